Background: an optimization exercise with open tools, aiming at a short achievable clock period and few clock cycles. Do not read the settings as production practice.
RTL that was checked went through simulation tests only; none was proved equivalent to the original.
Order is by start time. A run may have started before the one above it ended, and the first run may already hold edits.
Some runs may be left out. An edit can pass the tests and still lose a function that they never use.
For runs 2 and 3, only the layout was checked, not whether the RTL still works.
Power is estimated from default activity; no workload was simulated.

`design.v`:
```
`default_nettype none
module vma(
	input		i_clk,
	input		i_rst,
	input	[31:0]	i_v_addr,
	input		i_v_stb,
	input	[3:0]	i_v_we,
	output		o_v_ack,
	output	[31:0]	o_p_addr,
	output		o_p_stb,
	output	[3:0]	o_p_we,
	input		i_p_ack,
	input	[31:0]	i_p_dat_r,
	input	[31:0]	i_satp,
	input		i_smode,
	input		i_sfence_vma,
	output		o_exception
);
wire [21:0] 	satp_ppn  = i_satp[21:0];
wire 		satp_mode = i_satp[31] & i_smode;
wire rst = i_rst|i_sfence_vma|exception;
assign o_exception=0;
assign o_p_addr[11:0]  = ~satp_mode? i_v_addr[11:0]: walk1? {i_v_addr[31:22],2'd0} : walk2? {i_v_addr[21:12],2'd0} : i_v_addr[11:0];
assign o_p_addr[31:12] = ~satp_mode? i_v_addr[31:12] : walk1? satp_ppn[19:0] : pte[29:10];
wire exception = (walk1|walk2) & i_p_ack & ~i_p_dat_r[0];
assign o_p_stb = ~satp_mode? i_v_stb: (walk3_stb|walk1_stb|walk2_stb);
assign o_v_ack = ~satp_mode? i_p_ack: (walk3 & i_p_ack);
assign o_p_we  = (~satp_mode | walk3)? i_v_we: 4'd0;
wire start_walk = satp_mode & i_v_stb;
reg walk1;
always @(posedge i_clk)
	if (rst) walk1 <= 0;
	else if (start_walk) walk1 <= 1;
	else if (walk1 & i_p_ack) walk1 <= 0;
reg walk2;
always @(posedge i_clk)
	if (rst) walk2 <= 0;
	else if (walk1 & i_p_ack) walk2 <= 1;
	else if (walk2 & i_p_ack) walk2 <= 0;
reg walk3;
always @(posedge i_clk)
	if (rst) walk3 <= 0;
	else if (walk2 & i_p_ack) walk3 <= 1;
	else if (walk3 & i_p_ack) walk3 <= 0;
reg walk1_stb;
always @(posedge i_clk)
	if (rst | walk1_stb) walk1_stb <= 0;
	else if (start_walk) walk1_stb <= 1;
reg walk2_stb;
always @(posedge i_clk)
	if (rst | walk2_stb) walk2_stb <= 0;
	else if (walk1 & i_p_ack) walk2_stb <= 1;
reg walk3_stb;
always @(posedge i_clk)
	if (rst | walk3_stb) walk3_stb <= 0;
	else if (walk2 & i_p_ack) walk3_stb <= 1;
reg [31:0] pte;
always @(posedge i_clk)
	if (rst) pte <= 0;
	else if ((walk1|walk2) & i_p_ack) pte <= i_p_dat_r;
endmodule
`default_nettype none
module rv32(
	input     		i_rst, 
	input	 		i_clk,
	output [31:0]	o_addr,
	output [31:0]	o_dat_w,
	output 	[3:0]   o_we, 
	input  [31:0]   i_dat_r,
	output	 		o_stb,
	output [1:0]	o_led,
	input      		i_ack,
	input      		i_mtip,
	input      		i_msip,
	input      		i_meip,
	input			i_seip
);
assign o_led=privileged_mode;
parameter RESET_ADDR       = 32'h00001000;
reg r_stb;					 
always @(posedge i_clk)
	if (i_rst | r_decode | (r_load | r_store) & virtual_memory_ack) r_stb <= 1;
	else r_stb <= 0;
wire fetch=(r_decode & ~(instr_Load|instr_Store|instr_Amoswap)) | ((r_load&~instr_Amoswap|r_store)&virtual_memory_ack); 
reg r_fetch;					 
always @(posedge i_clk)
	if (i_rst | fetch) r_fetch <= 1;
	else if (r_fetch & virtual_memory_ack) r_fetch <= 0;
wire decode = (r_fetch & virtual_memory_ack); 
reg r_decode;					 
always @(posedge i_clk)
	if (i_rst | r_decode) r_decode <= 0;
	else if (decode) r_decode <= 1;
reg r_load;					 
always @(posedge i_clk)
	if (i_rst | (r_load & virtual_memory_ack)) r_load <= 0;
	else if (r_decode & (instr_Load|instr_Amoswap)) r_load <= 1;
reg r_store;					 
always @(posedge i_clk)
	if (i_rst | (r_store & virtual_memory_ack)) r_store <= 0;
	else if ((r_decode & instr_Store) | (r_load & instr_Amoswap & virtual_memory_ack)) r_store <= 1;
reg  [31:0] r_pc;				 
always @(posedge i_clk)
	if (i_rst) r_pc <= RESET_ADDR;
	else if (interrupt_m) r_pc <= csr_mtvec;
	else if (interrupt_s) r_pc <= csr_stvec;
	else if (fetch) r_pc <= PC_new;
reg [31:0] r_instruction;			 
always @(posedge i_clk)
	if (i_rst) r_instruction <= 3;
	else if (decode) r_instruction <= i_dat_r;
reg [31:0] r_reg[31:0];
reg [31:0] r_rs1;						 
always @(posedge i_clk)
	if (decode) r_rs1 <= (i_dat_r[19:15] == 5'd0) ? 32'd0 : r_reg[i_dat_r[19:15]];	 
reg [31:0] r_rs2;						 
always @(posedge i_clk)
	if (decode) r_rs2 <= (i_dat_r[24:20] == 5'd0) ? 32'd0 : r_reg[i_dat_r[24:20]];	 
reg [4:0] r_rs2_r;						 
always @(posedge i_clk)
	if (decode) r_rs2_r <= i_dat_r[24:20];
wire [4:0] instr_rd = r_instruction[11:7];		 
wire [7:0] instr_funct3 = 8'b00000001 << r_instruction[14:12];
wire [31:0] instr_Uimm={    r_instruction[31],   r_instruction[30:12], {12{1'b0}}};
wire [31:0] instr_Iimm={{21{r_instruction[31]}}, r_instruction[30:20]};
wire [31:0] instr_Simm={{21{r_instruction[31]}}, r_instruction[30:25],r_instruction[11:7]};
wire [31:0] instr_Bimm={{20{r_instruction[31]}}, r_instruction[7],r_instruction[30:25],r_instruction[11:8],1'b0};
wire [31:0] instr_Jimm={{12{r_instruction[31]}}, r_instruction[19:12],r_instruction[20],r_instruction[30:21],1'b0};
wire [6:0] instr_opcode = r_instruction[6:0];
wire instr_Load    =  (instr_opcode[6:2] == 5'b00000);  
wire instr_ALUimm  =  (instr_opcode[6:2] == 5'b00100);  
wire instr_AUIPC   =  (instr_opcode[6:2] == 5'b00101);  
wire instr_Store   =  (instr_opcode[6:2] == 5'b01000);  
wire instr_ALUreg  =  (instr_opcode[6:2] == 5'b01100);  
wire instr_LUI     =  (instr_opcode[6:2] == 5'b01101);  
wire instr_Branch  =  (instr_opcode[6:2] == 5'b11000);  
wire instr_JALR    =  (instr_opcode[6:2] == 5'b11001);  
wire instr_JAL     =  (instr_opcode[6:2] == 5'b11011);  
wire instr_SYSTEM  =  (instr_opcode[6:2] == 5'b11100);  
wire instr_FENCE   =  (instr_opcode[6:2] == 5'b00011);  
wire instr_Amoswap =  (instr_opcode[6:2] == 5'b01011);  
wire instr_ALU = instr_ALUimm | instr_ALUreg;
wire [31:0] alu_In1 = r_rs1;
wire [31:0] alu_In2 = instr_ALUreg | instr_Branch ? r_rs2 : instr_Iimm;
wire [31:0] alu_Plus = alu_In1 + alu_In2;
wire [32:0] alu_Minus = {1'b1, ~alu_In2} + {1'b0,alu_In1} + 33'b1;
wire alu_lt  = (alu_In1[31]^alu_In2[31])? alu_In1[31] : alu_Minus[32];
wire alu_ltu = alu_Minus[32];
wire alu_eq  = (alu_Minus[31:0] == 0);
wire [31:0] alu_leftShift0 = alu_In1;
wire [31:0] alu_rightShift0 = alu_In1;
wire alu_rightShiftIn = r_instruction[30] & alu_rightShift0[31];
wire [31:0] alu_rightShift1 = alu_In2[4]? {{16{alu_rightShiftIn}},alu_rightShift0[31:16]} : alu_rightShift0;
wire [31:0] alu_rightShift2 = alu_In2[3]? {{ 8{alu_rightShiftIn}},alu_rightShift1[31: 8]} : alu_rightShift1;
wire [31:0] alu_rightShift3 = alu_In2[2]? {{ 4{alu_rightShiftIn}},alu_rightShift2[31: 4]} : alu_rightShift2;
wire [31:0] alu_rightShift4 = alu_In2[1]? {{ 2{alu_rightShiftIn}},alu_rightShift3[31: 2]} : alu_rightShift3;
wire [31:0] alu_rightShift5 = alu_In2[0]? {{ 1{alu_rightShiftIn}},alu_rightShift4[31: 1]} : alu_rightShift4;
wire [31:0] alu_leftShift1 = alu_In2[4]? (alu_leftShift0 << 16) : alu_leftShift0;
wire [31:0] alu_leftShift2 = alu_In2[3]? (alu_leftShift1 <<  8) : alu_leftShift1;
wire [31:0] alu_leftShift3 = alu_In2[2]? (alu_leftShift2 <<  4) : alu_leftShift2;
wire [31:0] alu_leftShift4 = alu_In2[1]? (alu_leftShift3 <<  2) : alu_leftShift3;
wire [31:0] alu_leftShift5 = alu_In2[0]? (alu_leftShift4 <<  1) : alu_leftShift4;
wire [31:0] alu_Out =
     (instr_funct3[0]  ? r_instruction[30] & r_instruction[5] ? alu_Minus[31:0] : alu_Plus : 32'b0) |
     (instr_funct3[1]  ? alu_leftShift5                                                    : 32'b0) |
     (instr_funct3[2]  ? {31'b0, alu_lt}                                                   : 32'b0) |
     (instr_funct3[3]  ? {31'b0, alu_ltu}                                                  : 32'b0) |
     (instr_funct3[4]  ? alu_In1 ^ alu_In2                                                 : 32'b0) |
     (instr_funct3[5]  ? alu_rightShift5                                                   : 32'b0) |
     (instr_funct3[6]  ? alu_In1 | alu_In2                                                 : 32'b0) |
     (instr_funct3[7]  ? alu_In1 & alu_In2                                                 : 32'b0) ;
wire alu_predicate =
        instr_funct3[0] &  alu_eq  |  
        instr_funct3[1] & !alu_eq  |  
        instr_funct3[4] &  alu_lt  |  
        instr_funct3[5] & !alu_lt  |  
        instr_funct3[6] &  alu_ltu |  
        instr_funct3[7] & !alu_ltu ;  
wire [31:0] load_store_addr = instr_Amoswap ? r_rs1 : r_rs1[31:0] + (r_instruction[5] ? instr_Simm[31:0] : instr_Iimm[31:0]);
wire load_store_byteAccess     = r_instruction[13:12] == 2'b00;
wire load_store_halfwordAccess = r_instruction[13:12] == 2'b01;
wire load_sign = !r_instruction[14] & (load_store_byteAccess ? load_byte[7] : load_halfword[15]);
wire [31:0] load_data     = load_store_byteAccess ? {{24{load_sign}},     load_byte} :
                            load_store_halfwordAccess ? {{16{load_sign}}, load_halfword} :  i_dat_r;
wire [15:0] load_halfword = load_store_addr[1] ? i_dat_r[31:16] : i_dat_r[15:0];
wire  [7:0] load_byte     = load_store_addr[0] ? load_halfword[15:8] : load_halfword[7:0];
assign o_dat_w[ 7: 0] = r_rs2[7:0];
assign o_dat_w[15: 8] = load_store_addr[0] ? r_rs2[7:0]  : r_rs2[15: 8];
assign o_dat_w[23:16] = load_store_addr[1] ? r_rs2[7:0]  : r_rs2[23:16];
assign o_dat_w[31:24] = load_store_addr[0] ? r_rs2[7:0]  :
                        load_store_addr[1] ? r_rs2[15:8] : r_rs2[31:24];
wire [3:0] store_wmask = load_store_byteAccess ?
								(load_store_addr[1] ?
									(load_store_addr[0] ? 4'b1000 : 4'b0100) :
									(load_store_addr[0] ? 4'b0010 : 4'b0001)
							) :
								load_store_halfwordAccess ?
									(load_store_addr[1] ? 4'b1100 : 4'b0011) :
									4'b1111;
wire[3:0] virtual_memory_we = {4{r_store}} & store_wmask;
wire [31:0] pc_plusImm = r_pc + ( r_instruction[3] ? instr_Jimm[31:0] : r_instruction[4] ? instr_Uimm[31:0] : instr_Bimm[31:0] );
wire [31:0] pc_plus4 = r_pc + 4;
wire writeBack = (r_decode & ~(instr_Branch | instr_Store | instr_Load | instr_Amoswap)) | (r_load & virtual_memory_ack);
wire [31:0] writeBackData  =
      (instr_SYSTEM                ? CSR_read    : 32'b0) |   
      (instr_LUI                   ? instr_Uimm  : 32'b0) |   
      (instr_ALU                   ? alu_Out     : 32'b0) |   
      (instr_AUIPC                 ? pc_plusImm  : 32'b0) |   
      (instr_JALR | instr_JAL      ? pc_plus4    : 32'b0) |   
      (instr_Load | instr_Amoswap  ? load_data   : 32'b0) ;   
reg [31:0] r_amo;
always @(posedge i_clk)
	if (i_rst) r_amo <= 0;
	else if (writeBack) r_amo <= writeBackData;
always @(posedge i_clk)
	if (writeBack & (instr_rd != 5'd0)) r_reg[instr_rd] <= writeBackData;
	else if ((r_rs2_r!=5'd0) & instr_Amoswap & r_store & r_stb) r_reg[r_rs2_r] <= r_amo; 
wire instr_Jump      =   instr_JAL | (instr_Branch & alu_predicate);
wire [31:0] PC_new   =   instr_ECALL ? csr_stvec :
						 instr_JALR ? {alu_Plus[31:1],1'b0} :
                         instr_Jump ? pc_plusImm :
                         instr_MRET ? csr_mepc :
                         instr_SRET ? csr_sepc :
                         pc_plus4;
wire [11:0] instr_csr = r_instruction[31:20];
wire csr_write = instr_CSRW & ~exception_csr & r_decode;
wire [31:0] CSR_modifier = r_instruction[14] ? {27'd0, r_instruction[19:15]} : r_rs1; 
wire [31:0] CSR_write = (r_instruction[13:12] == 2'b10) ? CSR_modifier | CSR_read  :
                        (r_instruction[13:12] == 2'b11) ? ~CSR_modifier & CSR_read :
                        CSR_modifier ;
wire exception_page_fault;
wire exception_csr = instr_CSRW & |(instr_csr[9:8] & ~privileged_mode);
wire exception_illegal_instruction = 0; 
wire [31:0] csr_mep = {16'd0,exception_page_fault&r_store,1'b0,exception_page_fault&r_load,exception_page_fault&r_fetch,r_decode&instr_ECALL&privileged_mode[1],1'b0,r_decode&instr_ECALL&~privileged_mode[1]&privileged_mode[0],r_decode&instr_ECALL&~privileged_mode[0],5'd0,exception_illegal_instruction&r_decode,2'b0};
wire exception_m = 0; 
wire exception_s = 0; 
wire interrupt_m = fetch & (|(csr_mip & csr_mie & ~csr_mideleg)) & (~privileged_mode[1] | (privileged_mode[1]&r_mie));        
wire interrupt_s = fetch & (|(csr_sip & csr_sie )) & (~privileged_mode[0] | (~privileged_mode[1]&privileged_mode[0]&r_sie));
wire instr_ECALL = instr_SYSTEM & instr_funct3[0] & (r_instruction[31:20]==12'h000) & r_decode;
wire instr_MRET = instr_SYSTEM & instr_funct3[0] & (r_instruction[31:20]==12'h302) & r_decode;
wire instr_SRET = instr_SYSTEM & instr_funct3[0] & (r_instruction[31:20]==12'h102) & r_decode;
wire instr_SFENCE_VMA = instr_SYSTEM & instr_funct3[0] & (r_instruction[31:25]==7'h09) & r_decode;
wire instr_CSRW = instr_SYSTEM & (r_instruction[14:12] != 0) & r_decode;
reg [1:0] privileged_mode;					 
always @(posedge i_clk)
	if (i_rst) privileged_mode <=2'b11;
	else if (exception_m) privileged_mode <= 2'b11;
	else if (exception_s) privileged_mode <= 2'b01;
	else if (interrupt_m) privileged_mode <= 2'b11;
	else if (interrupt_s) privileged_mode <= 2'b01;
	else if (instr_ECALL) privileged_mode <= 2'b01;
	else if (instr_MRET) privileged_mode <= r_mpp;
	else if (instr_SRET & ~privileged_mode[1]) privileged_mode <= {1'b0,r_spp};
reg r_sie;
always @(posedge i_clk)
	if (i_rst) r_sie <= 0;
	else if (exception_m) r_sie <= r_sie;
	else if (exception_s) r_sie <= 0;
	else if (interrupt_m) r_sie <= r_sie;
	else if (interrupt_s) r_sie <= 0;
	else if (csr_write & sel_mstatus) r_sie <= CSR_write[1];
	else if (csr_write & sel_sstatus) r_sie <= CSR_write[1];
reg r_mie;
always @(posedge i_clk)
	if (i_rst) r_mie <= 0;
	else if (exception_m) r_mie <= 0;
	else if (exception_s) r_mie <= r_mie;
	else if (interrupt_m) r_mie <= 0;
	else if (interrupt_s) r_mie <= r_mie;
	else if (csr_write & sel_mstatus) r_mie <= CSR_write[3];
reg r_spie;
always @(posedge i_clk)
	if (i_rst) r_spie <= 0;
	else if (exception_m) r_spie <= r_spie;
	else if (exception_s) r_spie <= r_sie;
	else if (interrupt_m) r_spie <= r_spie;
	else if (interrupt_s) r_spie <= r_sie;
reg r_mpie;
always @(posedge i_clk)
	if (i_rst) r_mpie <= 0;
	else if (exception_m) r_mpie <= r_mie;
	else if (exception_s) r_mpie <= r_mpie;
	else if (interrupt_m) r_mpie <= r_mie;
	else if (interrupt_s) r_mpie <= r_mpie;
	else if (csr_write & sel_mstatus) r_mpie <= CSR_write[7];
reg r_spp;
always @(posedge i_clk)
	if (i_rst) r_spp <= 0;
	else if (exception_m) r_spp <= r_spp;
	else if (exception_s) r_spp <= privileged_mode[0];
	else if (interrupt_m) r_spp <= r_spp;
	else if (interrupt_s) r_spp <= privileged_mode[0];
	else if (csr_write & sel_mstatus) r_spp <= CSR_write[8];
	else if (csr_write & sel_sstatus) r_spp <= CSR_write[8];
reg [1:0] r_mpp;
always @(posedge i_clk)
	if (i_rst) r_mpp <= 0;
	else if (exception_m) r_mpp <= privileged_mode;
	else if (exception_s) r_mpp <= r_mpp;
	else if (interrupt_m) r_mpp <= privileged_mode;
	else if (interrupt_s) r_mpp <= r_mpp;
	else if (instr_MRET) r_mpp <= 0;
	else if (csr_write & sel_mstatus) r_mpp <= CSR_write[12:11];
wire sel_mstatus = (instr_csr == 12'h300);
wire [31:0] csr_mstatus={19'd0,r_mpp,2'b00,r_spp,r_mpie,1'b0,r_spie,1'b0,r_mie,1'b0,r_sie,1'b0};
wire [31:0] csr_sstatus={19'd0,2'b00,2'b00,r_spp,1'b0,1'b0,r_spie,1'b0,1'b0,1'b0,r_sie,1'b0};
wire sel_sstatus = (instr_csr == 12'h100);
reg  [31:0] csr_medeleg;	 
wire sel_medeleg = (instr_csr == 12'h302);
always @(posedge i_clk)
	if (i_rst) csr_medeleg <= 0;
	else if (csr_write & sel_medeleg) csr_medeleg <= CSR_write[31:0];
reg  [31:0] csr_mideleg;	 
wire sel_mideleg = (instr_csr == 12'h303);
always @(posedge i_clk)
	if (i_rst) csr_mideleg <= 0;
	else if (csr_write & sel_mideleg) csr_mideleg <= CSR_write[31:0] & 32'b00000000000000000000_0010_0010_0010;
reg [31:0] csr_mie;
wire sel_mie = (instr_csr == 12'h304);
always @(posedge i_clk)
	if (i_rst) csr_mie <= 0;
	else if (csr_write & sel_mie) csr_mie <= CSR_write;
	else if (csr_write & sel_sie) csr_mie <= (csr_mie   & ~csr_mideleg) | (CSR_write & csr_mideleg);
wire  [31:0] csr_sie = csr_mie & csr_mideleg;	 
wire sel_sie     = (instr_csr == 12'h104);
reg r_ssip;
reg r_stip;
reg r_seip;
wire sel_mip = (instr_csr == 12'h344);
wire [31:0] csr_mip = {20'd0,i_meip,1'b0,r_seip|i_seip,1'b0,i_mtip,1'b0,r_stip,1'b0,i_msip,1'b0,r_ssip,1'b0};
always @(posedge i_clk)
	if (i_rst) r_ssip <= 0;
	else if (csr_write & sel_mip) r_ssip <= CSR_write[1];
	else if (csr_write & sel_sip & csr_mideleg[1]) r_ssip <= CSR_write[1];
always @(posedge i_clk)
	if (i_rst) r_stip <= 0;
	else if (csr_write & sel_mip) r_stip <= CSR_write[5];
always @(posedge i_clk)
	if (i_rst) r_seip <= 0;
	else if (csr_write & sel_mip) r_seip <= CSR_write[9];
wire  [31:0] csr_sip = csr_mip & csr_mideleg;
wire sel_sip     = (instr_csr == 12'h144);
reg  [31:0] csr_mtvec;    
wire sel_mtvec   = (instr_csr == 12'h305);
always @(posedge i_clk)
	if (i_rst) csr_mtvec <= 0;
	else if (csr_write & sel_mtvec) csr_mtvec <= CSR_write[31:0];
reg  [31:0] csr_stvec;	 
wire sel_stvec   = (instr_csr == 12'h105);
always @(posedge i_clk)
	if (i_rst) csr_stvec <= 0;
	else if (csr_write & sel_stvec) csr_stvec <= CSR_write[31:0];
reg  [31:0] csr_mscratch;	 
wire sel_mscratch= (instr_csr == 12'h340);
always @(posedge i_clk)
	if (i_rst) csr_mscratch <= 0;
	else if (csr_write & sel_mscratch) csr_mscratch <= CSR_write[31:0];
reg  [31:0] csr_sscratch;	 
wire sel_sscratch= (instr_csr == 12'h140);
always @(posedge i_clk)
	if (i_rst) csr_sscratch <= 0;
	else if (csr_write & sel_sscratch) csr_sscratch <= CSR_write[31:0];
reg  [31:0] csr_mepc;     
wire sel_mepc    = (instr_csr == 12'h341);
always @(posedge i_clk)
	if (i_rst) csr_mepc <= 0;
	else if (exception_m) csr_mepc <= PC_new; 
	else if (exception_s) csr_mepc <= csr_mepc;
	else if (interrupt_m) csr_mepc <= PC_new;
	else if (interrupt_s) csr_mepc <= csr_mepc;
	else if (csr_write & sel_mepc) csr_mepc <= CSR_write[31:0];
reg  [31:0] csr_sepc;	 
wire sel_sepc    = (instr_csr == 12'h141);
always @(posedge i_clk)
	if (i_rst) csr_sepc <= 0;
	else if (exception_m) csr_sepc <= csr_sepc;
	else if (exception_s) csr_sepc <= r_pc;
	else if (interrupt_m) csr_sepc <= csr_sepc;
	else if (interrupt_s) csr_sepc <= PC_new;
	else if (instr_ECALL) csr_sepc <= r_pc;
	else if (csr_write & sel_sepc) csr_sepc <= CSR_write[31:0];
reg  [31:0] csr_mcause;   
wire sel_mcause  = (instr_csr == 12'h342);
always @(posedge i_clk)
	if (i_rst) csr_mcause <= 0;
	else if (exception_m) csr_mcause <= 32'd42; 
	else if (exception_s) csr_mcause <= csr_mcause;
	else if (interrupt_m) csr_mcause <= csr_mip[7]? {1'b1,31'd7}: csr_mip[11]? {1'b1,31'd11}:csr_mip[9]?{1'b1,31'd9}:32'd42;
	else if (interrupt_s) csr_mcause <= csr_mcause;
reg  [31:0] csr_scause;	 
wire sel_scause  = (instr_csr == 12'h142);
always @(posedge i_clk)
	if (i_rst) csr_scause <= 0;
	else if (exception_m) csr_scause <= csr_scause; 
	else if (exception_s) csr_scause <= 32'd42;
	else if (interrupt_m) csr_scause <= csr_scause;
	else if (interrupt_s) csr_scause <= csr_mip[1]? {1'b1,31'd1}: csr_mip[9]?{1'b1,31'd9}:32'd41;
	else if (instr_ECALL) csr_scause <= 32'd8;
reg  [31:0] csr_mtval;    
wire sel_mtval   = (instr_csr == 12'h343);
always @(posedge i_clk)
	if (i_rst) csr_mtval <= 0;
	else if (exception_m) csr_mtval <= exception_illegal_instruction?r_instruction: exception_page_fault?virtual_memory_addr:32'd42;
	else if (exception_s) csr_mtval <= csr_mtval;
	else if (csr_write & sel_mtval) csr_mtval <= CSR_write[31:0];
reg  [31:0] csr_stval;	 
wire sel_stval   = (instr_csr == 12'h143);
always @(posedge i_clk)
	if (i_rst) csr_stval <= 0;
	else if (exception_m) csr_stval <= csr_stval;
	else if (exception_s) csr_stval <= exception_illegal_instruction?r_instruction: exception_page_fault?virtual_memory_addr:32'd42;
	else if (csr_write & sel_stval) csr_stval <= CSR_write[31:0];
reg  [31:0] csr_satp;	 
wire sel_satp    = (instr_csr == 12'h180);
always @(posedge i_clk)
	if (i_rst) csr_satp <= 0;
	else if (csr_write & sel_satp) csr_satp <= CSR_write[31:0];
reg  [63:0] csr_cycles;   
wire sel_cycles  = (instr_csr == 12'hC00);
wire sel_cyclesh = (instr_csr == 12'hC80);
always @(posedge i_clk)
	if(i_rst) csr_cycles <= 0;
	else csr_cycles <= csr_cycles + 1;
wire [31:0] CSR_read =
     (sel_sstatus ? csr_sstatus         : 32'b0) |
     (sel_sie     ? csr_sie             : 32'b0) |
     (sel_stvec   ? csr_stvec           : 32'b0) |
     (sel_sscratch? csr_sscratch        : 32'b0) |
     (sel_sepc    ? csr_sepc            : 32'b0) |
     (sel_scause  ? csr_scause          : 32'b0) |
     (sel_stval   ? csr_stval           : 32'b0) |
     (sel_sip     ? csr_sip             : 32'b0) |
     (sel_satp    ? csr_satp            : 32'b0) |
     (sel_mstatus ? csr_mstatus         : 32'b0) |
     (sel_medeleg ? csr_medeleg         : 32'b0) |
     (sel_mideleg ? csr_mideleg         : 32'b0) |
     (sel_mie     ? csr_mie             : 32'b0) |
     (sel_mtvec   ? csr_mtvec           : 32'b0) |
     (sel_mscratch? csr_mscratch        : 32'b0) |
     (sel_mepc    ? csr_mepc            : 32'b0) |
     (sel_mcause  ? csr_mcause          : 32'b0) |
     (sel_mtval   ? csr_mtval           : 32'b0) |
     (sel_mip     ? csr_mip             : 32'b0) |
     (sel_cycles  ? csr_cycles[31:0]    : 32'b0) |
     (sel_cyclesh ? csr_cycles[63:32]   : 32'b0) ;
wire [31:0] virtual_memory_addr = (r_fetch) ? r_pc: (r_load | r_store)? load_store_addr:r_pc;
wire virtual_memory_ack;
vma VMA(
	.i_rst(i_rst),
	.i_clk(i_clk),
	.i_v_addr(virtual_memory_addr),
	.i_v_stb(r_stb),
	.i_v_we(virtual_memory_we),
	.o_v_ack(virtual_memory_ack),
	.o_p_addr(o_addr),
	.o_p_stb(o_stb),
	.o_p_we(o_we),
	.i_p_ack(i_ack),
	.i_p_dat_r(i_dat_r),
	.i_satp(csr_satp),
	.i_smode(~privileged_mode[1]),
	.i_sfence_vma(instr_SFENCE_VMA),
	.o_exception(exception_page_fault)
);
endmodule
```
`constraint.sdc`:
```
create_clock -name core_clock -period 11.0 [get_ports {i_clk}]
set_input_delay 2.2000 -clock core_clock [delete_from_list [all_inputs] [get_ports {i_clk}]]
set_output_delay 2.2000 -clock core_clock [all_outputs]
set_load 0.01 [all_outputs]
```
`run.sh`:
```
#!/bin/bash
# synth_recipe.tcl (not shown) runs the flow's synth.tcl, then flattens the netlist and writes it again
# the make line also repeats each setting of config.mk as NAME=value (left out here)
make -C /OpenROAD-flow-scripts/flow DESIGN_CONFIG=/design/flow/config.mk WORK_HOME=/design/flow/orfs CLKGATE_MAP_FILE= SYNTH_SCRIPT=/design/flow/synth_recipe.tcl finish
```
`config.mk`:
```
export PLATFORM = sky130hd
export DESIGN_NAME = rv32
export DESIGN_NICKNAME = rv32
export VERILOG_FILES = /design/flow/design.v
export SDC_FILE = /design/flow/constraint.sdc
export NUM_CORES = 4
export LEC_CHECK = 0
export CAP_MARGIN = 20
export CORE_MARGIN = 2
export CORE_UTILIZATION = 40
export SLEW_MARGIN = 20
```
==> results of run 1 <==
[how the worst max path moves through the flow]
| stage | start | to | slack, ns | depth (start not counted) |
|---|---|---|---|---|
| global route | r_instruction[5]$_SDFFE_PP0P_ | o_addr[28] | 1.20 | 19 |
| global placement | r_instruction[5]$_SDFFE_PP0P_ | o_addr[28] | 2.04 | 19 |
| CTS | r_instruction[5]$_SDFFE_PP0P_ | o_addr[30] | 1.55 | 19 |
| floorplan | r_instruction[5]$_SDFFE_PP0P_ | o_addr[28] | 4.09 | 19 |
| detailed placement | r_instruction[5]$_SDFFE_PP0P_ | o_addr[30] | 2.41 | 19 |
| finish | r_instruction[5]$_SDFFE_PP0P_ | o_addr[30] | 1.49 | 19 |
[power by group through the flow]
| stage | registers, mW | logic, mW | clock network [mW] |
|---|---|---|---|
| final | 7.07 | 2.99 | 6.14 |
| after global routing | 7.07 | 3.11 | 6.43 |
| after CTS | 7.06 | 2.90 | 6.18 |
| after detailed placement | 7.20 | 2.90 | 0 |
| after global placement | 7.19 | 2.87 | 0 |
| after floorplan | 7.16 | 1.68 | 0 |
[cell families (layout without fill, tap and decap cells)]
group	after synthesis	in the layout
DFF	1658	1658
muxes	909	909
other	1	43
xor gates and xnor gates	190	190
AOI/OAI and AO/OA	2194	2194
buffers and inverters	849	844
adders and majority gates	155	155
and+or+nand+nor	2552	2552
[cells in the mapped netlist (all sizes together) (92+ instances only)]
library cell,n
xnor2,105
inv,132
nor2,709
mux2i,266
a21oi,762
nand2,1258
clkbuf,576
nor3,123
edfxtp,1093
nand3,115
mux4,577
a21o,92
a22oi,101
buf,132
ha,152
o21ai,386
dfxtp,565
a211oi,150
[final cells by class]
class                      count  area (um2)  area share (%)
sequential                  1658       44100            42.6
clock inverter                98        1150            1.11
tap                         3026        3790            3.65
antenna                       11        27.5          0.0266
timing repair buffer         381        3290            3.17
clock buffer                 224        4740            4.57
inverter                     141         532           0.513
multi-input combinational   6032       46000            44.4
[per-stage QoR]
stage	setup WS [ns]	utilization [%]	cells	cell area, um2	hold WS, ns
after CTS	1.55	45.0	11600	104000	0.429
after floorplan	4.09	-	8539	92700	0.398
after global routing	1.20	45.0	11600	104000	0.439
after detailed placement	2.41	42.4	11200	97600	0.420
after global placement	2.04	42.4	11200	97600	0.409
final	1.49	45.0	11600	104000	0.426
[cells in the final DEF (no fill, tap or decap), types with 126 or more instances in the layout]
master and n:
a211oi_1 147, inv_1 126, mux2i_1 261, ha_1 152, o21ai_0 364, mux4_2 577, clkbuf_16 178, nor2_1 655
a21oi_1 736, nand2_1 1247, dfxtp_1 562, edfxtp_1 1093, buf_4 265
[worst reg2reg max path, cell delays in order, from the launching register on]
cell and delay [ns]:
dfxtp_1 0.84, or3b_4 0.55, nor2_4 0.48, buf_4 0.42
mux2_2 0.41, inv_1 0.08, ha_1 0.52, o2111ai_1 0.24
a311o_1 0.43, a211oi_2 0.53, o211ai_1 0.22, xnor2_1 0.21
a2111oi_0 0.47, nor4b_2 0.41, nand4_2 0.28, o32a_4 0.43
a21oi_2 0.13, buf_4 0.24, or2_1 0.59, a221oi_1 0.28
or4_1 0.52, a21oi_1 0.14
[per-layer routing]
layer	global-route usage [%]	up-vias	wire length, um
met2	52.0	4965	183000
li1	-	32100	-
met1	44.0	38800	155000
met5	0	-	177
met4	23.1	28	33300
met3	6.78	1133	41100
==> summary.txt, run 1 <==
outcome=no timing/DRC/antenna violations; via count=77000; post-synthesis adder-cell area fraction=2.12%; Die W=485 um; Crit Path Max Fanout=16; Worst Setup End Kind=output port; I/O pins=110; CTS sink count=1658; initial DRC count=approximately 12000; Total GRT Usage=34.1%; Cells after Synth=about 8500; layout cell share with drive strength beyond 1=16.1%; combinational share of power=18.4%; clk buf depth=3; Largest register FFs=1024; Final Max Tran Viols=0; Post-synth EDFFs=1093; post-route clock skew=0.105 ns; RePlAce Congestion=~1.1; Avg Vias per Cell=6.66; setup violators final=0; Synth Warn #=2; area growth from synthesis to layout=12.0%; Critical Path RT=8.80 ns; number of global-route vias before repair=73000; post-synthesis cell area=~90000 um2; H-tree levels=4; Post-Synth XOR/XNOR Area=1.81%; Netlist cell types=~110; most used cell, CP=a21oi_1; CP Launch Type=flip-flop; core area=between 200000 and 250000 um2; Simple-Gate Fraction of Synth Area=11.8%; mux cell area share after synthesis=between 15 and 20%; post-CTS resize count=0; DR DRC count=0; starting density of the core=just over 40%; Synth area leader=edfxtp_1; final-layout fill cell count=21000; share of Yosys cell area claimed by the top area cell type=approximately 35%; power per cell area=between 150 and 200 nW/um2; Hold EP=VMA.walk2_stb$_SDFFE_PP0P_; number of detailed-route iterations in the first pass=13; post-synthesis sequential area ratio=47.7%; P_leak=35.3 nW; CP max stage delay=0.84 ns; initial antenna violation count=26; critical path class=flip-flop to output port; Routed wire per std cell=approximately 36 um; top cell family by delay on the critical path=compound AO/OA/AOI/OAI gates; Slowest cell on crit path=dfxtp_1; hold_sp=VMA.walk2_stb$_SDFFE_PP0P_; worst vdd ir=0.000131 V; Final #Nets=8586; grt total ovfl=0; Worst EP arrival=around 7.3 ns; largest cells by area after synthesis=edfxtp_1 (35%), mux4_2 (14%), dfxtp_1 (12%); Root Driver=clkbuf_16; hold path cells=1; TritonCTS clock tree=done; global-route wire length before repair=572000 um; TNS Setup=0 ns; min-delay worst type=flip-flop to flip-flop; compound-gate portion of the synthesized area=15.4%; Clk pin slew, worst setup/hold paths=0.06 ns; RR Startpoint=r_instruction[5]$_SDFFE_PP0P_; r2r worst-path depth=21; Fmax=0.105 GHz; clock share of power=37.9%; antenna viol nets, final=0; Flop pwr share=43.7%; Post-synth ARST share=0%; cts bufs inserted=around 180; die height=485 um; row cnt=176; port bufs=109; final hold violations=0; Tot Pwr=16.2 mW; post-route clock period utilization=86.5%; Pint=11.3 mW; unrepaired setup endpoints after global routing=false; synthesized flop and latch total=between 1500 and 2000; FF-to-FF End=csr_sepc[5]$_SDFFE_PP0P_; largest family of logic cells by synthesized area=multiplexers; top_reg_cell synth=edfxtp_1; CP cell instances=mux2_2 -> ha_1 -> fa_1 -> a21oi_1 -> o21bai_1 -> a2111oi_1 -> o31ai_1 -> o21ai_0 -> a31oi_1 -> o2bb2ai_1 -> o41ai_1 -> o21ai_0 -> nand2_1 -> a21oi_1 -> a21oi_1 -> xor2_1 -> mux2_2 -> o31ai_1 -> clkdlybuf4s50_1; syn avg cell area=~11 um2; drt total wl=413000 um; max-cap viol count=0; worst path bufs/invs=1; die area=approximately 240000 um2; sw frac=30.3%; pin count of the biggest net entering global routing=245; Slew headroom=~13%; worst-margin pin slew=1.30 ns; postcts setup bufs=0; Final min period=9.51 ns; P_sw=4.91 mW; Skew-Pair Late Insertion Delay=0.92 ns; HPWL after detailed placement=283000 um; Hold Buf Count CTS=0; reg2reg setup slack=2.55 ns
Testbench counts, summed over its fixed seeds: cycles 300,594.
==> inputs of run 2 (changes only) <==
==> design.v (replaced) <==
`default_nettype none
module vma(
	input	[31:0]	i_v_addr,
	input		i_pg,
	input	[31:0]	i_satp,
	output	[31:0]	o_p_addr
);
assign o_p_addr = i_pg ? {i_satp[19:0], i_v_addr[31:22], 2'd0} : i_v_addr;
endmodule
`default_nettype none
module rv32_ctl(
	input  ack,		 
	input  busy,
	input  b_fetch,
	input  b_kill,
	input  b_last,
	input  f_act,
	input  f_paused,
	input  nb_v,
	input  ir_v,
	input  mem,		 
	input  x_started,
	input  amo,
	input  d_wr,
	input  redirect,
	input  d_rdy,		 
	output stb,
	output cont,		 
	output cont_d,
	output f_cont,
	output f_pause,
	output data_new,	 
	output f_resume,
	output f_new,		 
	output fin_fetch,
	output fin_data,
	output x_mem_done,
	output x_done,
	output ir_free,
	output nb_to_ir,
	output arr_ir,
	output arr_nb
);
wire ackb      = ack & busy;
wire free      = ~busy | ack;
wire ack_f     = ackb & b_fetch & ~b_kill;
assign fin_fetch = ack_f & b_last;
wire cont_f    = ack_f & ~b_last;
wire ack_d     = ackb & ~b_fetch;
assign fin_data  = ack_d & b_last;
assign cont_d    = ack_d & ~b_last;
wire sel_d     = ir_v & mem & d_rdy & (~x_started | (amo & ~d_wr));
wire x_go      = ir_v & ~mem;
assign x_mem_done = fin_data & ~(amo & ~d_wr);
assign x_done  = x_go | x_mem_done;
assign ir_free = ~ir_v | x_done;
assign data_new = free & sel_d & ~cont_d;
assign f_cont  = cont_f & ~data_new & ~redirect;
assign f_pause = cont_f & data_new;
assign cont    = cont_d | f_cont;
wire arr       = fin_fetch & ~redirect;
assign nb_to_ir = nb_v & ir_free;
assign arr_ir  = arr & ir_free & ~nb_v;
assign arr_nb  = fin_fetch & ~(ir_free & ~nb_v);
wire nb_next   = (nb_v & ~ir_free) | arr_nb;
wire f_busy_after = f_act & ~fin_fetch & ~redirect;
assign f_resume = free & f_act & f_paused & ~data_new & ~cont_d & ~redirect;
assign f_new   = free & ~data_new & ~cont_d & ~f_busy_after & ~nb_next;
assign stb     = cont | data_new | f_resume | f_new;
endmodule
module rv32(
	input     		i_rst,
	input	 		i_clk,
	output [31:0]	o_addr,
	output [31:0]	o_dat_w,
	output 	[3:0]   o_we,
	input  [31:0]   i_dat_r,
	output	 		o_stb,
	output [1:0]	o_led,
	input      		i_ack,
	input      		i_mtip,
	input      		i_msip,
	input      		i_meip,
	input			i_seip
);
parameter RESET_ADDR       = 32'h00001000;
reg [1:0] privileged_mode;		 
assign o_led = privileged_mode;
reg        ir_v;
reg [31:0] ir;
reg [31:0] ir_pc;
reg [31:0] op1, op2;		 
reg [31:0] x_dva;		 
reg [31:0] x_tgt;		 
reg        x_taken;		 
reg [31:0] sd_q;		 
reg [3:0]  swm_q;		 
reg        x_started;		 
reg        d_wr;		 
reg        nb_v;
reg [31:0] nb;
reg [31:0] nb_pc;
reg [31:0] nb_op1, nb_op2;
reg        busy;		 
reg        b_fetch;		 
reg        b_kill;		 
reg [1:0]  b_ph;		 
reg        b_wr;
reg [31:0] h_addr;
reg [3:0]  h_we;
reg        f_act;		 
reg        f_paused;		 
reg [1:0]  f_nph;
reg [19:0] pte_sv;
reg [31:0] f_va;
reg [31:0] nf_va;		 
reg        nf_ok;		 
reg [19:0] nf_ppn;
reg [19:0] f_ppn;		 
reg [19:0] ir_ppn, nb_ppn;	 
reg        x_tsame;		 
reg        d_lk;		 
reg        d_hit;
reg [19:0] d_ppn;
reg  [7:0] t_v;
reg [19:0] t_vpn[0:7];
reg [19:0] t_ppn[0:7];
reg  [2:0] t_rr;
reg [31:0] amo_q;
reg [31:0] r_reg[31:1];
wire [7:0] instr_funct3 = 8'b00000001 << ir[14:12];
wire [31:0] instr_Uimm={    ir[31],   ir[30:12], {12{1'b0}}};
wire [31:0] instr_Iimm={{21{ir[31]}}, ir[30:20]};
wire [4:0] opc = ir[6:2];
wire instr_Load    =  (opc == 5'b00000);
wire instr_ALUimm  =  (opc == 5'b00100);
wire instr_AUIPC   =  (opc == 5'b00101);
wire instr_Store   =  (opc == 5'b01000);
wire instr_ALUreg  =  (opc == 5'b01100);
wire instr_LUI     =  (opc == 5'b01101);
wire instr_Branch  =  (opc == 5'b11000);
wire instr_JALR    =  (opc == 5'b11001);
wire instr_JAL     =  (opc == 5'b11011);
wire instr_SYSTEM  =  (opc == 5'b11100);
wire instr_Amoswap =  (opc == 5'b01011);
wire instr_Mem     =  instr_Load | instr_Store | instr_Amoswap;
wire [4:0] instr_rd  = ir[11:7];
wire [4:0] instr_rs2 = ir[24:20];
wire instr_ALU = instr_ALUimm | instr_ALUreg;
wire [31:0] alu_In1 = op1;
wire [31:0] alu_In2 = instr_ALUreg ? op2 : instr_Iimm;
wire [31:0] alu_Plus  = alu_In1 + alu_In2;
wire [31:0] alu_Minus = alu_In1 - alu_In2;
wire alu_ltu = alu_In1 < alu_In2;
wire alu_lt  = $signed(alu_In1) < $signed(alu_In2);
wire alu_rightShiftIn = ir[30] & alu_In1[31];
wire [31:0] alu_rightShift = $signed({alu_rightShiftIn, alu_In1}) >>> alu_In2[4:0];
wire [31:0] alu_leftShift  = alu_In1 << alu_In2[4:0];
wire [31:0] alu_Out =
     (instr_funct3[0]  ? ir[30] & ir[5] ? alu_Minus : alu_Plus : 32'b0) |
     (instr_funct3[1]  ? alu_leftShift                         : 32'b0) |
     (instr_funct3[2]  ? {31'b0, alu_lt}                       : 32'b0) |
     (instr_funct3[3]  ? {31'b0, alu_ltu}                      : 32'b0) |
     (instr_funct3[4]  ? alu_In1 ^ alu_In2                     : 32'b0) |
     (instr_funct3[5]  ? alu_rightShift                        : 32'b0) |
     (instr_funct3[6]  ? alu_In1 | alu_In2                     : 32'b0) |
     (instr_funct3[7]  ? alu_In1 & alu_In2                     : 32'b0) ;
wire redirect = ir_v & ~instr_Mem & x_taken;	 
wire x_go     = ir_v & ~instr_Mem;		 
wire cA_stb, cA_cont, cA_cont_d, cA_f_cont, cA_f_pause, cA_data_new, cA_f_resume, cA_f_new,
     cA_fin_fetch, cA_fin_data, cA_x_mem_done, cA_x_done, cA_ir_free, cA_nb_to_ir, cA_arr_ir, cA_arr_nb;
wire cI_stb, cI_cont, cI_cont_d, cI_f_cont, cI_f_pause, cI_data_new, cI_f_resume, cI_f_new,
     cI_fin_fetch, cI_fin_data, cI_x_mem_done, cI_x_done, cI_ir_free, cI_nb_to_ir, cI_arr_ir, cI_arr_nb;
wire b_last = (b_ph == 2'd3);
rv32_ctl CTL_A(.ack(1'b1), .busy(1'b1), .b_fetch(b_fetch), .b_kill(b_kill), .b_last(b_last),
	.f_act(f_act), .f_paused(f_paused), .nb_v(nb_v), .ir_v(ir_v), .mem(instr_Mem), .x_started(x_started),
	.amo(instr_Amoswap), .d_wr(d_wr), .redirect(redirect), .d_rdy(d_rdy),
	.stb(cA_stb), .cont(cA_cont), .cont_d(cA_cont_d), .f_cont(cA_f_cont), .f_pause(cA_f_pause),
	.data_new(cA_data_new), .f_resume(cA_f_resume), .f_new(cA_f_new), .fin_fetch(cA_fin_fetch),
	.fin_data(cA_fin_data), .x_mem_done(cA_x_mem_done), .x_done(cA_x_done), .ir_free(cA_ir_free),
	.nb_to_ir(cA_nb_to_ir), .arr_ir(cA_arr_ir), .arr_nb(cA_arr_nb));
rv32_ctl CTL_I(.ack(1'b0), .busy(1'b0), .b_fetch(b_fetch), .b_kill(b_kill), .b_last(b_last),
	.f_act(f_act), .f_paused(f_paused), .nb_v(nb_v), .ir_v(ir_v), .mem(instr_Mem), .x_started(x_started),
	.amo(instr_Amoswap), .d_wr(d_wr), .redirect(redirect), .d_rdy(d_rdy),
	.stb(cI_stb), .cont(cI_cont), .cont_d(cI_cont_d), .f_cont(cI_f_cont), .f_pause(cI_f_pause),
	.data_new(cI_data_new), .f_resume(cI_f_resume), .f_new(cI_f_new), .fin_fetch(cI_fin_fetch),
	.fin_data(cI_fin_data), .x_mem_done(cI_x_mem_done), .x_done(cI_x_done), .ir_free(cI_ir_free),
	.nb_to_ir(cI_nb_to_ir), .arr_ir(cI_arr_ir), .arr_nb(cI_arr_nb));
wire ackc = busy & i_ack;		 
wire idle = ~busy;
wire c_stb        = ackc ? cA_stb        : idle & cI_stb;
wire c_cont       = ackc & cA_cont;
wire c_cont_d     = ackc & cA_cont_d;
wire c_f_cont     = ackc & cA_f_cont;
wire c_f_pause    = ackc & cA_f_pause;
wire c_data_new   = ackc ? cA_data_new   : idle & cI_data_new;
wire c_f_resume   = ackc ? cA_f_resume   : idle & cI_f_resume;
wire c_f_new      = ackc ? cA_f_new      : idle & cI_f_new;
wire fin_fetch    = ackc & cA_fin_fetch;
wire fin_data     = ackc & cA_fin_data;
wire x_mem_done   = ackc & cA_x_mem_done;
wire x_done       = ackc ? cA_x_done     : x_go;
wire ir_free      = ackc ? cA_ir_free    : (~ir_v | x_go);
wire nb_to_ir     = nb_v & ir_free;
wire arr_ir       = ackc & cA_arr_ir;
wire arr_nb       = ackc & cA_arr_nb;
wire amo_rd_done  = fin_data & instr_Amoswap & ~d_wr;
wire x_mem_start  = c_data_new & ~x_started;
wire load_store_byteAccess     = ir[13:12] == 2'b00;
wire load_store_halfwordAccess = ir[13:12] == 2'b01;
wire [15:0] load_halfword = x_dva[1] ? i_dat_r[31:16] : i_dat_r[15:0];
wire  [7:0] load_byte     = x_dva[0] ? load_halfword[15:8] : load_halfword[7:0];
wire load_sign = !ir[14] & (load_store_byteAccess ? load_byte[7] : load_halfword[15]);
wire [31:0] load_data     = load_store_byteAccess ? {{24{load_sign}},     load_byte} :
                            load_store_halfwordAccess ? {{16{load_sign}}, load_halfword} :  i_dat_r;
wire [31:0] pc_plus4 = ir_pc + 4;
wire [11:0] instr_csr = ir[31:20];
wire instr_ECALL = instr_SYSTEM & instr_funct3[0] & (ir[31:20]==12'h000) & x_go;
wire instr_MRET  = instr_SYSTEM & instr_funct3[0] & (ir[31:20]==12'h302) & x_go;
wire instr_SRET  = instr_SYSTEM & instr_funct3[0] & (ir[31:20]==12'h102) & x_go;
wire instr_CSRW  = instr_SYSTEM & (ir[14:12] != 0) & x_go;
wire exception_csr = instr_CSRW & |(instr_csr[9:8] & ~privileged_mode);
wire csr_write = instr_CSRW & ~exception_csr;
wire [31:0] CSR_read;
wire [31:0] CSR_modifier = ir[14] ? {27'd0, ir[19:15]} : op1;
wire [31:0] CSR_write = (ir[13:12] == 2'b10) ? CSR_modifier | CSR_read  :
                        (ir[13:12] == 2'b11) ? ~CSR_modifier & CSR_read :
                                               CSR_modifier ;
wire instr_Jump = x_taken;
wire [31:0] csr_stvec, csr_mepc, csr_sepc, csr_mtvec;
wire [31:0] PC_new   =   instr_ECALL ? csr_stvec :
						 instr_JALR ? {x_dva[31:1],1'b0} :
                         instr_Jump ? x_tgt :
                         instr_MRET ? csr_mepc :
                         instr_SRET ? csr_sepc :
                         pc_plus4;
wire [31:0] writeBackData  =
      (instr_SYSTEM                ? CSR_read    : 32'b0) |
      (instr_LUI                   ? instr_Uimm  : 32'b0) |
      (instr_ALU                   ? alu_Out     : 32'b0) |
      (instr_AUIPC                 ? x_tgt       : 32'b0) |
      (instr_JALR | instr_JAL      ? pc_plus4    : 32'b0) ;
wire wb_x   = x_go & ~instr_Branch & (instr_rd != 5'd0);
wire wb_ld  = fin_data & (instr_Load | instr_Amoswap & ~d_wr) & (instr_rd != 5'd0);
wire wb_amo = x_mem_done & instr_Amoswap & (instr_rs2 != 5'd0);
wire       w_en  = wb_x | wb_ld | wb_amo;
wire [4:0] w_idx = wb_amo ? instr_rs2 : instr_rd;
wire [31:0] w_dat = wb_x ? writeBackData : wb_ld ? load_data : amo_q;
always @(posedge i_clk)
	if (w_en) r_reg[w_idx] <= w_dat;
always @(posedge i_clk)
	if (amo_rd_done) amo_q <= load_data;
wire sel_satp = (instr_csr == 12'h180);
wire [31:0] csr_mip, csr_mie, csr_mideleg, csr_sip, csr_sie, csr_satp;
reg r_mie, r_sie;
wire interrupt_m = x_done & (|(csr_mip & csr_mie & ~csr_mideleg)) & (~privileged_mode[1] | (privileged_mode[1]&r_mie));
wire interrupt_s = x_done & (|(csr_sip & csr_sie )) & (~privileged_mode[0] | (~privileged_mode[1]&privileged_mode[0]&r_sie));
wire cur_pg = csr_satp[31] & ~privileged_mode[1];
wire x_hit = (x_dva[11:2] == pc_plus4[11:2]) | cur_pg & ((x_dva[11:2] == pc_plus4[21:12]) | (x_dva[11:2] == pc_plus4[31:22]));
wire lr_now = interrupt_m | interrupt_s |
              instr_ECALL | instr_MRET | instr_SRET | (x_go & instr_JALR) | (csr_write & sel_satp) | instr_SFENCE_VMA |
              (x_mem_done & d_wr & x_hit);
wire [31:0] lr_target = interrupt_m ? csr_mtvec : interrupt_s ? csr_stvec : PC_new;
wire d_rdy   = ~cur_pg | d_lk;
wire sel_d   = ir_v & instr_Mem & d_rdy & (~x_started | (instr_Amoswap & ~d_wr));
wire sel_res = ~sel_d & f_act & f_paused;
wire [31:0] nc_va  = sel_d ? x_dva : redirect ? x_tgt : nf_va;
wire [19:0] nc_ppn = sel_d ? d_ppn : redirect ? ir_ppn : nf_ppn;
wire        nc_dir = sel_d ? d_hit : redirect ? x_tsame : nf_ok;	 
wire [31:0] a_nc = ~cur_pg ? nc_va : nc_dir ? {nc_ppn, nc_va[11:0]} : {csr_satp[19:0], nc_va[31:22], 2'b00};
wire [31:0] a_res   = {pte_sv, (f_nph == 2'd2) ? {f_va[21:12], 2'b00} : f_va[11:0]};
wire [31:0] nc_addr = sel_res ? a_res : a_nc;
wire d_wr_now = instr_Store | (instr_Amoswap & x_started);
wire [3:0] nc_we = (sel_d & d_wr_now & (~cur_pg | d_hit)) ? swm_q : 4'd0;
wire [1:0] nc_ph = sel_res ? f_nph : (cur_pg & ~nc_dir) ? 2'd1 : 2'd3;
wire [31:0] cont_va = b_fetch ? f_va : x_dva;
wire [11:0] cont_lo = (b_ph == 2'd1) ? {cont_va[21:12], 2'b00} : cont_va[11:0];
wire [3:0]  cont_we = (b_ph == 2'd2 & b_wr) ? swm_q : 4'd0;
wire s_cont = ackc & cA_cont;
wire s_nc   = ackc ? (~cA_cont & cA_stb) : idle;
assign o_stb   = c_stb;
assign o_addr  = s_cont ? {i_dat_r[29:10], cont_lo} : s_nc ? nc_addr : h_addr;
assign o_we    = s_cont ? cont_we : s_nc ? nc_we : h_we;
assign o_dat_w = sd_q;
always @(posedge i_clk)
	if (i_rst) begin
		busy <= 0;
		b_kill <= 0;
	end else if (c_stb) begin
		busy    <= 1;
		b_fetch <= ~(c_cont_d | c_data_new);
		b_ph    <= c_cont ? b_ph + 2'd1 : nc_ph;
		b_wr    <= c_cont ? b_wr : (c_data_new & d_wr_now);
		b_kill  <= ~(c_cont_d | c_data_new) & lr_now;
		h_addr  <= o_addr;
		h_we    <= o_we;
	end else begin
		if (ackc) busy <= 0;
		b_kill <= b_kill | lr_now | redirect;
	end
wire c_fetch_iss = c_stb & ~(c_cont_d | c_data_new);
wire [1:0] c_ph  = c_cont ? b_ph + 2'd1 : nc_ph;
wire [31:0] new_va = redirect ? x_tgt : nf_va;
wire [31:0] fva_iss = c_f_new ? new_va : f_va;
wire lr_ok = x_go & instr_JALR & ~interrupt_m & ~interrupt_s & (x_dva[31:12] == ir_pc[31:12]);
always @(posedge i_clk)
	if (i_rst) begin
		f_act <= 0;
		f_paused <= 0;
		nf_va <= RESET_ADDR;
		nf_ok <= 0;
	end else if (lr_now) begin
		f_act <= 0;
		f_paused <= 0;
		nf_va <= lr_target;
		nf_ok <= lr_ok;
		nf_ppn <= ir_ppn;
	end else begin
		if (c_f_new) begin
			f_act <= 1;
			f_paused <= 0;
			f_va <= new_va;
			nf_va <= new_va + 4;
		end else if (redirect) begin
			f_act <= 0;
			f_paused <= 0;
			nf_va <= x_tgt;
		end else if (fin_fetch) begin
			f_act <= 0;
		end else if (c_f_pause) begin
			f_paused <= 1;
			f_nph <= b_ph + 2'd1;
			pte_sv <= i_dat_r[29:10];
		end else if (c_f_resume) begin
			f_paused <= 0;
		end
		if (c_fetch_iss & (c_ph == 2'd3)) begin
			f_ppn  <= o_addr[31:12];
			nf_ppn <= o_addr[31:12];
			nf_ok  <= (fva_iss[11:2] != 10'h3ff);
		end else if (c_f_new) begin
			nf_ok  <= 0;
		end else if (redirect) begin
			nf_ok  <= x_tsame;
			nf_ppn <= ir_ppn;
		end
	end
wire [7:0] t_hitv;
wire [7:0] t_inv;
genvar gi;
generate for (gi = 0; gi < 8; gi = gi + 1) begin : TLB
	assign t_hitv[gi] = t_v[gi] & (t_vpn[gi] == x_dva[31:12]);
	assign t_inv[gi]  = (x_dva[11:2] == t_vpn[gi][19:10]) | (x_dva[11:2] == t_vpn[gi][9:0]);
end endgenerate
reg [19:0] t_lk_ppn;
integer ti;
always @(*) begin
	t_lk_ppn = 20'd0;
	for (ti = 0; ti < 8; ti = ti + 1)
		t_lk_ppn = t_lk_ppn | ({20{t_hitv[ti]}} & t_ppn[ti]);
end
wire c_wr_iss = c_stb & (c_cont_d | c_data_new) & (c_ph == 2'd3) & (c_cont ? b_wr : d_wr_now);
wire t_fill = c_cont_d & (b_ph == 2'd2);
wire t_fill_ok = ~(c_wr_iss & ((x_dva[11:2] == x_dva[31:22]) | (x_dva[11:2] == x_dva[21:12])));
wire instr_SFENCE_VMA = instr_SYSTEM & instr_funct3[0] & (ir[31:25]==7'h09) & x_go;
always @(posedge i_clk)
	if (i_rst | (csr_write & sel_satp) | instr_SFENCE_VMA) begin
		t_v <= 0;
	end else begin
		if (c_wr_iss) t_v <= t_v & ~t_inv;
		if (t_fill) begin
			t_v[t_rr]   <= t_fill_ok;
			t_vpn[t_rr] <= x_dva[31:12];
			t_ppn[t_rr] <= i_dat_r[29:10];
			t_rr <= t_rr + 3'd1;
		end
	end
always @(posedge i_clk) begin
	if (ir_v & instr_Mem & ~d_lk) begin
		d_lk  <= 1;
		d_hit <= |t_hitv;
		d_ppn <= t_lk_ppn;
	end
	if (t_fill) begin
		d_hit <= 1;
		d_ppn <= i_dat_r[29:10];
	end
	if (i_rst | lr_now | ir_load) d_lk <= 0;
end
wire [4:0] rs1_in = i_dat_r[19:15];
wire [4:0] rs2_in = i_dat_r[24:20];
wire [31:0] rf1 = r_reg[rs1_in];
wire [31:0] rf2 = r_reg[rs2_in];
wire [31:0] rd1 = (rs1_in == 5'd0) ? 32'd0 : (wb_x & (instr_rd == rs1_in)) ? writeBackData : rf1;
wire [31:0] rd2 = (rs2_in == 5'd0) ? 32'd0 : (wb_x & (instr_rd == rs2_in)) ? writeBackData : rf2;
wire [31:0] nb_op1_s = (w_en & (w_idx == nb[19:15])) ? w_dat : nb_op1;
wire [31:0] nb_op2_s = (w_en & (w_idx == nb[24:20])) ? w_dat : nb_op2;
wire [31:0] inw = nb_v ? nb : i_dat_r;
wire [31:0] inpc = nb_v ? nb_pc : f_va;
wire [31:0] in1 = nb_v ? nb_op1_s : rd1;
wire [31:0] in2 = nb_v ? nb_op2_s : rd2;
wire [31:0] inw_I = {{21{inw[31]}}, inw[30:20]};
wire [31:0] inw_S = {{21{inw[31]}}, inw[30:25], inw[11:7]};
wire [31:0] inw_B = {{20{inw[31]}}, inw[7], inw[30:25], inw[11:8], 1'b0};
wire [31:0] inw_J = {{12{inw[31]}}, inw[19:12], inw[20], inw[30:21], 1'b0};
wire [31:0] inw_U = {inw[31:12], 12'd0};
wire inw_store = (inw[6:2] == 5'b01000);
wire inw_amo   = (inw[6:2] == 5'b01011);
wire [31:0] inw_immA = inw_store ? inw_S : inw_amo ? 32'd0 : inw_I;
wire [31:0] inw_immT = inw[3] ? inw_J : inw[4] ? inw_U : inw_B;
wire [31:0] in_dva = in1 + inw_immA;
wire [31:0] in_tgt = inpc + inw_immT;
wire in_tsame = (in_tgt[31:12] == inpc[31:12]);
wire [19:0] inppn = nb_v ? nb_ppn : f_ppn;
wire [7:0]  in_f3 = 8'b00000001 << inw[14:12];
wire in_eq  = in1 == in2;
wire in_lt  = $signed(in1) < $signed(in2);
wire in_ltu = in1 < in2;
wire in_pred =
        in_f3[0] &  in_eq  |
        in_f3[1] & !in_eq  |
        in_f3[4] &  in_lt  |
        in_f3[5] & !in_lt  |
        in_f3[6] &  in_ltu |
        in_f3[7] & !in_ltu ;
wire in_taken = (inw[6:2] == 5'b11011) | ((inw[6:2] == 5'b11000) & in_pred);
wire in_byte = inw[13:12] == 2'b00;
wire in_half = inw[13:12] == 2'b01;
wire [31:0] in_sdat;
assign in_sdat[ 7: 0] = in2[7:0];
assign in_sdat[15: 8] = in_dva[0] ? in2[7:0]  : in2[15: 8];
assign in_sdat[23:16] = in_dva[1] ? in2[7:0]  : in2[23:16];
assign in_sdat[31:24] = in_dva[0] ? in2[7:0]  :
                        in_dva[1] ? in2[15:8] : in2[31:24];
wire [3:0] in_wmask = in_byte ?
							(in_dva[1] ? (in_dva[0] ? 4'b1000 : 4'b0100) :
							             (in_dva[0] ? 4'b0010 : 4'b0001)) :
						in_half ?
							(in_dva[1] ? 4'b1100 : 4'b0011) :
							4'b1111;
wire ir_load = nb_to_ir | arr_ir;
always @(posedge i_clk)
	if (i_rst | lr_now) begin
		ir_v <= 0;
		nb_v <= 0;
		x_started <= 0;
	end else begin
		if (c_data_new) x_started <= 1;
		if (ir_free) begin
			x_started <= 0;
			ir_v <= ir_load;
		end
		if (ir_load) begin
			ir    <= inw;
			ir_pc <= inpc;
			op1   <= in1;
			op2   <= in2;
			x_dva <= in_dva;
			x_tgt <= in_tgt;
			x_taken <= in_taken;
			x_tsame <= in_tsame;
			ir_ppn <= inppn;
			sd_q  <= in_sdat;
			swm_q <= in_wmask;
			d_wr  <= inw_store;
		end else if (c_data_new & instr_Amoswap & x_started)
			d_wr  <= 1;
		if (nb_to_ir) nb_v <= 0;
		if (arr_nb) begin
			nb_v   <= 1;
			nb     <= i_dat_r;
			nb_pc  <= f_va;
			nb_ppn <= f_ppn;
			nb_op1 <= rd1;
			nb_op2 <= rd2;
		end else if (nb_v) begin
			nb_op1 <= nb_op1_s;
			nb_op2 <= nb_op2_s;
		end
	end
always @(posedge i_clk)
	if (i_rst) privileged_mode <=2'b11;
	else if (interrupt_m) privileged_mode <= 2'b11;
	else if (interrupt_s) privileged_mode <= 2'b01;
	else if (instr_ECALL) privileged_mode <= 2'b01;
	else if (instr_MRET) privileged_mode <= r_mpp;
	else if (instr_SRET & ~privileged_mode[1]) privileged_mode <= {1'b0,r_spp};
always @(posedge i_clk)
	if (i_rst) r_sie <= 0;
	else if (interrupt_m) r_sie <= r_sie;
	else if (interrupt_s) r_sie <= 0;
	else if (csr_write & sel_mstatus) r_sie <= CSR_write[1];
	else if (csr_write & sel_sstatus) r_sie <= CSR_write[1];
always @(posedge i_clk)
	if (i_rst) r_mie <= 0;
	else if (interrupt_m) r_mie <= 0;
	else if (interrupt_s) r_mie <= r_mie;
	else if (csr_write & sel_mstatus) r_mie <= CSR_write[3];
reg r_spie;
always @(posedge i_clk)
	if (i_rst) r_spie <= 0;
	else if (interrupt_m) r_spie <= r_spie;
	else if (interrupt_s) r_spie <= r_sie;
reg r_mpie;
always @(posedge i_clk)
	if (i_rst) r_mpie <= 0;
	else if (interrupt_m) r_mpie <= r_mie;
	else if (interrupt_s) r_mpie <= r_mpie;
	else if (csr_write & sel_mstatus) r_mpie <= CSR_write[7];
reg r_spp;
always @(posedge i_clk)
	if (i_rst) r_spp <= 0;
	else if (interrupt_m) r_spp <= r_spp;
	else if (interrupt_s) r_spp <= privileged_mode[0];
	else if (csr_write & sel_mstatus) r_spp <= CSR_write[8];
	else if (csr_write & sel_sstatus) r_spp <= CSR_write[8];
reg [1:0] r_mpp;
always @(posedge i_clk)
	if (i_rst) r_mpp <= 0;
	else if (interrupt_m) r_mpp <= privileged_mode;
	else if (interrupt_s) r_mpp <= r_mpp;
	else if (instr_MRET) r_mpp <= 0;
	else if (csr_write & sel_mstatus) r_mpp <= CSR_write[12:11];
wire sel_mstatus = (instr_csr == 12'h300);
wire [31:0] csr_mstatus={19'd0,r_mpp,2'b00,r_spp,r_mpie,1'b0,r_spie,1'b0,r_mie,1'b0,r_sie,1'b0};
wire [31:0] csr_sstatus={19'd0,2'b00,2'b00,r_spp,1'b0,1'b0,r_spie,1'b0,1'b0,1'b0,r_sie,1'b0};
wire sel_sstatus = (instr_csr == 12'h100);
reg  [31:0] r_medeleg;
wire sel_medeleg = (instr_csr == 12'h302);
always @(posedge i_clk)
	if (i_rst) r_medeleg <= 0;
	else if (csr_write & sel_medeleg) r_medeleg <= CSR_write[31:0];
reg  [31:0] r_mideleg;
wire sel_mideleg = (instr_csr == 12'h303);
always @(posedge i_clk)
	if (i_rst) r_mideleg <= 0;
	else if (csr_write & sel_mideleg) r_mideleg <= CSR_write[31:0] & 32'b00000000000000000000_0010_0010_0010;
assign csr_mideleg = r_mideleg;
reg [31:0] r_mie_csr;
wire sel_mie = (instr_csr == 12'h304);
wire sel_sie = (instr_csr == 12'h104);
always @(posedge i_clk)
	if (i_rst) r_mie_csr <= 0;
	else if (csr_write & sel_mie) r_mie_csr <= CSR_write;
	else if (csr_write & sel_sie) r_mie_csr <= (r_mie_csr & ~csr_mideleg) | (CSR_write & csr_mideleg);
assign csr_mie = r_mie_csr;
assign csr_sie = csr_mie & csr_mideleg;
reg r_ssip;
reg r_stip;
reg r_seip;
wire sel_mip = (instr_csr == 12'h344);
wire sel_sip = (instr_csr == 12'h144);
assign csr_mip = {20'd0,i_meip,1'b0,r_seip|i_seip,1'b0,i_mtip,1'b0,r_stip,1'b0,i_msip,1'b0,r_ssip,1'b0};
always @(posedge i_clk)
	if (i_rst) r_ssip <= 0;
	else if (csr_write & sel_mip) r_ssip <= CSR_write[1];
	else if (csr_write & sel_sip & csr_mideleg[1]) r_ssip <= CSR_write[1];
always @(posedge i_clk)
	if (i_rst) r_stip <= 0;
	else if (csr_write & sel_mip) r_stip <= CSR_write[5];
always @(posedge i_clk)
	if (i_rst) r_seip <= 0;
	else if (csr_write & sel_mip) r_seip <= CSR_write[9];
assign csr_sip = csr_mip & csr_mideleg;
reg  [31:0] r_mtvec;
wire sel_mtvec   = (instr_csr == 12'h305);
always @(posedge i_clk)
	if (i_rst) r_mtvec <= 0;
	else if (csr_write & sel_mtvec) r_mtvec <= CSR_write[31:0];
assign csr_mtvec = r_mtvec;
reg  [31:0] r_stvec;
wire sel_stvec   = (instr_csr == 12'h105);
always @(posedge i_clk)
	if (i_rst) r_stvec <= 0;
	else if (csr_write & sel_stvec) r_stvec <= CSR_write[31:0];
assign csr_stvec = r_stvec;
reg  [31:0] csr_mscratch;
wire sel_mscratch= (instr_csr == 12'h340);
always @(posedge i_clk)
	if (i_rst) csr_mscratch <= 0;
	else if (csr_write & sel_mscratch) csr_mscratch <= CSR_write[31:0];
reg  [31:0] csr_sscratch;
wire sel_sscratch= (instr_csr == 12'h140);
always @(posedge i_clk)
	if (i_rst) csr_sscratch <= 0;
	else if (csr_write & sel_sscratch) csr_sscratch <= CSR_write[31:0];
reg  [31:0] r_mepc;
wire sel_mepc    = (instr_csr == 12'h341);
always @(posedge i_clk)
	if (i_rst) r_mepc <= 0;
	else if (interrupt_m) r_mepc <= PC_new;
	else if (interrupt_s) r_mepc <= r_mepc;
	else if (csr_write & sel_mepc) r_mepc <= CSR_write[31:0];
assign csr_mepc = r_mepc;
reg  [31:0] r_sepc;
wire sel_sepc    = (instr_csr == 12'h141);
always @(posedge i_clk)
	if (i_rst) r_sepc <= 0;
	else if (interrupt_m) r_sepc <= r_sepc;
	else if (interrupt_s) r_sepc <= PC_new;
	else if (instr_ECALL) r_sepc <= ir_pc;
	else if (csr_write & sel_sepc) r_sepc <= CSR_write[31:0];
assign csr_sepc = r_sepc;
reg  [31:0] csr_mcause;
wire sel_mcause  = (instr_csr == 12'h342);
always @(posedge i_clk)
	if (i_rst) csr_mcause <= 0;
	else if (interrupt_m) csr_mcause <= csr_mip[7]? {1'b1,31'd7}: csr_mip[11]? {1'b1,31'd11}:csr_mip[9]?{1'b1,31'd9}:32'd42;
reg  [31:0] csr_scause;
wire sel_scause  = (instr_csr == 12'h142);
always @(posedge i_clk)
	if (i_rst) csr_scause <= 0;
	else if (interrupt_m) csr_scause <= csr_scause;
	else if (interrupt_s) csr_scause <= csr_mip[1]? {1'b1,31'd1}: csr_mip[9]?{1'b1,31'd9}:32'd41;
	else if (instr_ECALL) csr_scause <= 32'd8;
reg  [31:0] csr_mtval;
wire sel_mtval   = (instr_csr == 12'h343);
always @(posedge i_clk)
	if (i_rst) csr_mtval <= 0;
	else if (csr_write & sel_mtval) csr_mtval <= CSR_write[31:0];
reg  [31:0] csr_stval;
wire sel_stval   = (instr_csr == 12'h143);
always @(posedge i_clk)
	if (i_rst) csr_stval <= 0;
	else if (csr_write & sel_stval) csr_stval <= CSR_write[31:0];
reg  [31:0] r_satp;
always @(posedge i_clk)
	if (i_rst) r_satp <= 0;
	else if (csr_write & sel_satp) r_satp <= CSR_write[31:0];
assign csr_satp = r_satp;
reg  [63:0] csr_cycles;
wire sel_cycles  = (instr_csr == 12'hC00);
wire sel_cyclesh = (instr_csr == 12'hC80);
always @(posedge i_clk)
	if(i_rst) csr_cycles <= 0;
	else csr_cycles <= csr_cycles + 1;
assign CSR_read =
     (sel_sstatus ? csr_sstatus         : 32'b0) |
     (sel_sie     ? csr_sie             : 32'b0) |
     (sel_stvec   ? csr_stvec           : 32'b0) |
     (sel_sscratch? csr_sscratch        : 32'b0) |
     (sel_sepc    ? csr_sepc            : 32'b0) |
     (sel_scause  ? csr_scause          : 32'b0) |
     (sel_stval   ? csr_stval           : 32'b0) |
     (sel_sip     ? csr_sip             : 32'b0) |
     (sel_satp    ? csr_satp            : 32'b0) |
     (sel_mstatus ? csr_mstatus         : 32'b0) |
     (sel_medeleg ? r_medeleg           : 32'b0) |
     (sel_mideleg ? csr_mideleg         : 32'b0) |
     (sel_mie     ? csr_mie             : 32'b0) |
     (sel_mtvec   ? csr_mtvec           : 32'b0) |
     (sel_mscratch? csr_mscratch        : 32'b0) |
     (sel_mepc    ? csr_mepc            : 32'b0) |
     (sel_mcause  ? csr_mcause          : 32'b0) |
     (sel_mtval   ? csr_mtval           : 32'b0) |
     (sel_mip     ? csr_mip             : 32'b0) |
     (sel_cycles  ? csr_cycles[31:0]    : 32'b0) |
     (sel_cyclesh ? csr_cycles[63:32]   : 32'b0) ;
endmodule
--- a/config.mk
+++ b/config.mk
@@ -9,3 +9,5 @@
 export CORE_MARGIN = 2
 export CORE_UTILIZATION = 40
+export SETUP_SLACK_MARGIN = 5
 export SLEW_MARGIN = 20
+export TNS_END_PERCENT = 100
==> summary.txt, run 2 <==
mux cell area share after synthesis=14.4% (was 17.7%); worst-margin pin slew=1.26 ns (was 1.30 ns); Clk pin slew, worst setup/hold paths=0.06 ns (about the same); global-route wire length before repair=828000 um (was 572000 um); most used cell, CP=buf_4 (was a21oi_1); max-cap viol count=0 (unchanged); Die W=574 um (was 485 um); Post-Synth XOR/XNOR Area=4.10% (was 1.81%); core area=324000 um2 (was 230000 um2); top_reg_cell synth=edfxtp_1 (unchanged); initial DRC count=16800 (was 12000); final hold violations=0 (unchanged); leading cell type in the layout, fill and taps excluded=edfxtp_1 (was nand2_1); commonest cells in the netlist=edfxtp_1 (1887), nor2_1 (1167), nand2_1 (780), clkbuf_1 (684), mux4_2 (594) (was nand2_1 (1258), edfxtp_1 (1093), a21oi_1 (758), nor2_1 (708), mux4_2 (577)); Cells after Synth=11100 (was 8508); CTS sink count=2377 (was 1658); pin count of the biggest net entering global routing=100 (was 245); Avg Vias per Cell=6.75 (was 6.66); hold path cells=0 (was 1); die height=574 um (was 485 um); post-placement cell count=15200 (was 11200); die area=329000 um2 (was 235000 um2); Worst Setup End Kind=flip-flop (was output port); post-synthesis sequential area ratio=51.2% (was 47.7%); drt total wl=608000 um (was 413000 um); antenna viol nets, final=0 (unchanged); Fmax=0.132 GHz (was 0.105 GHz); sw frac=27.5% (was 30.3%); TNS Setup=0 ns (unchanged); hold_sp=f_ppn[4]$_DFFE_PP_ (was VMA.walk2_stb$_SDFFE_PP0P_); number of detailed-route iterations in the first pass=7 (was 13); port bufs=109 (unchanged); CP max stage delay=0.62 ns (was 0.84 ns); starting density of the core=40.1% (was 40.2%); Post-synth EDFFs=1887 (was 1093); reg2reg setup slack=3.44 ns (was 2.55 ns); final-layout fill cell count=28600 (was 21000); grt total ovfl=0 (unchanged); RR Startpoint=ir[6]$_DFFE_PP_ (was r_instruction[5]$_SDFFE_PP0P_); row cnt=209 (was 176); synthesized flop and latch total=2377 (was 1658); Total GRT Usage=35.4% (was 34.1%); min-delay worst type=flip-flop to flip-flop (unchanged); H-tree levels=5 (was 4); syn avg cell area=11.7 um2 (was 10.9 um2); largest cells by area after synthesis=edfxtp_1 (44%), mux4_2 (10%), dfxtp_1 (7.5%) (was edfxtp_1 (35%), mux4_2 (14%), dfxtp_1 (12%)); FF-to-FF End=x_dva[29]$_DFFE_PP_ (was csr_sepc[5]$_SDFFE_PP0P_); share of Yosys cell area claimed by the top area cell type=43.6% (was 35.5%); P_sw=6.28 mW (was 4.91 mW); layout cell share with drive strength beyond 1=24.8% (was 16.1%); Synth Warn #=1 (was 2); combinational share of power=15.2% (was 18.4%); Non-Filler Instances=16100 (was 11600); Slowest cell on crit path=mux4_2 (was dfxtp_1); area growth from synthesis to layout=20.5% (was 12.0%); setup violators final=0 (unchanged); clock share of power=41.0% (was 37.9%); post-route clock skew=0.0558 ns (was 0.105 ns); worst path bufs/invs=6 (was 1); post-synthesis cell area=130000 um2 (was 92600 um2); number of global-route vias before repair=102000 (was 73000); r2r worst-path depth=28 (was 21); Hold EP=nb_ppn[4]$_DFFE_PP_ (was VMA.walk2_stb$_SDFFE_PP0P_); top cell family by delay on the critical path=compound AO/OA/AOI/OAI gates (unchanged); Worst EP arrival=8.24 ns (was 7.31 ns); Critical Path RT=11.68 ns (was 8.80 ns); clk buf depth=4 (was 3); I/O pins=110 (unchanged); Final Max Tran Viols=0 (unchanged); Flop pwr share=43.8% (was 43.7%); RePlAce Congestion=1.02 (was 1.07); cts bufs inserted=278 (was 178); HPWL after detailed placement=402000 um (was 283000 um); cell with the most instances after synthesis=edfxtp_1 (was nand2_1); power per cell area=146 nW/um2 (was 156 nW/um2); Post-synth ARST share=0% (unchanged); Final #Nets=11800 (was 8586); DR DRC count=0 (unchanged); CP Launch Type=flip-flop (unchanged); commonest non-fill, non-tap cells in the layout=edfxtp_1 (1887), nor2_1 (1089), nand2_1 (758) (was nand2_1 (1247), edfxtp_1 (1093), a21oi_1 (736)); Root Driver=clkbuf_16 (unchanged); compound-gate portion of the synthesized area=14.8% (was 15.4%); unrepaired setup endpoints after global routing=true (was false); Synth area leader=edfxtp_1 (unchanged); Simple-Gate Fraction of Synth Area=10.1% (was 11.8%); Routed wire per std cell=37.7 um (was 35.7 um); outcome=no timing/DRC/antenna violations (unchanged); Largest register FFs=992 (was 1024); largest family of logic cells by synthesized area=compound AO/OA/AOI/OAI gates (was multiplexers); Pint=16.5 mW (was 11.3 mW); Crit Path Max Fanout=38 (was 16); via count=109000 (was 77000); TritonCTS clock tree=done (unchanged); post-synthesis adder-cell area fraction=1.97% (was 2.12%); critical path class=flip-flop to flip-flop (was flip-flop to output port); initial antenna violation count=39 (was 26); P_leak=52.7 nW (was 35.3 nW); Slew headroom=16.1% (was 13.4%); Final min period=7.56 ns (was 9.51 ns); post-route clock period utilization=68.7% (was 86.5%); Netlist cell types=115 (was 106); worst vdd ir=0.000144 V (was 0.000131 V); Skew-Pair Late Insertion Delay=0.95 ns (was 0.92 ns)
## run 2: cell count changes in the layout (fill, tap and decap cells not counted), sizes merged, moves of 213 or more
cell | previous run | this run
buf | 282 | 950
a21oi | 762 | 549
a211oi | 150 | 577
nand2 | 1258 | 783
nor2 | 709 | 1170
xnor2 | 105 | 322
edfxtp | 1093 | 1887
## run 2: layer usage
layer	GRT usage [%]	wire length (um)	vias up	part of all wire, %
met3	9.30	71200	1999	12
li1	-	-	44100	-
met1	45.5	224000	55000	37
met4	23.7	49500	36	8.2
met2	52.5	262000	7872	43
met5	0	261	-	0.043
## run 2: repair_timing
| action | in CTS | in global routing |
|---|---|---|
| setup buffers | 299 | 96 |
| gates cloned | 32 | 8 |
| resized for setup | 953 | 282 |
| pin swaps | 181 | 128 |
| setup endpoints to repair | 1220 | 577 |
| hold endpoints to repair | 0 | 0 |
| hold buffers | 0 | 0 |
## run 2: power groups by stage
stage                     Clock (mW)  Sequential [mW]  Combinational, mW
after floorplan                    0             10.1               1.68
after detailed placement           0             10.2               2.79
final                           9.34             9.99               3.48
after global placement             0             10.2               2.79
after CTS                       9.40             9.98               3.21
after global routing            9.73             9.99               3.59
## run 2: per-stage QoR
stage / util (%) / cell area (um2) / hold slack, ns / setup slack (ns) / total power [mW]
5_1_grt: 48.3 / 156000 / 0.461 / 3.32 / 23.3
3_3_place_gp: 42.7 / 138000 / 0.428 / 1.29 / 12.9
2_1_floorplan: - / 131000 / 0.422 / 3.03 / 11.8
3_5_place_dp: 42.7 / 138000 / 0.433 / 1.25 / 13.0
6_report: 48.4 / 157000 / 0.443 / 3.44 / 22.8
4_1_cts: 47.6 / 154000 / 0.446 / 3.58 / 22.6
## run 2: cells by family (layout without fill, tap and decap cells)
kind of cell	after synthesis	after routing
other	0	27
buffers and inverters	1134	1769
AND/OR/NAND/NOR	2905	2907
multiplexers	1107	1107
adder cells (fa/ha/maj)	202	202
AO/OA/AOI/OAI	2800	2808
flip-flops	2377	2377
XOR/XNOR	609	609
## run 2: how the worst max path moves through the flow
stage / start / end / slack [ns] / cells after the start
after floorplan: i_seip / ir[10]$_DFFE_PP_ / 3.03 / 14
after global placement: ir[3]$_DFFE_PP_ / x_dva[30]$_DFFE_PP_ / 1.29 / 33
after global routing: ir[6]$_DFFE_PP_ / x_dva[28]$_DFFE_PP_ / 3.32 / 34
final: ir[6]$_DFFE_PP_ / x_dva[29]$_DFFE_PP_ / 3.44 / 28
after detailed placement: ir[3]$_DFFE_PP_ / x_dva[30]$_DFFE_PP_ / 1.25 / 32
after CTS: ir[6]$_DFFE_PP_ / x_dva[30]$_DFFE_PP_ / 3.58 / 34
## run 2: final cells by class
type / count / area (um2) / area share [%]
Multi-Input combinational cell: 7633 / 64600 / 41.2
Tap cell: 4325 / 5410 / 3.46
Clock buffer: 363 / 7510 / 4.80
Clock inverter: 131 / 1490 / 0.950
Antenna cell: 27 / 67.6 / 0.0432
Timing Repair Buffer: 1035 / 10100 / 6.42
Inverter: 239 / 955 / 0.610
Sequential cell: 2377 / 66500 / 42.5
Timing Repair inverter: 1 / 7.51 / 0.00480
==> inputs of run 3 (changes only) <==
--- a/design.v
+++ b/design.v
@@ -24,5 +24,4 @@
 	input  d_wr,
 	input  redirect,
-	input  d_rdy,		 
 	output stb,
 	output cont,		 
@@ -50,5 +49,5 @@
 assign fin_data  = ack_d & b_last;
 assign cont_d    = ack_d & ~b_last;
-wire sel_d     = ir_v & mem & d_rdy & (~x_started | (amo & ~d_wr));
+wire sel_d     = ir_v & mem & (~x_started | (amo & ~d_wr));
 wire x_go      = ir_v & ~mem;
 assign x_mem_done = fin_data & ~(amo & ~d_wr);
@@ -115,16 +114,4 @@
 reg [31:0] f_va;
 reg [31:0] nf_va;		 
-reg        nf_ok;		 
-reg [19:0] nf_ppn;
-reg [19:0] f_ppn;		 
-reg [19:0] ir_ppn, nb_ppn;	 
-reg        x_tsame;		 
-reg        d_lk;		 
-reg        d_hit;
-reg [19:0] d_ppn;
-reg  [7:0] t_v;
-reg [19:0] t_vpn[0:7];
-reg [19:0] t_ppn[0:7];
-reg  [2:0] t_rr;
 reg [31:0] amo_q;
 reg [31:0] r_reg[31:1];
@@ -175,5 +162,5 @@
 rv32_ctl CTL_A(.ack(1'b1), .busy(1'b1), .b_fetch(b_fetch), .b_kill(b_kill), .b_last(b_last),
 	.f_act(f_act), .f_paused(f_paused), .nb_v(nb_v), .ir_v(ir_v), .mem(instr_Mem), .x_started(x_started),
-	.amo(instr_Amoswap), .d_wr(d_wr), .redirect(redirect), .d_rdy(d_rdy),
+	.amo(instr_Amoswap), .d_wr(d_wr), .redirect(redirect),
 	.stb(cA_stb), .cont(cA_cont), .cont_d(cA_cont_d), .f_cont(cA_f_cont), .f_pause(cA_f_pause),
 	.data_new(cA_data_new), .f_resume(cA_f_resume), .f_new(cA_f_new), .fin_fetch(cA_fin_fetch),
@@ -182,5 +169,5 @@
 rv32_ctl CTL_I(.ack(1'b0), .busy(1'b0), .b_fetch(b_fetch), .b_kill(b_kill), .b_last(b_last),
 	.f_act(f_act), .f_paused(f_paused), .nb_v(nb_v), .ir_v(ir_v), .mem(instr_Mem), .x_started(x_started),
-	.amo(instr_Amoswap), .d_wr(d_wr), .redirect(redirect), .d_rdy(d_rdy),
+	.amo(instr_Amoswap), .d_wr(d_wr), .redirect(redirect),
 	.stb(cI_stb), .cont(cI_cont), .cont_d(cI_cont_d), .f_cont(cI_f_cont), .f_pause(cI_f_pause),
 	.data_new(cI_data_new), .f_resume(cI_f_resume), .f_new(cI_f_new), .fin_fetch(cI_fin_fetch),
@@ -259,19 +246,17 @@
 wire x_hit = (x_dva[11:2] == pc_plus4[11:2]) | cur_pg & ((x_dva[11:2] == pc_plus4[21:12]) | (x_dva[11:2] == pc_plus4[31:22]));
 wire lr_now = interrupt_m | interrupt_s |
-              instr_ECALL | instr_MRET | instr_SRET | (x_go & instr_JALR) | (csr_write & sel_satp) | instr_SFENCE_VMA |
+              instr_ECALL | instr_MRET | instr_SRET | (x_go & instr_JALR) | (csr_write & sel_satp) |
               (x_mem_done & d_wr & x_hit);
 wire [31:0] lr_target = interrupt_m ? csr_mtvec : interrupt_s ? csr_stvec : PC_new;
-wire d_rdy   = ~cur_pg | d_lk;
-wire sel_d   = ir_v & instr_Mem & d_rdy & (~x_started | (instr_Amoswap & ~d_wr));
+wire sel_d   = ir_v & instr_Mem & (~x_started | (instr_Amoswap & ~d_wr));
 wire sel_res = ~sel_d & f_act & f_paused;
-wire [31:0] nc_va  = sel_d ? x_dva : redirect ? x_tgt : nf_va;
-wire [19:0] nc_ppn = sel_d ? d_ppn : redirect ? ir_ppn : nf_ppn;
-wire        nc_dir = sel_d ? d_hit : redirect ? x_tsame : nf_ok;	 
-wire [31:0] a_nc = ~cur_pg ? nc_va : nc_dir ? {nc_ppn, nc_va[11:0]} : {csr_satp[19:0], nc_va[31:22], 2'b00};
+wire [31:0] nc_va = sel_d ? x_dva : redirect ? x_tgt : nf_va;
+wire [31:0] a_nc;
+vma VMA(.i_v_addr(nc_va), .i_pg(cur_pg), .i_satp(csr_satp), .o_p_addr(a_nc));
 wire [31:0] a_res   = {pte_sv, (f_nph == 2'd2) ? {f_va[21:12], 2'b00} : f_va[11:0]};
 wire [31:0] nc_addr = sel_res ? a_res : a_nc;
 wire d_wr_now = instr_Store | (instr_Amoswap & x_started);
-wire [3:0] nc_we = (sel_d & d_wr_now & (~cur_pg | d_hit)) ? swm_q : 4'd0;
-wire [1:0] nc_ph = sel_res ? f_nph : (cur_pg & ~nc_dir) ? 2'd1 : 2'd3;
+wire [3:0] nc_we = (sel_d & d_wr_now & ~cur_pg) ? swm_q : 4'd0;
+wire [1:0] nc_ph = sel_res ? f_nph : cur_pg ? 2'd1 : 2'd3;
 wire [31:0] cont_va = b_fetch ? f_va : x_dva;
 wire [11:0] cont_lo = (b_ph == 2'd1) ? {cont_va[21:12], 2'b00} : cont_va[11:0];
@@ -299,9 +284,4 @@
 		b_kill <= b_kill | lr_now | redirect;
 	end
-wire c_fetch_iss = c_stb & ~(c_cont_d | c_data_new);
-wire [1:0] c_ph  = c_cont ? b_ph + 2'd1 : nc_ph;
-wire [31:0] new_va = redirect ? x_tgt : nf_va;
-wire [31:0] fva_iss = c_f_new ? new_va : f_va;
-wire lr_ok = x_go & instr_JALR & ~interrupt_m & ~interrupt_s & (x_dva[31:12] == ir_pc[31:12]);
 always @(posedge i_clk)
 	if (i_rst) begin
@@ -309,83 +289,26 @@
 		f_paused <= 0;
 		nf_va <= RESET_ADDR;
-		nf_ok <= 0;
 	end else if (lr_now) begin
 		f_act <= 0;
 		f_paused <= 0;
 		nf_va <= lr_target;
-		nf_ok <= lr_ok;
-		nf_ppn <= ir_ppn;
-	end else begin
-		if (c_f_new) begin
-			f_act <= 1;
-			f_paused <= 0;
-			f_va <= new_va;
-			nf_va <= new_va + 4;
-		end else if (redirect) begin
-			f_act <= 0;
-			f_paused <= 0;
-			nf_va <= x_tgt;
-		end else if (fin_fetch) begin
-			f_act <= 0;
-		end else if (c_f_pause) begin
-			f_paused <= 1;
-			f_nph <= b_ph + 2'd1;
-			pte_sv <= i_dat_r[29:10];
-		end else if (c_f_resume) begin
-			f_paused <= 0;
-		end
-		if (c_fetch_iss & (c_ph == 2'd3)) begin
-			f_ppn  <= o_addr[31:12];
-			nf_ppn <= o_addr[31:12];
-			nf_ok  <= (fva_iss[11:2] != 10'h3ff);
-		end else if (c_f_new) begin
-			nf_ok  <= 0;
-		end else if (redirect) begin
-			nf_ok  <= x_tsame;
-			nf_ppn <= ir_ppn;
-		end
-	end
-wire [7:0] t_hitv;
-wire [7:0] t_inv;
-genvar gi;
-generate for (gi = 0; gi < 8; gi = gi + 1) begin : TLB
-	assign t_hitv[gi] = t_v[gi] & (t_vpn[gi] == x_dva[31:12]);
-	assign t_inv[gi]  = (x_dva[11:2] == t_vpn[gi][19:10]) | (x_dva[11:2] == t_vpn[gi][9:0]);
-end endgenerate
-reg [19:0] t_lk_ppn;
-integer ti;
-always @(*) begin
-	t_lk_ppn = 20'd0;
-	for (ti = 0; ti < 8; ti = ti + 1)
-		t_lk_ppn = t_lk_ppn | ({20{t_hitv[ti]}} & t_ppn[ti]);
-end
-wire c_wr_iss = c_stb & (c_cont_d | c_data_new) & (c_ph == 2'd3) & (c_cont ? b_wr : d_wr_now);
-wire t_fill = c_cont_d & (b_ph == 2'd2);
-wire t_fill_ok = ~(c_wr_iss & ((x_dva[11:2] == x_dva[31:22]) | (x_dva[11:2] == x_dva[21:12])));
-wire instr_SFENCE_VMA = instr_SYSTEM & instr_funct3[0] & (ir[31:25]==7'h09) & x_go;
-always @(posedge i_clk)
-	if (i_rst | (csr_write & sel_satp) | instr_SFENCE_VMA) begin
-		t_v <= 0;
-	end else begin
-		if (c_wr_iss) t_v <= t_v & ~t_inv;
-		if (t_fill) begin
-			t_v[t_rr]   <= t_fill_ok;
-			t_vpn[t_rr] <= x_dva[31:12];
-			t_ppn[t_rr] <= i_dat_r[29:10];
-			t_rr <= t_rr + 3'd1;
-		end
-	end
-always @(posedge i_clk) begin
-	if (ir_v & instr_Mem & ~d_lk) begin
-		d_lk  <= 1;
-		d_hit <= |t_hitv;
-		d_ppn <= t_lk_ppn;
-	end
-	if (t_fill) begin
-		d_hit <= 1;
-		d_ppn <= i_dat_r[29:10];
+	end else if (c_f_new) begin
+		f_act <= 1;
+		f_paused <= 0;
+		f_va <= redirect ? x_tgt : nf_va;
+		nf_va <= (redirect ? x_tgt : nf_va) + 4;
+	end else if (redirect) begin
+		f_act <= 0;
+		f_paused <= 0;
+		nf_va <= x_tgt;
+	end else if (fin_fetch) begin
+		f_act <= 0;
+	end else if (c_f_pause) begin
+		f_paused <= 1;
+		f_nph <= b_ph + 2'd1;
+		pte_sv <= i_dat_r[29:10];
+	end else if (c_f_resume) begin
+		f_paused <= 0;
 	end
-	if (i_rst | lr_now | ir_load) d_lk <= 0;
-end
 wire [4:0] rs1_in = i_dat_r[19:15];
 wire [4:0] rs2_in = i_dat_r[24:20];
@@ -411,6 +334,4 @@
 wire [31:0] in_dva = in1 + inw_immA;
 wire [31:0] in_tgt = inpc + inw_immT;
-wire in_tsame = (in_tgt[31:12] == inpc[31:12]);
-wire [19:0] inppn = nb_v ? nb_ppn : f_ppn;
 wire [7:0]  in_f3 = 8'b00000001 << inw[14:12];
 wire in_eq  = in1 == in2;
@@ -459,6 +380,4 @@
 			x_tgt <= in_tgt;
 			x_taken <= in_taken;
-			x_tsame <= in_tsame;
-			ir_ppn <= inppn;
 			sd_q  <= in_sdat;
 			swm_q <= in_wmask;
@@ -471,5 +390,4 @@
 			nb     <= i_dat_r;
 			nb_pc  <= f_va;
-			nb_ppn <= f_ppn;
 			nb_op1 <= rd1;
 			nb_op2 <= rd2;
==> summary.txt, run 3 <==
outcome=no timing/DRC/antenna violations (unchanged); gr busiest metal=met2 (unchanged); Simple-Gate Fraction of Synth Area=10.7% (was 10.1%); die height=526 um (was 574 um); Final #Nets=10200 (was 11800); Fmax=0.127 GHz (was 0.132 GHz); leading cell type in the layout, fill and taps excluded=edfxtp_1 (unchanged); Post-Synth XOR/XNOR Area=1.79% (was 4.10%); number of detailed-route iterations in the first pass=9 (was 7); layout cell share with drive strength beyond 1=23.8% (was 24.8%); worst setup path start=ir[3]$_DFFE_PP_ (was ir[6]$_DFFE_PP_); global-route wire length before repair=696000 um (was 828000 um); routing usage on met2=53.1% (was 52.5%); initial DRC count=14600 (was 16800); CP max stage delay=0.81 ns (was 0.62 ns); critical path class=flip-flop to flip-flop (unchanged); Largest register FFs=992 (unchanged); r2r worst-path depth=32 (was 28); grt total ovfl=0 (unchanged); HPWL after detailed placement=335000 um (was 402000 um); Synth Warn #=1 (unchanged); core area=271000 um2 (was 324000 um2); RR Startpoint=ir[3]$_DFFE_PP_ (was ir[6]$_DFFE_PP_); Slowest cell on crit path=a311oi_1 (was mux4_2); Critical Path RT=11.66 ns (was 11.68 ns); FF-to-FF End=x_dva[31]$_DFFE_PP_ (was x_dva[29]$_DFFE_PP_); worst-margin pin slew=1.39 ns (was 1.26 ns); share of Yosys cell area claimed by the top area cell type=40.3% (was 43.6%); Total GRT Usage=35.3% (was 35.4%); port bufs=109 (unchanged); drt total wl=508000 um (was 608000 um); CP Launch Type=flip-flop (unchanged); DR DRC count=0 (unchanged); number of global-route vias before repair=87400 (was 102000); initial antenna violation count=34 (was 39); Cells after Synth=9704 (was 11100); syn avg cell area=11.2 um2 (was 11.7 um2); Root Driver=clkbuf_16 (unchanged); Hold Buf Count CTS=0 (unchanged); TritonCTS clock tree=done (unchanged); GRT met3 Usage=8.84% (was 9.30%); Routed wire per std cell=37.0 um (was 37.7 um); RePlAce Congestion=1.06 (was 1.02); worst vdd ir=0.000167 V (was 0.000144 V); TNS Setup=0 ns (unchanged); Crit Path Max Fanout=22 (was 38); Skew-Pair Late Insertion Delay=0.95 ns (about the same); max-cap viol count=0 (unchanged); most used cell, CP=a21o_1 (was buf_4); min-delay worst type=flip-flop to flip-flop (unchanged); Post-synth EDFFs=1463 (was 1887); mux cell area share after synthesis=15.9% (was 14.4%); clk buf depth=4 (unchanged); post-route clock skew=0.0775 ns (was 0.0558 ns); final hold violations=0 (unchanged); top_reg_cell synth=edfxtp_1 (unchanged); commonest non-fill, non-tap cells in the layout=edfxtp_1 (1463), nor2_1 (943), nand2_1 (650) (was edfxtp_1 (1887), nor2_1 (1089), nand2_1 (758)); via count=94000 (was 109000); Worst EP arrival=8.51 ns (was 8.24 ns); Avg Vias per Cell=6.85 (was 6.75); Synth area leader=edfxtp_1 (unchanged); Clk pin slew, worst setup/hold paths=0.06 ns (about the same); post-route clock period utilization=71.3% (was 68.7%); synthesized flop and latch total=1942 (was 2377); commonest cells in the netlist=edfxtp_1 (1463), nor2_1 (1016), nand2_1 (689), clkbuf_1 (629), a21oi_1 (547) (was edfxtp_1 (1887), nor2_1 (1167), nand2_1 (780), clkbuf_1 (684), mux4_2 (594)); reg2reg setup slack=3.15 ns (was 3.44 ns); P_leak=44.4 nW (was 52.7 nW); unrepaired setup endpoints after global routing=true (unchanged); setup violators final=0 (unchanged); worst path bufs/invs=5 (was 6); starting density of the core=40.2% (was 40.1%); Post-synth ARST share=0% (unchanged); area growth from synthesis to layout=19.1% (was 20.5%); Final Max Tran Viols=0 (unchanged); Netlist cell types=108 (was 115); Tot Pwr=18.0 mW (was 22.8 mW); WP depth=32 (was 28); H-tree levels=4 (was 5); post-synthesis adder-cell area fraction=2.26% (was 1.97%); top cell family by delay on the critical path=compound AO/OA/AOI/OAI gates (unchanged); compound-gate portion of the synthesized area=16.4% (was 14.8%); Slew headroom=6.77% (was 16.1%); largest cells by area after synthesis=edfxtp_1 (40%), mux4_2 (11%), dfxtp_1 (8.8%) (was edfxtp_1 (44%), mux4_2 (10%), dfxtp_1 (7.5%)); Die W=526 um (was 574 um); final core utilization=47.9% (was 48.4%); post-synthesis sequential area ratio=49.1% (was 51.2%); largest family of logic cells by synthesized area=compound AO/OA/AOI/OAI gates (unchanged); CTS sink count=1942 (was 2377); antenna viol nets, final=0 (unchanged); pin count of the biggest net entering global routing=100 (unchanged); cts bufs inserted=216 (was 278); row cnt=191 (was 209); I/O pins=110 (unchanged); power per cell area=138 nW/um2 (was 146 nW/um2); crit path capture=x_dva[31]$_DFFE_PP_ (was x_dva[29]$_DFFE_PP_); post-synthesis cell area=109000 um2 (was 130000 um2); Worst Setup End Kind=flip-flop (unchanged); die area=277000 um2 (was 329000 um2); Final min period=7.85 ns (was 7.56 ns); cell with the most instances after synthesis=edfxtp_1 (unchanged); grt met1 use=44.6% (was 45.5%)
==> run 3: report_power, final <==
group          switching, mW  internal, mW  total [mW]
sequential             0.108          7.96        8.07
clock                   3.16          4.22        7.38
combinational           1.54         0.969        2.51
total                   4.81          13.1        18.0
==> run 3: through the flow <==
| stage | hold WS (ns) | cell area [um2] | instances | setup WS (ns) |
|---|---|---|---|---|
| after floorplan | 0.422 | 110000 | 9704 | 3.16 |
| after global placement | 0.430 | 115000 | 12900 | 1.60 |
| after detailed placement | 0.435 | 115000 | 12900 | 1.43 |
| after CTS | 0.418 | 127000 | 13600 | 3.43 |
| after global routing | 0.455 | 130000 | 13700 | 3.10 |
| final | 0.430 | 130000 | 13700 | 3.15 |
==> run 3: how the worst min path moves through the flow <==
stage                  startpoint             endpoint  cells after the start
6_report       f_va[26]$_DFFE_PP_  nb_pc[26]$_DFFE_PP_                      0
5_1_grt        f_va[26]$_DFFE_PP_  nb_pc[26]$_DFFE_PP_                      0
4_1_cts        f_va[26]$_DFFE_PP_  nb_pc[26]$_DFFE_PP_                      0
3_5_place_dp   f_va[26]$_DFFE_PP_  nb_pc[26]$_DFFE_PP_                      0
3_3_place_gp   f_va[25]$_DFFE_PP_  nb_pc[25]$_DFFE_PP_                      0
2_1_floorplan  f_va[22]$_DFFE_PP_  nb_pc[22]$_DFFE_PP_                      0
==> run 3: repair_timing <==
item / CTS / global route
resized for setup: 758 / 278
endpoints found under the setup margin: 1408 / 559
setup buffers: 237 / 115
pin swaps: 159 / 140
gates cloned: 30 / 5
==> run 3: layout make-up <==
| cell class | count | area, um2 |
|---|---|---|
| multi-input combinational | 6712 | 55700 |
| clock buffer | 274 | 5730 |
| fill | 24000 | 141000 |
| timing repair inverter | 1 | 8.76 |
| antenna | 14 | 35.0 |
| inverter | 241 | 952 |
| timing repair buffer | 843 | 8070 |
| tap | 3570 | 4470 |
| sequential | 1942 | 53500 |
| clock inverter | 120 | 1270 |
==> run 3: kinds of logic (layout without fill, tap and decap cells) <==
kind of cell / after synthesis / count (layout)
other: 0 / 14
multiplexers: 1045 / 1047
flip-flops: 1942 / 1942
XOR/XNOR: 223 / 223
AND/OR/NAND/NOR: 2598 / 2603
adder cells (fa/ha/maj): 195 / 195
AO/OA/AOI/OAI: 2636 / 2644
buffers and inverters: 1065 / 1479
==> run 3: layer usage <==
metal | share of wire (%) | vias to the layer above | routed length, um
li1 | - | 38300 | -
met1 | 36 | 47100 | 183000
met2 | 43 | 6890 | 221000
met3 | 12 | 1706 | 59700
met4 | 8.8 | 20 | 44500
met5 | 0.027 | - | 139
==> inputs of run 4 (changes only) <==
--- a/design.v
+++ b/design.v
@@ -24,4 +24,5 @@
 	input  d_wr,
 	input  redirect,
+	input  d_rdy,		 
 	output stb,
 	output cont,		 
@@ -49,5 +50,5 @@
 assign fin_data  = ack_d & b_last;
 assign cont_d    = ack_d & ~b_last;
-wire sel_d     = ir_v & mem & (~x_started | (amo & ~d_wr));
+wire sel_d     = ir_v & mem & d_rdy & (~x_started | (amo & ~d_wr));
 wire x_go      = ir_v & ~mem;
 assign x_mem_done = fin_data & ~(amo & ~d_wr);
@@ -114,4 +115,16 @@
 reg [31:0] f_va;
 reg [31:0] nf_va;		 
+reg        nf_ok;		 
+reg [19:0] nf_ppn;
+reg [19:0] f_ppn;		 
+reg [19:0] ir_ppn, nb_ppn;	 
+reg        x_tsame;		 
+reg        d_lk;		 
+reg        d_hit;
+reg [19:0] d_ppn;
+reg  [7:0] t_v;
+reg [19:0] t_vpn[0:7];
+reg [19:0] t_ppn[0:7];
+reg  [2:0] t_rr;
 reg [31:0] amo_q;
 reg [31:0] r_reg[31:1];
@@ -140,7 +153,8 @@
 wire [31:0] alu_Minus = alu_In1 - alu_In2;
 wire alu_ltu = alu_In1 < alu_In2;
-wire alu_lt  = $signed(alu_In1) < $signed(alu_In2);
+wire alu_lt  = (alu_In1[31] ^ alu_In2[31]) ? alu_In1[31] : alu_ltu;
 wire alu_rightShiftIn = ir[30] & alu_In1[31];
-wire [31:0] alu_rightShift = $signed({alu_rightShiftIn, alu_In1}) >>> alu_In2[4:0];
+wire [63:0] alu_rightShiftW = {{32{alu_rightShiftIn}}, alu_In1} >> alu_In2[4:0];
+wire [31:0] alu_rightShift = alu_rightShiftW[31:0];
 wire [31:0] alu_leftShift  = alu_In1 << alu_In2[4:0];
 wire [31:0] alu_Out =
@@ -162,5 +176,5 @@
 rv32_ctl CTL_A(.ack(1'b1), .busy(1'b1), .b_fetch(b_fetch), .b_kill(b_kill), .b_last(b_last),
 	.f_act(f_act), .f_paused(f_paused), .nb_v(nb_v), .ir_v(ir_v), .mem(instr_Mem), .x_started(x_started),
-	.amo(instr_Amoswap), .d_wr(d_wr), .redirect(redirect),
+	.amo(instr_Amoswap), .d_wr(d_wr), .redirect(redirect), .d_rdy(d_rdy),
 	.stb(cA_stb), .cont(cA_cont), .cont_d(cA_cont_d), .f_cont(cA_f_cont), .f_pause(cA_f_pause),
 	.data_new(cA_data_new), .f_resume(cA_f_resume), .f_new(cA_f_new), .fin_fetch(cA_fin_fetch),
@@ -169,5 +183,5 @@
 rv32_ctl CTL_I(.ack(1'b0), .busy(1'b0), .b_fetch(b_fetch), .b_kill(b_kill), .b_last(b_last),
 	.f_act(f_act), .f_paused(f_paused), .nb_v(nb_v), .ir_v(ir_v), .mem(instr_Mem), .x_started(x_started),
-	.amo(instr_Amoswap), .d_wr(d_wr), .redirect(redirect),
+	.amo(instr_Amoswap), .d_wr(d_wr), .redirect(redirect), .d_rdy(d_rdy),
 	.stb(cI_stb), .cont(cI_cont), .cont_d(cI_cont_d), .f_cont(cI_f_cont), .f_pause(cI_f_pause),
 	.data_new(cI_data_new), .f_resume(cI_f_resume), .f_new(cI_f_new), .fin_fetch(cI_fin_fetch),
@@ -246,17 +260,19 @@
 wire x_hit = (x_dva[11:2] == pc_plus4[11:2]) | cur_pg & ((x_dva[11:2] == pc_plus4[21:12]) | (x_dva[11:2] == pc_plus4[31:22]));
 wire lr_now = interrupt_m | interrupt_s |
-              instr_ECALL | instr_MRET | instr_SRET | (x_go & instr_JALR) | (csr_write & sel_satp) |
+              instr_ECALL | instr_MRET | instr_SRET | (x_go & instr_JALR) | (csr_write & sel_satp) | instr_SFENCE_VMA |
               (x_mem_done & d_wr & x_hit);
 wire [31:0] lr_target = interrupt_m ? csr_mtvec : interrupt_s ? csr_stvec : PC_new;
-wire sel_d   = ir_v & instr_Mem & (~x_started | (instr_Amoswap & ~d_wr));
+wire d_rdy   = ~cur_pg | d_lk;
+wire sel_d   = ir_v & instr_Mem & d_rdy & (~x_started | (instr_Amoswap & ~d_wr));
 wire sel_res = ~sel_d & f_act & f_paused;
-wire [31:0] nc_va = sel_d ? x_dva : redirect ? x_tgt : nf_va;
-wire [31:0] a_nc;
-vma VMA(.i_v_addr(nc_va), .i_pg(cur_pg), .i_satp(csr_satp), .o_p_addr(a_nc));
+wire [31:0] nc_va  = sel_d ? x_dva : redirect ? x_tgt : nf_va;
+wire [19:0] nc_ppn = sel_d ? d_ppn : redirect ? ir_ppn : nf_ppn;
+wire        nc_dir = sel_d ? d_hit : redirect ? x_tsame : nf_ok;	 
+wire [31:0] a_nc = ~cur_pg ? nc_va : nc_dir ? {nc_ppn, nc_va[11:0]} : {csr_satp[19:0], nc_va[31:22], 2'b00};
 wire [31:0] a_res   = {pte_sv, (f_nph == 2'd2) ? {f_va[21:12], 2'b00} : f_va[11:0]};
 wire [31:0] nc_addr = sel_res ? a_res : a_nc;
 wire d_wr_now = instr_Store | (instr_Amoswap & x_started);
-wire [3:0] nc_we = (sel_d & d_wr_now & ~cur_pg) ? swm_q : 4'd0;
-wire [1:0] nc_ph = sel_res ? f_nph : cur_pg ? 2'd1 : 2'd3;
+wire [3:0] nc_we = (sel_d & d_wr_now & (~cur_pg | d_hit)) ? swm_q : 4'd0;
+wire [1:0] nc_ph = sel_res ? f_nph : (cur_pg & ~nc_dir) ? 2'd1 : 2'd3;
 wire [31:0] cont_va = b_fetch ? f_va : x_dva;
 wire [11:0] cont_lo = (b_ph == 2'd1) ? {cont_va[21:12], 2'b00} : cont_va[11:0];
@@ -284,4 +300,9 @@
 		b_kill <= b_kill | lr_now | redirect;
 	end
+wire c_fetch_iss = c_stb & ~(c_cont_d | c_data_new);
+wire [1:0] c_ph  = c_cont ? b_ph + 2'd1 : nc_ph;
+wire [31:0] new_va = redirect ? x_tgt : nf_va;
+wire [31:0] fva_iss = c_f_new ? new_va : f_va;
+wire lr_ok = x_go & instr_JALR & ~interrupt_m & ~interrupt_s & (x_dva[31:12] == ir_pc[31:12]);
 always @(posedge i_clk)
 	if (i_rst) begin
@@ -289,26 +310,83 @@
 		f_paused <= 0;
 		nf_va <= RESET_ADDR;
+		nf_ok <= 0;
 	end else if (lr_now) begin
 		f_act <= 0;
 		f_paused <= 0;
 		nf_va <= lr_target;
-	end else if (c_f_new) begin
-		f_act <= 1;
-		f_paused <= 0;
-		f_va <= redirect ? x_tgt : nf_va;
-		nf_va <= (redirect ? x_tgt : nf_va) + 4;
-	end else if (redirect) begin
-		f_act <= 0;
-		f_paused <= 0;
-		nf_va <= x_tgt;
-	end else if (fin_fetch) begin
-		f_act <= 0;
-	end else if (c_f_pause) begin
-		f_paused <= 1;
-		f_nph <= b_ph + 2'd1;
-		pte_sv <= i_dat_r[29:10];
-	end else if (c_f_resume) begin
-		f_paused <= 0;
+		nf_ok <= lr_ok;
+		nf_ppn <= ir_ppn;
+	end else begin
+		if (c_f_new) begin
+			f_act <= 1;
+			f_paused <= 0;
+			f_va <= new_va;
+			nf_va <= new_va + 4;
+		end else if (redirect) begin
+			f_act <= 0;
+			f_paused <= 0;
+			nf_va <= x_tgt;
+		end else if (fin_fetch) begin
+			f_act <= 0;
+		end else if (c_f_pause) begin
+			f_paused <= 1;
+			f_nph <= b_ph + 2'd1;
+			pte_sv <= i_dat_r[29:10];
+		end else if (c_f_resume) begin
+			f_paused <= 0;
+		end
+		if (c_fetch_iss & (c_ph == 2'd3)) begin
+			f_ppn  <= o_addr[31:12];
+			nf_ppn <= o_addr[31:12];
+			nf_ok  <= (fva_iss[11:2] != 10'h3ff);
+		end else if (c_f_new) begin
+			nf_ok  <= 0;
+		end else if (redirect) begin
+			nf_ok  <= x_tsame;
+			nf_ppn <= ir_ppn;
+		end
+	end
+wire [7:0] t_hitv;
+wire [7:0] t_inv;
+genvar gi;
+generate for (gi = 0; gi < 8; gi = gi + 1) begin : TLB
+	assign t_hitv[gi] = t_v[gi] & (t_vpn[gi] == x_dva[31:12]);
+	assign t_inv[gi]  = (x_dva[11:2] == t_vpn[gi][19:10]) | (x_dva[11:2] == t_vpn[gi][9:0]);
+end endgenerate
+reg [19:0] t_lk_ppn;
+integer ti;
+always @(*) begin
+	t_lk_ppn = 20'd0;
+	for (ti = 0; ti < 8; ti = ti + 1)
+		t_lk_ppn = t_lk_ppn | ({20{t_hitv[ti]}} & t_ppn[ti]);
+end
+wire c_wr_iss = c_stb & (c_cont_d | c_data_new) & (c_ph == 2'd3) & (c_cont ? b_wr : d_wr_now);
+wire t_fill = c_cont_d & (b_ph == 2'd2);
+wire t_fill_ok = ~(c_wr_iss & ((x_dva[11:2] == x_dva[31:22]) | (x_dva[11:2] == x_dva[21:12])));
+wire instr_SFENCE_VMA = instr_SYSTEM & instr_funct3[0] & (ir[31:25]==7'h09) & x_go;
+always @(posedge i_clk)
+	if (i_rst | (csr_write & sel_satp) | instr_SFENCE_VMA) begin
+		t_v <= 0;
+	end else begin
+		if (c_wr_iss) t_v <= t_v & ~t_inv;
+		if (t_fill) begin
+			t_v[t_rr]   <= t_fill_ok;
+			t_vpn[t_rr] <= x_dva[31:12];
+			t_ppn[t_rr] <= i_dat_r[29:10];
+			t_rr <= t_rr + 3'd1;
+		end
+	end
+always @(posedge i_clk) begin
+	if (ir_v & instr_Mem & ~d_lk) begin
+		d_lk  <= 1;
+		d_hit <= |t_hitv;
+		d_ppn <= t_lk_ppn;
+	end
+	if (t_fill) begin
+		d_hit <= 1;
+		d_ppn <= i_dat_r[29:10];
 	end
+	if (i_rst | lr_now | ir_load) d_lk <= 0;
+end
 wire [4:0] rs1_in = i_dat_r[19:15];
 wire [4:0] rs2_in = i_dat_r[24:20];
@@ -334,8 +412,10 @@
 wire [31:0] in_dva = in1 + inw_immA;
 wire [31:0] in_tgt = inpc + inw_immT;
+wire in_tsame = (in_tgt[31:12] == inpc[31:12]);
+wire [19:0] inppn = nb_v ? nb_ppn : f_ppn;
 wire [7:0]  in_f3 = 8'b00000001 << inw[14:12];
 wire in_eq  = in1 == in2;
-wire in_lt  = $signed(in1) < $signed(in2);
 wire in_ltu = in1 < in2;
+wire in_lt  = (in1[31] ^ in2[31]) ? in1[31] : in_ltu;
 wire in_pred =
         in_f3[0] &  in_eq  |
@@ -380,4 +460,6 @@
 			x_tgt <= in_tgt;
 			x_taken <= in_taken;
+			x_tsame <= in_tsame;
+			ir_ppn <= inppn;
 			sd_q  <= in_sdat;
 			swm_q <= in_wmask;
@@ -390,4 +472,5 @@
 			nb     <= i_dat_r;
 			nb_pc  <= f_va;
+			nb_ppn <= f_ppn;
 			nb_op1 <= rd1;
 			nb_op2 <= rd2;
==> summary.txt, run 4 <==
outcome=no timing/DRC/antenna violations (unchanged); pin count of the biggest net entering global routing=181 (was 100); die height=573 um (was 526 um); core area=322000 um2 (was 271000 um2); syn avg cell area=11.5 um2 (was 11.2 um2); port bufs=109 (unchanged); largest cells by area after synthesis=edfxtp_1 (44%), mux4_2 (9.5%), dfxtp_1 (7.6%) (was edfxtp_1 (40%), mux4_2 (11%), dfxtp_1 (8.8%)); Worst EP arrival=8.53 ns (was 8.51 ns); post-route clock skew=0.0562 ns (was 0.0775 ns); reg2reg setup slack=3.11 ns (was 3.15 ns); max-cap viol count=0 (unchanged); Hold Buf Count CTS=0 (unchanged); Crit Path Max Fanout=55 (was 22); Die W=573 um (was 526 um); min-delay worst type=flip-flop to flip-flop (unchanged); Synth Warn #=1 (unchanged); cts bufs inserted=272 (was 216); HPWL after detailed placement=404000 um (was 335000 um); Total GRT Usage=36.2% (was 35.3%); worst vdd ir=0.000146 V (was 0.000167 V); FF-to-FF End=x_taken$_DFFE_PP_ (was x_dva[31]$_DFFE_PP_); Reg area=66500 um2 (was 53500 um2); area growth from synthesis to layout=19.3% (was 19.1%); Slew headroom=8.82% (was 6.77%); post-synthesis sequential area ratio=51.3% (was 49.1%); synthesized flop and latch total=2377 (was 1942); Post-synth ARST share=0% (unchanged); Worst Setup End Kind=flip-flop (unchanged); Routed wire per std cell=38.4 um (was 37.0 um); die area=328000 um2 (was 277000 um2); power per cell area=145 nW/um2 (was 138 nW/um2); hold_sp=f_ppn[4]$_DFFE_PP_ (was f_va[26]$_DFFE_PP_); commonest non-fill, non-tap cells in the layout=edfxtp_1 (1887), nor2_1 (1139), nand2_1 (821) (was edfxtp_1 (1463), nor2_1 (943), nand2_1 (650)); number of detailed-route iterations in the first pass=9 (unchanged); Fmax=0.127 GHz (about the same); Critical Path RT=11.64 ns (was 11.66 ns); Final min period=7.89 ns (was 7.85 ns); Avg Vias per Cell=6.80 (was 6.85); antenna viol nets, final=0 (unchanged); worst setup path start=ir[6]$_DFFE_PP_ (was ir[3]$_DFFE_PP_); H-tree levels=5 (was 4); Clk pin slew, worst setup/hold paths=0.06 ns (about the same); Root Driver=clkbuf_16 (unchanged); P_leak=52.7 nW (was 44.4 nW); I/O pins=110 (unchanged); clock share of power=41.1% (about the same); WHS=0.423 ns (was 0.430 ns); final core utilization=48.0% (was 47.9%); global-route wire length before repair=840000 um (was 696000 um); r2r worst-path depth=28 (was 32); crit path capture=x_taken$_DFFE_PP_ (was x_dva[31]$_DFFE_PP_); critical path class=flip-flop to flip-flop (unchanged); layout cell share with drive strength beyond 1=23.3% (was 23.8%); Cells after Synth=11200 (was 9704); Slowest cell on crit path=a2111oi_0 (was a311oi_1); Pint=16.3 mW (was 13.1 mW); setup violators final=0 (unchanged); Netlist cell types=121 (was 108); Final Max Tran Viols=0 (unchanged); cell area after layout=154000 um2 (was 130000 um2); multi-input logic area=63400 um2 (was 55700 um2); Skew-Pair Late Insertion Delay=0.95 ns (about the same); DR DRC count=0 (unchanged); post-route clock period utilization=71.7% (was 71.3%); worst-margin pin slew=1.35 ns (was 1.39 ns); Largest register FFs=992 (unchanged); CTS sink count=2377 (was 1942); unrepaired setup endpoints after global routing=true (unchanged); Post-DP Area=137000 um2 (was 115000 um2); initial antenna violation count=46 (was 34); post-synthesis cell area=129000 um2 (was 109000 um2); Synth area leader=edfxtp_1 (unchanged); TritonCTS clock tree=done (unchanged); top_reg_cell synth=edfxtp_1 (unchanged); combinational share of power=14.4% (was 14.0%); initial DRC count=17500 (was 14600); final hold violations=0 (unchanged); RR Startpoint=ir[6]$_DFFE_PP_ (was ir[3]$_DFFE_PP_); Post-synth EDFFs=1887 (was 1463); leading cell type in the layout, fill and taps excluded=edfxtp_1 (unchanged); commonest cells in the netlist=edfxtp_1 (1887), nor2_1 (1213), nand2_1 (840), clkbuf_1 (679), a21oi_1 (615) (was edfxtp_1 (1463), nor2_1 (1016), nand2_1 (689), clkbuf_1 (629), a21oi_1 (547)); drt total wl=620000 um (was 508000 um); clk buf depth=4 (unchanged); Final #Nets=11800 (was 10200); sw frac=27.1% (was 26.8%); number of global-route vias before repair=103000 (was 87400); final-layout fill cell count=28500 (was 24000); cell with the most instances after synthesis=edfxtp_1 (unchanged); grt total ovfl=0 (unchanged); row cnt=208 (was 191); via count=110000 (was 94000); CP max stage delay=1.17 ns (was 0.81 ns); Tot Pwr=22.4 mW (was 18.0 mW); starting density of the core=40.3% (was 40.2%); share of Yosys cell area claimed by the top area cell type=43.8% (was 40.3%); P_sw=6.06 mW (was 4.81 mW); TNS Setup=0 ns (unchanged); Flop pwr share=44.5% (was 44.9%); CP Launch Type=flip-flop (unchanged); RePlAce Congestion=1.04 (was 1.06)
[run 4: cell type report]
cell class / instances / area share, %
Antenna cell: 20 / 0.0324
Multi-Input combinational cell: 7738 / 41.1
Clock buffer: 336 / 4.76
Inverter: 241 / 0.620
Tap cell: 4305 / 3.49
Timing Repair Buffer: 972 / 6.08
Sequential cell: 2377 / 43.0
Clock inverter: 141 / 0.910
[run 4: worst min-delay path by stage]
| stage | endpoint | slack (ns) | cells after the start |
|---|---|---|---|
| after floorplan | nb_pc[22]$_DFFE_PP_ | 0.42 | 0 |
| after global placement | nb_ppn[11]$_DFFE_PP_ | 0.43 | 0 |
| after global routing | nb_ppn[18]$_DFFE_PP_ | 0.45 | 0 |
| after detailed placement | nb_ppn[18]$_DFFE_PP_ | 0.43 | 0 |
| after CTS | nb_ppn[4]$_DFFE_PP_ | 0.43 | 0 |
| final | nb_ppn[4]$_DFFE_PP_ | 0.42 | 0 |
[run 4: layer usage]
layer | GRT usage [%] | vias up | wire length [um]
met3 | 9.55 | 2037 | 77000
met2 | 53.7 | 8384 | 264000
met1 | 46.9 | 55100 | 227000
met5 | 0 | - | 253
li1 | - | 44000 | -
met4 | 23.5 | 32 | 51600
[run 4: power by group through the flow]
| stage | logic [mW] | clock network [mW] | registers [mW] |
|---|---|---|---|
| 6_report | 3.22 | 9.19 | 9.96 |
| 5_1_grt | 3.31 | 9.56 | 9.95 |
| 4_1_cts | 2.98 | 9.23 | 9.94 |
| 3_5_place_dp | 2.62 | 0 | 10.1 |
| 3_3_place_gp | 2.61 | 0 | 10.1 |
| 2_1_floorplan | 1.59 | 0 | 10.1 |
[run 4: cell families after synthesis]
| logic type | Yosys count | share of synthesized area (%) |
|---|---|---|
| and+or+nand+nor | 3010 | 10.4 |
| buffers and inverters | 1152 | 3.49 |
| adders and majority gates | 200 | 1.95 |
| xor gates and xnor gates | 618 | 4.19 |
| AOI/OAI and AO/OA | 2759 | 14.5 |
| DFF | 2377 | 51.3 |
| muxes | 1126 | 14.1 |
[run 4: metrics by stage]
stage | worst slack [ns] | cells
CTS | 3.41 | 16000
detailed placement | 1.29 | 15200
global route | 3.03 | 16100
floorplan | 4.05 | 11200
global placement | 1.25 | 15200
finish | 3.11 | 16100
[run 4: what timing repair did]
action	in CTS	in global routing
cloned	44	7
setup endpoints to repair	1701	367
pin swaps	176	145
setup buffers	302	83
gates resized for setup	850	240
[run 4: critical path: cells and delay by family (launching register included)]
family	cells	cell delay (ns)
buffers and inverters	7	1.51
multiplexers	1	0.17
adder cells (fa/ha/maj)	1	0.54
AO/OA/AOI/OAI	10	2.86
AND/OR/NAND/NOR	9	1.97
flip-flops	1	0.45
Testbench counts for the RTL of run 4, summed over its fixed seeds: cycles 81,680.
==> inputs of run 5 (changes only) <==
--- a/design.v
+++ b/design.v
@@ -24,5 +24,4 @@
 	input  d_wr,
 	input  redirect,
-	input  d_rdy,		 
 	output stb,
 	output cont,		 
@@ -50,5 +49,5 @@
 assign fin_data  = ack_d & b_last;
 assign cont_d    = ack_d & ~b_last;
-wire sel_d     = ir_v & mem & d_rdy & (~x_started | (amo & ~d_wr));
+wire sel_d     = ir_v & mem & (~x_started | (amo & ~d_wr));
 wire x_go      = ir_v & ~mem;
 assign x_mem_done = fin_data & ~(amo & ~d_wr);
@@ -115,16 +114,4 @@
 reg [31:0] f_va;
 reg [31:0] nf_va;		 
-reg        nf_ok;		 
-reg [19:0] nf_ppn;
-reg [19:0] f_ppn;		 
-reg [19:0] ir_ppn, nb_ppn;	 
-reg        x_tsame;		 
-reg        d_lk;		 
-reg        d_hit;
-reg [19:0] d_ppn;
-reg  [7:0] t_v;
-reg [19:0] t_vpn[0:7];
-reg [19:0] t_ppn[0:7];
-reg  [2:0] t_rr;
 reg [31:0] amo_q;
 reg [31:0] r_reg[31:1];
@@ -176,5 +163,5 @@
 rv32_ctl CTL_A(.ack(1'b1), .busy(1'b1), .b_fetch(b_fetch), .b_kill(b_kill), .b_last(b_last),
 	.f_act(f_act), .f_paused(f_paused), .nb_v(nb_v), .ir_v(ir_v), .mem(instr_Mem), .x_started(x_started),
-	.amo(instr_Amoswap), .d_wr(d_wr), .redirect(redirect), .d_rdy(d_rdy),
+	.amo(instr_Amoswap), .d_wr(d_wr), .redirect(redirect),
 	.stb(cA_stb), .cont(cA_cont), .cont_d(cA_cont_d), .f_cont(cA_f_cont), .f_pause(cA_f_pause),
 	.data_new(cA_data_new), .f_resume(cA_f_resume), .f_new(cA_f_new), .fin_fetch(cA_fin_fetch),
@@ -183,5 +170,5 @@
 rv32_ctl CTL_I(.ack(1'b0), .busy(1'b0), .b_fetch(b_fetch), .b_kill(b_kill), .b_last(b_last),
 	.f_act(f_act), .f_paused(f_paused), .nb_v(nb_v), .ir_v(ir_v), .mem(instr_Mem), .x_started(x_started),
-	.amo(instr_Amoswap), .d_wr(d_wr), .redirect(redirect), .d_rdy(d_rdy),
+	.amo(instr_Amoswap), .d_wr(d_wr), .redirect(redirect),
 	.stb(cI_stb), .cont(cI_cont), .cont_d(cI_cont_d), .f_cont(cI_f_cont), .f_pause(cI_f_pause),
 	.data_new(cI_data_new), .f_resume(cI_f_resume), .f_new(cI_f_new), .fin_fetch(cI_fin_fetch),
@@ -260,19 +247,17 @@
 wire x_hit = (x_dva[11:2] == pc_plus4[11:2]) | cur_pg & ((x_dva[11:2] == pc_plus4[21:12]) | (x_dva[11:2] == pc_plus4[31:22]));
 wire lr_now = interrupt_m | interrupt_s |
-              instr_ECALL | instr_MRET | instr_SRET | (x_go & instr_JALR) | (csr_write & sel_satp) | instr_SFENCE_VMA |
+              instr_ECALL | instr_MRET | instr_SRET | (x_go & instr_JALR) | (csr_write & sel_satp) |
               (x_mem_done & d_wr & x_hit);
 wire [31:0] lr_target = interrupt_m ? csr_mtvec : interrupt_s ? csr_stvec : PC_new;
-wire d_rdy   = ~cur_pg | d_lk;
-wire sel_d   = ir_v & instr_Mem & d_rdy & (~x_started | (instr_Amoswap & ~d_wr));
+wire sel_d   = ir_v & instr_Mem & (~x_started | (instr_Amoswap & ~d_wr));
 wire sel_res = ~sel_d & f_act & f_paused;
-wire [31:0] nc_va  = sel_d ? x_dva : redirect ? x_tgt : nf_va;
-wire [19:0] nc_ppn = sel_d ? d_ppn : redirect ? ir_ppn : nf_ppn;
-wire        nc_dir = sel_d ? d_hit : redirect ? x_tsame : nf_ok;	 
-wire [31:0] a_nc = ~cur_pg ? nc_va : nc_dir ? {nc_ppn, nc_va[11:0]} : {csr_satp[19:0], nc_va[31:22], 2'b00};
+wire [31:0] nc_va = sel_d ? x_dva : redirect ? x_tgt : nf_va;
+wire [31:0] a_nc;
+vma VMA(.i_v_addr(nc_va), .i_pg(cur_pg), .i_satp(csr_satp), .o_p_addr(a_nc));
 wire [31:0] a_res   = {pte_sv, (f_nph == 2'd2) ? {f_va[21:12], 2'b00} : f_va[11:0]};
 wire [31:0] nc_addr = sel_res ? a_res : a_nc;
 wire d_wr_now = instr_Store | (instr_Amoswap & x_started);
-wire [3:0] nc_we = (sel_d & d_wr_now & (~cur_pg | d_hit)) ? swm_q : 4'd0;
-wire [1:0] nc_ph = sel_res ? f_nph : (cur_pg & ~nc_dir) ? 2'd1 : 2'd3;
+wire [3:0] nc_we = (sel_d & d_wr_now & ~cur_pg) ? swm_q : 4'd0;
+wire [1:0] nc_ph = sel_res ? f_nph : cur_pg ? 2'd1 : 2'd3;
 wire [31:0] cont_va = b_fetch ? f_va : x_dva;
 wire [11:0] cont_lo = (b_ph == 2'd1) ? {cont_va[21:12], 2'b00} : cont_va[11:0];
@@ -300,9 +285,4 @@
 		b_kill <= b_kill | lr_now | redirect;
 	end
-wire c_fetch_iss = c_stb & ~(c_cont_d | c_data_new);
-wire [1:0] c_ph  = c_cont ? b_ph + 2'd1 : nc_ph;
-wire [31:0] new_va = redirect ? x_tgt : nf_va;
-wire [31:0] fva_iss = c_f_new ? new_va : f_va;
-wire lr_ok = x_go & instr_JALR & ~interrupt_m & ~interrupt_s & (x_dva[31:12] == ir_pc[31:12]);
 always @(posedge i_clk)
 	if (i_rst) begin
@@ -310,83 +290,26 @@
 		f_paused <= 0;
 		nf_va <= RESET_ADDR;
-		nf_ok <= 0;
 	end else if (lr_now) begin
 		f_act <= 0;
 		f_paused <= 0;
 		nf_va <= lr_target;
-		nf_ok <= lr_ok;
-		nf_ppn <= ir_ppn;
-	end else begin
-		if (c_f_new) begin
-			f_act <= 1;
-			f_paused <= 0;
-			f_va <= new_va;
-			nf_va <= new_va + 4;
-		end else if (redirect) begin
-			f_act <= 0;
-			f_paused <= 0;
-			nf_va <= x_tgt;
-		end else if (fin_fetch) begin
-			f_act <= 0;
-		end else if (c_f_pause) begin
-			f_paused <= 1;
-			f_nph <= b_ph + 2'd1;
-			pte_sv <= i_dat_r[29:10];
-		end else if (c_f_resume) begin
-			f_paused <= 0;
-		end
-		if (c_fetch_iss & (c_ph == 2'd3)) begin
-			f_ppn  <= o_addr[31:12];
-			nf_ppn <= o_addr[31:12];
-			nf_ok  <= (fva_iss[11:2] != 10'h3ff);
-		end else if (c_f_new) begin
-			nf_ok  <= 0;
-		end else if (redirect) begin
-			nf_ok  <= x_tsame;
-			nf_ppn <= ir_ppn;
-		end
-	end
-wire [7:0] t_hitv;
-wire [7:0] t_inv;
-genvar gi;
-generate for (gi = 0; gi < 8; gi = gi + 1) begin : TLB
-	assign t_hitv[gi] = t_v[gi] & (t_vpn[gi] == x_dva[31:12]);
-	assign t_inv[gi]  = (x_dva[11:2] == t_vpn[gi][19:10]) | (x_dva[11:2] == t_vpn[gi][9:0]);
-end endgenerate
-reg [19:0] t_lk_ppn;
-integer ti;
-always @(*) begin
-	t_lk_ppn = 20'd0;
-	for (ti = 0; ti < 8; ti = ti + 1)
-		t_lk_ppn = t_lk_ppn | ({20{t_hitv[ti]}} & t_ppn[ti]);
-end
-wire c_wr_iss = c_stb & (c_cont_d | c_data_new) & (c_ph == 2'd3) & (c_cont ? b_wr : d_wr_now);
-wire t_fill = c_cont_d & (b_ph == 2'd2);
-wire t_fill_ok = ~(c_wr_iss & ((x_dva[11:2] == x_dva[31:22]) | (x_dva[11:2] == x_dva[21:12])));
-wire instr_SFENCE_VMA = instr_SYSTEM & instr_funct3[0] & (ir[31:25]==7'h09) & x_go;
-always @(posedge i_clk)
-	if (i_rst | (csr_write & sel_satp) | instr_SFENCE_VMA) begin
-		t_v <= 0;
-	end else begin
-		if (c_wr_iss) t_v <= t_v & ~t_inv;
-		if (t_fill) begin
-			t_v[t_rr]   <= t_fill_ok;
-			t_vpn[t_rr] <= x_dva[31:12];
-			t_ppn[t_rr] <= i_dat_r[29:10];
-			t_rr <= t_rr + 3'd1;
-		end
-	end
-always @(posedge i_clk) begin
-	if (ir_v & instr_Mem & ~d_lk) begin
-		d_lk  <= 1;
-		d_hit <= |t_hitv;
-		d_ppn <= t_lk_ppn;
-	end
-	if (t_fill) begin
-		d_hit <= 1;
-		d_ppn <= i_dat_r[29:10];
+	end else if (c_f_new) begin
+		f_act <= 1;
+		f_paused <= 0;
+		f_va <= redirect ? x_tgt : nf_va;
+		nf_va <= (redirect ? x_tgt : nf_va) + 4;
+	end else if (redirect) begin
+		f_act <= 0;
+		f_paused <= 0;
+		nf_va <= x_tgt;
+	end else if (fin_fetch) begin
+		f_act <= 0;
+	end else if (c_f_pause) begin
+		f_paused <= 1;
+		f_nph <= b_ph + 2'd1;
+		pte_sv <= i_dat_r[29:10];
+	end else if (c_f_resume) begin
+		f_paused <= 0;
 	end
-	if (i_rst | lr_now | ir_load) d_lk <= 0;
-end
 wire [4:0] rs1_in = i_dat_r[19:15];
 wire [4:0] rs2_in = i_dat_r[24:20];
@@ -412,6 +335,4 @@
 wire [31:0] in_dva = in1 + inw_immA;
 wire [31:0] in_tgt = inpc + inw_immT;
-wire in_tsame = (in_tgt[31:12] == inpc[31:12]);
-wire [19:0] inppn = nb_v ? nb_ppn : f_ppn;
 wire [7:0]  in_f3 = 8'b00000001 << inw[14:12];
 wire in_eq  = in1 == in2;
@@ -460,6 +381,4 @@
 			x_tgt <= in_tgt;
 			x_taken <= in_taken;
-			x_tsame <= in_tsame;
-			ir_ppn <= inppn;
 			sd_q  <= in_sdat;
 			swm_q <= in_wmask;
@@ -472,5 +391,4 @@
 			nb     <= i_dat_r;
 			nb_pc  <= f_va;
-			nb_ppn <= f_ppn;
 			nb_op1 <= rd1;
 			nb_op2 <= rd2;
==> summary.txt, run 5 <==
worst vdd ir=0.000191 V (was 0.000146 V); r2r worst-path depth=27 (was 28); starting density of the core=40.1% (was 40.3%); number of global-route vias before repair=89100 (was 103000); final hold violations=0 (unchanged); post-synthesis adder-cell area fraction=2.24% (was 1.95%); Crit Path Max Fanout=12 (was 55); Avg Vias per Cell=6.81 (was 6.80); setup violators final=0 (unchanged); largest cells by area after synthesis=edfxtp_1 (40%), mux4_2 (9.9%), dfxtp_1 (8.8%) (was edfxtp_1 (44%), mux4_2 (9.5%), dfxtp_1 (7.6%)); clk buf depth=4 (unchanged); Post-synth ARST share=0% (unchanged); via count=96100 (was 110000); Critical Path RT=11.70 ns (was 11.64 ns); die area=278000 um2 (was 328000 um2); Total GRT Usage=35.8% (was 36.2%); mux cell area share after synthesis=14.5% (was 14.1%); Final min period=7.53 ns (was 7.89 ns); cts bufs inserted=215 (was 272); Hold Buf Count CTS=0 (unchanged); worst-margin pin slew=1.40 ns (was 1.35 ns); Die W=527 um (was 573 um); I/O pins=110 (unchanged); grt total ovfl=0 (unchanged); Reg area=53500 um2 (was 66500 um2); cell with the most instances after synthesis=edfxtp_1 (unchanged); Largest register FFs=992 (unchanged); global-route wire length before repair=707000 um (was 840000 um); row cnt=192 (was 208); number of detailed-route iterations in the first pass=9 (unchanged); Final #Nets=10600 (was 11800); initial DRC count=15000 (was 17500); top_reg_cell synth=edfxtp_1 (unchanged); leading cell type in the layout, fill and taps excluded=edfxtp_1 (unchanged); share of Yosys cell area claimed by the top area cell type=40.2% (was 43.8%); commonest non-fill, non-tap cells in the layout=edfxtp_1 (1463), nor2_1 (1075), buf_4 (703) (was edfxtp_1 (1887), nor2_1 (1139), nand2_1 (821)); cell area after layout=132000 um2 (was 154000 um2); port bufs=109 (unchanged); drt total wl=520000 um (was 620000 um); Routed wire per std cell=36.9 um (was 38.4 um); Worst Setup End Kind=flip-flop (unchanged); Clk pin slew, worst setup/hold paths=0.06 ns (about the same); layout cell share with drive strength beyond 1=24.8% (was 23.3%); HPWL after detailed placement=345000 um (was 404000 um); power per cell area=138 nW/um2 (was 145 nW/um2); initial antenna violation count=32 (was 46); Root Driver=clkbuf_16 (unchanged); RR Startpoint=ir[26]$_DFFE_PP_ (was ir[6]$_DFFE_PP_); worst setup path start=ir[26]$_DFFE_PP_ (was ir[6]$_DFFE_PP_); pre-CTS WS=1.25 ns (was 1.29 ns); commonest cells in the netlist=edfxtp_1 (1463), nor2_1 (1135), nand2_1 (675), clkbuf_1 (608), a211oi_1 (586) (was edfxtp_1 (1887), nor2_1 (1213), nand2_1 (840), clkbuf_1 (679), a21oi_1 (615)); max-cap viol count=0 (unchanged); CP Launch Type=flip-flop (unchanged); syn avg cell area=11.0 um2 (was 11.5 um2); post-route clock period utilization=68.4% (was 71.7%); Cells after Synth=9914 (was 11200); Simple-Gate Fraction of Synth Area=11.1% (was 10.4%); largest family of logic cells by synthesized area=compound AO/OA/AOI/OAI gates (unchanged); Non-Filler Instances=14100 (was 16100); multi-input logic area=56800 um2 (was 63400 um2); outcome=no timing/DRC/antenna violations (unchanged); Netlist cell types=113 (was 121); P_leak=45.4 nW (was 52.7 nW); min-delay worst type=flip-flop to flip-flop (unchanged); critical path class=flip-flop to flip-flop (unchanged); post-synthesis cell area=109000 um2 (was 129000 um2); area growth from synthesis to layout=20.6% (was 19.3%); final core utilization=48.4% (was 48.0%); post-route clock skew=0.117 ns (was 0.0562 ns); H-tree levels=4 (was 5); hold path cells=0 (unchanged); DR DRC count=0 (unchanged); Skew-Pair Late Insertion Delay=0.98 ns (was 0.95 ns); die height=527 um (was 573 um); Post-Synth XOR/XNOR Area=1.81% (was 4.19%); Post-DP Area=116000 um2 (was 137000 um2); Post-synth EDFFs=1463 (was 1887); antenna viol nets, final=0 (unchanged); post-synthesis sequential area ratio=48.9% (was 51.3%); TritonCTS clock tree=done (unchanged); post-route worst setup slack=3.47 ns (was 3.11 ns); Synth area leader=edfxtp_1 (unchanged); Fmax=0.133 GHz (was 0.127 GHz); pin count of the biggest net entering global routing=130 (was 181); synthesized flop and latch total=1942 (was 2377); RePlAce Congestion=1.02 (was 1.04); WHS=0.441 ns (was 0.423 ns); unrepaired setup endpoints after global routing=true (unchanged); core area=273000 um2 (was 322000 um2); compound-gate portion of the synthesized area=17.6% (was 14.5%); hold_sp=f_va[31]$_DFFE_PP_ (was f_ppn[4]$_DFFE_PP_); Worst EP arrival=8.22 ns (was 8.53 ns); post-placement cell count=13200 (was 15200); Tot Pwr=18.3 mW (was 22.4 mW); Final Max Tran Viols=0 (unchanged); Synth Warn #=1 (unchanged); CTS sink count=1942 (was 2377); TNS Setup=0 ns (unchanged); Slew headroom=6.41% (was 8.82%); final-layout fill cell count=24200 (was 28500)
-- run 5: final timing paths --
kind	slack (ns)	endpoint
worst min-delay path	0.44	nb_pc[31]$_DFFE_PP_
worst max-delay path	3.47	x_dva[31]$_DFFE_PP_
worst max register to register	3.47	x_dva[31]$_DFFE_PP_
worst min register to register	0.44	nb_pc[31]$_DFFE_PP_
-- run 5: cell type report --
class	instances	share of cell area (%)
Antenna cell	14	0.0265
Clock buffer	271	4.35
Clock inverter	120	1.00
Inverter	229	0.683
Multi-Input combinational cell	6942	43.0
Sequential cell	1942	40.6
Tap cell	3589	3.40
Timing Repair Buffer	994	6.94
-- run 5: routing by layer --
metal	vias to the layer above	GRT usage, %	part of all wire (%)
met5	-	0	0.031
met4	24	24.5	8.6
met3	1763	9.28	12
met2	7082	53.6	43
met1	47900	45.3	36
li1	39300	-	-
-- run 5: repair_timing --
item                                   4_1_cts  5_1_grt
resized for setup                          765      351
gates cloned                                27       14
pin swaps                                  176      171
setup endpoints to repair                  959      456
endpoints found under the hold margin        0        0
setup buffers                              308      154
-- run 5: kinds of logic after synthesis --
group | count (synthesis)
AO/OA/AOI/OAI | 2826
AND/OR/NAND/NOR | 2699
flip-flops | 1942
buffers and inverters | 1054
multiplexers | 974
XOR/XNOR | 225
adder cells (fa/ha/maj) | 194
-- run 5: power breakdown --
part,switching [mW],internal (mW)
clock network,3.20,4.20
logic,1.73,1.06
registers,0.0874,7.99
total,5.02,13.2
-- run 5: worst max-delay path, stage by stage, from the launching register on --
cell	delay (ns)
edfxtp_1	0.61
buf_4	0.26
nor4b_2	0.06
buf_4	0.19
nand2_1	0.12
buf_4	0.29
o21ai_0	0.41
a221oi_1	0.35
o211ai_1	0.30
a21oi_1	0.85
nand4_1	0.24
o31ai_2	0.32
buf_6	0.21
a21oi_4	0.07
mux2_4	0.30
mux2_4	0.33
ha_4	0.32
o21a_1	0.14
o21a_1	0.12
o21ai_2	0.07
o21a_2	0.24
a211oi_4	0.27
a21oi_2	0.11
o211a_1	0.25
o21ai_2	0.17
nand3_2	0.10
a31o_2	0.22
xnor3_1	0.32
Testbench counts for the RTL of run 5, summed over its fixed seeds: cycles 119,695.
==> inputs of run 6 (changes only) <==
--- a/design.v
+++ b/design.v
@@ -1,71 +1,113 @@
 `default_nettype none
-module vma(
-	input	[31:0]	i_v_addr,
-	input		i_pg,
-	input	[31:0]	i_satp,
-	output	[31:0]	o_p_addr
+module rv32_bus(
+	input		i_ack,
+	input		busy,		 
+	input		k_cont,		 
+	input		k_stb,		 
+	input		k_stb_idle,	 
+	input	[19:0]	pte,
+	input	[11:0]	cont_lo,
+	input	[3:0]	cont_we,
+	input	[31:0]	nc_addr,
+	input	[3:0]	nc_we,
+	input	[31:0]	h_addr,
+	input	[3:0]	h_we,
+	output		o_stb,
+	output	[31:0]	o_addr,
+	output	[3:0]	o_we
 );
-assign o_p_addr = i_pg ? {i_satp[19:0], i_v_addr[31:22], 2'd0} : i_v_addr;
+wire sel_c = busy & i_ack & k_cont;
+wire sel_h = busy & ~(i_ack & k_stb);
+assign o_stb  = busy ? (i_ack & k_stb) : k_stb_idle;
+assign o_addr = sel_c ? {pte, cont_lo} : sel_h ? h_addr : nc_addr;
+assign o_we   = sel_c ? cont_we : sel_h ? h_we : nc_we;
 endmodule
-`default_nettype none
-module rv32_ctl(
-	input  ack,		 
-	input  busy,
-	input  b_fetch,
-	input  b_kill,
-	input  b_last,
-	input  f_act,
-	input  f_paused,
-	input  nb_v,
-	input  ir_v,
-	input  mem,		 
-	input  x_started,
-	input  amo,
-	input  d_wr,
-	input  redirect,
-	output stb,
-	output cont,		 
-	output cont_d,
-	output f_cont,
-	output f_pause,
-	output data_new,	 
-	output f_resume,
-	output f_new,		 
-	output fin_fetch,
-	output fin_data,
-	output x_mem_done,
-	output x_done,
-	output ir_free,
-	output nb_to_ir,
-	output arr_ir,
-	output arr_nb
+module rv32_add(
+	input	[31:0]	a,
+	input	[31:0]	b,
+	output	[31:0]	s
+);
+assign s = a + b;
+endmodule
+module rv32_rfr(
+	input	[991:0]	regs,
+	input	[4:0]	idx,
+	output	[31:0]	q
+);
+wire [1023:0] all = {regs, 32'd0};
+assign q = all[32*idx +: 32];
+endmodule
+module rv32_brc(
+	input	[31:0]	a,
+	input	[31:0]	b,
+	input	[2:0]	f3,
+	output		y
+);
+wire [32:0] ds = {a[31], a} - {b[31], b};
+wire [32:0] du = {1'b0, a} - {1'b0, b};
+wire eq  = (a == b);
+wire lt  = ds[32];
+wire ltu = du[32];
+assign y = (f3 == 3'd0) ? eq : (f3 == 3'd1) ? ~eq : (f3 == 3'd4) ? lt : (f3 == 3'd5) ? ~lt :
+           (f3 == 3'd6) ? ltu : (f3 == 3'd7) ? ~ltu : 1'b0;
+endmodule
+module rv32_alu(
+	input	[31:0]	a,
+	input	[31:0]	b,
+	input	[2:0]	f3,
+	input		sub,
+	input		arith,
+	output	[31:0]	y
 );
-wire ackb      = ack & busy;
-wire free      = ~busy | ack;
-wire ack_f     = ackb & b_fetch & ~b_kill;
-assign fin_fetch = ack_f & b_last;
-wire cont_f    = ack_f & ~b_last;
-wire ack_d     = ackb & ~b_fetch;
-assign fin_data  = ack_d & b_last;
-assign cont_d    = ack_d & ~b_last;
-wire sel_d     = ir_v & mem & (~x_started | (amo & ~d_wr));
-wire x_go      = ir_v & ~mem;
-assign x_mem_done = fin_data & ~(amo & ~d_wr);
-assign x_done  = x_go | x_mem_done;
-assign ir_free = ~ir_v | x_done;
-assign data_new = free & sel_d & ~cont_d;
-assign f_cont  = cont_f & ~data_new & ~redirect;
-assign f_pause = cont_f & data_new;
-assign cont    = cont_d | f_cont;
-wire arr       = fin_fetch & ~redirect;
-assign nb_to_ir = nb_v & ir_free;
-assign arr_ir  = arr & ir_free & ~nb_v;
-assign arr_nb  = fin_fetch & ~(ir_free & ~nb_v);
-wire nb_next   = (nb_v & ~ir_free) | arr_nb;
-wire f_busy_after = f_act & ~fin_fetch & ~redirect;
-assign f_resume = free & f_act & f_paused & ~data_new & ~cont_d & ~redirect;
-assign f_new   = free & ~data_new & ~cont_d & ~f_busy_after & ~nb_next;
-assign stb     = cont | data_new | f_resume | f_new;
+wire [31:0] plus = a + b;
+wire [32:0] ds = {a[31], a} - {b[31], b};
+wire [32:0] du = {1'b0, a} - {1'b0, b};
+wire rsi = arith & a[31];
+wire [63:0] srw = {{32{rsi}}, a} >> b[4:0];
+wire [31:0] sr = srw[31:0];
+wire [31:0] sl = a << b[4:0];
+assign y = (f3 == 3'd0) ? (sub ? du[31:0] : plus) :
+           (f3 == 3'd1) ? sl :
+           (f3 == 3'd2) ? {31'd0, ds[32]} :
+           (f3 == 3'd3) ? {31'd0, du[32]} :
+           (f3 == 3'd4) ? a ^ b :
+           (f3 == 3'd5) ? sr :
+           (f3 == 3'd6) ? a | b : a & b;
 endmodule
+module rv32_tlbl(
+	input	[19:0]	hi,
+	input		d0,
+	input		dp,
+	input		dm,
+	input	[7:0]	v,
+	input	[159:0]	vpn,
+	input	[159:0]	vpp,
+	input	[159:0]	vpm,
+	input	[159:0]	ppn,
+	output		hit,
+	output	[19:0]	q
+);
+wire [7:0] h0, hp, hm;
+genvar i;
+generate for (i = 0; i < 8; i = i + 1) begin : E
+	assign h0[i] = v[i] & (hi == vpn[20*i +: 20]);
+	assign hp[i] = v[i] & (hi == vpm[20*i +: 20]);
+	assign hm[i] = v[i] & (hi == vpp[20*i +: 20]);
+end endgenerate
+function [19:0] sel8(input [7:0] h, input [159:0] p);
+	integer k;
+	begin
+		sel8 = 20'd0;
+		for (k = 0; k < 8; k = k + 1)
+			sel8 = sel8 | ({20{h[k]}} & p[20*k +: 20]);
+	end
+endfunction
+wire [19:0] q0 = sel8(h0, ppn);
+wire [19:0] qp = sel8(hp, ppn);
+wire [19:0] qm = sel8(hm, ppn);
+assign hit = d0 ? |h0 : dp ? |hp : |hm;
+assign q   = d0 ? q0 : dp ? qp : qm;
+endmodule
+`default_nettype none
 module rv32(
 	input     		i_rst,
@@ -93,5 +135,6 @@
 reg [31:0] x_tgt;		 
 reg        x_taken;		 
-reg [31:0] sd_q;		 
+reg [31:0] x_alub;		 
+reg        x_mem, x_amo;	 
 reg [3:0]  swm_q;		 
 reg        x_started;		 
@@ -114,4 +157,18 @@
 reg [31:0] f_va;
 reg [31:0] nf_va;		 
+reg        nf_ok;		 
+reg [19:0] nf_ppn;
+reg [19:0] f_ppn;		 
+reg [19:0] ir_ppn, nb_ppn;	 
+reg        x_tsame;		 
+reg        x_jalr;
+reg        d_hit;
+reg [19:0] d_ppn;
+reg  [7:0] t_v;
+reg [19:0] t_vpn[0:7];
+reg [19:0] t_vpp[0:7];		 
+reg [19:0] t_vpm[0:7];		 
+reg [19:0] t_ppn[0:7];
+reg  [2:0] t_rr;
 reg [31:0] amo_q;
 reg [31:0] r_reg[31:1];
@@ -136,24 +193,48 @@
 wire instr_ALU = instr_ALUimm | instr_ALUreg;
 wire [31:0] alu_In1 = op1;
-wire [31:0] alu_In2 = instr_ALUreg ? op2 : instr_Iimm;
-wire [31:0] alu_Plus  = alu_In1 + alu_In2;
-wire [31:0] alu_Minus = alu_In1 - alu_In2;
-wire alu_ltu = alu_In1 < alu_In2;
-wire alu_lt  = (alu_In1[31] ^ alu_In2[31]) ? alu_In1[31] : alu_ltu;
-wire alu_rightShiftIn = ir[30] & alu_In1[31];
-wire [63:0] alu_rightShiftW = {{32{alu_rightShiftIn}}, alu_In1} >> alu_In2[4:0];
-wire [31:0] alu_rightShift = alu_rightShiftW[31:0];
-wire [31:0] alu_leftShift  = alu_In1 << alu_In2[4:0];
-wire [31:0] alu_Out =
-     (instr_funct3[0]  ? ir[30] & ir[5] ? alu_Minus : alu_Plus : 32'b0) |
-     (instr_funct3[1]  ? alu_leftShift                         : 32'b0) |
-     (instr_funct3[2]  ? {31'b0, alu_lt}                       : 32'b0) |
-     (instr_funct3[3]  ? {31'b0, alu_ltu}                      : 32'b0) |
-     (instr_funct3[4]  ? alu_In1 ^ alu_In2                     : 32'b0) |
-     (instr_funct3[5]  ? alu_rightShift                        : 32'b0) |
-     (instr_funct3[6]  ? alu_In1 | alu_In2                     : 32'b0) |
-     (instr_funct3[7]  ? alu_In1 & alu_In2                     : 32'b0) ;
-wire redirect = ir_v & ~instr_Mem & x_taken;	 
-wire x_go     = ir_v & ~instr_Mem;		 
+wire [31:0] alu_In2 = x_alub;
+wire [31:0] alu_Out;
+rv32_alu ALU(.a(alu_In1), .b(alu_In2), .f3(ir[14:12]), .sub(ir[30] & ir[5]), .arith(ir[30]), .y(alu_Out));
+function [15:0] ctl(input ack, input busy, input b_fetch, input b_kill, input b_last,
+	input f_act, input f_paused, input nb_v, input ir_v, input mem, input x_started,
+	input amo, input d_wr, input redirect, input d_rdy);
+	reg ackb, free, ack_f, fin_fetch, cont_f, ack_d, fin_data, cont_d, sel_d, x_go, x_mem_done,
+	    x_done, ir_free, data_new, f_cont, f_pause, cont, arr, nb_to_ir, arr_ir, arr_nb, nb_next,
+	    f_busy_after, f_resume, f_new, stb, nbv;
+	begin
+		ackb      = ack & busy;
+		free      = ~busy | ack;
+		ack_f     = ackb & b_fetch & ~b_kill;
+		fin_fetch = ack_f & b_last;
+		cont_f    = ack_f & ~b_last;
+		ack_d     = ackb & ~b_fetch;
+		fin_data  = ack_d & b_last;
+		cont_d    = ack_d & ~b_last;
+		sel_d     = ir_v & mem & d_rdy & (~x_started | (amo & ~d_wr));
+		x_go      = ir_v & ~mem;
+		x_mem_done = fin_data & ~(amo & ~d_wr);
+		x_done    = x_go | x_mem_done;
+		ir_free   = ~ir_v | x_done;
+		data_new  = free & sel_d & ~cont_d;
+		f_cont    = cont_f & ~data_new & ~redirect;
+		f_pause   = cont_f & data_new;
+		cont      = cont_d | f_cont;
+		arr       = fin_fetch & ~redirect;
+		nbv       = nb_v & ~redirect;	 
+		nb_to_ir  = nbv & ir_free;
+		arr_ir    = arr & ir_free & ~nbv;
+		arr_nb    = fin_fetch & ~(ir_free & ~nbv);
+		nb_next   = (nbv & ~ir_free) | arr_nb;
+		f_busy_after = f_act & ~fin_fetch & ~redirect;
+		f_resume  = free & f_act & f_paused & ~data_new & ~cont_d & ~redirect;
+		f_new     = free & ~data_new & ~cont_d & ~f_busy_after & ~nb_next;
+		stb       = cont | data_new | f_resume | f_new;
+		ctl = {stb, cont, cont_d, f_cont, f_pause, data_new, f_resume, f_new,
+		       fin_fetch, fin_data, x_mem_done, x_done, ir_free, nb_to_ir, arr_ir, arr_nb};
+	end
+endfunction
+wire redirect = ir_v & ~x_mem & x_taken;	 
+wire [31:0] x_rtgt = x_jalr ? {x_dva[31:1], 1'b0} : x_tgt;
+wire x_go     = ir_v & ~x_mem;		 
 wire cA_stb, cA_cont, cA_cont_d, cA_f_cont, cA_f_pause, cA_data_new, cA_f_resume, cA_f_new,
      cA_fin_fetch, cA_fin_data, cA_x_mem_done, cA_x_done, cA_ir_free, cA_nb_to_ir, cA_arr_ir, cA_arr_nb;
@@ -161,18 +242,12 @@
      cI_fin_fetch, cI_fin_data, cI_x_mem_done, cI_x_done, cI_ir_free, cI_nb_to_ir, cI_arr_ir, cI_arr_nb;
 wire b_last = (b_ph == 2'd3);
-rv32_ctl CTL_A(.ack(1'b1), .busy(1'b1), .b_fetch(b_fetch), .b_kill(b_kill), .b_last(b_last),
-	.f_act(f_act), .f_paused(f_paused), .nb_v(nb_v), .ir_v(ir_v), .mem(instr_Mem), .x_started(x_started),
-	.amo(instr_Amoswap), .d_wr(d_wr), .redirect(redirect),
-	.stb(cA_stb), .cont(cA_cont), .cont_d(cA_cont_d), .f_cont(cA_f_cont), .f_pause(cA_f_pause),
-	.data_new(cA_data_new), .f_resume(cA_f_resume), .f_new(cA_f_new), .fin_fetch(cA_fin_fetch),
-	.fin_data(cA_fin_data), .x_mem_done(cA_x_mem_done), .x_done(cA_x_done), .ir_free(cA_ir_free),
-	.nb_to_ir(cA_nb_to_ir), .arr_ir(cA_arr_ir), .arr_nb(cA_arr_nb));
-rv32_ctl CTL_I(.ack(1'b0), .busy(1'b0), .b_fetch(b_fetch), .b_kill(b_kill), .b_last(b_last),
-	.f_act(f_act), .f_paused(f_paused), .nb_v(nb_v), .ir_v(ir_v), .mem(instr_Mem), .x_started(x_started),
-	.amo(instr_Amoswap), .d_wr(d_wr), .redirect(redirect),
-	.stb(cI_stb), .cont(cI_cont), .cont_d(cI_cont_d), .f_cont(cI_f_cont), .f_pause(cI_f_pause),
-	.data_new(cI_data_new), .f_resume(cI_f_resume), .f_new(cI_f_new), .fin_fetch(cI_fin_fetch),
-	.fin_data(cI_fin_data), .x_mem_done(cI_x_mem_done), .x_done(cI_x_done), .ir_free(cI_ir_free),
-	.nb_to_ir(cI_nb_to_ir), .arr_ir(cI_arr_ir), .arr_nb(cI_arr_nb));
+assign {cA_stb, cA_cont, cA_cont_d, cA_f_cont, cA_f_pause, cA_data_new, cA_f_resume, cA_f_new,
+        cA_fin_fetch, cA_fin_data, cA_x_mem_done, cA_x_done, cA_ir_free, cA_nb_to_ir, cA_arr_ir, cA_arr_nb} =
+	ctl(1'b1, 1'b1, b_fetch, b_kill, b_last, f_act, f_paused, nb_v, ir_v, x_mem, x_started,
+	    x_amo, d_wr, redirect, d_rdy);
+assign {cI_stb, cI_cont, cI_cont_d, cI_f_cont, cI_f_pause, cI_data_new, cI_f_resume, cI_f_new,
+        cI_fin_fetch, cI_fin_data, cI_x_mem_done, cI_x_done, cI_ir_free, cI_nb_to_ir, cI_arr_ir, cI_arr_nb} =
+	ctl(1'b0, 1'b0, b_fetch, b_kill, b_last, f_act, f_paused, nb_v, ir_v, x_mem, x_started,
+	    x_amo, d_wr, redirect, d_rdy);
 wire ackc = busy & i_ack;		 
 wire idle = ~busy;
@@ -190,5 +265,5 @@
 wire x_done       = ackc ? cA_x_done     : x_go;
 wire ir_free      = ackc ? cA_ir_free    : (~ir_v | x_go);
-wire nb_to_ir     = nb_v & ir_free;
+wire nb_to_ir     = nb_v & ~redirect & ir_free;
 wire arr_ir       = ackc & cA_arr_ir;
 wire arr_nb       = ackc & cA_arr_nb;
@@ -230,9 +305,9 @@
       (instr_JALR | instr_JAL      ? pc_plus4    : 32'b0) ;
 wire wb_x   = x_go & ~instr_Branch & (instr_rd != 5'd0);
-wire wb_ld  = fin_data & (instr_Load | instr_Amoswap & ~d_wr) & (instr_rd != 5'd0);
-wire wb_amo = x_mem_done & instr_Amoswap & (instr_rs2 != 5'd0);
-wire       w_en  = wb_x | wb_ld | wb_amo;
-wire [4:0] w_idx = wb_amo ? instr_rs2 : instr_rd;
-wire [31:0] w_dat = wb_x ? writeBackData : wb_ld ? load_data : amo_q;
+wire amo_w  = instr_Amoswap & d_wr;
+wire d_wen  = amo_w ? (instr_rs2 != 5'd0) : ((instr_Load | instr_Amoswap) & (instr_rd != 5'd0));
+wire       w_en  = wb_x | (fin_data & d_wen);
+wire [4:0] w_idx = amo_w ? instr_rs2 : instr_rd;
+wire [31:0] w_dat = wb_x ? writeBackData : amo_w ? amo_q : load_data;
 always @(posedge i_clk)
 	if (w_en) r_reg[w_idx] <= w_dat;
@@ -247,26 +322,51 @@
 wire x_hit = (x_dva[11:2] == pc_plus4[11:2]) | cur_pg & ((x_dva[11:2] == pc_plus4[21:12]) | (x_dva[11:2] == pc_plus4[31:22]));
 wire lr_now = interrupt_m | interrupt_s |
-              instr_ECALL | instr_MRET | instr_SRET | (x_go & instr_JALR) | (csr_write & sel_satp) |
+              instr_ECALL | instr_MRET | instr_SRET | (csr_write & sel_satp) | instr_SFENCE_VMA |
               (x_mem_done & d_wr & x_hit);
 wire [31:0] lr_target = interrupt_m ? csr_mtvec : interrupt_s ? csr_stvec : PC_new;
-wire sel_d   = ir_v & instr_Mem & (~x_started | (instr_Amoswap & ~d_wr));
+wire d_rdy   = 1'b1;
+wire sel_d   = ir_v & x_mem & (~x_started | (x_amo & ~d_wr));
 wire sel_res = ~sel_d & f_act & f_paused;
-wire [31:0] nc_va = sel_d ? x_dva : redirect ? x_tgt : nf_va;
-wire [31:0] a_nc;
-vma VMA(.i_v_addr(nc_va), .i_pg(cur_pg), .i_satp(csr_satp), .o_p_addr(a_nc));
-wire [31:0] a_res   = {pte_sv, (f_nph == 2'd2) ? {f_va[21:12], 2'b00} : f_va[11:0]};
-wire [31:0] nc_addr = sel_res ? a_res : a_nc;
+wire sel_r   = ~sel_d & ~sel_res & redirect;
+wire sel_n   = ~sel_d & ~sel_res & ~redirect;
+wire nc_dir  = sel_d ? d_hit : sel_r ? x_tsame : nf_ok;	 
+wire sd_dir = sel_d & (~cur_pg | d_hit), sd_p1 = sel_d & cur_pg & ~d_hit;
+wire sr_dir = sel_r & (~cur_pg | x_tsame), sr_p1 = sel_r & cur_pg & ~x_tsame;
+wire sn_dir = sel_n & (~cur_pg | nf_ok), sn_p1 = sel_n & cur_pg & ~nf_ok;
+wire [19:0] nc_hi =
+	({20{sd_dir & ~cur_pg}}          & x_dva[31:12]) |
+	({20{sd_dir &  cur_pg}}          & d_ppn) |
+	({20{sr_dir & ~cur_pg &  x_jalr}} & x_dva[31:12]) |
+	({20{sr_dir & ~cur_pg & ~x_jalr}} & x_tgt[31:12]) |
+	({20{sr_dir &  cur_pg}}          & ir_ppn) |
+	({20{sn_dir & ~cur_pg}}          & nf_va[31:12]) |
+	({20{sn_dir &  cur_pg}}          & nf_ppn) |
+	({20{sd_p1 | sr_p1 | sn_p1}}     & csr_satp[19:0]) |
+	({20{sel_res}}                   & pte_sv);
+wire [11:0] nc_lo =
+	({12{sd_dir}}                    & x_dva[11:0]) |
+	({12{sr_dir &  x_jalr}}          & {x_dva[11:1], 1'b0}) |
+	({12{sr_dir & ~x_jalr}}          & x_tgt[11:0]) |
+	({12{sn_dir}}                    & nf_va[11:0]) |
+	({12{sd_p1 | sr_p1 & x_jalr}}    & {x_dva[31:22], 2'b00}) |
+	({12{sr_p1 & ~x_jalr}}           & {x_tgt[31:22], 2'b00}) |
+	({12{sn_p1}}                     & {nf_va[31:22], 2'b00}) |
+	({12{sel_res & (f_nph == 2'd2)}} & {f_va[21:12], 2'b00}) |
+	({12{sel_res & (f_nph != 2'd2)}} & f_va[11:0]);
+wire [31:0] nc_addr = {nc_hi, nc_lo};
 wire d_wr_now = instr_Store | (instr_Amoswap & x_started);
-wire [3:0] nc_we = (sel_d & d_wr_now & ~cur_pg) ? swm_q : 4'd0;
-wire [1:0] nc_ph = sel_res ? f_nph : cur_pg ? 2'd1 : 2'd3;
+wire [3:0] nc_we = (sel_d & d_wr_now & (~cur_pg | d_hit)) ? swm_q : 4'd0;
+wire [1:0] nc_ph = sel_res ? f_nph : (cur_pg & ~nc_dir) ? 2'd1 : 2'd3;
 wire [31:0] cont_va = b_fetch ? f_va : x_dva;
 wire [11:0] cont_lo = (b_ph == 2'd1) ? {cont_va[21:12], 2'b00} : cont_va[11:0];
 wire [3:0]  cont_we = (b_ph == 2'd2 & b_wr) ? swm_q : 4'd0;
-wire s_cont = ackc & cA_cont;
-wire s_nc   = ackc ? (~cA_cont & cA_stb) : idle;
-assign o_stb   = c_stb;
-assign o_addr  = s_cont ? {i_dat_r[29:10], cont_lo} : s_nc ? nc_addr : h_addr;
-assign o_we    = s_cont ? cont_we : s_nc ? nc_we : h_we;
-assign o_dat_w = sd_q;
+rv32_bus BUS(.i_ack(i_ack), .busy(busy), .k_cont(cA_cont), .k_stb(cA_stb), .k_stb_idle(cI_stb),
+	.pte(i_dat_r[29:10]), .cont_lo(cont_lo), .cont_we(cont_we), .nc_addr(nc_addr), .nc_we(nc_we),
+	.h_addr(h_addr), .h_we(h_we), .o_stb(o_stb), .o_addr(o_addr), .o_we(o_we));
+assign o_dat_w[ 7: 0] = op2[7:0];
+assign o_dat_w[15: 8] = x_dva[0] ? op2[7:0]  : op2[15: 8];
+assign o_dat_w[23:16] = x_dva[1] ? op2[7:0]  : op2[23:16];
+assign o_dat_w[31:24] = x_dva[0] ? op2[7:0]  :
+                        x_dva[1] ? op2[15:8] : op2[31:24];
 always @(posedge i_clk)
 	if (i_rst) begin
@@ -285,4 +385,9 @@
 		b_kill <= b_kill | lr_now | redirect;
 	end
+wire c_fetch_iss = c_stb & ~(c_cont_d | c_data_new);
+wire [1:0] c_ph  = c_cont ? b_ph + 2'd1 : nc_ph;
+wire [31:0] new_va = redirect ? x_rtgt : nf_va;
+wire [31:0] fva_iss = c_f_new ? new_va : f_va;
+wire lr_ok = 1'b0;
 always @(posedge i_clk)
 	if (i_rst) begin
@@ -290,30 +395,83 @@
 		f_paused <= 0;
 		nf_va <= RESET_ADDR;
+		nf_ok <= 0;
 	end else if (lr_now) begin
 		f_act <= 0;
 		f_paused <= 0;
 		nf_va <= lr_target;
-	end else if (c_f_new) begin
-		f_act <= 1;
-		f_paused <= 0;
-		f_va <= redirect ? x_tgt : nf_va;
-		nf_va <= (redirect ? x_tgt : nf_va) + 4;
-	end else if (redirect) begin
-		f_act <= 0;
-		f_paused <= 0;
-		nf_va <= x_tgt;
-	end else if (fin_fetch) begin
-		f_act <= 0;
-	end else if (c_f_pause) begin
-		f_paused <= 1;
-		f_nph <= b_ph + 2'd1;
-		pte_sv <= i_dat_r[29:10];
-	end else if (c_f_resume) begin
-		f_paused <= 0;
+		nf_ok <= lr_ok;
+		nf_ppn <= ir_ppn;
+	end else begin
+		if (c_f_new) begin
+			f_act <= 1;
+			f_paused <= 0;
+			f_va <= new_va;
+			nf_va <= new_va + 4;
+		end else if (redirect) begin
+			f_act <= 0;
+			f_paused <= 0;
+			nf_va <= x_rtgt;
+		end else if (fin_fetch) begin
+			f_act <= 0;
+		end else if (c_f_pause) begin
+			f_paused <= 1;
+			f_nph <= b_ph + 2'd1;
+			pte_sv <= i_dat_r[29:10];
+		end else if (c_f_resume) begin
+			f_paused <= 0;
+		end
+		if (c_fetch_iss & (c_ph == 2'd3)) begin
+			f_ppn  <= o_addr[31:12];
+			nf_ppn <= o_addr[31:12];
+			nf_ok  <= (fva_iss[11:2] != 10'h3ff);
+		end else if (c_f_new) begin
+			nf_ok  <= 0;
+		end else if (redirect) begin
+			nf_ok  <= x_tsame;
+			nf_ppn <= ir_ppn;
+		end
+	end
+wire [7:0] t_inv;
+genvar gi;
+generate for (gi = 0; gi < 8; gi = gi + 1) begin : TLB
+	assign t_inv[gi]  = (x_dva[11:2] == t_vpn[gi][19:10]) | (x_dva[11:2] == t_vpn[gi][9:0]);
+end endgenerate
+wire c_wr_iss = c_stb & (c_cont_d | c_data_new) & (c_ph == 2'd3) & (c_cont ? b_wr : d_wr_now);
+wire t_fill = c_cont_d & (b_ph == 2'd2);
+wire t_fill_ok = ~(c_wr_iss & ((x_dva[11:2] == x_dva[31:22]) | (x_dva[11:2] == x_dva[21:12])));
+wire instr_SFENCE_VMA = instr_SYSTEM & instr_funct3[0] & (ir[31:25]==7'h09) & x_go;
+always @(posedge i_clk)
+	if (i_rst | (csr_write & sel_satp) | instr_SFENCE_VMA) begin
+		t_v <= 0;
+	end else begin
+		if (c_wr_iss) t_v <= t_v & ~t_inv;
+		if (t_fill) begin
+			t_v[t_rr]   <= t_fill_ok;
+			t_vpn[t_rr] <= x_dva[31:12];
+			t_vpp[t_rr] <= x_dva[31:12] + 20'd1;
+			t_vpm[t_rr] <= x_dva[31:12] - 20'd1;
+			t_ppn[t_rr] <= i_dat_r[29:10];
+			t_rr <= t_rr + 3'd1;
+		end
+	end
+always @(posedge i_clk) begin
+	if (ir_load) begin
+		d_hit <= in_hit;
+		d_ppn <= in_ppn;
+	end
+	if (t_fill) begin
+		d_hit <= 1;
+		d_ppn <= i_dat_r[29:10];
 	end
+end
 wire [4:0] rs1_in = i_dat_r[19:15];
 wire [4:0] rs2_in = i_dat_r[24:20];
-wire [31:0] rf1 = r_reg[rs1_in];
-wire [31:0] rf2 = r_reg[rs2_in];
+wire [991:0] rf_flat;
+generate for (gi = 1; gi < 32; gi = gi + 1) begin : RF
+	assign rf_flat[32*gi-32 +: 32] = r_reg[gi];
+end endgenerate
+wire [31:0] rf1, rf2;
+rv32_rfr RF1(.regs(rf_flat), .idx(rs1_in), .q(rf1));
+rv32_rfr RF2(.regs(rf_flat), .idx(rs2_in), .q(rf2));
 wire [31:0] rd1 = (rs1_in == 5'd0) ? 32'd0 : (wb_x & (instr_rd == rs1_in)) ? writeBackData : rf1;
 wire [31:0] rd2 = (rs2_in == 5'd0) ? 32'd0 : (wb_x & (instr_rd == rs2_in)) ? writeBackData : rf2;
@@ -322,6 +480,7 @@
 wire [31:0] inw = nb_v ? nb : i_dat_r;
 wire [31:0] inpc = nb_v ? nb_pc : f_va;
-wire [31:0] in1 = nb_v ? nb_op1_s : rd1;
+wire [31:0] in1 = nb_v ? nb_op1_s : rd1;	 
 wire [31:0] in2 = nb_v ? nb_op2_s : rd2;
+wire [31:0] in1_d = nb_v ? nb_op1 : rf1;	 
 wire [31:0] inw_I = {{21{inw[31]}}, inw[30:20]};
 wire [31:0] inw_S = {{21{inw[31]}}, inw[30:25], inw[11:7]};
@@ -333,26 +492,32 @@
 wire [31:0] inw_immA = inw_store ? inw_S : inw_amo ? 32'd0 : inw_I;
 wire [31:0] inw_immT = inw[3] ? inw_J : inw[4] ? inw_U : inw_B;
-wire [31:0] in_dva = in1 + inw_immA;
-wire [31:0] in_tgt = inpc + inw_immT;
+wire [31:0] in_dva, in_tgt;
+rv32_add ADD_D(.a(in1_d), .b(inw_immA), .s(in_dva));
+rv32_add ADD_T(.a(inpc), .b(inw_immT), .s(in_tgt));
+wire in_tsame = (in_tgt[31:12] == inpc[31:12]);
+wire [19:0] inppn = nb_v ? nb_ppn : f_ppn;
 wire [7:0]  in_f3 = 8'b00000001 << inw[14:12];
-wire in_eq  = in1 == in2;
-wire in_ltu = in1 < in2;
-wire in_lt  = (in1[31] ^ in2[31]) ? in1[31] : in_ltu;
-wire in_pred =
-        in_f3[0] &  in_eq  |
-        in_f3[1] & !in_eq  |
-        in_f3[4] &  in_lt  |
-        in_f3[5] & !in_lt  |
-        in_f3[6] &  in_ltu |
-        in_f3[7] & !in_ltu ;
-wire in_taken = (inw[6:2] == 5'b11011) | ((inw[6:2] == 5'b11000) & in_pred);
+wire in_pred;
+rv32_brc BRC(.a(in1), .b(in2), .f3(inw[14:12]), .y(in_pred));
+wire in_jalr  = (inw[6:2] == 5'b11001);
+wire in_taken = (inw[6:2] == 5'b11011) | in_jalr | ((inw[6:2] == 5'b11000) & in_pred);
+wire in_c12 = in_dva[12] ^ in1_d[12] ^ inw_immA[12];	 
+wire in_jsame = (in1_d[31:12] == inpc[31:12]) & (in_c12 == inw_immA[11]);
+wire in_d0 = (in_c12 == inw_immA[11]);
+wire in_dp = in_c12 & ~inw_immA[11];
+wire in_dm = ~in_c12 & inw_immA[11];
+wire [159:0] t_vpn_f, t_vpp_f, t_vpm_f, t_ppn_f;
+generate for (gi = 0; gi < 8; gi = gi + 1) begin : TLBF
+	assign t_vpn_f[20*gi +: 20] = t_vpn[gi];
+	assign t_vpp_f[20*gi +: 20] = t_vpp[gi];
+	assign t_vpm_f[20*gi +: 20] = t_vpm[gi];
+	assign t_ppn_f[20*gi +: 20] = t_ppn[gi];
+end endgenerate
+wire in_hit;
+wire [19:0] in_ppn;
+rv32_tlbl TLBL(.hi(in1_d[31:12]), .d0(in_d0), .dp(in_dp), .dm(in_dm), .v(t_v),
+	.vpn(t_vpn_f), .vpp(t_vpp_f), .vpm(t_vpm_f), .ppn(t_ppn_f), .hit(in_hit), .q(in_ppn));
 wire in_byte = inw[13:12] == 2'b00;
 wire in_half = inw[13:12] == 2'b01;
-wire [31:0] in_sdat;
-assign in_sdat[ 7: 0] = in2[7:0];
-assign in_sdat[15: 8] = in_dva[0] ? in2[7:0]  : in2[15: 8];
-assign in_sdat[23:16] = in_dva[1] ? in2[7:0]  : in2[23:16];
-assign in_sdat[31:24] = in_dva[0] ? in2[7:0]  :
-                        in_dva[1] ? in2[15:8] : in2[31:24];
 wire [3:0] in_wmask = in_byte ?
 							(in_dva[1] ? (in_dva[0] ? 4'b1000 : 4'b0100) :
@@ -361,5 +526,11 @@
 							(in_dva[1] ? 4'b1100 : 4'b0011) :
 							4'b1111;
-wire ir_load = nb_to_ir | arr_ir;
+wire inw_branch = (inw[6:2] == 5'b11000);
+wire inw_needd  = (inw[6:2] == 5'b11001) | (inw[6:2] == 5'b00000) | inw_store | inw_amo;
+wire in_haz = inw_needd & w_en & (w_idx == inw[19:15]);
+wire ir_load  = (nb_to_ir | arr_ir) & ~in_haz;
+wire nb_take  = nb_to_ir & ~in_haz;
+wire arr_to_nb = arr_nb | (arr_ir & in_haz);
+wire inw_alureg = (inw[6:2] == 5'b01100);
 always @(posedge i_clk)
 	if (i_rst | lr_now) begin
@@ -378,17 +549,23 @@
 			op1   <= in1;
 			op2   <= in2;
+			x_alub <= inw_alureg ? in2 : inw_I;
+			x_mem <= (inw[6:2] == 5'b00000) | inw_store | inw_amo;
+			x_amo <= inw_amo;
 			x_dva <= in_dva;
 			x_tgt <= in_tgt;
 			x_taken <= in_taken;
-			sd_q  <= in_sdat;
+			x_tsame <= in_jalr ? in_jsame : in_tsame;
+			x_jalr <= in_jalr;
+			ir_ppn <= inppn;
 			swm_q <= in_wmask;
 			d_wr  <= inw_store;
-		end else if (c_data_new & instr_Amoswap & x_started)
+		end else if (c_data_new & x_amo & x_started)
 			d_wr  <= 1;
-		if (nb_to_ir) nb_v <= 0;
-		if (arr_nb) begin
+		if (nb_take | redirect) nb_v <= 0;
+		if (arr_to_nb) begin
 			nb_v   <= 1;
 			nb     <= i_dat_r;
 			nb_pc  <= f_va;
+			nb_ppn <= f_ppn;
 			nb_op1 <= rd1;
 			nb_op2 <= rd2;
==> summary.txt, run 6 <==
Synth area leader=edfxtp_1 (unchanged); I/O pins=110 (unchanged); via count=134000 (was 96100); initial DRC count=25100 (was 15000); Clk pin slew, worst setup/hold paths=0.06 ns (about the same); cell area after layout=183000 um2 (was 132000 um2); Final Max Tran Viols=0 (unchanged); CP Launch Type=flip-flop (unchanged); post-route clock period utilization=59.4% (was 68.4%); grt total ovfl=0 (unchanged); initial antenna violation count=88 (was 32); final-layout fill cell count=33200 (was 24200); row cnt=225 (was 192); Skew-Pair Late Insertion Delay=0.99 ns (was 0.98 ns); HPWL after detailed placement=482000 um (was 345000 um); Final #Nets=14300 (was 10600); largest cells by area after synthesis=edfxtp_1 (44%), mux4_2 (7.3%), dfxtp_1 (6.5%) (was edfxtp_1 (40%), mux4_2 (9.9%), dfxtp_1 (8.8%)); Fmax=0.153 GHz (was 0.133 GHz); commonest cells in the netlist=edfxtp_1 (2210), nand2_1 (1190), nor2_1 (1078), a21oi_1 (809), clkbuf_1 (694) (was edfxtp_1 (1463), nor2_1 (1135), nand2_1 (675), clkbuf_1 (608), a211oi_1 (586)); drt total wl=765000 um (was 520000 um); Slew headroom=11.0% (was 6.41%); cts bufs inserted=308 (was 215); min-delay worst type=flip-flop to flip-flop (unchanged); Post-synth ARST share=0% (unchanged); max-cap viol count=0 (unchanged); die height=619 um (was 527 um); Avg Vias per Cell=6.96 (was 6.81); leading cell type in the layout, fill and taps excluded=edfxtp_1 (unchanged); pin count of the biggest net entering global routing=162 (was 130); synthesized flop and latch total=2699 (was 1942); number of detailed-route iterations in the first pass=17 (was 9); Netlist cell types=131 (was 113); TritonCTS clock tree=done (unchanged); layout cell share with drive strength beyond 1=24.2% (was 24.8%); P_leak=63.1 nW (was 45.4 nW); cell with the most instances after synthesis=edfxtp_1 (unchanged); unrepaired setup endpoints after global routing=true (unchanged); port bufs=109 (unchanged); worst-margin pin slew=1.33 ns (was 1.40 ns); clk buf depth=4 (unchanged); Post-synth EDFFs=2210 (was 1463); power per cell area=146 nW/um2 (was 138 nW/um2); number of global-route vias before repair=121000 (was 89100); global-route wire length before repair=1020000 um (was 707000 um); outcome=no timing/DRC/antenna violations (unchanged); Slowest cell on crit path=a21oi_1 (unchanged); Total GRT Usage=38.1% (was 35.8%); worst vdd ir=0.000139 V (was 0.000191 V); Non-Filler Instances=19300 (was 14100); post-placement cell count=18000 (was 13200); final hold violations=0 (unchanged); most used cell, CP=o21a_1 (was buf_4); critical path class=flip-flop to flip-flop (unchanged); die area=383000 um2 (was 278000 um2); CP max stage delay=0.63 ns (was 0.85 ns); Post-DP Area=159000 um2 (was 116000 um2); antenna viol nets, final=0 (unchanged); Synth Warn #=2 (was 1); final core utilization=48.7% (was 48.4%); post-synthesis sequential area ratio=50.4% (was 48.9%); Hold Buf Count CTS=0 (unchanged); Die W=619 um (was 527 um); area growth from synthesis to layout=21.1% (was 20.6%); setup violators final=0 (unchanged); top_reg_cell synth=edfxtp_1 (unchanged); DR DRC count=0 (unchanged); Cells after Synth=13300 (was 9914); post-route clock skew=0.103 ns (was 0.117 ns); CTS sink count=2699 (was 1942); Worst Setup End Kind=flip-flop (unchanged); Critical Path RT=11.65 ns (was 11.70 ns); share of Yosys cell area claimed by the top area cell type=43.9% (was 40.2%); TNS Setup=0 ns (unchanged); Final min period=6.54 ns (was 7.53 ns); Root Driver=clkbuf_16 (unchanged); syn avg cell area=11.3 um2 (was 11.0 um2); Worst EP arrival=7.19 ns (was 8.22 ns); Tot Pwr=26.6 mW (was 18.3 mW); core area=376000 um2 (was 273000 um2); H-tree levels=5 (was 4); RePlAce Congestion=1.05 (was 1.02); commonest non-fill, non-tap cells in the layout=edfxtp_1 (2210), nand2_1 (1157), nor2_1 (992) (was edfxtp_1 (1463), nor2_1 (1075), buf_4 (703)); Largest register FFs=992 (unchanged); Crit Path Max Fanout=33 (was 12); starting density of the core=40.2% (was 40.1%); post-synthesis cell area=151000 um2 (was 109000 um2); Routed wire per std cell=39.6 um (was 36.9 um)
[run 6: changes by cell type after synthesis, moves of 96 or more]
cell      previous run  this run
a211oi_1           586       295
a21oi_1            525       809
a222oi_1            22       118
a22oi_1            170       275
edfxtp_1          1463      2210
inv_1              221       333
mux2_2              89       244
nand2_1            675      1190
nand3_1            182       306
xnor2_1            119       568
xor2_1             105       321
[run 6: stage by stage]
step	setup WS [ns]	hold slack (ns)
final	4.46	0.444
after CTS	4.67	0.444
after global placement	1.71	0.425
after global routing	4.40	0.453
after floorplan	2.70	0.422
after detailed placement	1.68	0.432
[run 6: worst max-delay path: cells and delay by family, from the launching register on]
kind	cells	cell delay, ns
adder cells (fa/ha/maj)	1	0.32
buffers and inverters	6	1.10
AND/OR/NAND/NOR	7	1.24
XOR/XNOR	1	0.13
multiplexers	2	0.54
flip-flops	1	0.42
AO/OA/AOI/OAI	11	2.48
[run 6: cell families (layout without fill, tap and decap cells)]
group | after synthesis | in the layout | share of synthesized area, %
AO/OA/AOI/OAI | 3403 | 3412 | 15.6
adder cells (fa/ha/maj) | 206 | 206 | 1.73
other | 0 | 71 | 0
AND/OR/NAND/NOR | 3527 | 3541 | 10.7
XOR/XNOR | 892 | 892 | 5.20
multiplexers | 1236 | 1236 | 12.5
flip-flops | 2699 | 2699 | 50.4
buffers and inverters | 1362 | 2276 | 3.84
[run 6: metal layers]
metal / routed length (um) / up-vias / share of wire, % / track usage [%]
met5: 304 / - / 0.040 / 0.290
met4: 80500 / 36 / 11 / 30.8
met3: 118000 / 3298 / 15 / 13.6
met2: 305000 / 12500 / 40 / 53.0
met1: 261000 / 65800 / 34 / 47.5
li1: - / 52900 / - / -
[run 6: where the power goes]
part | total, mW | internal, mW | switching [mW]
sequential | 11.4 | 11.3 | 0.144
clock | 10.7 | 6.01 | 4.66
combinational | 4.56 | 1.66 | 2.90
total | 26.6 | 18.9 | 7.70
[run 6: repair_timing]
item,CTS,global route
resized for setup,1034,589
endpoints found under the setup margin,997,576
setup buffers,426,219
pin swaps,162,221
cloned,60,21
[run 6: layout make-up]
| class | count | area (um2) | area share (%) |
|---|---|---|---|
| multi-input combinational | 9287 | 74900 | 40.9 |
| clock buffer | 382 | 8190 | 4.47 |
| inverter | 344 | 1380 | 0.751 |
| sequential | 2699 | 76200 | 41.6 |
| timing repair buffer | 1369 | 14000 | 7.65 |
| antenna | 71 | 178 | 0.0971 |
| tap | 4994 | 6250 | 3.41 |
| clock inverter | 181 | 1990 | 1.09 |
[run 6: worst paths after layout]
check / cells after the start / start / endpoint / slack, ns
max: 28 / ir[30]$_DFFE_PP_ / x_taken$_DFFE_PP_ / 4.46
min reg2reg: 0 / f_ppn[16]$_DFFE_PP_ / nb_ppn[16]$_DFFE_PP_ / 0.44
max reg2reg: 28 / ir[30]$_DFFE_PP_ / x_taken$_DFFE_PP_ / 4.46
min: 0 / f_ppn[16]$_DFFE_PP_ / nb_ppn[16]$_DFFE_PP_ / 0.44
Testbench counts for the RTL of run 6, summed over its fixed seeds: cycles 78,253.
==> inputs of run 7 (changes only) <==
--- a/design.v
+++ b/design.v
@@ -157,18 +157,5 @@
 reg [31:0] f_va;
 reg [31:0] nf_va;		 
-reg        nf_ok;		 
-reg [19:0] nf_ppn;
-reg [19:0] f_ppn;		 
-reg [19:0] ir_ppn, nb_ppn;	 
-reg        x_tsame;		 
 reg        x_jalr;
-reg        d_hit;
-reg [19:0] d_ppn;
-reg  [7:0] t_v;
-reg [19:0] t_vpn[0:7];
-reg [19:0] t_vpp[0:7];		 
-reg [19:0] t_vpm[0:7];		 
-reg [19:0] t_ppn[0:7];
-reg  [2:0] t_rr;
 reg [31:0] amo_q;
 reg [31:0] r_reg[31:1];
@@ -330,16 +317,13 @@
 wire sel_r   = ~sel_d & ~sel_res & redirect;
 wire sel_n   = ~sel_d & ~sel_res & ~redirect;
-wire nc_dir  = sel_d ? d_hit : sel_r ? x_tsame : nf_ok;	 
-wire sd_dir = sel_d & (~cur_pg | d_hit), sd_p1 = sel_d & cur_pg & ~d_hit;
-wire sr_dir = sel_r & (~cur_pg | x_tsame), sr_p1 = sel_r & cur_pg & ~x_tsame;
-wire sn_dir = sel_n & (~cur_pg | nf_ok), sn_p1 = sel_n & cur_pg & ~nf_ok;
+wire nc_dir  = 1'b0;	 
+wire sd_dir = sel_d & ~cur_pg, sd_p1 = sel_d & cur_pg;
+wire sr_dir = sel_r & ~cur_pg, sr_p1 = sel_r & cur_pg;
+wire sn_dir = sel_n & ~cur_pg, sn_p1 = sel_n & cur_pg;
 wire [19:0] nc_hi =
 	({20{sd_dir & ~cur_pg}}          & x_dva[31:12]) |
-	({20{sd_dir &  cur_pg}}          & d_ppn) |
 	({20{sr_dir & ~cur_pg &  x_jalr}} & x_dva[31:12]) |
 	({20{sr_dir & ~cur_pg & ~x_jalr}} & x_tgt[31:12]) |
-	({20{sr_dir &  cur_pg}}          & ir_ppn) |
 	({20{sn_dir & ~cur_pg}}          & nf_va[31:12]) |
-	({20{sn_dir &  cur_pg}}          & nf_ppn) |
 	({20{sd_p1 | sr_p1 | sn_p1}}     & csr_satp[19:0]) |
 	({20{sel_res}}                   & pte_sv);
@@ -356,5 +340,5 @@
 wire [31:0] nc_addr = {nc_hi, nc_lo};
 wire d_wr_now = instr_Store | (instr_Amoswap & x_started);
-wire [3:0] nc_we = (sel_d & d_wr_now & (~cur_pg | d_hit)) ? swm_q : 4'd0;
+wire [3:0] nc_we = (sel_d & d_wr_now & ~cur_pg) ? swm_q : 4'd0;
 wire [1:0] nc_ph = sel_res ? f_nph : (cur_pg & ~nc_dir) ? 2'd1 : 2'd3;
 wire [31:0] cont_va = b_fetch ? f_va : x_dva;
@@ -395,11 +379,8 @@
 		f_paused <= 0;
 		nf_va <= RESET_ADDR;
-		nf_ok <= 0;
 	end else if (lr_now) begin
 		f_act <= 0;
 		f_paused <= 0;
 		nf_va <= lr_target;
-		nf_ok <= lr_ok;
-		nf_ppn <= ir_ppn;
 	end else begin
 		if (c_f_new) begin
@@ -421,48 +402,7 @@
 			f_paused <= 0;
 		end
-		if (c_fetch_iss & (c_ph == 2'd3)) begin
-			f_ppn  <= o_addr[31:12];
-			nf_ppn <= o_addr[31:12];
-			nf_ok  <= (fva_iss[11:2] != 10'h3ff);
-		end else if (c_f_new) begin
-			nf_ok  <= 0;
-		end else if (redirect) begin
-			nf_ok  <= x_tsame;
-			nf_ppn <= ir_ppn;
-		end
 	end
-wire [7:0] t_inv;
-genvar gi;
-generate for (gi = 0; gi < 8; gi = gi + 1) begin : TLB
-	assign t_inv[gi]  = (x_dva[11:2] == t_vpn[gi][19:10]) | (x_dva[11:2] == t_vpn[gi][9:0]);
-end endgenerate
-wire c_wr_iss = c_stb & (c_cont_d | c_data_new) & (c_ph == 2'd3) & (c_cont ? b_wr : d_wr_now);
-wire t_fill = c_cont_d & (b_ph == 2'd2);
-wire t_fill_ok = ~(c_wr_iss & ((x_dva[11:2] == x_dva[31:22]) | (x_dva[11:2] == x_dva[21:12])));
 wire instr_SFENCE_VMA = instr_SYSTEM & instr_funct3[0] & (ir[31:25]==7'h09) & x_go;
-always @(posedge i_clk)
-	if (i_rst | (csr_write & sel_satp) | instr_SFENCE_VMA) begin
-		t_v <= 0;
-	end else begin
-		if (c_wr_iss) t_v <= t_v & ~t_inv;
-		if (t_fill) begin
-			t_v[t_rr]   <= t_fill_ok;
-			t_vpn[t_rr] <= x_dva[31:12];
-			t_vpp[t_rr] <= x_dva[31:12] + 20'd1;
-			t_vpm[t_rr] <= x_dva[31:12] - 20'd1;
-			t_ppn[t_rr] <= i_dat_r[29:10];
-			t_rr <= t_rr + 3'd1;
-		end
-	end
-always @(posedge i_clk) begin
-	if (ir_load) begin
-		d_hit <= in_hit;
-		d_ppn <= in_ppn;
-	end
-	if (t_fill) begin
-		d_hit <= 1;
-		d_ppn <= i_dat_r[29:10];
-	end
-end
+genvar gi;
 wire [4:0] rs1_in = i_dat_r[19:15];
 wire [4:0] rs2_in = i_dat_r[24:20];
@@ -495,6 +435,4 @@
 rv32_add ADD_D(.a(in1_d), .b(inw_immA), .s(in_dva));
 rv32_add ADD_T(.a(inpc), .b(inw_immT), .s(in_tgt));
-wire in_tsame = (in_tgt[31:12] == inpc[31:12]);
-wire [19:0] inppn = nb_v ? nb_ppn : f_ppn;
 wire [7:0]  in_f3 = 8'b00000001 << inw[14:12];
 wire in_pred;
@@ -502,20 +440,4 @@
 wire in_jalr  = (inw[6:2] == 5'b11001);
 wire in_taken = (inw[6:2] == 5'b11011) | in_jalr | ((inw[6:2] == 5'b11000) & in_pred);
-wire in_c12 = in_dva[12] ^ in1_d[12] ^ inw_immA[12];	 
-wire in_jsame = (in1_d[31:12] == inpc[31:12]) & (in_c12 == inw_immA[11]);
-wire in_d0 = (in_c12 == inw_immA[11]);
-wire in_dp = in_c12 & ~inw_immA[11];
-wire in_dm = ~in_c12 & inw_immA[11];
-wire [159:0] t_vpn_f, t_vpp_f, t_vpm_f, t_ppn_f;
-generate for (gi = 0; gi < 8; gi = gi + 1) begin : TLBF
-	assign t_vpn_f[20*gi +: 20] = t_vpn[gi];
-	assign t_vpp_f[20*gi +: 20] = t_vpp[gi];
-	assign t_vpm_f[20*gi +: 20] = t_vpm[gi];
-	assign t_ppn_f[20*gi +: 20] = t_ppn[gi];
-end endgenerate
-wire in_hit;
-wire [19:0] in_ppn;
-rv32_tlbl TLBL(.hi(in1_d[31:12]), .d0(in_d0), .dp(in_dp), .dm(in_dm), .v(t_v),
-	.vpn(t_vpn_f), .vpp(t_vpp_f), .vpm(t_vpm_f), .ppn(t_ppn_f), .hit(in_hit), .q(in_ppn));
 wire in_byte = inw[13:12] == 2'b00;
 wire in_half = inw[13:12] == 2'b01;
@@ -555,7 +477,5 @@
 			x_tgt <= in_tgt;
 			x_taken <= in_taken;
-			x_tsame <= in_jalr ? in_jsame : in_tsame;
 			x_jalr <= in_jalr;
-			ir_ppn <= inppn;
 			swm_q <= in_wmask;
 			d_wr  <= inw_store;
@@ -567,5 +487,4 @@
 			nb     <= i_dat_r;
 			nb_pc  <= f_va;
-			nb_ppn <= f_ppn;
 			nb_op1 <= rd1;
 			nb_op2 <= rd2;
==> summary.txt, run 7 <==
max-cap viol count=0 (unchanged); P_leak=44.3 nW (was 63.1 nW); Synth Warn #=1 (was 2); Post-synth ARST share=0% (unchanged); starting density of the core=40.2% (about the same); Cells after Synth=9746 (was 13300); WP depth=21 (was 28); clk buf depth=4 (unchanged); Largest register FFs=992 (unchanged); cts bufs inserted=218 (was 308); Final min period=6.42 ns (was 6.54 ns); H-tree levels=4 (was 5); via count=94200 (was 134000); Slew headroom=18.1% (was 11.0%); port bufs=109 (unchanged); final hold violations=0 (unchanged); critical path class=flip-flop to flip-flop (unchanged); layout cell share with drive strength beyond 1=23.4% (was 24.2%); Post-Synth XOR/XNOR Area=1.76% (was 5.20%); Netlist cell types=110 (was 131); syn avg cell area=11.4 um2 (was 11.3 um2); Root Driver=clkbuf_16 (unchanged); setup violators final=0 (unchanged); row cnt=193 (was 225); r2r worst-path depth=21 (was 28); CP max stage delay=0.54 ns (was 0.63 ns); DR DRC count=0 (unchanged); share of Yosys cell area claimed by the top area cell type=39.8% (was 43.9%); post-route clock period utilization=58.4% (was 59.4%); largest cells by area after synthesis=edfxtp_1 (40%), mux4_2 (13%), dfxtp_1 (8.6%) (was edfxtp_1 (44%), mux4_2 (7.3%), dfxtp_1 (6.5%)); Critical Path RT=11.74 ns (was 11.65 ns); worst setup path start=ir[21]$_DFFE_PP_ (was ir[30]$_DFFE_PP_); RR Startpoint=ir[21]$_DFFE_PP_ (was ir[30]$_DFFE_PP_); commonest cells in the netlist=edfxtp_1 (1474), nand2_1 (1016), nor2_1 (881), mux4_2 (655), a21oi_1 (650) (was edfxtp_1 (2210), nand2_1 (1190), nor2_1 (1078), a21oi_1 (809), clkbuf_1 (694)); initial antenna violation count=33 (was 88); leading cell type in the layout, fill and taps excluded=edfxtp_1 (unchanged); RePlAce Congestion=1.02 (was 1.05); global-route wire length before repair=721000 um (was 1020000 um); Crit Path Max Fanout=18 (was 33); number of detailed-route iterations in the first pass=10 (was 17); Clk pin slew, worst setup/hold paths=0.06 ns (about the same); number of global-route vias before repair=89000 (was 121000); Avg Vias per Cell=6.81 (was 6.96); Hold Buf Count CTS=0 (unchanged); power per cell area=141 nW/um2 (was 146 nW/um2); synthesized flop and latch total=1953 (was 2699); Skew-Pair Late Insertion Delay=0.96 ns (was 0.99 ns); hold_sp=csr_mscratch[25]$_SDFFE_PP0P_ (was f_ppn[16]$_DFFE_PP_); core area=277000 um2 (was 376000 um2); Routed wire per std cell=38.2 um (was 39.6 um); drt total wl=528000 um (was 765000 um); post-synthesis adder-cell area fraction=2.28% (was 1.73%); I/O pins=110 (unchanged); outcome=no timing/DRC/antenna violations (unchanged); worst-margin pin slew=1.23 ns (was 1.33 ns); hold path cells=2 (was 0); CP cell instances=buf_12 -> nor4_4 -> buf_4 -> nand2_1 -> buf_4 -> o21ai_1 -> a221oi_1 -> nand3_1 -> a21o_2 -> a31o_2 -> o221ai_1 -> and2_1 -> ha_1 -> nand4_1 -> nor2_2 -> nand4_1 -> nor4_2 -> xnor2_1 -> o21ai_0 -> o311ai_0 -> a2111oi_1; pin count of the biggest net entering global routing=128 (was 162); commonest non-fill, non-tap cells in the layout=edfxtp_1 (1474), nand2_1 (1005), nor2_1 (822) (was edfxtp_1 (2210), nand2_1 (1157), nor2_1 (992)); Worst EP arrival=7.16 ns (was 7.19 ns); WHS=0.454 ns (was 0.444 ns); Slowest cell on crit path=edfxtp_1 (was a21oi_1); mux cell area share after synthesis=18.6% (was 12.5%); worst vdd ir=0.000160 V (was 0.000139 V); min-delay worst type=flip-flop to flip-flop (unchanged); largest family of logic cells by synthesized area=multiplexers (was compound AO/OA/AOI/OAI gates); grt total ovfl=0 (unchanged); top cell family by delay on the critical path=compound AO/OA/AOI/OAI gates (unchanged); unrepaired setup endpoints after global routing=true (unchanged); Simple-Gate Fraction of Synth Area=11.4% (was 10.7%); top_reg_cell synth=edfxtp_1 (unchanged); initial DRC count=15600 (was 25100); CP Launch Type=flip-flop (unchanged); area growth from synthesis to layout=17.5% (was 21.1%); Worst Setup End Kind=flip-flop (unchanged); compound-gate portion of the synthesized area=14.1% (was 15.6%); Final Max Tran Viols=0 (unchanged); post-route clock skew=0.101 ns (was 0.103 ns); Die W=532 um (was 619 um); Total GRT Usage=35.9% (was 38.1%); die height=532 um (was 619 um); Fmax=0.156 GHz (was 0.153 GHz); HPWL after detailed placement=354000 um (was 482000 um); Final #Nets=10200 (was 14300); die area=283000 um2 (was 383000 um2); Post-synth EDFFs=1474 (was 2210); TritonCTS clock tree=done (unchanged); worst path bufs/invs=3 (was 6); antenna viol nets, final=0 (unchanged); Synth area leader=edfxtp_1 (unchanged); TNS Setup=0 ns (unchanged); post-synthesis cell area=111000 um2 (was 151000 um2); CTS sink count=1953 (was 2699); post-synthesis sequential area ratio=48.4% (was 50.4%); cell with the most instances after synthesis=edfxtp_1 (unchanged)
==> run 7: cell count changes after synthesis, moves of 121 or more <==
cell / delta
mux4_2: +168
nand2_1: -174
inv_1: -123
clkbuf_1: -121
nor2_1: -197
a22oi_1: -151
a221oi_1: -148
a21oi_1: -159
xnor2_1: -444
mux2i_1: -132
xor2_1: -235
edfxtp_1: -736
==> run 7: kinds of logic after synthesis <==
logic type / after synthesis
xor+xnor: 215
simple gates: 2795
mux: 1221
fa+ha+maj: 200
flops: 1953
buf+inv: 996
compound gates: 2366
==> run 7: metal layers <==
layer	up-vias	global-route usage [%]	share of wire (%)
met5	-	0	0.028
met2	7106	54.4	44
met1	47300	45.3	36
li1	38000	-	-
met3	1744	7.82	11
met4	20	26.4	9.1
==> run 7: cell type report <==
type	count	area, um2
fillers	24800	146000
multi-input cells	6802	56500
flip-flops and latches	1953	53900
repair buffers	728	7610
clock buffers	258	5700
well taps	3705	4640
clock inverters	144	1530
inverters	218	897
diodes	17	42.5
repair inverters	1	8.76
==> run 7: timing repair <==
item                                   in CTS  in global routing
gates resized for setup                   508                270
setup endpoints to repair                 433                184
pin swaps                                  63                 54
gates cloned                               35                 11
buffers inserted                          158                 60
endpoints found under the hold margin       0                  0
==> run 7: power by group <==
group	internal [mW]	total [mW]	switching (mW)	leakage, nW
registers	8.09	8.20	0.113	17.3
logic	0.977	2.60	1.63	23.5
clock network	4.32	7.60	3.28	3.52
==> run 7: worst register-to-register path, stage by stage, from the launching register on <==
cell	delay, ns
edfxtp_1	0.54
buf_12	0.24
nor4_4	0.30
buf_4	0.38
nand2_1	0.21
buf_4	0.27
o21ai_1	0.47
a221oi_1	0.18
nand3_1	0.34
a21o_2	0.41
a31o_2	0.26
o221ai_1	0.23
and2_1	0.28
ha_1	0.30
nand4_1	0.12
nor2_2	0.27
nand4_1	0.26
nor4_2	0.36
xnor2_1	0.11
o21ai_0	0.15
o311ai_0	0.17
a2111oi_1	0.42
==> run 7: worst paths after layout <==
check	end	slack, ns
worst max-delay path	x_taken$_DFFE_PP_	4.58
worst min-delay path	csr_mscratch[25]$_SDFFE_PP0P_	0.45
worst max register to register	x_taken$_DFFE_PP_	4.58
worst min register to register	csr_mscratch[25]$_SDFFE_PP0P_	0.45
==> run 7: through the flow <==
| stage | setup slack (ns) | std cells | power [mW] | util, % | instance area (um2) |
|---|---|---|---|---|---|
| finish | 4.58 | 13800 | 18.4 | 47.3 | 131000 |
| global placement | 2.47 | 13100 | 10.6 | 42.5 | 118000 |
| CTS | 4.73 | 13700 | 18.3 | 46.7 | 129000 |
| detailed placement | 2.56 | 13100 | 10.6 | 42.5 | 118000 |
| floorplan | 1.42 | 9746 | 9.69 | - | 112000 |
| global route | 4.58 | 13800 | 18.8 | 47.2 | 131000 |
Testbench counts for the RTL of run 7, summed over its fixed seeds: cycles 119,568.
==> inputs of run 8 (changes only) <==
--- a/design.v
+++ b/design.v
@@ -157,5 +157,18 @@
 reg [31:0] f_va;
 reg [31:0] nf_va;		 
+reg        nf_ok;		 
+reg [19:0] nf_ppn;
+reg [19:0] f_ppn;		 
+reg [19:0] ir_ppn, nb_ppn;	 
+reg        x_tsame;		 
 reg        x_jalr;
+reg        d_hit;
+reg [19:0] d_ppn;
+reg  [7:0] t_v;
+reg [19:0] t_vpn[0:7];
+reg [19:0] t_vpp[0:7];		 
+reg [19:0] t_vpm[0:7];		 
+reg [19:0] t_ppn[0:7];
+reg  [2:0] t_rr;
 reg [31:0] amo_q;
 reg [31:0] r_reg[31:1];
@@ -309,5 +322,5 @@
 wire x_hit = (x_dva[11:2] == pc_plus4[11:2]) | cur_pg & ((x_dva[11:2] == pc_plus4[21:12]) | (x_dva[11:2] == pc_plus4[31:22]));
 wire lr_now = interrupt_m | interrupt_s |
-              instr_ECALL | instr_MRET | instr_SRET | (csr_write & sel_satp) | instr_SFENCE_VMA |
+              instr_ECALL | instr_MRET | instr_SRET | (csr_write & sel_satp & ~privileged_mode[1]) | instr_SFENCE_VMA |
               (x_mem_done & d_wr & x_hit);
 wire [31:0] lr_target = interrupt_m ? csr_mtvec : interrupt_s ? csr_stvec : PC_new;
@@ -317,13 +330,16 @@
 wire sel_r   = ~sel_d & ~sel_res & redirect;
 wire sel_n   = ~sel_d & ~sel_res & ~redirect;
-wire nc_dir  = 1'b0;	 
-wire sd_dir = sel_d & ~cur_pg, sd_p1 = sel_d & cur_pg;
-wire sr_dir = sel_r & ~cur_pg, sr_p1 = sel_r & cur_pg;
-wire sn_dir = sel_n & ~cur_pg, sn_p1 = sel_n & cur_pg;
+wire nc_dir  = sel_d ? d_hit : sel_r ? x_tsame : nf_ok;	 
+wire sd_dir = sel_d & (~cur_pg | d_hit), sd_p1 = sel_d & cur_pg & ~d_hit;
+wire sr_dir = sel_r & (~cur_pg | x_tsame), sr_p1 = sel_r & cur_pg & ~x_tsame;
+wire sn_dir = sel_n & (~cur_pg | nf_ok), sn_p1 = sel_n & cur_pg & ~nf_ok;
 wire [19:0] nc_hi =
 	({20{sd_dir & ~cur_pg}}          & x_dva[31:12]) |
+	({20{sd_dir &  cur_pg}}          & d_ppn) |
 	({20{sr_dir & ~cur_pg &  x_jalr}} & x_dva[31:12]) |
 	({20{sr_dir & ~cur_pg & ~x_jalr}} & x_tgt[31:12]) |
+	({20{sr_dir &  cur_pg}}          & ir_ppn) |
 	({20{sn_dir & ~cur_pg}}          & nf_va[31:12]) |
+	({20{sn_dir &  cur_pg}}          & nf_ppn) |
 	({20{sd_p1 | sr_p1 | sn_p1}}     & csr_satp[19:0]) |
 	({20{sel_res}}                   & pte_sv);
@@ -340,5 +356,5 @@
 wire [31:0] nc_addr = {nc_hi, nc_lo};
 wire d_wr_now = instr_Store | (instr_Amoswap & x_started);
-wire [3:0] nc_we = (sel_d & d_wr_now & ~cur_pg) ? swm_q : 4'd0;
+wire [3:0] nc_we = (sel_d & d_wr_now & (~cur_pg | d_hit)) ? swm_q : 4'd0;
 wire [1:0] nc_ph = sel_res ? f_nph : (cur_pg & ~nc_dir) ? 2'd1 : 2'd3;
 wire [31:0] cont_va = b_fetch ? f_va : x_dva;
@@ -379,8 +395,11 @@
 		f_paused <= 0;
 		nf_va <= RESET_ADDR;
+		nf_ok <= 0;
 	end else if (lr_now) begin
 		f_act <= 0;
 		f_paused <= 0;
 		nf_va <= lr_target;
+		nf_ok <= lr_ok;
+		nf_ppn <= ir_ppn;
 	end else begin
 		if (c_f_new) begin
@@ -402,7 +421,48 @@
 			f_paused <= 0;
 		end
+		if (c_fetch_iss & (c_ph == 2'd3)) begin
+			f_ppn  <= o_addr[31:12];
+			nf_ppn <= o_addr[31:12];
+			nf_ok  <= (fva_iss[11:2] != 10'h3ff);
+		end else if (c_f_new) begin
+			nf_ok  <= 0;
+		end else if (redirect) begin
+			nf_ok  <= x_tsame;
+			nf_ppn <= ir_ppn;
+		end
 	end
-wire instr_SFENCE_VMA = instr_SYSTEM & instr_funct3[0] & (ir[31:25]==7'h09) & x_go;
+wire [7:0] t_inv;
 genvar gi;
+generate for (gi = 0; gi < 8; gi = gi + 1) begin : TLB
+	assign t_inv[gi]  = (x_dva[11:2] == t_vpn[gi][19:10]) | (x_dva[11:2] == t_vpn[gi][9:0]);
+end endgenerate
+wire c_wr_iss = c_stb & (c_cont_d | c_data_new) & (c_ph == 2'd3) & (c_cont ? b_wr : d_wr_now);
+wire t_fill = c_cont_d & (b_ph == 2'd2);
+wire t_fill_ok = ~(c_wr_iss & ((x_dva[11:2] == x_dva[31:22]) | (x_dva[11:2] == x_dva[21:12])));
+wire instr_SFENCE_VMA = instr_SYSTEM & instr_funct3[0] & (ir[31:25]==7'h09) & x_go;
+always @(posedge i_clk)
+	if (i_rst | (csr_write & sel_satp) | instr_SFENCE_VMA) begin
+		t_v <= 0;
+	end else begin
+		if (c_wr_iss) t_v <= t_v & ~t_inv;
+		if (t_fill) begin
+			t_v[t_rr]   <= t_fill_ok;
+			t_vpn[t_rr] <= x_dva[31:12];
+			t_vpp[t_rr] <= x_dva[31:12] + 20'd1;
+			t_vpm[t_rr] <= x_dva[31:12] - 20'd1;
+			t_ppn[t_rr] <= i_dat_r[29:10];
+			t_rr <= t_rr + 3'd1;
+		end
+	end
+always @(posedge i_clk) begin
+	if (ir_load) begin
+		d_hit <= in_hit;
+		d_ppn <= in_ppn;
+	end
+	if (t_fill) begin
+		d_hit <= 1;
+		d_ppn <= i_dat_r[29:10];
+	end
+end
 wire [4:0] rs1_in = i_dat_r[19:15];
 wire [4:0] rs2_in = i_dat_r[24:20];
@@ -435,4 +495,6 @@
 rv32_add ADD_D(.a(in1_d), .b(inw_immA), .s(in_dva));
 rv32_add ADD_T(.a(inpc), .b(inw_immT), .s(in_tgt));
+wire in_tsame = (in_tgt[31:12] == inpc[31:12]);
+wire [19:0] inppn = nb_v ? nb_ppn : f_ppn;
 wire [7:0]  in_f3 = 8'b00000001 << inw[14:12];
 wire in_pred;
@@ -440,4 +502,20 @@
 wire in_jalr  = (inw[6:2] == 5'b11001);
 wire in_taken = (inw[6:2] == 5'b11011) | in_jalr | ((inw[6:2] == 5'b11000) & in_pred);
+wire in_c12 = in_dva[12] ^ in1_d[12] ^ inw_immA[12];	 
+wire in_jsame = (in1_d[31:12] == inpc[31:12]) & (in_c12 == inw_immA[11]);
+wire in_d0 = (in_c12 == inw_immA[11]);
+wire in_dp = in_c12 & ~inw_immA[11];
+wire in_dm = ~in_c12 & inw_immA[11];
+wire [159:0] t_vpn_f, t_vpp_f, t_vpm_f, t_ppn_f;
+generate for (gi = 0; gi < 8; gi = gi + 1) begin : TLBF
+	assign t_vpn_f[20*gi +: 20] = t_vpn[gi];
+	assign t_vpp_f[20*gi +: 20] = t_vpp[gi];
+	assign t_vpm_f[20*gi +: 20] = t_vpm[gi];
+	assign t_ppn_f[20*gi +: 20] = t_ppn[gi];
+end endgenerate
+wire in_hit;
+wire [19:0] in_ppn;
+rv32_tlbl TLBL(.hi(in1_d[31:12]), .d0(in_d0), .dp(in_dp), .dm(in_dm), .v(t_v),
+	.vpn(t_vpn_f), .vpp(t_vpp_f), .vpm(t_vpm_f), .ppn(t_ppn_f), .hit(in_hit), .q(in_ppn));
 wire in_byte = inw[13:12] == 2'b00;
 wire in_half = inw[13:12] == 2'b01;
@@ -477,5 +555,7 @@
 			x_tgt <= in_tgt;
 			x_taken <= in_taken;
+			x_tsame <= in_jalr ? in_jsame : in_tsame;
 			x_jalr <= in_jalr;
+			ir_ppn <= inppn;
 			swm_q <= in_wmask;
 			d_wr  <= inw_store;
@@ -487,4 +567,5 @@
 			nb     <= i_dat_r;
 			nb_pc  <= f_va;
+			nb_ppn <= f_ppn;
 			nb_op1 <= rd1;
 			nb_op2 <= rd2;
--- a/config.mk
+++ b/config.mk
@@ -8,5 +8,5 @@
 export CAP_MARGIN = 20
 export CORE_MARGIN = 2
-export CORE_UTILIZATION = 40
+export CORE_UTILIZATION = 55
 export SETUP_SLACK_MARGIN = 5
 export SLEW_MARGIN = 20
==> summary.txt, run 8 <==
area growth from synthesis to layout=16.1% (was 17.5%); Flop pwr share=44.7% (was 44.6%); outcome=complete, but fails checks (was no timing/DRC/antenna violations); post-placement cell count=16300 (was 13100); critical path class=flip-flop to flip-flop (unchanged); leading cell type in the layout, fill and taps excluded=edfxtp_1 (unchanged); worst-margin pin slew=1.63 ns (was 1.23 ns); r2r worst-path depth=26 (was 21); post-route worst setup slack=3.92 ns (was 4.58 ns); min-delay worst type=flip-flop to flip-flop (unchanged); Critical Path RT=11.71 ns (was 11.74 ns); CP Launch Type=flip-flop (unchanged); TNS Setup=0 ns (unchanged); Die W=525 um (was 532 um); Worst Setup End Kind=flip-flop (unchanged); HPWL after detailed placement=476000 um (was 354000 um); Non-Filler Instances=17200 (was 13800); SO Viols=max-capacitance violations, max-slew violations; Post-synth ARST share=0% (unchanged); pre-CTS WS=1.40 ns (was 2.56 ns); TritonCTS clock tree=done (unchanged); DR DRC count=0 (unchanged); Fmax=0.141 GHz (was 0.156 GHz); port bufs=109 (unchanged); cell with the most instances after synthesis=edfxtp_1 (unchanged); grt total ovfl=0 (unchanged); I/O pins=110 (unchanged); post-route clock skew=0.0617 ns (was 0.101 ns); Netlist cell types=124 (was 110); Avg Vias per Cell=7.59 (was 6.81); core area=270000 um2 (was 277000 um2); Post-synth EDFFs=2210 (was 1474); P_leak=60.0 nW (was 44.3 nW); commonest non-fill, non-tap cells in the layout=edfxtp_1 (2210), nand2_1 (1142), nor2_1 (1051) (was edfxtp_1 (1474), nand2_1 (1005), nor2_1 (822)); combinational share of power=15.3% (was 14.1%); max-cap viol count=1 (was 0); Post-DP Area=156000 um2 (was 118000 um2); worst vdd ir=0.000217 V (was 0.000160 V); final-layout fill cell count=20600 (was 24800); Pint=18.3 mW (was 13.4 mW); clk buf depth=4 (unchanged); via count=131000 (was 94200); RePlAce Congestion=1.07 (was 1.02); Final Max Tran Viols=4 (was 0); Largest register FFs=992 (unchanged); antenna viol nets, final=0 (unchanged); post-synthesis cell area=149000 um2 (was 111000 um2); Cells after Synth=13000 (was 9746); Slew headroom=-9.73% (was 18.1%); global-route wire length before repair=988000 um (was 721000 um); unrepaired setup endpoints after global routing=true (unchanged); clock share of power=40.0% (was 41.3%); Skew-Pair Late Insertion Delay=0.98 ns (was 0.96 ns); starting density of the core=55.2% (was 40.2%); multi-input logic area=71500 um2 (was 56500 um2); drt total wl=729000 um (was 528000 um); Crit Path Max Fanout=33 (was 18); commonest cells in the netlist=edfxtp_1 (2210), nand2_1 (1168), nor2_1 (1133), a21oi_1 (727), clkbuf_1 (663) (was edfxtp_1 (1474), nand2_1 (1016), nor2_1 (881), mux4_2 (655), a21oi_1 (650)); initial antenna violation count=67 (was 33); Final min period=7.08 ns (was 6.42 ns); synthesized flop and latch total=2699 (was 1953); Clk pin slew, worst setup/hold paths=0.07 ns (was 0.06 ns); WHS=0.446 ns (was 0.454 ns); H-tree levels=5 (was 4); Reg area=76200 um2 (was 53900 um2); cts bufs inserted=299 (was 218); layout cell share with drive strength beyond 1=20.9% (was 23.4%); initial DRC count=25800 (was 15600); share of Yosys cell area claimed by the top area cell type=44.5% (was 39.8%); Final #Nets=13600 (was 10200); final hold violations=0 (unchanged); Total GRT Usage=51.3% (was 35.9%); post-synthesis sequential area ratio=51.1% (was 48.4%); Routed wire per std cell=42.3 um (was 38.2 um); pin count of the biggest net entering global routing=90 (was 128); Synth Warn #=2 (was 1); syn avg cell area=11.5 um2 (was 11.4 um2); Root Driver=clkbuf_16 (unchanged); die area=275000 um2 (was 283000 um2); largest cells by area after synthesis=edfxtp_1 (44%), mux4_2 (8.2%), dfxtp_1 (6.6%) (was edfxtp_1 (40%), mux4_2 (13%), dfxtp_1 (8.6%)); setup violators final=0 (unchanged); Worst EP arrival=7.80 ns (was 7.16 ns); sw frac=28.2% (was 27.3%); cell area after layout=173000 um2 (was 131000 um2); P_sw=7.18 mW (was 5.02 mW); die height=525 um (was 532 um); CTS sink count=2699 (was 1953); post-route clock period utilization=64.4% (was 58.4%); power per cell area=147 nW/um2 (was 141 nW/um2); Synth area leader=edfxtp_1 (unchanged); number of detailed-route iterations in the first pass=11 (was 10); hold path cells=0 (was 2); top_reg_cell synth=edfxtp_1 (unchanged); number of global-route vias before repair=122000 (was 89000); row cnt=191 (was 193)
## run 8: cell type report
type	instances	share of cell area, %
clock buffer	374	4.63
antenna	51	0.0737
clock inverter	163	0.935
inverter	321	0.725
tap	3570	2.58
multi-input combinational	9014	41.3
sequential	2699	44.0
timing repair buffer	1045	5.74
## run 8: cells by family after synthesis
family          after synthesis  synth area share (%)
compound gates             3073                  14.1
xor+xnor                    967                  5.69
fa+ha+maj                   206                  1.75
buf+inv                    1297                  3.61
flops                      2699                  51.1
mux                        1253                  13.1
simple gates               3492                  10.6
## run 8: worst paths after layout
path | from | end | slack [ns]
max | ir[20]$_DFFE_PP_ | x_taken$_DFFE_PP_ | 3.92
min | f_ppn[10]$_DFFE_PP_ | nb_ppn[10]$_DFFE_PP_ | 0.45
min reg2reg | f_ppn[10]$_DFFE_PP_ | nb_ppn[10]$_DFFE_PP_ | 0.45
max reg2reg | ir[20]$_DFFE_PP_ | x_taken$_DFFE_PP_ | 3.92
## run 8: critical path: stages, from the launching register on
cell and delay, ns:
edfxtp_1 0.42, buf_4 0.24, or4b_2 0.82, nor3_1 0.81, a221o_1 0.29, nand2_1 0.06, nand4_1 0.25, a21oi_4 0.16
o21ai_2 0.25, o21a_1 0.19, buf_6 0.26, mux2i_1 0.16, mux2i_2 0.37, ha_1 0.33, nor2b_1 0.13, o21a_1 0.16
o21a_1 0.16, o21a_1 0.16, o21a_1 0.16, o21a_1 0.17, o21a_1 0.23, o21ai_2 0.15, nand2_2 0.11, a211oi_4 0.39
xnor2_1 0.17, a21o_1 0.12, o21ai_0 0.06
## run 8: per-layer routing
| layer | track usage (%) | share of wire, % | vias to the layer above |
|---|---|---|---|
| li1 | - | - | 50700 |
| met1 | 63.7 | 33 | 63400 |
| met2 | 70.8 | 40 | 13300 |
| met3 | 18.9 | 16 | 3514 |
| met4 | 43.2 | 11 | 26 |
| met5 | 0.935 | 0.039 | - |
## run 8: through the flow
stage | utilization, % | power [mW]
6_report | 64.0 | 25.5
3_3_place_gp | 57.8 | 14.8
4_1_cts | 63.3 | 25.0
3_5_place_dp | 57.8 | 14.8
2_1_floorplan | - | 13.4
5_1_grt | 64.0 | 25.8
## run 8: power by group through the flow
stage	registers [mW]	clock network [mW]	logic [mW]
2_1_floorplan	11.5	0	1.87
4_1_cts	11.4	10.1	3.55
5_1_grt	11.4	10.5	3.94
3_5_place_dp	11.6	0	3.23
6_report	11.4	10.2	3.90
3_3_place_gp	11.6	0	3.21
## run 8: repair_timing
item,CTS,global route
gates cloned,51,7
setup buffers,226,84
hold buffers,0,0
setup endpoints to repair,993,494
resized for setup,729,273
pin swaps,134,124
Testbench counts for the RTL of run 8, summed over its fixed seeds: cycles 77,863.
==> inputs of run 9 (changes only) <==
--- a/design.v
+++ b/design.v
@@ -44,12 +44,31 @@
 	output		y
 );
-wire [32:0] ds = {a[31], a} - {b[31], b};
-wire [32:0] du = {1'b0, a} - {1'b0, b};
-wire eq  = (a == b);
-wire lt  = ds[32];
-wire ltu = du[32];
+wire eq, ltu, lt;
+rv32_cmp CMP(.a(a), .b(b), .eq(eq), .ltu(ltu), .lt(lt));
 assign y = (f3 == 3'd0) ? eq : (f3 == 3'd1) ? ~eq : (f3 == 3'd4) ? lt : (f3 == 3'd5) ? ~lt :
            (f3 == 3'd6) ? ltu : (f3 == 3'd7) ? ~ltu : 1'b0;
 endmodule
+module rv32_cmp(
+	input	[31:0]	a,
+	input	[31:0]	b,
+	output		eq,
+	output		ltu,
+	output		lt
+);
+wire [7:0] ge, gl;	 
+genvar i;
+generate for (i = 0; i < 8; i = i + 1) begin : G
+	wire [3:0] x = a[4*i +: 4], z = b[4*i +: 4];
+	assign ge[i] = (x == z);
+	assign gl[i] = (~x[3] & z[3]) | ((x[3] ~^ z[3]) & ((~x[2] & z[2]) | ((x[2] ~^ z[2]) & ((~x[1] & z[1]) | ((x[1] ~^ z[1]) & ~x[0] & z[0])))));
+end endgenerate
+wire l_hi = gl[7] | ge[7] & (gl[6] | ge[6] & (gl[5] | ge[5] & gl[4]));
+wire e_hi = &ge[7:4];
+wire l_lo = gl[3] | ge[3] & (gl[2] | ge[2] & (gl[1] | ge[1] & gl[0]));
+wire e_lo = &ge[3:0];
+assign eq  = e_hi & e_lo;
+assign ltu = l_hi | e_hi & l_lo;
+assign lt  = (a[31] ^ b[31]) ? a[31] : ltu;
+endmodule
 module rv32_alu(
 	input	[31:0]	a,
@@ -61,14 +80,15 @@
 );
 wire [31:0] plus = a + b;
-wire [32:0] ds = {a[31], a} - {b[31], b};
-wire [32:0] du = {1'b0, a} - {1'b0, b};
+wire [31:0] minus = a - b;
+wire c_eq, c_ltu, c_lt;
+rv32_cmp CMP(.a(a), .b(b), .eq(c_eq), .ltu(c_ltu), .lt(c_lt));
 wire rsi = arith & a[31];
 wire [63:0] srw = {{32{rsi}}, a} >> b[4:0];
 wire [31:0] sr = srw[31:0];
 wire [31:0] sl = a << b[4:0];
-assign y = (f3 == 3'd0) ? (sub ? du[31:0] : plus) :
+assign y = (f3 == 3'd0) ? (sub ? minus : plus) :
            (f3 == 3'd1) ? sl :
-           (f3 == 3'd2) ? {31'd0, ds[32]} :
-           (f3 == 3'd3) ? {31'd0, du[32]} :
+           (f3 == 3'd2) ? {31'd0, c_lt} :
+           (f3 == 3'd3) ? {31'd0, c_ltu} :
            (f3 == 3'd4) ? a ^ b :
            (f3 == 3'd5) ? sr :
@@ -77,7 +97,4 @@
 module rv32_tlbl(
 	input	[19:0]	hi,
-	input		d0,
-	input		dp,
-	input		dm,
 	input	[7:0]	v,
 	input	[159:0]	vpn,
@@ -85,13 +102,17 @@
 	input	[159:0]	vpm,
 	input	[159:0]	ppn,
-	output		hit,
-	output	[19:0]	q
+	output		h0,
+	output		hp,
+	output		hm,
+	output	[19:0]	q0,
+	output	[19:0]	qp,
+	output	[19:0]	qm
 );
-wire [7:0] h0, hp, hm;
+wire [7:0] e0, ep, em;
 genvar i;
 generate for (i = 0; i < 8; i = i + 1) begin : E
-	assign h0[i] = v[i] & (hi == vpn[20*i +: 20]);
-	assign hp[i] = v[i] & (hi == vpm[20*i +: 20]);
-	assign hm[i] = v[i] & (hi == vpp[20*i +: 20]);
+	assign e0[i] = v[i] & (hi == vpn[20*i +: 20]);
+	assign ep[i] = v[i] & (hi == vpm[20*i +: 20]);
+	assign em[i] = v[i] & (hi == vpp[20*i +: 20]);
 end endgenerate
 function [19:0] sel8(input [7:0] h, input [159:0] p);
@@ -103,9 +124,10 @@
 	end
 endfunction
-wire [19:0] q0 = sel8(h0, ppn);
-wire [19:0] qp = sel8(hp, ppn);
-wire [19:0] qm = sel8(hm, ppn);
-assign hit = d0 ? |h0 : dp ? |hp : |hm;
-assign q   = d0 ? q0 : dp ? qp : qm;
+assign q0 = sel8(e0, ppn);
+assign qp = sel8(ep, ppn);
+assign qm = sel8(em, ppn);
+assign h0 = |e0;
+assign hp = |ep;
+assign hm = |em;
 endmodule
 `default_nettype none
@@ -137,4 +159,5 @@
 reg [31:0] x_alub;		 
 reg        x_mem, x_amo;	 
+reg        x_isadd;		 
 reg [3:0]  swm_q;		 
 reg        x_started;		 
@@ -163,6 +186,11 @@
 reg        x_tsame;		 
 reg        x_jalr;
-reg        d_hit;
-reg [19:0] d_ppn;
+reg        th0, thp, thm;
+reg [19:0] tq0, tqp, tqm;
+reg        tsel0, tselp;
+reg        tfill;		 
+reg [19:0] tfill_ppn;
+wire d_hit = tfill | (tsel0 ? th0 : tselp ? thp : thm);
+wire [19:0] d_ppn = tfill ? tfill_ppn : tsel0 ? tq0 : tselp ? tqp : tqm;
 reg  [7:0] t_v;
 reg [19:0] t_vpn[0:7];
@@ -457,10 +485,12 @@
 always @(posedge i_clk) begin
 	if (ir_load) begin
-		d_hit <= in_hit;
-		d_ppn <= in_ppn;
+		th0 <= in_h0; thp <= in_hp; thm <= in_hm;
+		tq0 <= in_q0; tqp <= in_qp; tqm <= in_qm;
+		tsel0 <= in_d0; tselp <= in_dp;
+		tfill <= 1'b0;
 	end
 	if (t_fill) begin
-		d_hit <= 1;
-		d_ppn <= i_dat_r[29:10];
+		tfill <= 1'b1;
+		tfill_ppn <= i_dat_r[29:10];
 	end
 end
@@ -483,4 +513,5 @@
 wire [31:0] in2 = nb_v ? nb_op2_s : rd2;
 wire [31:0] in1_d = nb_v ? nb_op1 : rf1;	 
+wire [31:0] in2_d = nb_v ? nb_op2 : rf2;
 wire [31:0] inw_I = {{21{inw[31]}}, inw[30:20]};
 wire [31:0] inw_S = {{21{inw[31]}}, inw[30:25], inw[11:7]};
@@ -494,4 +525,5 @@
 wire [31:0] in_dva, in_tgt;
 rv32_add ADD_D(.a(in1_d), .b(inw_immA), .s(in_dva));
+wire in_c12 = in_dva[12] ^ in1_d[12] ^ inw_immA[12];	 
 rv32_add ADD_T(.a(inpc), .b(inw_immT), .s(in_tgt));
 wire in_tsame = (in_tgt[31:12] == inpc[31:12]);
@@ -499,8 +531,12 @@
 wire [7:0]  in_f3 = 8'b00000001 << inw[14:12];
 wire in_pred;
-rv32_brc BRC(.a(in1), .b(in2), .f3(inw[14:12]), .y(in_pred));
+wire [31:0] x_sum;
+rv32_add ADD_X(.a(op1), .b(x_alub), .s(x_sum));
+wire x_addw = wb_x & x_isadd;
+wire [31:0] in1_b = (x_addw & (instr_rd == inw[19:15])) ? x_sum : in1_d;
+wire [31:0] in2_b = (x_addw & (instr_rd == inw[24:20])) ? x_sum : in2_d;
+rv32_brc BRC(.a(in1_b), .b(in2_b), .f3(inw[14:12]), .y(in_pred));
 wire in_jalr  = (inw[6:2] == 5'b11001);
 wire in_taken = (inw[6:2] == 5'b11011) | in_jalr | ((inw[6:2] == 5'b11000) & in_pred);
-wire in_c12 = in_dva[12] ^ in1_d[12] ^ inw_immA[12];	 
 wire in_jsame = (in1_d[31:12] == inpc[31:12]) & (in_c12 == inw_immA[11]);
 wire in_d0 = (in_c12 == inw_immA[11]);
@@ -514,8 +550,8 @@
 	assign t_ppn_f[20*gi +: 20] = t_ppn[gi];
 end endgenerate
-wire in_hit;
-wire [19:0] in_ppn;
-rv32_tlbl TLBL(.hi(in1_d[31:12]), .d0(in_d0), .dp(in_dp), .dm(in_dm), .v(t_v),
-	.vpn(t_vpn_f), .vpp(t_vpp_f), .vpm(t_vpm_f), .ppn(t_ppn_f), .hit(in_hit), .q(in_ppn));
+wire in_h0, in_hp, in_hm;
+wire [19:0] in_q0, in_qp, in_qm;
+rv32_tlbl TLBL(.hi(in1_d[31:12]), .v(t_v), .vpn(t_vpn_f), .vpp(t_vpp_f), .vpm(t_vpm_f), .ppn(t_ppn_f),
+	.h0(in_h0), .hp(in_hp), .hm(in_hm), .q0(in_q0), .qp(in_qp), .qm(in_qm));
 wire in_byte = inw[13:12] == 2'b00;
 wire in_half = inw[13:12] == 2'b01;
@@ -528,5 +564,6 @@
 wire inw_branch = (inw[6:2] == 5'b11000);
 wire inw_needd  = (inw[6:2] == 5'b11001) | (inw[6:2] == 5'b00000) | inw_store | inw_amo;
-wire in_haz = inw_needd & w_en & (w_idx == inw[19:15]);
+wire in_haz = inw_needd & w_en & (w_idx == inw[19:15]) |
+              inw_branch & w_en & ~x_addw & ((w_idx == inw[19:15]) | (w_idx == inw[24:20]));
 wire ir_load  = (nb_to_ir | arr_ir) & ~in_haz;
 wire nb_take  = nb_to_ir & ~in_haz;
@@ -552,4 +589,5 @@
 			x_mem <= (inw[6:2] == 5'b00000) | inw_store | inw_amo;
 			x_amo <= inw_amo;
+			x_isadd <= ((inw[6:2] == 5'b00100) | inw_alureg) & (inw[14:12] == 3'd0) & ~(inw[30] & inw[5]);
 			x_dva <= in_dva;
 			x_tgt <= in_tgt;
--- a/config.mk
+++ b/config.mk
@@ -8,5 +8,5 @@
 export CAP_MARGIN = 20
 export CORE_MARGIN = 2
-export CORE_UTILIZATION = 55
+export CORE_UTILIZATION = 40
 export SETUP_SLACK_MARGIN = 5
 export SLEW_MARGIN = 20
==> summary.txt, run 9 <==
largest cells by area after synthesis=edfxtp_1 (46%), mux4_2 (8.1%), dfxtp_1 (6.6%) (was edfxtp_1 (44%), mux4_2 (8.2%), dfxtp_1 (6.6%)); cell area after layout=174000 um2 (was 173000 um2); area growth from synthesis to layout=16.2% (was 16.1%); final hold violations=0 (unchanged); leading cell type in the layout, fill and taps excluded=edfxtp_1 (unchanged); max-cap viol count=0 (was 1); Tot Pwr=25.9 mW (was 25.5 mW); antenna viol nets, final=0 (unchanged); cts bufs inserted=315 (was 299); pin count of the biggest net entering global routing=118 (was 90); top_reg_cell synth=edfxtp_1 (unchanged); Routed wire per std cell=36.5 um (was 42.3 um); drt total wl=666000 um (was 729000 um); worst vdd ir=0.000156 V (was 0.000217 V); Post-synth EDFFs=2276 (was 2210); worst path bufs/invs=2 (unchanged); CP max stage delay=0.91 ns (was 0.82 ns); CP Launch Type=flip-flop (unchanged); post-route worst setup slack=4.54 ns (was 3.92 ns); routed wl met2=276000 um (was 292000 um); Final Max Tran Viols=0 (was 4); Met3 Wirelength=91500 um (was 119000 um); Post-synth ARST share=0% (unchanged); Skew-Pair Late Insertion Delay=0.98 ns (about the same); layout cell share with drive strength beyond 1=19.3% (was 20.9%); cell with the most instances after synthesis=edfxtp_1 (unchanged); starting density of the core=40.2% (was 55.2%); pre-CTS WS=2.49 ns (was 1.40 ns); Worst Setup End Kind=output port (was flip-flop); P_leak=58.8 nW (was 60.0 nW); commonest non-fill, non-tap cells in the layout=edfxtp_1 (2276), nand2_1 (1404), nor2_1 (815) (was edfxtp_1 (2210), nand2_1 (1142), nor2_1 (1051)); port bufs=109 (unchanged); Non-Filler Instances=18200 (was 17200); critical path class=flip-flop to output port (was flip-flop to flip-flop); post-placement cell count=17400 (was 16300); initial antenna violation count=48 (was 67); Slowest cell on crit path=o211ai_1 (was or4b_2); post-route clock skew=0.0756 ns (was 0.0617 ns); Synth Warn #=2 (unchanged); min-delay worst type=flip-flop to flip-flop (unchanged); Total GRT Usage=33.8% (was 51.3%); Synth area leader=edfxtp_1 (unchanged); die height=615 um (was 525 um); initial DRC count=20300 (was 25800); Fmax=0.155 GHz (was 0.141 GHz); DR DRC count=0 (unchanged); unrepaired setup endpoints after global routing=true (unchanged); RePlAce Congestion=1.02 (was 1.07); Final min period=6.46 ns (was 7.08 ns); multi-input logic area=69300 um2 (was 71500 um2); commonest cells in the netlist=edfxtp_1 (2276), nand2_1 (1428), nor2_1 (880), a21oi_1 (844), clkbuf_1 (601) (was edfxtp_1 (2210), nand2_1 (1168), nor2_1 (1133), a21oi_1 (727), clkbuf_1 (663)); top cell family by delay on the critical path=compound AO/OA/AOI/OAI gates (unchanged); Avg Vias per Cell=6.57 (was 7.59); row cnt=224 (was 191); post-route clock period utilization=58.8% (was 64.4%); Largest register FFs=992 (unchanged); Slew headroom=6.94% (was -9.73%); core area=372000 um2 (was 270000 um2); Clk pin slew, worst setup/hold paths=0.06 ns (was 0.07 ns); grt total ovfl=0 (unchanged); power per cell area=149 nW/um2 (was 147 nW/um2); syn avg cell area=11.7 um2 (was 11.5 um2); synthesized flop and latch total=2765 (was 2699); die area=378000 um2 (was 275000 um2); max layer used=met5 (unchanged); Post-DP Area=157000 um2 (was 156000 um2); I/O pins=110 (unchanged); post-synthesis sequential area ratio=52.3% (was 51.1%); via count=120000 (was 131000); worst-margin pin slew=1.39 ns (was 1.63 ns); Final #Nets=13200 (was 13600); Crit Path Max Fanout=7 (was 33); CTS sink count=2765 (was 2699); M1 WL=242000 um (was 238000 um); global-route wire length before repair=904000 um (was 988000 um); outcome=no timing/DRC/antenna violations (was complete, but fails checks); TNS Setup=0 ns (unchanged); Die W=615 um (was 525 um); HPWL after detailed placement=429000 um (was 476000 um); Cells after Synth=12800 (was 13000); WHS=0.427 ns (was 0.446 ns); Worst EP arrival=4.26 ns (was 7.80 ns); clk buf depth=4 (unchanged); setup violators final=0 (unchanged); final-layout fill cell count=33400 (was 20600); Netlist cell types=103 (was 124); H-tree levels=5 (unchanged); final core utilization=46.7% (was 64.0%); Root Driver=clkbuf_16 (unchanged); CP cell instances=and3b_2 -> o21ai_0 -> a211o_1 -> nand2_4 -> nand2_8 -> o211ai_1 -> o21ai_1 -> buf_6 -> buf_12; TritonCTS clock tree=done (unchanged); number of global-route vias before repair=110000 (was 122000); Reg area=78100 um2 (was 76200 um2); share of Yosys cell area claimed by the top area cell type=45.8% (was 44.5%); post-synthesis cell area=149000 um2 (about the same); Critical Path RT=8.80 ns (was 11.71 ns); number of detailed-route iterations in the first pass=10 (was 11)
## run 9: cell count changes after synthesis, sizes merged, moves of 66 or more
cell,change
a21oi,+117
edfxtp,+66
inv,-73
nor2,-257
nand2,+259
buf,+71
a211oi,-99
## run 9: repair_timing
| item | 4_1_cts | 5_1_grt |
|---|---|---|
| setup endpoints to repair | 856 | 599 |
| cloned | 42 | 12 |
| hold buffers | 0 | 0 |
| buffers inserted | 136 | 74 |
| pin swaps | 59 | 72 |
| resized for setup | 524 | 288 |
## run 9: cell type report
type	instances	area share (%)
Tap cell	4972	3.58
Inverter	244	0.544
Clock buffer	376	4.75
Clock inverter	190	1.22
Sequential cell	2765	45.0
Antenna cell	34	0.0490
Multi-Input combinational cell	8824	39.9
Timing Repair Buffer	838	4.92
## run 9: metal layers
metal	global-route usage [%]	vias up
met5	0	-
met4	23.3	10
met3	9.38	1980
met2	48.3	9339
met1	44.3	59500
li1	-	49000
## run 9: power by group
part           switching (mW)  internal (mW)  total (mW)
clock                    4.61           6.23        10.8
combinational            2.27           1.21        3.48
sequential              0.108           11.5        11.6
total                    6.99           18.9        25.9
## run 9: final timing paths
check / from / endpoint / slack [ns] / depth (start not counted)
worst max-delay path: x_mem$_DFFE_PP_ / o_addr[19] / 4.54 / 9
worst min-delay path: f_ppn[4]$_DFFE_PP_ / nb_ppn[4]$_DFFE_PP_ / 0.43 / 0
worst max register to register: ir[31]$_DFFE_PP_ / op2[23]$_DFFE_PP_ / 4.82 / 13
worst min register to register: f_ppn[4]$_DFFE_PP_ / nb_ppn[4]$_DFFE_PP_ / 0.43 / 0
## run 9: cells by family (layout without fill, tap and decap cells)
logic type | count (synthesis) | in the layout | synth area share, %
flip-flops | 2765 | 2765 | 52.3
AO/OA/AOI/OAI | 2822 | 2826 | 12.4
buffers and inverters | 1229 | 1648 | 3.51
adder cells (fa/ha/maj) | 222 | 222 | 1.88
other | 0 | 34 | 0
multiplexers | 1293 | 1293 | 13.4
AND/OR/NAND/NOR | 3459 | 3467 | 10.5
XOR/XNOR | 1016 | 1016 | 5.98
Testbench counts for the RTL of run 9, summed over its fixed seeds: cycles 77,918.
==> inputs of run 10 (changes only) <==
--- a/config.mk
+++ b/config.mk
@@ -11,3 +11,4 @@
 export SETUP_SLACK_MARGIN = 5
 export SLEW_MARGIN = 20
+export SYNTH_HIERARCHICAL = 1
 export TNS_END_PERCENT = 100
==> summary.txt, run 10 <==
post-route worst setup slack=4.87 ns (was 4.54 ns); grt total ovfl=0 (unchanged); starting density of the core=40.2% (about the same); power per cell area=148 nW/um2 (was 149 nW/um2); Total GRT Usage=35.1% (was 33.8%); unrepaired setup endpoints after global routing=true (unchanged); Critical Path RT=11.86 ns (was 8.80 ns); global-route wire length before repair=983000 um (was 904000 um); Final Max Tran Viols=3 (was 0); Die W=629 um (was 615 um); H-tree levels=5 (unchanged); Synth Warn #=8 (was 2); area growth from synthesis to layout=16.3% (was 16.2%); die area=396000 um2 (was 378000 um2); cts bufs inserted=316 (was 315); Final #Nets=14100 (was 13200); max layer used=met5 (unchanged); layout cell share with drive strength beyond 1=19.5% (was 19.3%); Worst Setup End Kind=flip-flop (was output port); Fmax=0.163 GHz (was 0.155 GHz); WHS=0.444 ns (was 0.427 ns); DR DRC count=0 (unchanged); setup violators final=0 (unchanged); worst-margin pin slew=1.86 ns (was 1.39 ns); P_leak=61.3 nW (was 58.8 nW); I/O pins=110 (unchanged); post-route clock skew=0.136 ns (was 0.0756 ns); TNS Setup=0 ns (unchanged); initial DRC count=21800 (was 20300); post-route clock period utilization=55.7% (was 58.8%); TritonCTS clock tree=done (unchanged); final hold violations=0 (unchanged); Clk pin slew, worst setup/hold paths=0.06 ns (about the same); leading cell type in the layout, fill and taps excluded=edfxtp_1 (unchanged); RePlAce Congestion=1.03 (was 1.02); routed wl met2=308000 um (was 276000 um); die height=629 um (was 615 um); Hold Buf Count CTS=0 (unchanged); post-placement cell count=18400 (was 17400); worst vdd ir=0.000138 V (was 0.000156 V); Slew headroom=-24.9% (was 6.94%); row cnt=229 (was 224); number of global-route vias before repair=121000 (was 110000); critical path class=input pin to flip-flop (was flip-flop to output port); drt total wl=725000 um (was 666000 um); pre-CTS WS=2.31 ns (was 2.49 ns); Final min period=6.13 ns (was 6.46 ns); min-delay worst type=flip-flop to flip-flop (unchanged); Largest register FFs=992 (unchanged); Routed wire per std cell=37.5 um (was 36.5 um); Crit Path Max Fanout=55 (was 7); Cells after Synth=13600 (was 12800); Non-Filler Instances=19300 (was 18200); syn avg cell area=11.5 um2 (was 11.7 um2); SO Viols=max-capacitance violations, max-slew violations; Root Driver=clkbuf_16 (unchanged); Skew-Pair Late Insertion Delay=1.02 ns (was 0.98 ns); antenna viol nets, final=0 (unchanged); Avg Vias per Cell=6.74 (was 6.57); CTS sink count=2766 (was 2765); CP Launch Type=input pin (was flip-flop); final core utilization=46.7% (about the same); Met3 Wirelength=92900 um (was 91500 um); commonest non-fill, non-tap cells in the layout=edfxtp_1 (2277), nor2_1 (1123), nand2_1 (808) (was edfxtp_1 (2276), nand2_1 (1404), nor2_1 (815)); port bufs=109 (unchanged); initial antenna violation count=55 (was 48); Worst EP arrival=6.99 ns (was 4.26 ns); pin count of the biggest net entering global routing=180 (was 118); post-synthesis cell area=156000 um2 (was 149000 um2); HPWL after detailed placement=464000 um (was 429000 um); via count=130000 (was 120000); core area=389000 um2 (was 372000 um2); outcome=complete, but fails checks (was no timing/DRC/antenna violations); clk buf depth=4 (unchanged); M1 WL=263000 um (was 242000 um); number of detailed-route iterations in the first pass=8 (was 10); max-cap viol count=1 (was 0)
-- run 10: area by class of cell --
class	instances	area [um2]
fillers	35100	207000
flip-flops and latches	2766	78200
multi-input cells	9511	75600
repair buffers	941	9520
clock buffers	393	8510
well taps	5197	6500
clock inverters	191	2120
inverters	287	1100
diodes	59	148
repair inverters	1	5.00
-- run 10: timing repair --
item | 4_1_cts | 5_1_grt
pin swaps | 50 | 87
endpoints found under the setup margin | 1362 | 621
gates resized for setup | 496 | 322
endpoints found under the hold margin | 0 | 0
cloned | 43 | 12
buffers inserted | 121 | 107
-- run 10: report_power, final --
| part | switching, mW | internal, mW | total, mW |
|---|---|---|---|
| registers | 0.163 | 11.6 | 11.8 |
| logic | 2.63 | 1.42 | 4.05 |
| clock network | 4.76 | 6.26 | 11.0 |
-- run 10: worst paths after layout --
| kind | endpoint | cells after the start | startpoint | slack [ns] |
|---|---|---|---|---|
| worst max register to register | x_alub[10]$_DFFE_PP_ | 20 | x_alub[3]$_DFFE_PP_ | 4.95 |
| worst max-delay path | nf_va[22]$_SDFF_PP0_ | 9 | i_meip | 4.87 |
| worst min-delay path | nb_ppn[12]$_DFFE_PP_ | 0 | f_ppn[12]$_DFFE_PP_ | 0.44 |
| worst min register to register | nb_ppn[12]$_DFFE_PP_ | 0 | f_ppn[12]$_DFFE_PP_ | 0.44 |
-- run 10: per-layer routing --
metal	GRT usage, %	up-vias
met1	44.7	64800
met3	9.63	2382
li1	-	52900
met4	24.3	30
met2	51.8	10300
met5	0.386	-
-- run 10: per-stage QoR --
stage          cell area (um2)  total power, mW
3_5_place_dp            164000             15.5
2_1_floorplan           156000             14.1
4_1_cts                 179000             26.5
3_3_place_gp            164000             15.5
5_1_grt                 182000             27.4
6_report                182000             26.8
-- run 10: critical path, cell delays in order --
cell	delay, ns
clkdlybuf4s50_1	0.65
a222oi_1	0.56
o221ai_2	0.32
o221ai_4	0.36
buf_4	0.65
nand2_1	0.60
o21ai_0	1.04
nor3_1	0.20
a211oi_2	0.36
==> inputs of run 11 (changes only) <==
--- a/design.v
+++ b/design.v
@@ -160,4 +160,13 @@
 reg        x_mem, x_amo;	 
 reg        x_isadd;		 
+reg [31:0] x_taddr;		 
+reg [31:0] nf_addr;		 
+reg        x_bthit;		 
+reg        bt_v;
+reg [31:0] bt_tag, bt_tag4;
+reg [31:0] bt_addr4;		 
+reg [31:0] bt_word;
+reg [19:0] bt_ppn;
+reg        bt_fill;		 
 reg [3:0]  swm_q;		 
 reg        x_started;		 
@@ -185,5 +194,4 @@
 reg [19:0] ir_ppn, nb_ppn;	 
 reg        x_tsame;		 
-reg        x_jalr;
 reg        th0, thp, thm;
 reg [19:0] tq0, tqp, tqm;
@@ -223,4 +231,6 @@
 wire [31:0] alu_In2 = x_alub;
 wire [31:0] alu_Out;
+wire [31:0] x_sum;		 
+rv32_add ADD_X(.a(op1), .b(x_alub), .s(x_sum));
 rv32_alu ALU(.a(alu_In1), .b(alu_In2), .f3(ir[14:12]), .sub(ir[30] & ir[5]), .arith(ir[30]), .y(alu_Out));
 function [15:0] ctl(input ack, input busy, input b_fetch, input b_kill, input b_last,
@@ -263,5 +273,6 @@
 endfunction
 wire redirect = ir_v & ~x_mem & x_taken;	 
-wire [31:0] x_rtgt = x_jalr ? {x_dva[31:1], 1'b0} : x_tgt;
+wire bthit = redirect & x_bthit;	 
+wire [31:0] x_rtgt = x_bthit ? bt_tag4 : x_tgt;
 wire x_go     = ir_v & ~x_mem;		 
 wire cA_stb, cA_cont, cA_cont_d, cA_f_cont, cA_f_pause, cA_data_new, cA_f_resume, cA_f_new,
@@ -321,5 +332,5 @@
 wire [31:0] csr_stvec, csr_mepc, csr_sepc, csr_mtvec;
 wire [31:0] PC_new   =   instr_ECALL ? csr_stvec :
-						 instr_JALR ? {x_dva[31:1],1'b0} :
+						 instr_JALR ? {x_sum[31:1],1'b0} :
                          instr_Jump ? x_tgt :
                          instr_MRET ? csr_mepc :
@@ -350,5 +361,5 @@
 wire x_hit = (x_dva[11:2] == pc_plus4[11:2]) | cur_pg & ((x_dva[11:2] == pc_plus4[21:12]) | (x_dva[11:2] == pc_plus4[31:22]));
 wire lr_now = interrupt_m | interrupt_s |
-              instr_ECALL | instr_MRET | instr_SRET | (csr_write & sel_satp & ~privileged_mode[1]) | instr_SFENCE_VMA |
+              instr_ECALL | instr_MRET | instr_SRET | (x_go & instr_JALR) | (csr_write & sel_satp & ~privileged_mode[1]) | instr_SFENCE_VMA |
               (x_mem_done & d_wr & x_hit);
 wire [31:0] lr_target = interrupt_m ? csr_mtvec : interrupt_s ? csr_stvec : PC_new;
@@ -359,28 +370,7 @@
 wire sel_n   = ~sel_d & ~sel_res & ~redirect;
 wire nc_dir  = sel_d ? d_hit : sel_r ? x_tsame : nf_ok;	 
-wire sd_dir = sel_d & (~cur_pg | d_hit), sd_p1 = sel_d & cur_pg & ~d_hit;
-wire sr_dir = sel_r & (~cur_pg | x_tsame), sr_p1 = sel_r & cur_pg & ~x_tsame;
-wire sn_dir = sel_n & (~cur_pg | nf_ok), sn_p1 = sel_n & cur_pg & ~nf_ok;
-wire [19:0] nc_hi =
-	({20{sd_dir & ~cur_pg}}          & x_dva[31:12]) |
-	({20{sd_dir &  cur_pg}}          & d_ppn) |
-	({20{sr_dir & ~cur_pg &  x_jalr}} & x_dva[31:12]) |
-	({20{sr_dir & ~cur_pg & ~x_jalr}} & x_tgt[31:12]) |
-	({20{sr_dir &  cur_pg}}          & ir_ppn) |
-	({20{sn_dir & ~cur_pg}}          & nf_va[31:12]) |
-	({20{sn_dir &  cur_pg}}          & nf_ppn) |
-	({20{sd_p1 | sr_p1 | sn_p1}}     & csr_satp[19:0]) |
-	({20{sel_res}}                   & pte_sv);
-wire [11:0] nc_lo =
-	({12{sd_dir}}                    & x_dva[11:0]) |
-	({12{sr_dir &  x_jalr}}          & {x_dva[11:1], 1'b0}) |
-	({12{sr_dir & ~x_jalr}}          & x_tgt[11:0]) |
-	({12{sn_dir}}                    & nf_va[11:0]) |
-	({12{sd_p1 | sr_p1 & x_jalr}}    & {x_dva[31:22], 2'b00}) |
-	({12{sr_p1 & ~x_jalr}}           & {x_tgt[31:22], 2'b00}) |
-	({12{sn_p1}}                     & {nf_va[31:22], 2'b00}) |
-	({12{sel_res & (f_nph == 2'd2)}} & {f_va[21:12], 2'b00}) |
-	({12{sel_res & (f_nph != 2'd2)}} & f_va[11:0]);
-wire [31:0] nc_addr = {nc_hi, nc_lo};
+wire [31:0] d_addr = ~cur_pg ? x_dva : d_hit ? {d_ppn, x_dva[11:0]} : {csr_satp[19:0], x_dva[31:22], 2'b00};
+wire [31:0] a_res  = {pte_sv, (f_nph == 2'd2) ? {f_va[21:12], 2'b00} : f_va[11:0]};
+wire [31:0] nc_addr = sel_d ? d_addr : sel_res ? a_res : sel_r ? (x_bthit ? bt_addr4 : x_taddr) : nf_addr;
 wire d_wr_now = instr_Store | (instr_Amoswap & x_started);
 wire [3:0] nc_we = (sel_d & d_wr_now & (~cur_pg | d_hit)) ? swm_q : 4'd0;
@@ -417,5 +407,12 @@
 wire [31:0] new_va = redirect ? x_rtgt : nf_va;
 wire [31:0] fva_iss = c_f_new ? new_va : f_va;
-wire lr_ok = 1'b0;
+wire lr_ok = x_go & instr_JALR & ~interrupt_m & ~interrupt_s & (x_sum[31:12] == ir_pc[31:12]);
+wire [31:0] nf_va_n = i_rst ? RESET_ADDR : lr_now ? lr_target : c_f_new ? new_va + 4 : redirect ? x_rtgt : nf_va;
+wire        nf_ok_n = i_rst ? 1'b0 : lr_now ? lr_ok : (c_fetch_iss & (c_ph == 2'd3)) ? (fva_iss[11:2] != 10'h3ff) :
+                      c_f_new ? 1'b0 : redirect ? x_tsame : nf_ok;
+wire [19:0] nf_ppn_n = lr_now ? ir_ppn : (c_fetch_iss & (c_ph == 2'd3)) ? o_addr[31:12] : redirect ? ir_ppn : nf_ppn;
+wire pg_n = satp_n[31] & ~priv_n[1];
+always @(posedge i_clk)
+	nf_addr <= ~pg_n ? nf_va_n : nf_ok_n ? {nf_ppn_n, nf_va_n[11:0]} : {satp_n[19:0], nf_va_n[31:22], 2'b00};
 always @(posedge i_clk)
 	if (i_rst) begin
@@ -495,4 +492,28 @@
 	end
 end
+wire in_jal = (inw[6:2] == 5'b11011) & (inw[11:7] != 5'd0);
+wire btw_needd  = (bt_word[6:2] == 5'b00000) | (bt_word[6:2] == 5'b01000) | (bt_word[6:2] == 5'b01011);
+wire btw_branch = (bt_word[6:2] == 5'b11000);
+wire bt_haz = in_jal & ((btw_needd | btw_branch) & (bt_word[19:15] == inw[11:7]) |
+                        btw_branch & (bt_word[24:20] == inw[11:7]));
+wire bt_inval = c_wr_iss & ((x_dva[11:2] == bt_tag[11:2]) | (x_dva[11:2] == bt_tag[21:12]) | (x_dva[11:2] == bt_tag[31:22]));
+wire bt_take  = bt_fill & fin_fetch & ~redirect & (f_va[11:2] != 10'h3ff);
+wire bt_change = bt_inval | bt_take | lr_now;
+always @(posedge i_clk)
+	if (i_rst | lr_now) begin
+		bt_v <= 0;
+		bt_fill <= 0;
+	end else begin
+		if (redirect & ~x_bthit) bt_fill <= 1;
+		else if (fin_fetch) bt_fill <= 0;
+		if (bt_take) begin
+			bt_v    <= 1;
+			bt_tag  <= f_va;
+			bt_tag4 <= nf_va;
+			bt_word <= i_dat_r;
+			bt_ppn  <= f_ppn;
+			bt_addr4 <= cur_pg ? {f_ppn, nf_va[11:0]} : nf_va;
+		end else if (bt_inval) bt_v <= 0;
+	end
 wire [4:0] rs1_in = i_dat_r[19:15];
 wire [4:0] rs2_in = i_dat_r[24:20];
@@ -508,10 +529,15 @@
 wire [31:0] nb_op1_s = (w_en & (w_idx == nb[19:15])) ? w_dat : nb_op1;
 wire [31:0] nb_op2_s = (w_en & (w_idx == nb[24:20])) ? w_dat : nb_op2;
-wire [31:0] inw = nb_v ? nb : i_dat_r;
-wire [31:0] inpc = nb_v ? nb_pc : f_va;
-wire [31:0] in1 = nb_v ? nb_op1_s : rd1;	 
-wire [31:0] in2 = nb_v ? nb_op2_s : rd2;
-wire [31:0] in1_d = nb_v ? nb_op1 : rf1;	 
-wire [31:0] in2_d = nb_v ? nb_op2 : rf2;
+wire [31:0] bt_rf1, bt_rf2;
+rv32_rfr RF3(.regs(rf_flat), .idx(bt_word[19:15]), .q(bt_rf1));
+rv32_rfr RF4(.regs(rf_flat), .idx(bt_word[24:20]), .q(bt_rf2));
+wire [31:0] bt_rd1 = (wb_x & (instr_rd == bt_word[19:15]) & (bt_word[19:15] != 5'd0)) ? writeBackData : bt_rf1;
+wire [31:0] bt_rd2 = (wb_x & (instr_rd == bt_word[24:20]) & (bt_word[24:20] != 5'd0)) ? writeBackData : bt_rf2;
+wire [31:0] inw = bthit ? bt_word : nb_v ? nb : i_dat_r;
+wire [31:0] inpc = bthit ? bt_tag : nb_v ? nb_pc : f_va;
+wire [31:0] in1 = bthit ? bt_rd1 : nb_v ? nb_op1_s : rd1;	 
+wire [31:0] in2 = bthit ? bt_rd2 : nb_v ? nb_op2_s : rd2;
+wire [31:0] in1_d = bthit ? bt_rf1 : nb_v ? nb_op1 : rf1;	 
+wire [31:0] in2_d = bthit ? bt_rf2 : nb_v ? nb_op2 : rf2;
 wire [31:0] inw_I = {{21{inw[31]}}, inw[30:20]};
 wire [31:0] inw_S = {{21{inw[31]}}, inw[30:25], inw[11:7]};
@@ -523,21 +549,31 @@
 wire [31:0] inw_immA = inw_store ? inw_S : inw_amo ? 32'd0 : inw_I;
 wire [31:0] inw_immT = inw[3] ? inw_J : inw[4] ? inw_U : inw_B;
-wire [31:0] in_dva, in_tgt;
-rv32_add ADD_D(.a(in1_d), .b(inw_immA), .s(in_dva));
+wire [31:0] in_tgt;
+wire [31:0] arr_I = {{21{i_dat_r[31]}}, i_dat_r[30:20]};
+wire [31:0] arr_S = {{21{i_dat_r[31]}}, i_dat_r[30:25], i_dat_r[11:7]};
+wire [31:0] arr_immA = (i_dat_r[6:2] == 5'b01000) ? arr_S : (i_dat_r[6:2] == 5'b01011) ? 32'd0 : arr_I;
+wire [31:0] nb_I = {{21{nb[31]}}, nb[30:20]};
+wire [31:0] nb_S = {{21{nb[31]}}, nb[30:25], nb[11:7]};
+wire [31:0] nb_immA = (nb[6:2] == 5'b01000) ? nb_S : (nb[6:2] == 5'b01011) ? 32'd0 : nb_I;
+wire [31:0] arr_dva, nb_dva;
+rv32_add ADD_DA(.a(rf1), .b(arr_immA), .s(arr_dva));
+rv32_add ADD_DN(.a(nb_op1), .b(nb_immA), .s(nb_dva));
+wire [31:0] bt_I = {{21{bt_word[31]}}, bt_word[30:20]};
+wire [31:0] bt_S = {{21{bt_word[31]}}, bt_word[30:25], bt_word[11:7]};
+wire [31:0] bt_immA = (bt_word[6:2] == 5'b01000) ? bt_S : (bt_word[6:2] == 5'b01011) ? 32'd0 : bt_I;
+wire [31:0] bt_dva;
+rv32_add ADD_DB(.a(bt_rf1), .b(bt_immA), .s(bt_dva));
+wire [31:0] in_dva = bthit ? bt_dva : nb_v ? nb_dva : arr_dva;
 wire in_c12 = in_dva[12] ^ in1_d[12] ^ inw_immA[12];	 
 rv32_add ADD_T(.a(inpc), .b(inw_immT), .s(in_tgt));
 wire in_tsame = (in_tgt[31:12] == inpc[31:12]);
-wire [19:0] inppn = nb_v ? nb_ppn : f_ppn;
+wire [19:0] inppn = bthit ? bt_ppn : nb_v ? nb_ppn : f_ppn;
 wire [7:0]  in_f3 = 8'b00000001 << inw[14:12];
 wire in_pred;
-wire [31:0] x_sum;
-rv32_add ADD_X(.a(op1), .b(x_alub), .s(x_sum));
 wire x_addw = wb_x & x_isadd;
 wire [31:0] in1_b = (x_addw & (instr_rd == inw[19:15])) ? x_sum : in1_d;
 wire [31:0] in2_b = (x_addw & (instr_rd == inw[24:20])) ? x_sum : in2_d;
 rv32_brc BRC(.a(in1_b), .b(in2_b), .f3(inw[14:12]), .y(in_pred));
-wire in_jalr  = (inw[6:2] == 5'b11001);
-wire in_taken = (inw[6:2] == 5'b11011) | in_jalr | ((inw[6:2] == 5'b11000) & in_pred);
-wire in_jsame = (in1_d[31:12] == inpc[31:12]) & (in_c12 == inw_immA[11]);
+wire in_taken = (inw[6:2] == 5'b11011) | ((inw[6:2] == 5'b11000) & in_pred);
 wire in_d0 = (in_c12 == inw_immA[11]);
 wire in_dp = in_c12 & ~inw_immA[11];
@@ -563,8 +599,8 @@
 							4'b1111;
 wire inw_branch = (inw[6:2] == 5'b11000);
-wire inw_needd  = (inw[6:2] == 5'b11001) | (inw[6:2] == 5'b00000) | inw_store | inw_amo;
+wire inw_needd  = (inw[6:2] == 5'b00000) | inw_store | inw_amo;
 wire in_haz = inw_needd & w_en & (w_idx == inw[19:15]) |
               inw_branch & w_en & ~x_addw & ((w_idx == inw[19:15]) | (w_idx == inw[24:20]));
-wire ir_load  = (nb_to_ir | arr_ir) & ~in_haz;
+wire ir_load  = bthit | (nb_to_ir | arr_ir) & ~in_haz;
 wire nb_take  = nb_to_ir & ~in_haz;
 wire arr_to_nb = arr_nb | (arr_ir & in_haz);
@@ -593,6 +629,7 @@
 			x_tgt <= in_tgt;
 			x_taken <= in_taken;
-			x_tsame <= in_jalr ? in_jsame : in_tsame;
-			x_jalr <= in_jalr;
+			x_tsame <= in_tsame;
+			x_taddr <= ~cur_pg ? in_tgt : in_tsame ? {inppn, in_tgt[11:0]} : {csr_satp[19:0], in_tgt[31:22], 2'b00};
+			x_bthit <= bt_v & (in_tgt == bt_tag) & ~bt_haz & ~bt_change;
 			ir_ppn <= inppn;
 			swm_q <= in_wmask;
@@ -613,11 +650,13 @@
 		end
 	end
+wire [1:0] priv_n =
+	i_rst ? 2'b11 :
+	interrupt_m ? 2'b11 :
+	interrupt_s ? 2'b01 :
+	instr_ECALL ? 2'b01 :
+	instr_MRET ? r_mpp :
+	(instr_SRET & ~privileged_mode[1]) ? {1'b0,r_spp} : privileged_mode;
 always @(posedge i_clk)
-	if (i_rst) privileged_mode <=2'b11;
-	else if (interrupt_m) privileged_mode <= 2'b11;
-	else if (interrupt_s) privileged_mode <= 2'b01;
-	else if (instr_ECALL) privileged_mode <= 2'b01;
-	else if (instr_MRET) privileged_mode <= r_mpp;
-	else if (instr_SRET & ~privileged_mode[1]) privileged_mode <= {1'b0,r_spp};
+	privileged_mode <= priv_n;
 always @(posedge i_clk)
 	if (i_rst) r_sie <= 0;
@@ -759,7 +798,7 @@
 	else if (csr_write & sel_stval) csr_stval <= CSR_write[31:0];
 reg  [31:0] r_satp;
+wire [31:0] satp_n = i_rst ? 32'd0 : (csr_write & sel_satp) ? CSR_write[31:0] : r_satp;
 always @(posedge i_clk)
-	if (i_rst) r_satp <= 0;
-	else if (csr_write & sel_satp) r_satp <= CSR_write[31:0];
+	r_satp <= satp_n;
 assign csr_satp = r_satp;
 reg  [63:0] csr_cycles;
==> summary.txt, run 11 <==
initial DRC count=27900 (was 21800); RePlAce Congestion=1.03 (about the same); CTS sink count=2966 (was 2766); syn avg cell area=11.1 um2 (was 11.5 um2); clk buf depth=4 (unchanged); Die W=688 um (was 629 um); starting density of the core=40.1% (was 40.2%); Largest register FFs=992 (unchanged); Final #Nets=17400 (was 14100); sw frac=29.4% (was 28.1%); Routed wire per std cell=39.8 um (was 37.5 um); commonest non-fill, non-tap cells in the layout=edfxtp_1 (2443), nor2_1 (1354), nand2_1 (976) (was edfxtp_1 (2277), nor2_1 (1123), nand2_1 (808)); CP cell instances=buf_6 -> buf_6 -> nor2b_4 -> buf_6 -> a22o_1 -> a211oi_1 -> o31ai_1 -> o21ai_0 -> o21ai_1 -> ha_1 -> o21ai_0 -> a22oi_1 -> a211oi_2 -> o211ai_2 -> a21oi_1 -> a41oi_2 -> xor2_1 -> mux2i_1 -> o21ai_2 -> a21oi_2 -> nor4_2 (was clkdlybuf4s50_1 -> a222oi_1 -> o221ai_2 -> o221ai_4 -> buf_4 -> nand2_1 -> o21ai_0 -> nor3_1 -> a211oi_2); Flop pwr share=42.2% (was 43.8%); Tot Pwr=30.0 mW (was 26.8 mW); Worst Setup End Kind=flip-flop (unchanged); number of detailed-route iterations in the first pass=17 (was 8); Final min period=6.39 ns (was 6.13 ns); leading cell type in the layout, fill and taps excluded=edfxtp_1 (unchanged); Pint=21.2 mW (was 19.3 mW); Root Driver=clkbuf_16 (unchanged); Total GRT Usage=37.7% (was 35.1%); post-synthesis cell area=187000 um2 (was 156000 um2); CP max stage delay=0.78 ns (was 1.04 ns); layout cell share with drive strength beyond 1=21.8% (was 19.5%); DR DRC count=0 (unchanged); initial antenna violation count=87 (was 55); Cells after Synth=16800 (was 13600); worst-margin pin slew=1.31 ns (was 1.86 ns); combinational share of power=17.4% (was 15.1%); Slowest cell on crit path=edfxtp_1 (was o21ai_0); TNS Setup=0 ns (unchanged); cts bufs inserted=348 (was 316); Skew-Pair Late Insertion Delay=1.11 ns (was 1.02 ns); worst vdd ir=0.000126 V (was 0.000138 V); outcome=no timing/DRC/antenna violations (was complete, but fails checks); die area=474000 um2 (was 396000 um2); Clk pin slew, worst setup/hold paths=0.06 ns (about the same); core area=467000 um2 (was 389000 um2); power per cell area=137 nW/um2 (was 148 nW/um2); TritonCTS clock tree=done (unchanged); row cnt=251 (was 229); port bufs=109 (unchanged); post-route clock skew=0.158 ns (was 0.136 ns); die height=688 um (was 629 um); critical path class=flip-flop to flip-flop (was input pin to flip-flop); via count=165000 (was 130000); final hold violations=0 (unchanged); Avg Vias per Cell=6.98 (was 6.74); Final Max Tran Viols=0 (was 3); P_leak=74.9 nW (was 61.3 nW); top cell family by delay on the critical path=compound AO/OA/AOI/OAI gates (unchanged); unrepaired setup endpoints after global routing=true (unchanged); most used cell, CP=buf_6; Worst EP arrival=7.16 ns (was 6.99 ns); pin count of the biggest net entering global routing=173 (was 180); Slew headroom=12.6% (was -24.9%); min-delay worst type=flip-flop to flip-flop (unchanged); Synth Warn #=8 (unchanged); RR Startpoint=bt_word[21]$_DFFE_PP_ (was x_alub[3]$_DFFE_PP_); global-route wire length before repair=1250000 um (was 983000 um); number of global-route vias before repair=151000 (was 121000); I/O pins=110 (unchanged); hold_sp=nf_va[1]$_DFF_P_ (was f_ppn[12]$_DFFE_PP_); Hold Buf Count CTS=0 (unchanged); worst setup path start=bt_word[21]$_DFFE_PP_ (was i_meip); drt total wl=939000 um (was 725000 um); CP Launch Type=flip-flop (was input pin); grt total ovfl=0 (unchanged); P_sw=8.81 mW (was 7.55 mW); Crit Path Max Fanout=32 (was 55); worst path bufs/invs=3 (was 2); Critical Path RT=11.77 ns (was 11.86 ns); HPWL after detailed placement=599000 um (was 464000 um); clock share of power=40.4% (was 41.1%); setup violators final=0 (unchanged); post-route clock period utilization=58.1% (was 55.7%); antenna viol nets, final=0 (unchanged); Fmax=0.156 GHz (was 0.163 GHz); H-tree levels=5 (unchanged); area growth from synthesis to layout=17.2% (was 16.3%); max-cap viol count=0 (was 1)
run 11: cell types whose count changed in the layout (fill, tap and decap cells not counted), sizes merged, moves of 166 or more:
| cell | before | now |
|---|---|---|
| a211oi | 359 | 573 |
| a21oi | 665 | 834 |
| a22o | 217 | 440 |
| buf | 827 | 1179 |
| edfxtp | 2277 | 2443 |
| mux2i | 598 | 898 |
| mux4 | 461 | 845 |
| nand2 | 833 | 1001 |
| nor2 | 1190 | 1457 |
| o21ai | 488 | 716 |
run 11: cell type report:
cell class | instances | area [um2]
antenna | 100 | 250
sequential | 2966 | 83800
clock inverter | 190 | 2160
tap | 6198 | 7750
multi-input combinational | 12100 | 101000
timing repair inverter | 3 | 17.5
fill | 42400 | 247000
clock buffer | 448 | 9410
inverter | 295 | 1130
timing repair buffer | 1293 | 13700
run 11: what timing repair did:
action,in CTS,in global routing
gates resized for setup,866,405
pin swaps,161,199
buffers inserted,217,159
setup endpoints to repair,1546,827
gates cloned,67,26
run 11: worst paths after layout:
check / depth (start not counted) / slack, ns / to
max: 21 / 4.61 / x_taken$_DFFE_PP_
min: 0 / 0.41 / bt_addr4[1]$_DFFE_PP_
max reg2reg: 21 / 4.61 / x_taken$_DFFE_PP_
min reg2reg: 0 / 0.41 / bt_addr4[1]$_DFFE_PP_
run 11: per-stage QoR:
| stage | area [um2] | setup slack (ns) | cells | hold WS [ns] | util [%] |
|---|---|---|---|---|---|
| 6_report | 219000 | 4.61 | 23600 | 0.408 | 47.0 |
| 5_1_grt | 219000 | 4.66 | 23500 | 0.420 | 47.0 |
| 4_1_cts | 216000 | 4.78 | 23300 | 0.405 | 46.2 |
| 3_5_place_dp | 197000 | 2.02 | 22400 | 0.415 | 42.2 |
| 3_3_place_gp | 197000 | 1.99 | 22400 | 0.411 | 42.2 |
| 2_1_floorplan | 187000 | 2.18 | 16800 | 0.408 | - |
run 11: metal layers:
metal	part of all wire [%]	track usage (%)	wire, um	vias up
met2	41	54.1	387000	14000
met1	35	47.2	332000	81700
li1	-	-	-	65700
met5	0.057	0.347	533	-
met3	15	13.8	139000	3352
met4	8.6	25.9	81200	32
run 11: power by group through the flow:
stage	sequential, mW	combinational, mW	clock, mW
floorplan	12.8	2.49	0
global placement	12.9	4.30	0
detailed placement	12.9	4.30	0
CTS	12.6	4.78	12.1
global route	12.6	5.30	12.5
finish	12.6	5.22	12.1
Testbench counts for the RTL of run 11, summed over its fixed seeds: cycles 75,832.
==> inputs of run 12 (changes only) <==
--- a/config.mk
+++ b/config.mk
@@ -11,4 +11,3 @@
 export SETUP_SLACK_MARGIN = 5
 export SLEW_MARGIN = 20
-export SYNTH_HIERARCHICAL = 1
 export TNS_END_PERCENT = 100
==> summary.txt, run 12 <==
grt total ovfl=0 (unchanged); core area=449000 um2 (was 467000 um2); drt total wl=876000 um (was 939000 um); TritonCTS clock tree=done (unchanged); post-route clock period utilization=59.1% (was 58.1%); largest cells by area after synthesis=edfxtp_1 (41%), mux4_2 (13%), dfxtp_1 (5.8%); share of Yosys cell area claimed by the top area cell type=roughly two fifths; Hold Buf Count CTS=0 (unchanged); outcome=no timing/DRC/antenna violations (unchanged); Synth Warn #=2 (was 8); post-synthesis sequential area ratio=46.5%; CP Launch Type=input pin (was flip-flop); Crit Path Max Fanout=26 (was 32); Post-synth ARST share=0%; Synth area leader=edfxtp_1; combinational share of power=16.2% (was 17.4%); DR DRC count=0 (unchanged); Cells after Synth=15800 (was 16800); reg2reg setup slack=4.55 ns (was 4.61 ns); worst-margin pin slew=1.34 ns (was 1.31 ns); RePlAce Congestion=1.06 (was 1.03); synthesized flop and latch total=2965; area growth from synthesis to layout=17.8% (was 17.2%); number of detailed-route iterations in the first pass=9 (was 17); crit path capture=x_taken$_DFFE_PP_ (unchanged); HPWL after detailed placement=566000 um (was 599000 um); Final Max Tran Viols=0 (unchanged); Flop pwr share=43.4% (was 42.2%); Simple-Gate Fraction of Synth Area=10.3%; cell with the most instances after synthesis=edfxtp_1; critical path class=input pin to flip-flop (was flip-flop to flip-flop); Tot Pwr=28.9 mW (was 30.0 mW); Slew headroom=8.27% (was 12.6%); antenna viol nets, final=0 (unchanged); setup violators final=0 (unchanged); via count=154000 (was 165000); pin count of the biggest net entering global routing=137 (was 173); P_sw=8.24 mW (was 8.81 mW); starting density of the core=40.2% (was 40.1%); compound-gate portion of the synthesized area=a little over an eighth; number of global-route vias before repair=141000 (was 151000); P_leak=73.0 nW (was 74.9 nW); Worst Setup End Kind=flip-flop (unchanged); worst setup path start=i_dat_r[24] (was bt_word[21]$_DFFE_PP_); sw frac=28.5% (was 29.4%); final hold violations=0 (unchanged); power per cell area=136 nW/um2 (was 137 nW/um2); Skew-Pair Late Insertion Delay=1.02 ns (was 1.11 ns); final-layout fill cell count=40300 (was 42400); Final min period=6.50 ns (was 6.39 ns); Netlist cell types=110; H-tree levels=5 (unchanged); post-synthesis cell area=180000 um2 (was 187000 um2); Die W=675 um (was 688 um); post-route clock skew=0.0863 ns (was 0.158 ns); multi-input logic area=94500 um2 (was 101000 um2); mux cell area share after synthesis=18.7%; Root Driver=clkbuf_16 (unchanged); Fmax=0.154 GHz (was 0.156 GHz); initial antenna violation count=107 (was 87); I/O pins=110 (unchanged); layout cell share with drive strength beyond 1=22.4% (was 21.8%); initial DRC count=27200 (was 27900); die area=456000 um2 (was 474000 um2); r2r worst-path depth=13 (was 21); clock share of power=40.4% (about the same); Reg area=83800 um2 (about the same); global-route wire length before repair=1170000 um (was 1250000 um); die height=675 um (was 688 um); leading cell type in the layout, fill and taps excluded=edfxtp_1 (unchanged); min-delay worst type=flip-flop to flip-flop (unchanged); Total GRT Usage=36.8% (was 37.7%); commonest non-fill, non-tap cells in the layout=edfxtp_1 (2442), nand2_1 (1600), nor2_1 (1078) (was edfxtp_1 (2443), nor2_1 (1354), nand2_1 (976)); Clk pin slew, worst setup/hold paths=0.06 ns (about the same); CTS sink count=2965 (was 2966); Post-synth EDFFs=about 2400; largest family of logic cells by synthesized area=multiplexers; clk buf depth=4 (unchanged); worst vdd ir=0.000144 V (was 0.000126 V); unrepaired setup endpoints after global routing=true (unchanged); RR Startpoint=ir[25]$_DFFE_PP_ (was bt_word[21]$_DFFE_PP_); Worst EP arrival=7.23 ns (was 7.16 ns); max-cap viol count=0 (unchanged); syn avg cell area=11.4 um2 (was 11.1 um2); post-synthesis adder-cell area fraction=2.00%; row cnt=246 (was 251); port bufs=109 (unchanged); Final #Nets=16400 (was 17400); TNS Setup=0 ns (unchanged); cts bufs inserted=333 (was 348); FF-to-FF End=op1[12]$_DFFE_PP_ (was x_taken$_DFFE_PP_); Routed wire per std cell=39.1 um (was 39.8 um); Pint=20.7 mW (was 21.2 mW); Post-Synth XOR/XNOR Area=about 5.7%; Critical Path RT=11.73 ns (was 11.77 ns); commonest cells in the netlist=edfxtp_1 (2442), nand2_1 (1619), nor2_1 (1145), a21oi_1 (1058), mux4_2 (1053); Avg Vias per Cell=6.89 (was 6.98); Largest register FFs=992 (unchanged); top_reg_cell synth=edfxtp_1
## run 12: cell count changes in the layout (fill, tap and decap cells not counted), sizes merged, moves of 132 or more
| cell | before | now |
|---|---|---|
| nand2 | 1001 | 1619 |
| a22o | 440 | 78 |
| nor2 | 1457 | 1145 |
| a211oi | 573 | 326 |
| xnor2 | 828 | 596 |
| a21oi | 834 | 1063 |
| nand4 | 367 | 156 |
| mux4 | 845 | 1053 |
| a22oi | 95 | 298 |
| and2 | 238 | 57 |
| xor2 | 362 | 540 |
| mux2 | 269 | 136 |
| o31ai | 167 | 35 |
## run 12: cells by family after synthesis
family,after synthesis
buf+inv,1584
compound gates,3632
fa+ha+maj,285
simple gates,4127
flops,2965
xor+xnor,1147
mux,2025
## run 12: critical path, cell delays in order
cell and delay (ns):
buf_6 0.26, buf_16 0.35, buf_6 0.55, nand2b_1 0.64, a2bb2oi_1 0.49, o2111ai_1 0.42
a22oi_2 0.59, mux2_2 0.32, xor2_1 0.11, a2111oi_4 0.40, nand3_1 0.14, and4bb_1 0.31
xnor2_1 0.07, o211ai_1 0.16, o22ai_1 0.09
## run 12: through the flow
stage	utilization, %	instance area (um2)	cells	hold WS [ns]	setup WS [ns]
final	47.3	212000	22400	0.429	4.50
after global routing	47.3	212000	22400	0.441	4.56
after CTS	46.3	208000	22100	0.419	4.65
after detailed placement	42.3	190000	21200	0.419	1.94
after global placement	42.3	190000	21200	0.412	1.99
after floorplan	-	180000	15800	0.408	2.16
## run 12: cell type report
| type | count | share of cell area (%) |
|---|---|---|
| Timing Repair Buffer | 1253 | 6.60 |
| Tap cell | 5952 | 3.51 |
| Clock inverter | 184 | 0.963 |
| Timing Repair inverter | 2 | 0.00589 |
| Clock buffer | 426 | 4.25 |
| Multi-Input combinational cell | 11200 | 44.5 |
| Inverter | 335 | 0.613 |
| Antenna cell | 86 | 0.101 |
| Sequential cell | 2965 | 39.5 |
## run 12: layer usage
| layer | up-vias | part of all wire [%] | global-route usage, % |
|---|---|---|---|
| li1 | 61300 | - | - |
| met1 | 76200 | 34 | 45.4 |
| met2 | 13500 | 41 | 51.6 |
| met3 | 3487 | 15 | 14.2 |
| met4 | 54 | 9.4 | 28.4 |
| met5 | - | 0.042 | 0.149 |
## run 12: repair_timing
item,CTS,global route
resized for setup,806,522
endpoints found under the setup margin,1052,494
setup buffers,215,203
gates cloned,66,34
pin swaps,107,164
## run 12: worst min-delay path by stage
stage | startpoint | endpoint | slack, ns | cells past startpoint
after floorplan | nf_va[0]$_DFF_P_ | bt_tag4[0]$_DFFE_PP_ | 0.41 | 0
after global placement | nf_va[0]$_DFF_P_ | bt_tag4[0]$_DFFE_PP_ | 0.41 | 0
after detailed placement | nf_va[5]$_DFF_P_ | bt_tag4[5]$_DFFE_PP_ | 0.42 | 0
after CTS | nf_va[1]$_DFF_P_ | bt_tag4[1]$_DFFE_PP_ | 0.42 | 0
after global routing | nf_va[1]$_DFF_P_ | bt_tag4[1]$_DFFE_PP_ | 0.44 | 0
final | nf_va[1]$_DFF_P_ | bt_tag4[1]$_DFFE_PP_ | 0.43 | 0
## run 12: power groups by stage
stage | logic, mW | clock network, mW | registers, mW
global route | 4.77 | 12.1 | 12.5
finish | 4.70 | 11.7 | 12.5
floorplan | 2.20 | 0 | 12.7
detailed placement | 3.79 | 0 | 12.8
global placement | 3.78 | 0 | 12.8
CTS | 4.24 | 11.7 | 12.5
==> inputs of run 13 (changes only) <==
--- a/design.v
+++ b/design.v
@@ -167,5 +167,4 @@
 reg [31:0] bt_addr4;		 
 reg [31:0] bt_word;
-reg [19:0] bt_ppn;
 reg        bt_fill;		 
 reg [3:0]  swm_q;		 
@@ -189,22 +188,4 @@
 reg [31:0] f_va;
 reg [31:0] nf_va;		 
-reg        nf_ok;		 
-reg [19:0] nf_ppn;
-reg [19:0] f_ppn;		 
-reg [19:0] ir_ppn, nb_ppn;	 
-reg        x_tsame;		 
-reg        th0, thp, thm;
-reg [19:0] tq0, tqp, tqm;
-reg        tsel0, tselp;
-reg        tfill;		 
-reg [19:0] tfill_ppn;
-wire d_hit = tfill | (tsel0 ? th0 : tselp ? thp : thm);
-wire [19:0] d_ppn = tfill ? tfill_ppn : tsel0 ? tq0 : tselp ? tqp : tqm;
-reg  [7:0] t_v;
-reg [19:0] t_vpn[0:7];
-reg [19:0] t_vpp[0:7];		 
-reg [19:0] t_vpm[0:7];		 
-reg [19:0] t_ppn[0:7];
-reg  [2:0] t_rr;
 reg [31:0] amo_q;
 reg [31:0] r_reg[31:1];
@@ -369,11 +350,10 @@
 wire sel_r   = ~sel_d & ~sel_res & redirect;
 wire sel_n   = ~sel_d & ~sel_res & ~redirect;
-wire nc_dir  = sel_d ? d_hit : sel_r ? x_tsame : nf_ok;	 
-wire [31:0] d_addr = ~cur_pg ? x_dva : d_hit ? {d_ppn, x_dva[11:0]} : {csr_satp[19:0], x_dva[31:22], 2'b00};
+wire [31:0] d_addr = ~cur_pg ? x_dva : {csr_satp[19:0], x_dva[31:22], 2'b00};
 wire [31:0] a_res  = {pte_sv, (f_nph == 2'd2) ? {f_va[21:12], 2'b00} : f_va[11:0]};
 wire [31:0] nc_addr = sel_d ? d_addr : sel_res ? a_res : sel_r ? (x_bthit ? bt_addr4 : x_taddr) : nf_addr;
 wire d_wr_now = instr_Store | (instr_Amoswap & x_started);
-wire [3:0] nc_we = (sel_d & d_wr_now & (~cur_pg | d_hit)) ? swm_q : 4'd0;
-wire [1:0] nc_ph = sel_res ? f_nph : (cur_pg & ~nc_dir) ? 2'd1 : 2'd3;
+wire [3:0] nc_we = (sel_d & d_wr_now & ~cur_pg) ? swm_q : 4'd0;
+wire [1:0] nc_ph = sel_res ? f_nph : cur_pg ? 2'd1 : 2'd3;
 wire [31:0] cont_va = b_fetch ? f_va : x_dva;
 wire [11:0] cont_lo = (b_ph == 2'd1) ? {cont_va[21:12], 2'b00} : cont_va[11:0];
@@ -409,10 +389,7 @@
 wire lr_ok = x_go & instr_JALR & ~interrupt_m & ~interrupt_s & (x_sum[31:12] == ir_pc[31:12]);
 wire [31:0] nf_va_n = i_rst ? RESET_ADDR : lr_now ? lr_target : c_f_new ? new_va + 4 : redirect ? x_rtgt : nf_va;
-wire        nf_ok_n = i_rst ? 1'b0 : lr_now ? lr_ok : (c_fetch_iss & (c_ph == 2'd3)) ? (fva_iss[11:2] != 10'h3ff) :
-                      c_f_new ? 1'b0 : redirect ? x_tsame : nf_ok;
-wire [19:0] nf_ppn_n = lr_now ? ir_ppn : (c_fetch_iss & (c_ph == 2'd3)) ? o_addr[31:12] : redirect ? ir_ppn : nf_ppn;
 wire pg_n = satp_n[31] & ~priv_n[1];
 always @(posedge i_clk)
-	nf_addr <= ~pg_n ? nf_va_n : nf_ok_n ? {nf_ppn_n, nf_va_n[11:0]} : {satp_n[19:0], nf_va_n[31:22], 2'b00};
+	nf_addr <= ~pg_n ? nf_va_n : {satp_n[19:0], nf_va_n[31:22], 2'b00};
 always @(posedge i_clk)
 	if (i_rst) begin
@@ -420,11 +397,8 @@
 		f_paused <= 0;
 		nf_va <= RESET_ADDR;
-		nf_ok <= 0;
 	end else if (lr_now) begin
 		f_act <= 0;
 		f_paused <= 0;
 		nf_va <= lr_target;
-		nf_ok <= lr_ok;
-		nf_ppn <= ir_ppn;
 	end else begin
 		if (c_f_new) begin
@@ -446,50 +420,8 @@
 			f_paused <= 0;
 		end
-		if (c_fetch_iss & (c_ph == 2'd3)) begin
-			f_ppn  <= o_addr[31:12];
-			nf_ppn <= o_addr[31:12];
-			nf_ok  <= (fva_iss[11:2] != 10'h3ff);
-		end else if (c_f_new) begin
-			nf_ok  <= 0;
-		end else if (redirect) begin
-			nf_ok  <= x_tsame;
-			nf_ppn <= ir_ppn;
-		end
 	end
-wire [7:0] t_inv;
-genvar gi;
-generate for (gi = 0; gi < 8; gi = gi + 1) begin : TLB
-	assign t_inv[gi]  = (x_dva[11:2] == t_vpn[gi][19:10]) | (x_dva[11:2] == t_vpn[gi][9:0]);
-end endgenerate
 wire c_wr_iss = c_stb & (c_cont_d | c_data_new) & (c_ph == 2'd3) & (c_cont ? b_wr : d_wr_now);
-wire t_fill = c_cont_d & (b_ph == 2'd2);
-wire t_fill_ok = ~(c_wr_iss & ((x_dva[11:2] == x_dva[31:22]) | (x_dva[11:2] == x_dva[21:12])));
 wire instr_SFENCE_VMA = instr_SYSTEM & instr_funct3[0] & (ir[31:25]==7'h09) & x_go;
-always @(posedge i_clk)
-	if (i_rst | (csr_write & sel_satp) | instr_SFENCE_VMA) begin
-		t_v <= 0;
-	end else begin
-		if (c_wr_iss) t_v <= t_v & ~t_inv;
-		if (t_fill) begin
-			t_v[t_rr]   <= t_fill_ok;
-			t_vpn[t_rr] <= x_dva[31:12];
-			t_vpp[t_rr] <= x_dva[31:12] + 20'd1;
-			t_vpm[t_rr] <= x_dva[31:12] - 20'd1;
-			t_ppn[t_rr] <= i_dat_r[29:10];
-			t_rr <= t_rr + 3'd1;
-		end
-	end
-always @(posedge i_clk) begin
-	if (ir_load) begin
-		th0 <= in_h0; thp <= in_hp; thm <= in_hm;
-		tq0 <= in_q0; tqp <= in_qp; tqm <= in_qm;
-		tsel0 <= in_d0; tselp <= in_dp;
-		tfill <= 1'b0;
-	end
-	if (t_fill) begin
-		tfill <= 1'b1;
-		tfill_ppn <= i_dat_r[29:10];
-	end
-end
+genvar gi;
 wire in_jal = (inw[6:2] == 5'b11011) & (inw[11:7] != 5'd0);
 wire btw_needd  = (bt_word[6:2] == 5'b00000) | (bt_word[6:2] == 5'b01000) | (bt_word[6:2] == 5'b01011);
@@ -512,6 +444,5 @@
 			bt_tag4 <= nf_va;
 			bt_word <= i_dat_r;
-			bt_ppn  <= f_ppn;
-			bt_addr4 <= cur_pg ? {f_ppn, nf_va[11:0]} : nf_va;
+			bt_addr4 <= nf_va;
 		end else if (bt_inval) bt_v <= 0;
 	end
@@ -565,9 +496,5 @@
 rv32_add ADD_DB(.a(bt_rf1), .b(bt_immA), .s(bt_dva));
 wire [31:0] in_dva = bthit ? bt_dva : nb_v ? nb_dva : arr_dva;
-wire in_c12 = in_dva[12] ^ in1_d[12] ^ inw_immA[12];	 
 rv32_add ADD_T(.a(inpc), .b(inw_immT), .s(in_tgt));
-wire in_tsame = (in_tgt[31:12] == inpc[31:12]);
-wire [19:0] inppn = bthit ? bt_ppn : nb_v ? nb_ppn : f_ppn;
-wire [7:0]  in_f3 = 8'b00000001 << inw[14:12];
 wire in_pred;
 wire x_addw = wb_x & x_isadd;
@@ -576,18 +503,4 @@
 rv32_brc BRC(.a(in1_b), .b(in2_b), .f3(inw[14:12]), .y(in_pred));
 wire in_taken = (inw[6:2] == 5'b11011) | ((inw[6:2] == 5'b11000) & in_pred);
-wire in_d0 = (in_c12 == inw_immA[11]);
-wire in_dp = in_c12 & ~inw_immA[11];
-wire in_dm = ~in_c12 & inw_immA[11];
-wire [159:0] t_vpn_f, t_vpp_f, t_vpm_f, t_ppn_f;
-generate for (gi = 0; gi < 8; gi = gi + 1) begin : TLBF
-	assign t_vpn_f[20*gi +: 20] = t_vpn[gi];
-	assign t_vpp_f[20*gi +: 20] = t_vpp[gi];
-	assign t_vpm_f[20*gi +: 20] = t_vpm[gi];
-	assign t_ppn_f[20*gi +: 20] = t_ppn[gi];
-end endgenerate
-wire in_h0, in_hp, in_hm;
-wire [19:0] in_q0, in_qp, in_qm;
-rv32_tlbl TLBL(.hi(in1_d[31:12]), .v(t_v), .vpn(t_vpn_f), .vpp(t_vpp_f), .vpm(t_vpm_f), .ppn(t_ppn_f),
-	.h0(in_h0), .hp(in_hp), .hm(in_hm), .q0(in_q0), .qp(in_qp), .qm(in_qm));
 wire in_byte = inw[13:12] == 2'b00;
 wire in_half = inw[13:12] == 2'b01;
@@ -629,8 +542,6 @@
 			x_tgt <= in_tgt;
 			x_taken <= in_taken;
-			x_tsame <= in_tsame;
-			x_taddr <= ~cur_pg ? in_tgt : in_tsame ? {inppn, in_tgt[11:0]} : {csr_satp[19:0], in_tgt[31:22], 2'b00};
-			x_bthit <= bt_v & (in_tgt == bt_tag) & ~bt_haz & ~bt_change;
-			ir_ppn <= inppn;
+			x_taddr <= ~cur_pg ? in_tgt : {csr_satp[19:0], in_tgt[31:22], 2'b00};
+			x_bthit <= ~cur_pg & bt_v & (in_tgt == bt_tag) & ~bt_haz & ~bt_change;
 			swm_q <= in_wmask;
 			d_wr  <= inw_store;
@@ -642,5 +553,4 @@
 			nb     <= i_dat_r;
 			nb_pc  <= f_va;
-			nb_ppn <= f_ppn;
 			nb_op1 <= rd1;
 			nb_op2 <= rd2;
--- a/config.mk
+++ b/config.mk
@@ -6,8 +6,9 @@
 export NUM_CORES = 4
 export LEC_CHECK = 0
-export CAP_MARGIN = 20
+export CAP_MARGIN = 40
 export CORE_MARGIN = 2
 export CORE_UTILIZATION = 40
 export SETUP_SLACK_MARGIN = 5
-export SLEW_MARGIN = 20
+export SLEW_MARGIN = 40
+export SYNTH_HIERARCHICAL = 1
 export TNS_END_PERCENT = 100
==> summary.txt, run 13 <==
outcome=no timing/DRC/antenna violations (unchanged); Routed wire per std cell=39.7 um (was 39.1 um); Crit Path Max Fanout=38 (was 26); antenna viol nets, final=0 (unchanged); min-delay worst type=flip-flop to flip-flop (unchanged); Worst EP arrival=7.08 ns (was 7.23 ns); final core utilization=46.8% (was 47.3%); commonest non-fill, non-tap cells in the layout=edfxtp_1 (1602), nand2_1 (1477), mux4_2 (844) (was edfxtp_1 (2442), nand2_1 (1600), nor2_1 (1078)); RePlAce Congestion=1.05 (was 1.06); core area=362000 um2 (was 449000 um2); CP Launch Type=input pin (unchanged); DR DRC count=0 (unchanged); port bufs=109 (unchanged); P_leak=58.9 nW (was 73.0 nW); max-cap viol count=0 (unchanged); pre-CTS WS=2.64 ns (was 1.94 ns); worst path bufs/invs=2 (was 3); CP cell instances=clkdlybuf4s15_2 -> and4b_1 -> a21o_1 -> o211ai_1 -> buf_4 -> nand2_1 -> a2111oi_1 -> nor2_1 -> mux2i_1 -> o22ai_1 (was buf_6 -> buf_16 -> buf_6 -> nand2b_1 -> a2bb2oi_1 -> o2111ai_1 -> a22oi_2 -> mux2_2 -> xor2_1 -> a2111oi_4 -> nand3_1 -> and4bb_1 -> xnor2_1 -> o211ai_1 -> o22ai_1); global-route wire length before repair=989000 um (was 1170000 um); final hold violations=0 (unchanged); Critical Path RT=11.87 ns (was 11.73 ns); setup violators final=0 (unchanged); pin count of the biggest net entering global routing=143 (was 137); clk buf depth=4 (unchanged); Final min period=6.21 ns (was 6.50 ns); Non-Filler Instances=18700 (was 22400); hold path cells=0 (unchanged); TritonCTS clock tree=done (unchanged); initial DRC count=23800 (was 27200); Largest register FFs=992 (unchanged); die height=606 um (was 675 um); CTS sink count=2115 (was 2965); Synth Warn #=7 (was 2); Fmax=0.161 GHz (was 0.154 GHz); Slew headroom=31.0% (was 8.27%); drt total wl=742000 um (was 876000 um); post-route clock period utilization=56.4% (was 59.1%); die area=368000 um2 (was 456000 um2); post-synthesis cell area=145000 um2 (was 180000 um2); WP depth=10 (was 15); unrepaired setup endpoints after global routing=true (unchanged); row cnt=221 (was 246); Final Max Tran Viols=0 (unchanged); syn avg cell area=10.7 um2 (was 11.4 um2); starting density of the core=40.1% (was 40.2%); Skew-Pair Late Insertion Delay=1.02 ns (about the same); Root Driver=clkbuf_16 (unchanged); number of global-route vias before repair=120000 (was 141000); worst vdd ir=0.000154 V (was 0.000144 V); critical path class=input pin to flip-flop (unchanged); Die W=606 um (was 675 um); leading cell type in the layout, fill and taps excluded=edfxtp_1 (unchanged); Final #Nets=14000 (was 16400); Worst Setup End Kind=flip-flop (unchanged); top cell family by delay on the critical path=compound AO/OA/AOI/OAI gates (unchanged); via count=132000 (was 154000); I/O pins=110 (unchanged); multi-input logic area=85100 um2 (was 94500 um2); CP max stage delay=0.78 ns (was 0.64 ns); number of detailed-route iterations in the first pass=13 (was 9); Total GRT Usage=38.3% (was 36.8%); H-tree levels=4 (was 5); layout cell share with drive strength beyond 1=23.1% (was 22.4%); post-placement cell count=17900 (was 21200); Slowest cell on crit path=a2111oi_1 (was nand2b_1); Reg area=58400 um2 (was 83800 um2); Avg Vias per Cell=7.06 (was 6.89); grt total ovfl=0 (unchanged); r2r worst-path depth=11 (was 13); Clk pin slew, worst setup/hold paths=0.06 ns (about the same); Hold Buf Count CTS=0 (unchanged); post-route worst setup slack=4.79 ns (was 4.50 ns); final-layout fill cell count=32900 (was 40300); cts bufs inserted=243 (was 333); post-route clock skew=0.109 ns (was 0.0863 ns); HPWL after detailed placement=492000 um (was 566000 um); power per cell area=125 nW/um2 (was 136 nW/um2); TNS Setup=0 ns (unchanged); Cells after Synth=13500 (was 15800); worst-margin pin slew=1.02 ns (was 1.34 ns); area growth from synthesis to layout=16.7% (was 17.8%); initial antenna violation count=50 (was 107)
-- run 13: stage by stage --
step / hold slack (ns) / power, mW / area, um2
2_1_floorplan: 0.404 / 10.8 / 145000
3_3_place_gp: 0.410 / 12.1 / 152000
3_5_place_dp: 0.416 / 12.2 / 153000
4_1_cts: 0.430 / 20.8 / 166000
5_1_grt: 0.437 / 21.5 / 169000
6_report: 0.429 / 21.2 / 169000
-- run 13: worst paths after layout --
check                                  startpoint                     end  slack, ns
worst max-delay path                        i_ack      nf_addr[9]$_DFF_P_       4.79
worst min-delay path            nf_va[22]$_DFF_P_  bt_addr4[22]$_DFFE_PP_       0.43
worst max register to register   ir[12]$_DFFE_PP_        op1[2]$_DFFE_PP_       4.82
worst min register to register  nf_va[22]$_DFF_P_  bt_addr4[22]$_DFFE_PP_       0.43
-- run 13: what timing repair did --
item                       CTS  global route
buffers inserted           122           135
setup endpoints to repair  772           579
cloned                      39            35
resized for setup          492           419
pin swaps                   78           117
-- run 13: area by class of cell --
class	instances	share of cell area [%]
clock buffers	305	3.84
multi-input cells	10100	50.2
flip-flops and latches	2115	34.5
well taps	4794	3.54
inverters	250	0.571
diodes	31	0.0458
clock inverters	141	0.981
repair buffers	995	6.31
-- run 13: layer usage --
metal	wire (um)	part of all wire (%)	GRT usage [%]
met5	93	0.013	0
met4	73700	9.9	30.2
met3	104000	14	11.8
met2	309000	42	55.7
met1	255000	34	47.1
-- run 13: power breakdown --
group	total, mW	switching [mW]	internal, mW
logic	3.68	2.39	1.28
registers	8.92	0.143	8.78
clock network	8.59	3.69	4.89
total	21.2	6.23	15.0
Testbench counts for the RTL of run 13, summed over its fixed seeds: cycles 118,107.

==> re-timing with driven ports <==
In the flow no input, the clock included, has a driving cell. The finished layouts below were timed again as built, in two steps.
Step 1 sets driving cells, clkbuf_16 on the clock port and buf_2 on the other inputs (assumed; they add their load-dependent delay and slew).
Step 2 adds t to the input delays and takes it off the output delays; t is the mean of the earliest and latest rising clock arrival at the registers after step 1. Input paths then give back, and output paths get back, about the clock's delay inside the block.
Three values: ideal ports, drivers, drivers and shift; two values: the first two.
run	shift t [ns]	setup slack, ns	hold slack, ns	cell pins on the clock port's net
run 1	0.944	1.486 / 1.405 / 2.349	0.426 / 0.426 / 0.426	1
run 2	1.020	3.438 / 3.438 / 2.605	0.443 / 0.443 / 0.443	1
run 3	1.003	3.154 / 3.154 / 2.271	0.430 / 0.430 / 0.430	1
run 4	1.028	3.112 / 3.112 / 2.378	0.423 / 0.423 / 0.423	1
run 5	1.031	3.474 / 3.474 / 2.622	0.441 / 0.441 / 0.441	1
run 6	1.063	4.465 / 4.257 / 3.193	0.444 / 0.444 / 0.444	1
run 7	1.020	4.580 / 4.531 / 3.511	0.454 / 0.454 / 0.454	1
run 8	1.050	3.915 / 3.779 / 2.729	0.446 / 0.446 / 0.446	1
run 9	1.047	4.535 / 4.433 / 3.413	0.427 / 0.427 / 0.427	1
run 10	1.075	4.873 / 4.582 / 3.507	0.444 / 0.444 / 0.444	1
run 11	1.150	4.608 / 4.229 / 3.079	0.408 / 0.408 / 0.408	1
run 12	1.102	4.501 / 4.005 / 2.904	0.429 / 0.429 / 0.429	1
run 13	1.087	4.793 / 4.514 / 3.428	0.429 / 0.429 / 0.429	1
The setup slack of run 12, which loses most, moves by -0.496 ns with the drivers and by -1.597 ns with both steps.
